From an optimization exercise on the open Yosys and OpenROAD flow, aimed at small area; shortcuts taken in it are not production practice. At most, simulation tests tie the RTL to the original design; equivalence was not proved. The runs stand in the order in which they began. Some may have run side by side, so a run need not build on the results above it, and the first need not be the original design. Not every run is shown, and edits may drop behaviour that the tests do not exercise. For runs 2 to 6, only the layout was checked, not whether the RTL still works. Power and IR drop assume default switching activity.

==> flow/design.v <==
`timescale 1ns/1ns
module frame_top (
    input         clk,
    input         rst_n,
    input  [15:0] data_in,
    output        crc_err,
    output        fifo_full,
    output        fifo_empty,
    output        crc_valid_o,
    output        data_out_ch1,
    output        data_out_ch2,
    output        data_out_ch3,
    output        data_out_ch4,
    output        data_out_ch5,
    output        data_out_ch6,
    output        data_out_ch7,
    output        data_out_ch8,
    output        data_vld_ch1,
    output        data_vld_ch2,
    output        data_vld_ch3,
    output        data_vld_ch4,
    output        data_vld_ch5,
    output        data_vld_ch6,
    output        data_vld_ch7,
    output        data_vld_ch8
);
    localparam [15:0] CRC_OK = 16'h7b9a;
    function [15:0] crc_step;
        input [15:0] d;
        input [15:0] q;
        reg   [15:0] x;
        begin
            x = d ^ q;
            crc_step[0]  = x[0] ^ x[4] ^ x[8] ^ x[11] ^ x[12];
            crc_step[1]  = x[1] ^ x[5] ^ x[9] ^ x[12] ^ x[13];
            crc_step[2]  = x[2] ^ x[6] ^ x[10] ^ x[13] ^ x[14];
            crc_step[3]  = x[3] ^ x[7] ^ x[11] ^ x[14] ^ x[15];
            crc_step[4]  = x[4] ^ x[8] ^ x[12] ^ x[15];
            crc_step[5]  = x[0] ^ x[4] ^ x[5] ^ x[8] ^ x[9] ^ x[11] ^ x[12] ^ x[13];
            crc_step[6]  = x[1] ^ x[5] ^ x[6] ^ x[9] ^ x[10] ^ x[12] ^ x[13] ^ x[14];
            crc_step[7]  = x[2] ^ x[6] ^ x[7] ^ x[10] ^ x[11] ^ x[13] ^ x[14] ^ x[15];
            crc_step[8]  = x[3] ^ x[7] ^ x[8] ^ x[11] ^ x[12] ^ x[14] ^ x[15];
            crc_step[9]  = x[4] ^ x[8] ^ x[9] ^ x[12] ^ x[13] ^ x[15];
            crc_step[10] = x[5] ^ x[9] ^ x[10] ^ x[13] ^ x[14];
            crc_step[11] = x[6] ^ x[10] ^ x[11] ^ x[14] ^ x[15];
            crc_step[12] = x[0] ^ x[4] ^ x[7] ^ x[8] ^ x[15];
            crc_step[13] = x[1] ^ x[5] ^ x[8] ^ x[9];
            crc_step[14] = x[2] ^ x[6] ^ x[9] ^ x[10];
            crc_step[15] = x[3] ^ x[7] ^ x[10] ^ x[11];
        end
    endfunction
    reg        e1, e2;           
    reg        t1, t2;           
    reg  [3:0] st;               
    reg [15:0] crc;              
    reg  [7:0] ch_sel;
    reg  [7:0] ch_pend;          
    reg        crc_err_r;
    reg        p0, p1, p2, p3;   
    reg  [3:0] fs;               
    reg  [3:0] wp;               
    reg [15:0] mem [0:7];
    reg  [7:0] vld;              
    reg [15:0] ow;               
    reg        pb;               
    reg  [3:0] bc;               
    reg  [2:0] wr;               
    reg  [3:0] rp;               
    wire hdr     = e1 & e2;
    wire trl     = t1 & t2;
    wire in_data = st[3] | st[2];
    wire active  = |vld;
    wire at_trl  = in_data & trl;
    wire good    = (st != 4'd4) & (crc == CRC_OK);
    wire last_w  = (wr == 3'd0);
    wire will_ld = (|ch_sel) & (~active | (last_w & bc[3] & bc[2]));
    wire [3:0] wdist = wp - rp;
    wire wr_ok   = (st != 4'd0) & ~wdist[3];
    wire load    = p3 & ~active & (|ch_pend);
    wire wend    = active & (bc == 4'd15);
    always @(posedge clk or negedge rst_n) begin
        if (!rst_n) begin
            e1 <= 1'b0; e2 <= 1'b0; t1 <= 1'b0; t2 <= 1'b0;
            st <= 4'd0;
            crc_err_r <= 1'b0;
            p0 <= 1'b0; p1 <= 1'b0; p2 <= 1'b0; p3 <= 1'b0;
            fs <= 4'd0; wp <= 4'd0; rp <= 4'd0;
            vld <= 8'd0;
        end else begin
            e1 <= (data_in == 16'he0e0);
            e2 <= e1;
            t1 <= (data_in == 16'h0e0e);
            t2 <= t1;
            case (st)
                4'd0:    if (hdr) st <= 4'd1;
                4'd1:    st <= 4'd2;
                4'd2:    st <= 4'd3;
                4'd3:    st <= 4'd4;
                4'd12:   st <= 4'd0;
                default: st <= trl ? 4'd0 : st + 4'd1;
            endcase
            crc_err_r <= at_trl & ~good;
            p0 <= at_trl & good;
            p1 <= p0;
            p2 <= p1;
            p3 <= p2;
            if (at_trl & good & will_ld)
                fs <= fs + (st - 4'd4);
            if (st == 4'd0)
                wp <= fs;
            else if (wr_ok)
                wp <= wp + 4'd1;
            if (load) begin
                vld <= ch_pend;
                rp  <= rp + 4'd1;
            end else if (wend) begin
                if (last_w)
                    vld <= 8'd0;
                else
                    rp <= rp + 4'd1;
            end
        end
    end
    always @(posedge clk) begin
        crc <= crc_step(data_in, (st[3:1] == 3'd0) ? 16'd0 : crc);
        if (st == 4'd0 && hdr)
            ch_sel <= data_in[7:0];
        if (at_trl & good)
            ch_pend <= ch_sel;
        if (wr_ok)
            mem[wp[2:0]] <= data_in;
        pb <= active & ow[15];
        if (load || (wend && !last_w))
            ow <= mem[rp[2:0]];
        else
            ow <= {ow[14:0], 1'b0};
        if (load) begin
            bc <= 4'd0;
            wr <= fs[2:0] - rp[2:0] - 3'd1;
        end else begin
            bc <= bc + 4'd1;
            if (wend && !last_w)
                wr <= wr - 3'd1;
        end
    end
    wire bit_o = ow[15] ^ pb;
    assign crc_err     = crc_err_r;
    assign fifo_full   = 1'b0;
    assign fifo_empty  = ~p3;
    assign crc_valid_o = active;
    assign data_vld_ch1 = vld[0];
    assign data_vld_ch2 = vld[1];
    assign data_vld_ch3 = vld[2];
    assign data_vld_ch4 = vld[3];
    assign data_vld_ch5 = vld[4];
    assign data_vld_ch6 = vld[5];
    assign data_vld_ch7 = vld[6];
    assign data_vld_ch8 = vld[7];
    assign data_out_ch1 = vld[0] & bit_o;
    assign data_out_ch2 = vld[1] & bit_o;
    assign data_out_ch3 = vld[2] & bit_o;
    assign data_out_ch4 = vld[3] & bit_o;
    assign data_out_ch5 = vld[4] & bit_o;
    assign data_out_ch6 = vld[5] & bit_o;
    assign data_out_ch7 = vld[6] & bit_o;
    assign data_out_ch8 = vld[7] & bit_o;
endmodule
==> flow/run.sh <==
#!/bin/bash
# synth_recipe.tcl (not shown) runs the flow's synth.tcl, then flattens the netlist and writes it again
# the make line also repeats each setting of config.mk as NAME=value (left out here)
make -C /OpenROAD-flow-scripts/flow DESIGN_CONFIG=/design/flow/config.mk WORK_HOME=/design/flow/orfs CLKGATE_MAP_FILE= SYNTH_SCRIPT=/design/flow/synth_recipe.tcl finish
==> flow/config.mk <==
export PLATFORM = sky130hd
export DESIGN_NAME = frame_top
export DESIGN_NICKNAME = frame_top
export VERILOG_FILES = /design/flow/design.v
export SDC_FILE = /design/flow/constraint.sdc
export NUM_CORES = 4
export LEC_CHECK = 0
export CAP_MARGIN = 20
export CORE_MARGIN = 2
export CORE_UTILIZATION = 40
export PLACE_DENSITY = 0.6
export SLEW_MARGIN = 20
==> flow/constraint.sdc <==
create_clock -name core_clock -period 5.0 [get_ports {clk}]
set_input_delay 1.0000 -clock core_clock [delete_from_list [all_inputs] [get_ports {clk}]]
set_output_delay 1.0000 -clock core_clock [all_outputs]
set_load 0.01 [all_outputs]
==> notes.md, run 1 <==
Timing:
- The total negative setup slack is 0 ns.
- The final critical-path share of the clock period is 0.612.
- Based on the critical path, the design can be clocked at up to roughly 0.33 GHz.
- The actual slew at the worst max-slew pin is a little over 0.7 ns.
- The worst max-slew margin expressed relative to the limit is 0.519.
- The final hold slack is 0.347 ns.
- Setup repair after global routing left no endpoint under its margin.
- The hold violation count in the final report is 0.
- The max-slew violation count is 0.
- The worst-case clock skew is 0.00972 ns.
- The clock period minus final worst setup slack is between 3 and 4 ns.
- The number of failing setup endpoints in the final timing report is 0.

Clock tree:
- Clock tree synthesis inserted a total of 23 buffers.
- After clock tree synthesis, the clock-pin slew on the worst setup and hold paths is about 0.060 ns.
- The clock latency reported for the late side of the worst-skew pair is 0.51 ns.
- In this run the post-CTS setup repair buffer count came out at 0.
- The root cell of the clock tree is sky130_fd_sc_hd__clkbuf_16.
- The CTS tree is built.
- In this run the number of H-tree levels came out at 1.
- After clock tree synthesis, the repair step resized 0 gates.
- The number of hold buffers added after CTS was 0.
- The maximum buffer depth of the clock tree is 3.
- CTS saw 217 sinks.

Final layout:
- The synthesis-to-layout area growth is 15.8%.
- The number of antenna diodes in the final layout is 0.
- Counting the fill cells in the layout gives roughly 1900.
- The commonest non-fill, non-tap cell in the layout is sky130_fd_sc_hd__edfxtp_1.
- Leaving out fill and tap cells, the most frequent cells in the layout are sky130_fd_sc_hd__edfxtp_1 (147), sky130_fd_sc_hd__xnor2_1 (62), sky130_fd_sc_hd__dfxtp_1 (37).
- The share of cells above drive strength 1 is 0.149.
- The number of nets in the layout is 670.

Routing:
- The remaining routing DRC violations is 0.
- The number of optimization iterations in the first detailed-route pass is 5.
- Using the TritonRoute via totals, the vias-per-cell ratio works out to a little over 5.
- The antenna violation net count after detailed routing is 0.
- The final layout contains routed wiring with a total length of 18.1 mm.
- The count of vias placed by the detailed router is between 4000 and 5000.
- After detailed routing, the average wire length per cell comes to between 15 and 20 um.
- In this run, the number of DRC markers left after iteration 0 of detailed routing was 258.

GRT:
- The first global-routing pass estimated 29.0 mm of wire.
- The total routing usage reported by global routing is 0.157.
- The via count of the first global-routing pass is just over 5000.
- The global route total overflow is 0.
- The number of antenna violations at the first check in global routing is 0.
- Entering global routing, the biggest net connects 37 pins.

Placed design:
- The total half-perimeter wirelength after legalization and detailed placement is 11.5 mm.
- The congestion estimate from routability-driven global placement came to roughly 0.8.
- Buffers placed on the I/O ports in this run total 36.

Die:
- The region available for standard cell placement spans 22500 um^2.
- Measured along the y axis, the die boundary spans 155 um.
- The die is roughly 150 um wide.
- For this configuration, the core starts out at a cell density of 0.405.
- The top-level I/O count is 38.
- The die area is ~24000 um^2.
- The number of rows created at floorplan is 55.

Setup path:
- The maximum cell stage delay along the critical path is approximately 0.57 ns.
- Data on the critical path is required at its endpoint by around 4 ns.
- The kind of critical path is reg2out.
- The reg2reg setup slack is a little over 2 ns.
- The category of the worst setup path launch point is a register.
- The critical-path cell with the highest stage delay is sky130_fd_sc_hd__clkdlybuf4s50_1.
- The number of buffer and inverter stages on the critical path is 1.
- STA classifies the critical path endpoint as an output port.
- Among cell families on the critical path, the largest total delay comes from simple AND/OR/NAND/NOR gates.
- The maximum fanout along the worst path is 6.
- The signal on the critical path passes through nor4_1 -> nand2_1 -> clkdlybuf4s50_1.
- For the worst setup path, the data arrival time is around 2.1 ns.

Hold path:
- The class of the tightest hold or removal check is reg2reg.

Synth:
- For this run, the number of Yosys warnings is 1.
- The number of synthesized flops with an enable pin is 147.
- The average cell area after synthesis is ~16 um^2.
- The most frequently used flop master after synthesis is sky130_fd_sc_hd__edfxtp_1.
- The post-synthesis sequential area ratio is 0.656.
- The number of nets in the synthesized netlist is roughly 620.
- The proportion of synthesized flip-flops having asynchronous set or reset is 0.152.
- The count of different cell masters after synthesis is 54.
- The cell area that synthesis handed to floorplanning was 9110 um^2.
- Synthesis inferred between 200 and 250 register bits.
- The synthesized netlist cell count is a little under 600.

Power:
- For this design the ratio of total power to cell area is about 360 nW/um^2.
- IR analysis of the VDD net gives a maximum drop of between 0.2 and 0.25 mV.
- The design draws roughly 3800 uW.
- Summed over all cells, the static leakage comes to around 0.0037 uW.

Status:
- The flow ran to the end and the layout has no timing, DRC or antenna violations.

Flow run:
- The tool flagged a number of max-cap violations equal to 0.
sequential cells by signal (all words and copies together), names as in the netlist:
| signal | flops |
|---|---|
| bc | 4 |
| vld | 8 |
| rp | 4 |
| st | 4 |
| ow | 16 |
| e1 | 1 |
| p2 | 1 |
| pb | 1 |
| t2 | 1 |
| wp | 4 |
| p3 | 1 |
| p0 | 1 |
| t1 | 1 |
| crc_err_r | 1 |
| ch_sel | 8 |
| e2 | 1 |
| wr | 3 |
| p1 | 1 |
| mem | 128 |
| ch_pend | 8 |
| fs | 4 |
| crc | 16 |
kinds of logic (layout without fill, tap and decap cells):
kind of cell	Yosys count	after routing	share of synthesized area
other	1	1	0.000412
AO/OA/AOI/OAI	48	48	0.0363
XOR/XNOR	85	85	0.0902
multiplexers	53	53	0.103
flip-flops	217	217	0.656
AND/OR/NAND/NOR	121	121	0.0677
buffers and inverters	40	107	0.0200
adder cells (fa/ha/maj)	18	18	0.0264
through the flow:
stage	instances	instance area, um^2	setup WS [ns]	util
finish	935	10600	1.94	0.469
CTS	935	10500	1.94	0.469
detailed placement	894	9830	1.86	0.437
floorplan	583	9110	1.26	-
global route	935	10600	1.79	0.469
global placement	894	9830	1.98	0.437
cells in the mapped netlist (2+ instances only):
master,instances,area share
sky130_fd_sc_hd__nor2_1,27,0.011
sky130_fd_sc_hd__xnor2_1,62,0.060
sky130_fd_sc_hd__a21oi_1,4,0.0022
sky130_fd_sc_hd__a21o_1,3,0.0025
sky130_fd_sc_hd__and2_1,9,0.0062
sky130_fd_sc_hd__nor4_1,9,0.0062
sky130_fd_sc_hd__mux4_2,32,0.079
sky130_fd_sc_hd__inv_1,16,0.0066
sky130_fd_sc_hd__buf_6,3,0.0037
sky130_fd_sc_hd__fa_1,2,0.0044
sky130_fd_sc_hd__dfxtp_1,37,0.081
sky130_fd_sc_hd__nor2b_1,3,0.0021
sky130_fd_sc_hd__xor2_4,3,0.0091
sky130_fd_sc_hd__xor2_1,18,0.017
sky130_fd_sc_hd__nand3_1,12,0.0066
sky130_fd_sc_hd__nand2b_1,4,0.0027
sky130_fd_sc_hd__nand2_2,2,0.0014
sky130_fd_sc_hd__nand2_1,35,0.014
sky130_fd_sc_hd__ha_1,16,0.022
sky130_fd_sc_hd__o21ai_0,22,0.012
sky130_fd_sc_hd__dfrtp_1,33,0.091
sky130_fd_sc_hd__buf_2,4,0.0022
sky130_fd_sc_hd__a31oi_1,3,0.0021
sky130_fd_sc_hd__mux2_2,4,0.0049
sky130_fd_sc_hd__a22o_1,8,0.0077
sky130_fd_sc_hd__clkbuf_1,13,0.0054
sky130_fd_sc_hd__edfxtp_1,147,0.48
sky130_fd_sc_hd__nand4b_1,7,0.0067
sky130_fd_sc_hd__mux2i_1,17,0.019
sky130_fd_sc_hd__nor3_1,4,0.0022
worst reg2reg max path, cell delays in order, from the launching register on:
cell and delay [ns]:
sky130_fd_sc_hd__dfrtp_1 0.41, sky130_fd_sc_hd__inv_2 0.48, sky130_fd_sc_hd__ha_1 0.27, sky130_fd_sc_hd__a21oi_1 0.05, sky130_fd_sc_hd__xnor2_1 0.56, sky130_fd_sc_hd__nand3b_1 0.27, sky130_fd_sc_hd__nor2_1 0.32, sky130_fd_sc_hd__buf_4 0.30
per-layer routing:
layer | global-route usage | share of wire
met1 | 0.212 | 0.45
met5 | 0 | 0
met2 | 0.266 | 0.49
met3 | 0.0256 | 0.041
met4 | 0.0410 | 0.018
final timing paths:
check,startpoint,endpoint,cells after the start
worst max-delay path,vld[5]$_DFFE_PN0P_,crc_valid_o,3
worst min-delay path,p2$_DFF_PN0_,p3$_DFF_PN0_,0
worst max register to register,rp[2]$_DFFE_PN0P_,mem[6][15]$_DFFE_PP_,7
worst min register to register,p2$_DFF_PN0_,p3$_DFF_PN0_,0
max in group asynchronous,rst_n,rp[0]$_DFFE_PN0P_,2
min in group asynchronous,rst_n,crc_err_r$_DFF_PN0_,2
area by class of cell:
class / instances / area (um^2) / share of cell area
inverters: 17 / 63.8 / 0.00605
multi-input cells: 326 / 2970 / 0.282
repair buffers: 49 / 458 / 0.0434
clock inverters: 11 / 87.6 / 0.00830
flip-flops and latches: 217 / 5980 / 0.567
clock buffers: 30 / 632 / 0.0599
well taps: 285 / 357 / 0.0338
report_power, final:
group	switching (uW)	total (uW)	internal [uW]
clock network	665	1610	943
logic	99.6	208	108
registers	47.1	2000	1950
==> run 2: changes to the inputs <==
--- a/flow/design.v
+++ b/flow/design.v
@@ -27,26 +27,2 @@
     localparam [15:0] CRC_OK = 16'h7b9a;
-    function [15:0] crc_step;
-        input [15:0] d;
-        input [15:0] q;
-        reg   [15:0] x;
-        begin
-            x = d ^ q;
-            crc_step[0]  = x[0] ^ x[4] ^ x[8] ^ x[11] ^ x[12];
-            crc_step[1]  = x[1] ^ x[5] ^ x[9] ^ x[12] ^ x[13];
-            crc_step[2]  = x[2] ^ x[6] ^ x[10] ^ x[13] ^ x[14];
-            crc_step[3]  = x[3] ^ x[7] ^ x[11] ^ x[14] ^ x[15];
-            crc_step[4]  = x[4] ^ x[8] ^ x[12] ^ x[15];
-            crc_step[5]  = x[0] ^ x[4] ^ x[5] ^ x[8] ^ x[9] ^ x[11] ^ x[12] ^ x[13];
-            crc_step[6]  = x[1] ^ x[5] ^ x[6] ^ x[9] ^ x[10] ^ x[12] ^ x[13] ^ x[14];
-            crc_step[7]  = x[2] ^ x[6] ^ x[7] ^ x[10] ^ x[11] ^ x[13] ^ x[14] ^ x[15];
-            crc_step[8]  = x[3] ^ x[7] ^ x[8] ^ x[11] ^ x[12] ^ x[14] ^ x[15];
-            crc_step[9]  = x[4] ^ x[8] ^ x[9] ^ x[12] ^ x[13] ^ x[15];
-            crc_step[10] = x[5] ^ x[9] ^ x[10] ^ x[13] ^ x[14];
-            crc_step[11] = x[6] ^ x[10] ^ x[11] ^ x[14] ^ x[15];
-            crc_step[12] = x[0] ^ x[4] ^ x[7] ^ x[8] ^ x[15];
-            crc_step[13] = x[1] ^ x[5] ^ x[8] ^ x[9];
-            crc_step[14] = x[2] ^ x[6] ^ x[9] ^ x[10];
-            crc_step[15] = x[3] ^ x[7] ^ x[10] ^ x[11];
-        end
-    endfunction
     reg        e1, e2;           
@@ -57,2 +33,3 @@
     reg  [7:0] ch_pend;          
+    reg        cflag;            
     reg        crc_err_r;
@@ -63,7 +40,41 @@
     reg  [7:0] vld;              
-    reg [15:0] ow;               
+    reg  [7:0] ow;               
     reg        pb;               
     reg  [3:0] bc;               
-    reg  [2:0] wr;               
     reg  [3:0] rp;               
+    wire [15:0] x = data_in ^ ((st[3:1] == 3'd0) ? 16'd0 : crc);
+    wire [15:0] crc_nx;
+    wire s0 = x[8] ^ x[12];
+    wire s1 = x[10] ^ x[14];
+    wire s2 = x[5] ^ x[9];
+    wire s3 = x[7] ^ x[11];
+    wire s4 = x[13] ^ s2;
+    wire s5 = x[6] ^ s1;
+    wire s6 = x[4] ^ s0;
+    wire s7 = x[15] ^ s3;
+    wire s8 = x[2] ^ s5;
+    wire s9 = x[14] ^ s7;
+    wire s10 = x[1] ^ s4;
+    wire s11 = x[12] ^ s10;
+    wire s12 = x[0] ^ s6;
+    wire s13 = x[13] ^ s8;
+    wire s14 = x[3] ^ s9;
+    wire s15 = x[11] ^ s12;
+    wire s16 = x[15] ^ s6;
+    assign crc_nx[0] = s15;
+    assign crc_nx[1] = s11;
+    assign crc_nx[2] = s13;
+    assign crc_nx[3] = s14;
+    assign crc_nx[4] = s16;
+    assign crc_nx[5] = s4 ^ s15;
+    assign crc_nx[6] = s5 ^ s11;
+    assign crc_nx[7] = s7 ^ s13;
+    assign crc_nx[8] = s0 ^ s14;
+    assign crc_nx[9] = x[9] ^ x[13] ^ s16;
+    assign crc_nx[10] = s1 ^ s4;
+    assign crc_nx[11] = x[11] ^ x[15] ^ s5;
+    assign crc_nx[12] = x[0] ^ x[4] ^ x[7] ^ x[8] ^ x[15];
+    assign crc_nx[13] = x[1] ^ x[8] ^ s2;
+    assign crc_nx[14] = x[2] ^ x[6] ^ x[9] ^ x[10];
+    assign crc_nx[15] = x[3] ^ x[10] ^ s3;
     wire hdr     = e1 & e2;
@@ -74,8 +85,11 @@
     wire good    = (st != 4'd4) & (crc == CRC_OK);
-    wire last_w  = (wr == 3'd0);
-    wire will_ld = (|ch_sel) & (~active | (last_w & bc[3] & bc[2]));
-    wire [3:0] wdist = wp - rp;
-    wire wr_ok   = (st != 4'd0) & ~wdist[3];
-    wire load    = p3 & ~active & (|ch_pend);
-    wire wend    = active & (bc == 4'd15);
+    wire rp_fs   = (rp == fs);
+    wire will_ld = (|ch_sel) & (~active | (rp_fs & bc[3] & bc[2]));
+    wire full    = (wp[2:0] == rp[2:0]) & (wp[3] ^ rp[3]);
+    wire wr_ok   = (st != 4'd0) & ~full;
+    wire load    = cflag & p3;
+    wire bend    = active & (bc[2:0] == 3'd7);
+    wire wend    = bend & bc[3];
+    wire last_w  = rp_fs | cflag;
+    wire [15:0] rword = mem[rp[2:0]];
     always @(posedge clk or negedge rst_n) begin
@@ -86,2 +100,3 @@
             p0 <= 1'b0; p1 <= 1'b0; p2 <= 1'b0; p3 <= 1'b0;
+            cflag <= 1'b0;
             fs <= 4'd0; wp <= 4'd0; rp <= 4'd0;
@@ -106,4 +121,8 @@
             p3 <= p2;
-            if (at_trl & good & will_ld)
-                fs <= fs + (st - 4'd4);
+            if (at_trl & good & will_ld) begin
+                fs    <= fs + (st - 4'd4);
+                cflag <= 1'b1;
+            end else if (load) begin
+                cflag <= 1'b0;
+            end
             if (st == 4'd0)
@@ -112,11 +131,8 @@
                 wp <= wp + 4'd1;
-            if (load) begin
+            if (load)
                 vld <= ch_pend;
-                rp  <= rp + 4'd1;
-            end else if (wend) begin
-                if (last_w)
-                    vld <= 8'd0;
-                else
-                    rp <= rp + 4'd1;
-            end
+            else if (wend && last_w)
+                vld <= 8'd0;
+            if (bend && !bc[3])
+                rp <= rp + 4'd1;
         end
@@ -124,3 +140,3 @@
     always @(posedge clk) begin
-        crc <= crc_step(data_in, (st[3:1] == 3'd0) ? 16'd0 : crc);
+        crc <= crc_nx;
         if (st == 4'd0 && hdr)
@@ -131,17 +147,15 @@
             mem[wp[2:0]] <= data_in;
-        pb <= active & ow[15];
+        pb <= active & ow[7];
         if (load || (wend && !last_w))
-            ow <= mem[rp[2:0]];
+            ow <= rword[15:8];
+        else if (bend)
+            ow <= rword[7:0];
         else
-            ow <= {ow[14:0], 1'b0};
-        if (load) begin
+            ow <= {ow[6:0], 1'b0};
+        if (load)
             bc <= 4'd0;
-            wr <= fs[2:0] - rp[2:0] - 3'd1;
-        end else begin
+        else
             bc <= bc + 4'd1;
-            if (wend && !last_w)
-                wr <= wr - 3'd1;
-        end
     end
-    wire bit_o = ow[15] ^ pb;
+    wire bit_o = ow[7] ^ pb;
     assign crc_err     = crc_err_r;
==> run 2 against run 1 <==
Effect of this change:
- count of clock-buffer cells in the layout grew 2
- clock skew hardly changed
- cell count down 4.0%
- non-clock buffer count down 2
- critical path depth unchanged
- largest power group unchanged
- highest routed layer unchanged
==> notes.md, run 2 <==
Clock tree:
- The number of buffers inserted during clock tree synthesis came to 22 (was 23).
- The maximum buffer depth of the clock tree is 3 (unchanged).
- The total of cells resized after clock tree synthesis is 0 (unchanged).
- The clock latency reported for the late side of the worst-skew pair is 0.49 ns (was 0.51 ns).
- The total clock sinks was 207 (was 217).
- The deepest level of the CTS H-tree was 1 (unchanged).
- The root cell of the clock tree is sky130_fd_sc_hd__clkbuf_16 (unchanged).
- The CTS tree is built (unchanged).
- The post-CTS clock slew at the launch and capture registers of the worst setup and hold paths is 0.06 ns (about the same).
- The number of hold buffers added after cts is 0 (unchanged).
- The post-CTS repair timing setup buffer count is 0 (unchanged).

Hold path:
- The worst min-delay path endpoint was p2$_DFF_PN0_ (was p3$_DFF_PN0_).
- The class of the tightest hold or removal check is reg2reg (unchanged).
- The startpoint of the tightest hold check path is p1$_DFF_PN0_ (was p2$_DFF_PN0_).
- The number of cells on the worst hold path is 0 (unchanged).

Power:
- The leakage dissipation is 0.00352 uW (was 0.00375 uW).
- The worst ir drop on vdd is 0.229 mV (about the same).
- The cell area power density is 365 nW/um^2 (was 362 nW/um^2).
- The overall power consumption is 3760 uW (was 3820 uW).

Final layout:
- The final design area excluding fillers is 10300 um^2 (was 10600 um^2).
- Most frequent cells in the layout: sky130_fd_sc_hd__edfxtp_1 (144), sky130_fd_sc_hd__xnor2_1 (67), sky130_fd_sc_hd__nor2_1 (37) (was sky130_fd_sc_hd__edfxtp_1 (147), sky130_fd_sc_hd__xnor2_1 (62), sky130_fd_sc_hd__dfxtp_1 (37)).
- The commonest non-fill, non-tap cell in the layout is sky130_fd_sc_hd__edfxtp_1 (unchanged).
- The number of flip-flops under the largest register name came to 128 (unchanged).
- The number of antenna diodes is 0 (unchanged).
- The synthesis-to-layout area growth is 15.0% (was 15.8%).
- The number of nets in the layout is 633 (was 670).
- The core utilization of the finished layout came to 0.470 (was 0.469).
- The share of cells above drive strength 1 is 0.168 (was 0.149).

Routing:
- The number of DRC markers after the initial detailed-route iteration is 303 (was 258).
- The count of vias placed by the detailed router is 4668 (was 4823).
- The overall routed net length came to 18.1 mm (about the same).
- The number of optimization iterations in the first detailed-route pass came to 7 (was 5).
- The routed via count divided by cell count was 5.20 (was 5.16).
- The average detailed-routed wire length per instance came to 20.1 um (was 19.4 um).
- The antenna violation net count after detailed routing came to 0 (unchanged).
- The remaining routing DRC violations is 0 (unchanged).

Synth:
- The most frequently used flop master after synthesis is sky130_fd_sc_hd__edfxtp_1 (unchanged).
- The count of different cell masters after synthesis is 54 (unchanged).
- The cell area after technology mapping is 8950 um^2 (was 9110 um^2).
- The synthesized netlist cell count was 555 (was 583).
- The post-synthesis register bit count was 207 (was 217).
- The proportion of synthesized flip-flops having asynchronous set or reset was 0.164 (was 0.152).
- Most frequent cells after synthesis: sky130_fd_sc_hd__edfxtp_1 (144), sky130_fd_sc_hd__xnor2_1 (67), sky130_fd_sc_hd__nor2_1 (37), sky130_fd_sc_hd__dfrtp_1 (34), sky130_fd_sc_hd__mux4_2 (32) (was sky130_fd_sc_hd__edfxtp_1 (147), sky130_fd_sc_hd__xnor2_1 (62), sky130_fd_sc_hd__dfxtp_1 (37), sky130_fd_sc_hd__nand2_1 (35), sky130_fd_sc_hd__dfrtp_1 (33)).
- The post-synthesis sequential area ratio is 0.643 (was 0.656).
- The leading area contributor after synthesis is sky130_fd_sc_hd__edfxtp_1 (unchanged).
- The synthesized net count is 586 (was 619).
- The most common cell in the netlist is sky130_fd_sc_hd__edfxtp_1 (unchanged).
- The portion of synthesized cell area occupied by the leading cell type came to 0.483 (was 0.484).
- The warning count from the yosys run is 1 (unchanged).
- The number of synthesized flops with an enable pin is 144 (was 147).
- Most area-consuming cells after synthesis: sky130_fd_sc_hd__edfxtp_1 (48%), sky130_fd_sc_hd__dfrtp_1 (9.5%), sky130_fd_sc_hd__mux4_2 (8.1%) (was sky130_fd_sc_hd__edfxtp_1 (48%), sky130_fd_sc_hd__dfrtp_1 (9.1%), sky130_fd_sc_hd__dfxtp_1 (8.1%)).
- The average cell area after synthesis is 16.1 um^2 (was 15.6 um^2).

Timing:
- The clock period minus final worst setup slack is 3.12 ns (was 3.06 ns).
- The number of failing setup endpoints in the final timing report is 0 (unchanged).
- The actual slew at the worst max-slew pin is 0.824 ns (was 0.719 ns).
- The worst max-slew margin expressed relative to the limit was 0.451 (was 0.519).
- The highest attainable clock frequency came to 0.320 GHz (was 0.327 GHz).
- The hold violation count in the final report is 0 (unchanged).
- The worst path setup slack after routing is 1.88 ns (was 1.94 ns).
- The total negative setup slack is 0 ns (unchanged).
- The worst-case clock skew is 0.0101 ns (was 0.00972 ns).
- The max-slew violation count is 0 (unchanged).
- RSZ-0062 raised after global routing: no (unchanged).
- The final critical-path share of the clock period was 0.625 (was 0.612).

Flow run:
- The count of maximum capacitance violations is 0 (unchanged).

Placed design:
- The worst slack at placement is 2.02 ns (was 1.86 ns).
- The post-place instance area is 9600 um^2 (was 9830 um^2).
- The number of buffer cells added on primary ports is 36 (unchanged).
- The total half-perimeter wirelength after legalization and detailed placement was 11.5 mm (about the same).
- The final RePlAce weighted congestion is 0.810 (was 0.794).

Die:
- The die area is 23600 um^2 (was 24000 um^2).
- The top-level I/O count came to 38 (unchanged).
- The initial core utilization is 0.409 (was 0.405).
- The number of rows created at floorplan is 54 (was 55).
- The x dimension of the die is 154 um (was 155 um).
- The area of the placeable core was 21900 um^2 (was 22500 um^2).
- The vertical extent of the die came to 154 um (was 155 um).

Setup path:
- The maximum fanout along the worst path is 4 (was 6).
- The launch point of the worst reg-to-reg path is rp[0]$_DFFE_PN0P_ (was rp[2]$_DFFE_PN0P_).
- The category of the worst setup path launch point is a register (unchanged).
- The reg-to-reg endpoint was ow[7]$_DFF_P_ (was mem[6][15]$_DFFE_PP_).
- The critical path capture point type is an output port (unchanged).
- The reg2reg setup slack came to 2.44 ns (was 2.03 ns).
- The required time of the worst setup path is 4.00 ns (about the same).
- The cell count of the worst reg-to-reg path is 4 (was 7).
- The kind of critical path is reg2out (unchanged).
- The signal arrival time at the worst endpoint was 2.12 ns (was 2.06 ns).

GRT:
- The largest net degree at the start of global routing was 35 (was 37).
- The total routing usage reported by global routing is 0.156 (was 0.157).
- The global-route wire length before repair came to 28.4 mm (was 29.0 mm).
- The number of antenna violations at the first check in global routing is 0 (unchanged).
- The via count of the first global-routing pass is 4859 (was 5093).
- The global route total overflow is 0 (unchanged).

Status:
- Run status: complete, no violations (unchanged).
## run 2: cell types whose count changed after synthesis, moves of 8 or more
cell	previous run	this run
sky130_fd_sc_hd__nand2_1	35	15
sky130_fd_sc_hd__o21ai_0	22	9
sky130_fd_sc_hd__clkbuf_1	13	3
sky130_fd_sc_hd__nor2_1	27	37
sky130_fd_sc_hd__buf_2	4	13
sky130_fd_sc_hd__xnor2_2	0	9
sky130_fd_sc_hd__dfxtp_1	37	29
## run 2: how the worst max path moves through the flow
stage | to | start | depth (start not counted)
after floorplan | mem[1][0]$_DFFE_PP_ | st[1]$_DFFE_PN0P_ | 7
after global placement | crc[7]$_DFF_P_ | data_in[6] | 6
after detailed placement | crc[7]$_DFF_P_ | data_in[6] | 6
after CTS | crc_valid_o | vld[5]$_DFFE_PN0P_ | 3
after global routing | crc_valid_o | vld[5]$_DFFE_PN0P_ | 3
final | crc_valid_o | vld[5]$_DFFE_PN0P_ | 3
## run 2: report_power, final
group	switching (uW)	total, uW	leakage [uW]	internal, uW
Clock	629	1530	0.000333	901
Sequential	57.7	1930	0.00201	1870
Combinational	126	300	0.00117	174
Total	812	3760	0.00352	2950
## run 2: critical path: stages, from the launching register on
cell and delay, ns:
sky130_fd_sc_hd__dfrtp_1 0.40, sky130_fd_sc_hd__nor4_1 0.47, sky130_fd_sc_hd__nand2_1 0.22, sky130_fd_sc_hd__clkdlybuf4s50_1 0.53
## run 2: stage by stage
stage | hold slack, ns | instances
floorplan | 0.331 | 555
global placement | 0.336 | 858
detailed placement | 0.336 | 858
CTS | 0.350 | 898
global route | 0.355 | 898
finish | 0.346 | 898
## run 2: area by class of cell
cell class                 instances  area [um^2]
tap                              280          350
sequential                       207         5760
clock inverter                     8         65.1
timing repair buffer              47          438
inverter                           9         33.8
fill                            1907        11600
multi-input combinational        315         3030
clock buffer                      32          612
## run 2: kinds of logic (layout without fill, tap and decap cells)
family,count (synthesis),in the layout,synth area share
muxes,61,61,0.114
and+or+nand+nor,109,109,0.0673
adders and majority gates,13,13,0.0190
other,1,1,0.000419
AOI/OAI and AO/OA,35,35,0.0280
buffers and inverters,33,96,0.0207
DFF,207,207,0.643
xor gates and xnor gates,96,96,0.108
## run 2: per-layer routing
layer,global-route usage,share of wire,routed length [um]
met1,0.215,0.45,8040
met2,0.263,0.49,8870
met3,0.0225,0.047,842
met4,0.0363,0.017,316
met5,0,0,0
==> run 3: changes to the inputs <==
--- a/flow/config.mk
+++ b/flow/config.mk
@@ -10,2 +10,3 @@
 export CORE_UTILIZATION = 40
+export CTS_BUF_LIST = sky130_fd_sc_hd__clkbuf_4
 export PLACE_DENSITY = 0.6
==> run 3 against run 2 <==
Effect of this change:
- wire length increased by 0.90%
- sequential share of layout area decreased by 0.34 points
- clock skew increased by 0.034 ns
- global-route usage increased by 0.36 points
- largest cell class unchanged
- combinational power about the same
==> notes.md, run 3 <==
Clock tree:
- The number of hold buffers added after cts is 0 (unchanged).
- The post-CTS clock slew at the launch and capture registers of the worst setup and hold paths is 0.06 ns (about the same).
- The root cell of the clock tree was sky130_fd_sc_hd__clkbuf_4 (was sky130_fd_sc_hd__clkbuf_16).
- The total of cells resized after clock tree synthesis came to 0 (unchanged).
- The total clock sinks is 207 (unchanged).
- The deepest level of the CTS H-tree is 2 (was 1).
- The CTS tree is built (unchanged).
- The post-CTS repair timing setup buffer count came to 0 (unchanged).
- The number of buffers inserted during clock tree synthesis came to 54 (was 22).
- The clock latency reported for the late side of the worst-skew pair came to 0.67 ns (was 0.49 ns).
- The maximum buffer depth of the clock tree is 3 (unchanged).

Placed design:
- The number of buffer cells added on primary ports is 36 (unchanged).
- The number of instances in the placed design was 858 (unchanged).
- The final RePlAce weighted congestion is 0.810 (unchanged).
- The total half-perimeter wirelength after legalization and detailed placement came to 11.5 mm (unchanged).
- The post-place instance area came to 9600 um^2 (unchanged).

GRT:
- The total routing usage reported by global routing is 0.160 (was 0.156).
- The largest net degree at the start of global routing is 35 (unchanged).
- The via count of the first global-routing pass is 5084 (was 4859).
- The global route total overflow was 0 (unchanged).
- The global-route wire length before repair is 28.7 mm (was 28.4 mm).
- The number of antenna violations at the first check in global routing came to 1 (was 0).

Timing:
- The total negative setup slack is 0 ns (unchanged).
- The clock period minus final worst setup slack is 3.29 ns (was 3.12 ns).
- The final critical-path share of the clock period was 0.658 (was 0.625).
- The highest attainable clock frequency came to 0.304 GHz (was 0.320 GHz).
- RSZ-0062 raised after global routing: no (unchanged).
- The number of failing setup endpoints in the final timing report is 0 (unchanged).
- The max-slew violation count is 0 (unchanged).
- The actual slew at the worst max-slew pin is 0.820 ns (was 0.824 ns).
- The worst max-slew margin expressed relative to the limit is 0.454 (was 0.451).
- The worst-case clock skew is 0.0444 ns (was 0.0101 ns).
- The hold violation count in the final report is 0 (unchanged).

Final layout:
- The synthesis-to-layout area growth is 15.7% (was 15.0%).
- The area occupied by multi-input gates was 3030 um^2 (unchanged).
- The number of flip-flops under the largest register name came to 128 (unchanged).
- The final design area excluding fillers is 10400 um^2 (was 10300 um^2).
- The number of nets in the layout is 665 (was 633).
- The share of cells above drive strength 1 is 0.244 (was 0.168).
- The count of non-filler cells in the finished layout is 958 (was 898).
- The commonest non-fill, non-tap cell in the layout is sky130_fd_sc_hd__edfxtp_1 (unchanged).
- The number of fill cells is 1940 (was 1907).
- Most frequent cells in the layout: sky130_fd_sc_hd__edfxtp_1 (144), sky130_fd_sc_hd__clkbuf_4 (89), sky130_fd_sc_hd__xnor2_1 (67) (was sky130_fd_sc_hd__edfxtp_1 (144), sky130_fd_sc_hd__xnor2_1 (67), sky130_fd_sc_hd__nor2_1 (37)).
- The sequential cell area was 5760 um^2 (unchanged).

Routing:
- The count of vias placed by the detailed router is 4860 (was 4668).
- The routed via count divided by cell count is 5.07 (was 5.20).
- The top routing layer in use is met4 (unchanged).
- The wire length on met3 is 973 um (was 842 um).
- The remaining routing DRC violations came to 0 (unchanged).
- The average detailed-routed wire length per instance is 19.0 um (was 20.1 um).
- The overall routed net length was 18.2 mm (was 18.1 mm).
- The number of optimization iterations in the first detailed-route pass was 4 (was 7).
- The number of DRC markers after the initial detailed-route iteration came to 244 (was 303).
- The post-route met1 wirelength came to 7.99 mm (was 8.04 mm).
- The antenna violation net count after detailed routing was 0 (unchanged).
- The met2 wire length is 8.92 mm (was 8.87 mm).

Synth:
- The number of synthesized flops with an enable pin is 144 (unchanged).
- The synthesized netlist cell count was 555 (unchanged).
- The warning count from the yosys run is 1 (unchanged).
- The proportion of synthesized flip-flops having asynchronous set or reset is 0.164 (unchanged).
- The most common cell in the netlist is sky130_fd_sc_hd__edfxtp_1 (unchanged).
- The most frequently used flop master after synthesis is sky130_fd_sc_hd__edfxtp_1 (unchanged).
- The post-synthesis sequential area ratio came to 0.643 (unchanged).
- Most area-consuming cells after synthesis: sky130_fd_sc_hd__edfxtp_1 (48%), sky130_fd_sc_hd__dfrtp_1 (9.5%), sky130_fd_sc_hd__mux4_2 (8.1%) (unchanged).
- Most frequent cells after synthesis: sky130_fd_sc_hd__edfxtp_1 (144), sky130_fd_sc_hd__xnor2_1 (67), sky130_fd_sc_hd__nor2_1 (37), sky130_fd_sc_hd__dfrtp_1 (34), sky130_fd_sc_hd__mux4_2 (32) (unchanged).
- The synthesized net count was 586 (unchanged).
- The leading area contributor after synthesis is sky130_fd_sc_hd__edfxtp_1 (unchanged).
- The count of different cell masters after synthesis is 54 (unchanged).
- The average cell area after synthesis is 16.1 um^2 (unchanged).
- The portion of synthesized cell area occupied by the leading cell type is 0.483 (unchanged).
- The cell area after technology mapping was 8950 um^2 (unchanged).
- The post-synthesis register bit count came to 207 (unchanged).

Die:
- The initial core utilization was 0.409 (unchanged).
- The number of rows created at floorplan was 54 (unchanged).
- The top-level I/O count is 38 (unchanged).
- The x dimension of the die is 154 um (unchanged).
- The vertical extent of the die is 154 um (unchanged).
- The die area is 23600 um^2 (unchanged).
- The area of the placeable core is 21900 um^2 (unchanged).

Flow run:
- The count of maximum capacitance violations was 0 (unchanged).

Setup path:
- The reg2reg setup slack was 2.45 ns (was 2.44 ns).
- The launch point of the worst reg-to-reg path is rp[0]$_DFFE_PN0P_ (unchanged).
- The signal arrival time at the worst endpoint is 2.29 ns (was 2.12 ns).
- The maximum fanout along the worst path is 4 (unchanged).
- The kind of critical path is reg2out (unchanged).
- The cell count of the worst reg-to-reg path is 4 (unchanged).
- The category of the worst setup path launch point is a register (unchanged).
- The required time of the worst setup path is 4.00 ns (about the same).
- The reg-to-reg endpoint is ow[7]$_DFF_P_ (unchanged).
- The critical path capture point type is an output port (unchanged).

Hold path:
- The startpoint of the tightest hold check path is p1$_DFF_PN0_ (unchanged).
- The number of cells on the worst hold path came to 0 (unchanged).
- The class of the tightest hold or removal check was reg2reg (unchanged).
- The worst min-delay path endpoint is p2$_DFF_PN0_ (unchanged).

Power:
- The leakage dissipation is 0.00362 uW (was 0.00352 uW).
- The cell area power density came to 361 nW/um^2 (was 365 nW/um^2).
- The overall power consumption is 3740 uW (was 3760 uW).
- The worst ir drop on vdd was 0.151 mV (was 0.229 mV).

Status:
- Run status: complete, no violations (unchanged).
run 3: changes by cell type in the layout (fill, tap and decap cells not counted), moves of 2 or more:
cell | before | now
sky130_fd_sc_hd__diode_2 | 0 | 2
sky130_fd_sc_hd__clkinv_1 | 2 | 6
sky130_fd_sc_hd__clkbuf_1 | 7 | 0
sky130_fd_sc_hd__clkinv_2 | 4 | 0
sky130_fd_sc_hd__clkbuf_2 | 2 | 0
sky130_fd_sc_hd__clkbuf_4 | 0 | 89
sky130_fd_sc_hd__clkbuf_16 | 23 | 0
run 3: kinds of logic (layout without fill, tap and decap cells):
kind of cell,count (synthesis),after routing,share of synthesized area
xor+xnor,96,96,0.108
flops,207,207,0.643
mux,61,61,0.114
compound gates,35,35,0.0280
fa+ha+maj,13,13,0.0190
other cells,1,3,0.000419
simple gates,109,109,0.0673
buf+inv,33,154,0.0207
run 3: power by group:
part	switching, uW	internal (uW)	leakage (uW)
sequential	57.6	1870	0.00201
combinational	125	174	0.00117
clock	661	849	0.000433
total	843	2900	0.00362
run 3: how the worst max path moves through the flow:
stage / cells past startpoint / slack (ns) / endpoint / startpoint
floorplan: 7 / 2.17 / mem[1][0]$_DFFE_PP_ / st[1]$_DFFE_PN0P_
global placement: 6 / 2.07 / crc[7]$_DFF_P_ / data_in[6]
detailed placement: 6 / 2.02 / crc[7]$_DFF_P_ / data_in[6]
CTS: 3 / 1.63 / crc_valid_o / vld[5]$_DFFE_PN0P_
global route: 3 / 1.55 / crc_valid_o / vld[5]$_DFFE_PN0P_
finish: 3 / 1.71 / crc_valid_o / vld[5]$_DFFE_PN0P_
run 3: worst max-delay path, stage by stage (launching register included):
cell	delay (ns)
sky130_fd_sc_hd__dfrtp_1	0.40
sky130_fd_sc_hd__nor4_1	0.47
sky130_fd_sc_hd__nand2_1	0.22
sky130_fd_sc_hd__clkdlybuf4s50_1	0.53
run 3: metrics by stage:
stage                     setup slack [ns]  hold slack [ns]   util
after floorplan                       2.17            0.331      -
after global placement                2.07            0.336  0.439
after detailed placement              2.02            0.336  0.439
after CTS                             1.63            0.349  0.472
after global routing                  1.55            0.355  0.473
final                                 1.71            0.346  0.473
run 3: cell type report:
class	count	share of cell area
Timing Repair Buffer	47	0.0423
Clock inverter	9	0.00653
Clock buffer	89	0.0645
Multi-Input combinational cell	315	0.293
Sequential cell	207	0.556
Tap cell	280	0.0338
Inverter	9	0.00326
Antenna cell	2	0.000483
run 3: routing by layer:
| layer | track usage | vias up |
|---|---|---|
| met5 | 0 | - |
| met4 | 0.0520 | 0 |
| met3 | 0.0389 | 31 |
| met2 | 0.263 | 116 |
| met1 | 0.209 | 2456 |
| li1 | - | 2257 |
==> run 4: changes to the inputs <==
--- a/flow/config.mk
+++ b/flow/config.mk
@@ -10,3 +10,3 @@
 export CORE_UTILIZATION = 40
-export CTS_BUF_LIST = sky130_fd_sc_hd__clkbuf_4
+export CTS_BUF_LIST = sky130_fd_sc_hd__clkbuf_8
 export PLACE_DENSITY = 0.6
==> run 4 against run 3 <==
Effect of this change:
- setup slack better by 0.14 ns
- sequential share of layout area is 0.20 points higher
- die area stayed put
- critical path type unchanged
- critical endpoint unchanged
- largest power group unchanged
==> notes.md, run 4 <==
Status:
- Run status: complete, no violations (unchanged).

Clock tree:
- The post-CTS clock slew at the launch and capture registers of the worst setup and hold paths is 0.06 ns (about the same).
- The maximum buffer depth of the clock tree came to 3 (unchanged).
- The clock latency reported for the late side of the worst-skew pair was 0.53 ns (was 0.67 ns).
- The CTS tree is built (unchanged).
- The post-CTS repair timing setup buffer count is 0 (unchanged).
- The number of hold buffers added after cts is 0 (unchanged).
- The total clock sinks is 207 (unchanged).
- The number of buffers inserted during clock tree synthesis is 36 (was 54).
- The total of cells resized after clock tree synthesis is 0 (unchanged).
- The deepest level of the CTS H-tree came to 2 (unchanged).
- The root cell of the clock tree is sky130_fd_sc_hd__clkbuf_8 (was sky130_fd_sc_hd__clkbuf_4).

Power:
- The proportion of power drawn by flip-flops and latches is 0.521 (was 0.516).
- The portion of total power attributed to the clock network is 0.398 (was 0.404).
- The power spent charging and discharging nets is 852 uW (was 843 uW).
- The portion of total power attributed to combinational logic is 0.081 (was 0.080).
- The internal portion of total power is 2850 uW (was 2900 uW).
- The worst ir drop on vdd came to 0.146 mV (was 0.151 mV).
- The leakage dissipation was 0.00360 uW (was 0.00362 uW).
- The fraction of power spent switching nets is 0.230 (was 0.226).
- The cell area power density is 359 nW/um^2 (was 361 nW/um^2).

Final layout:
- The number of flip-flops under the largest register name was 128 (unchanged).
- Most frequent cells in the layout: sky130_fd_sc_hd__edfxtp_1 (144), sky130_fd_sc_hd__xnor2_1 (67), sky130_fd_sc_hd__clkbuf_8 (41) (was sky130_fd_sc_hd__edfxtp_1 (144), sky130_fd_sc_hd__clkbuf_4 (89), sky130_fd_sc_hd__xnor2_1 (67)).
- The number of fill cells was 1920 (was 1940).
- The count of non-filler cells in the finished layout is 924 (was 958).
- The synthesis-to-layout area growth is 15.3% (was 15.7%).
- The number of nets in the layout is 647 (was 665).
- The share of cells above drive strength 1 was 0.186 (was 0.244).
- The commonest non-fill, non-tap cell in the layout is sky130_fd_sc_hd__edfxtp_1 (unchanged).
- The number of antenna diodes was 0 (was 2).

Synth:
- The average cell area after synthesis was 16.1 um^2 (unchanged).
- The cell area after technology mapping is 8950 um^2 (unchanged).
- The most common cell in the netlist is sky130_fd_sc_hd__edfxtp_1 (unchanged).
- The post-synthesis sequential area ratio is 0.643 (unchanged).
- The post-synthesis register bit count is 207 (unchanged).
- The proportion of synthesized flip-flops having asynchronous set or reset is 0.164 (unchanged).
- The leading area contributor after synthesis is sky130_fd_sc_hd__edfxtp_1 (unchanged).
- The most frequently used flop master after synthesis is sky130_fd_sc_hd__edfxtp_1 (unchanged).
- Most frequent cells after synthesis: sky130_fd_sc_hd__edfxtp_1 (144), sky130_fd_sc_hd__xnor2_1 (67), sky130_fd_sc_hd__nor2_1 (37), sky130_fd_sc_hd__dfrtp_1 (34), sky130_fd_sc_hd__mux4_2 (32) (unchanged).
- The warning count from the yosys run is 1 (unchanged).
- The number of synthesized flops with an enable pin was 144 (unchanged).
- The count of different cell masters after synthesis is 54 (unchanged).
- The portion of synthesized cell area occupied by the leading cell type is 0.483 (unchanged).
- The synthesized netlist cell count is 555 (unchanged).
- Most area-consuming cells after synthesis: sky130_fd_sc_hd__edfxtp_1 (48%), sky130_fd_sc_hd__dfrtp_1 (9.5%), sky130_fd_sc_hd__mux4_2 (8.1%) (unchanged).
- The synthesized net count came to 586 (unchanged).

Routing:
- The routed via count divided by cell count is 5.18 (was 5.07).
- The count of vias placed by the detailed router came to 4782 (was 4860).
- The remaining routing DRC violations was 0 (unchanged).
- The number of DRC markers after the initial detailed-route iteration is 276 (was 244).
- The overall routed net length is 18.2 mm (about the same).
- The number of optimization iterations in the first detailed-route pass is 6 (was 4).
- The average detailed-routed wire length per instance is 19.7 um (was 19.0 um).
- The antenna violation net count after detailed routing is 0 (unchanged).

GRT:
- The via count of the first global-routing pass is 4942 (was 5084).
- The number of antenna violations at the first check in global routing is 0 (was 1).
- The global-route wire length before repair is 28.6 mm (was 28.7 mm).
- The global route total overflow came to 0 (unchanged).
- The largest net degree at the start of global routing is 35 (unchanged).
- The total routing usage reported by global routing is 0.158 (was 0.160).

Timing:
- The actual slew at the worst max-slew pin is 0.823 ns (was 0.820 ns).
- The highest attainable clock frequency is 0.317 GHz (was 0.304 GHz).
- The number of failing setup endpoints in the final timing report is 0 (unchanged).
- The worst-case clock skew is 0.0231 ns (was 0.0444 ns).
- The final critical-path share of the clock period is 0.631 (was 0.658).
- RSZ-0062 raised after global routing: no (unchanged).
- The worst max-slew margin expressed relative to the limit came to 0.451 (was 0.454).
- The max-slew violation count is 0 (unchanged).
- The total negative setup slack is 0 ns (unchanged).
- The hold violation count in the final report is 0 (unchanged).
- The clock period minus final worst setup slack is 3.15 ns (was 3.29 ns).

Flow run:
- The count of maximum capacitance violations is 0 (unchanged).

Die:
- The vertical extent of the die is 154 um (unchanged).
- The number of rows created at floorplan is 54 (unchanged).
- The initial core utilization is 0.409 (unchanged).
- The area of the placeable core was 21900 um^2 (unchanged).
- The x dimension of the die is 154 um (unchanged).
- The die area is 23600 um^2 (unchanged).
- The top-level I/O count came to 38 (unchanged).

Setup path:
- The number of buffer and inverter stages on the critical path is 1 (unchanged).
- The signal arrival time at the worst endpoint is 2.15 ns (was 2.29 ns).
- The critical-path cell with the highest stage delay is sky130_fd_sc_hd__clkdlybuf4s50_1 (unchanged).
- The family with the most delay on the worst path is simple AND/OR/NAND/NOR gates (unchanged).
- The critical path capture point type is an output port (unchanged).
- The maximum fanout along the worst path came to 4 (unchanged).
- The kind of critical path was reg2out (unchanged).
- Critical path cell sequence: nor4_1 -> nand2_1 -> clkdlybuf4s50_1 (unchanged).
- The maximum cell stage delay along the critical path is 0.53 ns (about the same).
- The category of the worst setup path launch point was a register (unchanged).
- The required time of the worst setup path is 4.00 ns (about the same).

Placed design:
- The number of instances in the placed design came to 858 (unchanged).
- The number of buffer cells added on primary ports came to 36 (unchanged).
- The final RePlAce weighted congestion was 0.810 (unchanged).
- The total half-perimeter wirelength after legalization and detailed placement was 11.5 mm (unchanged).

Hold path:
- The class of the tightest hold or removal check is reg2reg (unchanged).
-- run 4: power groups by stage --
stage               clock [uW]  combinational [uW]  sequential [uW]
floorplan                    0                 253             1940
global placement             0                 297             1970
detailed placement           0                 299             1970
CTS                       1510                 303             1930
global route              1600                 327             1940
finish                    1480                 300             1930
-- run 4: logic make-up after synthesis --
logic type / count (synthesis) / share of synthesized area
flops: 207 / 0.643
simple gates: 109 / 0.0673
xor+xnor: 96 / 0.108
mux: 61 / 0.114
compound gates: 35 / 0.0280
buf+inv: 33 / 0.0207
fa+ha+maj: 13 / 0.0190
other cells: 1 / 0.000419
-- run 4: final timing paths --
path	start	endpoint	slack (ns)	cells past startpoint
worst max-delay path	vld[5]$_DFFE_PN0P_	crc_valid_o	1.85	3
worst min-delay path	p1$_DFF_PN0_	p2$_DFF_PN0_	0.35	0
worst max register to register	rp[0]$_DFFE_PN0P_	ow[3]$_DFF_P_	2.42	4
worst min register to register	p1$_DFF_PN0_	p2$_DFF_PN0_	0.35	0
max in group asynchronous	rst_n	rp[0]$_DFFE_PN0P_	3.87	1
min in group asynchronous	rst_n	vld[1]$_DFFE_PN0P_	0.57	1
-- run 4: cell type report --
type | instances | area [um^2] | share of cell area
Inverter | 9 | 33.8 | 0.00328
Clock buffer | 41 | 564 | 0.0547
Multi-Input combinational cell | 315 | 3030 | 0.294
Sequential cell | 207 | 5760 | 0.558
Clock inverter | 25 | 139 | 0.0135
Tap cell | 280 | 350 | 0.0340
Timing Repair Buffer | 47 | 438 | 0.0425
-- run 4: layer usage --
layer / track usage / routed length (um) / vias up
li1: - / - / 2185
met1: 0.219 / 8320 / 2449
met2: 0.256 / 8730 / 119
met3: 0.0316 / 782 / 29
met4: 0.0467 / 365 / 0
met5: 0 / 0 / -
-- run 4: through the flow --
step                hold WS, ns  setup WS [ns]  power (uW)  cell area, um^2  utilization
finish                    0.345           1.85        3710            10300        0.471
global route              0.354           1.73        3860            10300        0.471
CTS                       0.348           1.80        3740            10300        0.471
detailed placement        0.336           2.02        2270             9600        0.439
global placement          0.336           2.07        2260             9600        0.439
floorplan                 0.331           2.17        2190             8950            -
==> run 5: changes to the inputs <==
--- a/flow/config.mk
+++ b/flow/config.mk
@@ -10,3 +10,5 @@
 export CORE_UTILIZATION = 40
-export CTS_BUF_LIST = sky130_fd_sc_hd__clkbuf_8
+export CTS_BUF_LIST = sky130_fd_sc_hd__clkbuf_16
+export CTS_CLUSTER_DIAMETER = 200
+export CTS_CLUSTER_SIZE = 30
 export PLACE_DENSITY = 0.6
==> run 5 against run 4 <==
Effect of this change:
- final area shrank 4.0%
- core utilization shrank 1.9 points
- sequential power is essentially flat
- highest routed layer unchanged
==> notes.md, run 5 <==
Status:
- Run status: complete, no violations (unchanged).

Routing:
- The average detailed-routed wire length per instance came to 20.1 um (was 19.7 um).
- The overall routed net length is 17.6 mm (was 18.2 mm).
- The wire length on met3 is 761 um (was 782 um).
- The remaining routing DRC violations was 0 (unchanged).
- The number of optimization iterations in the first detailed-route pass was 4 (was 6).
- The antenna violation net count after detailed routing is 0 (unchanged).
- The post-route met1 wirelength is 7.76 mm (was 8.32 mm).
- The top routing layer in use is met4 (unchanged).
- The number of DRC markers after the initial detailed-route iteration was 300 (was 276).
- The count of vias placed by the detailed router is 4555 (was 4782).
- The routed via count divided by cell count is 5.21 (was 5.18).
- The met2 wire length was 8.84 mm (was 8.73 mm).

Setup path:
- The kind of critical path is reg2out (unchanged).
- The number of buffer and inverter stages on the critical path came to 1 (unchanged).
- The required time of the worst setup path was 4.00 ns (about the same).
- The family with the most delay on the worst path is simple AND/OR/NAND/NOR gates (unchanged).
- The category of the worst setup path launch point is a register (unchanged).
- The signal arrival time at the worst endpoint is 2.11 ns (was 2.15 ns).
- The critical-path cell with the highest stage delay is sky130_fd_sc_hd__clkdlybuf4s50_1 (unchanged).
- The maximum cell stage delay along the critical path came to 0.53 ns (about the same).
- Critical path cell sequence: nor4_1 -> nand2_1 -> clkdlybuf4s50_1 (unchanged).
- The maximum fanout along the worst path is 4 (unchanged).
- The critical path capture point type is an output port (unchanged).

Final layout:
- The count of non-filler cells in the finished layout is 874 (was 924).
- The area occupied by multi-input gates is 3030 um^2 (unchanged).
- The number of antenna diodes is 0 (unchanged).
- The number of nets in the layout was 621 (was 647).
- The number of flip-flops under the largest register name was 128 (unchanged).
- The number of fill cells is 1933 (was 1920).
- The synthesis-to-layout area growth is 10.7% (was 15.3%).
- The sequential cell area is 5760 um^2 (unchanged).
- The core utilization of the finished layout came to 0.453 (was 0.471).
- The share of cells above drive strength 1 is 0.143 (was 0.186).
- Most frequent cells in the layout: sky130_fd_sc_hd__edfxtp_1 (144), sky130_fd_sc_hd__xnor2_1 (67), sky130_fd_sc_hd__nor2_1 (37) (was sky130_fd_sc_hd__edfxtp_1 (144), sky130_fd_sc_hd__xnor2_1 (67), sky130_fd_sc_hd__clkbuf_8 (41)).
- The commonest non-fill, non-tap cell in the layout was sky130_fd_sc_hd__edfxtp_1 (unchanged).

Synth:
- The warning count from the yosys run is 1 (unchanged).
- The portion of synthesized cell area occupied by the leading cell type is 0.483 (unchanged).
- The cell area after technology mapping is 8950 um^2 (unchanged).
- The post-synthesis register bit count is 207 (unchanged).
- The most frequently used flop master after synthesis is sky130_fd_sc_hd__edfxtp_1 (unchanged).
- Most frequent cells after synthesis: sky130_fd_sc_hd__edfxtp_1 (144), sky130_fd_sc_hd__xnor2_1 (67), sky130_fd_sc_hd__nor2_1 (37), sky130_fd_sc_hd__dfrtp_1 (34), sky130_fd_sc_hd__mux4_2 (32) (unchanged).
- The average cell area after synthesis was 16.1 um^2 (unchanged).
- The leading area contributor after synthesis is sky130_fd_sc_hd__edfxtp_1 (unchanged).
- The most common cell in the netlist is sky130_fd_sc_hd__edfxtp_1 (unchanged).
- Most area-consuming cells after synthesis: sky130_fd_sc_hd__edfxtp_1 (48%), sky130_fd_sc_hd__dfrtp_1 (9.5%), sky130_fd_sc_hd__mux4_2 (8.1%) (unchanged).
- The proportion of synthesized flip-flops having asynchronous set or reset was 0.164 (unchanged).
- The number of synthesized flops with an enable pin is 144 (unchanged).
- The synthesized netlist cell count is 555 (unchanged).
- The count of different cell masters after synthesis is 54 (unchanged).
- The post-synthesis sequential area ratio is 0.643 (unchanged).
- The synthesized net count is 586 (unchanged).

Clock tree:
- The total of cells resized after clock tree synthesis was 0 (unchanged).
- The post-CTS repair timing setup buffer count is 0 (unchanged).
- The deepest level of the CTS H-tree is 1 (was 2).
- The number of buffers inserted during clock tree synthesis is 10 (was 36).
- The total clock sinks is 207 (unchanged).
- The clock latency reported for the late side of the worst-skew pair came to 0.46 ns (was 0.53 ns).
- The CTS tree is built (unchanged).
- The number of hold buffers added after cts is 0 (unchanged).
- The root cell of the clock tree is sky130_fd_sc_hd__clkbuf_16 (was sky130_fd_sc_hd__clkbuf_8).
- The maximum buffer depth of the clock tree is 3 (unchanged).
- The post-CTS clock slew at the launch and capture registers of the worst setup and hold paths is 0.11 ns (was 0.06 ns).

Timing:
- The clock period minus final worst setup slack is 3.11 ns (was 3.15 ns).
- The max-slew violation count is 0 (unchanged).
- The total negative setup slack is 0 ns (unchanged).
- The final critical-path share of the clock period is 0.622 (was 0.631).
- The worst path setup slack after routing is 1.89 ns (was 1.85 ns).
- The highest attainable clock frequency was 0.321 GHz (was 0.317 GHz).
- The worst-case clock skew is 0.0148 ns (was 0.0231 ns).
- The worst max-slew margin expressed relative to the limit is 0.457 (was 0.451).
- The hold violation count in the final report came to 0 (unchanged).
- The number of failing setup endpoints in the final timing report came to 0 (unchanged).
- The actual slew at the worst max-slew pin is 0.815 ns (was 0.823 ns).
- RSZ-0062 raised after global routing: no (unchanged).

GRT:
- The largest net degree at the start of global routing is 35 (unchanged).
- The global route total overflow is 0 (unchanged).
- The total routing usage reported by global routing is 0.152 (was 0.158).
- The global-route wire length before repair is 27.7 mm (was 28.6 mm).
- The number of antenna violations at the first check in global routing was 0 (unchanged).
- The via count of the first global-routing pass is 4716 (was 4942).

Hold path:
- The class of the tightest hold or removal check is reg2reg (unchanged).

Power:
- The overall power consumption is 3120 uW (was 3710 uW).
- The cell area power density is 315 nW/um^2 (was 359 nW/um^2).
- The leakage dissipation is 0.00334 uW (was 0.00360 uW).
- The worst ir drop on vdd came to 0.190 mV (was 0.146 mV).

Placed design:
- The number of buffer cells added on primary ports is 36 (unchanged).
- The worst slack at placement is 2.02 ns (unchanged).
- The number of instances in the placed design was 858 (unchanged).
- The total half-perimeter wirelength after legalization and detailed placement is 11.5 mm (unchanged).
- The final RePlAce weighted congestion is 0.810 (unchanged).

Die:
- The initial core utilization is 0.409 (unchanged).
- The die area is 23600 um^2 (unchanged).
- The vertical extent of the die is 154 um (unchanged).
- The top-level I/O count is 38 (unchanged).
- The area of the placeable core is 21900 um^2 (unchanged).
- The x dimension of the die came to 154 um (unchanged).
- The number of rows created at floorplan is 54 (unchanged).

Flow run:
- The count of maximum capacitance violations is 0 (unchanged).
-- run 5: cell counts after synthesis --
Identical to the previous run, type by type.
-- run 5: final timing paths --
check	from	endpoint	slack [ns]	depth (start not counted)
max	vld[4]$_DFFE_PN0P_	crc_valid_o	1.89	3
min	p1$_DFF_PN0_	p2$_DFF_PN0_	0.36	0
max reg2reg	rp[0]$_DFFE_PN0P_	ow[7]$_DFF_P_	2.45	4
min reg2reg	p1$_DFF_PN0_	p2$_DFF_PN0_	0.36	0
max in group asynchronous	rst_n	rp[0]$_DFFE_PN0P_	3.83	1
min in group asynchronous	rst_n	wp[0]$_DFFE_PN0P_	0.62	1
-- run 5: routing by layer --
layer,global-route usage,vias up
met5,0,-
li1,-,2112
met2,0.260,98
met4,0.0266,0
met3,0.0194,12
met1,0.212,2333
-- run 5: power by group --
| part | switching (uW) | internal (uW) |
|---|---|---|
| registers | 58.1 | 1870 |
| clock network | 496 | 402 |
| logic | 126 | 174 |
| total | 680 | 2450 |
-- run 5: final cells by class --
cell class	count	share of cell area
clock buffer	11	0.0278
clock inverter	5	0.00202
inverter	9	0.00341
multi-input combinational	315	0.306
sequential	207	0.581
tap	280	0.0354
timing repair buffer	47	0.0442
-- run 5: metrics by stage --
| stage | hold slack [ns] | area, um^2 |
|---|---|---|
| 6_report | 0.357 | 9910 |
| 5_1_grt | 0.368 | 9910 |
| 4_1_cts | 0.361 | 9900 |
| 3_5_place_dp | 0.336 | 9600 |
| 3_3_place_gp | 0.336 | 9600 |
| 2_1_floorplan | 0.331 | 8950 |
-- run 5: cell families (layout without fill, tap and decap cells) --
family	after synthesis	count (layout)	share of synthesized area
flip-flops	207	207	0.643
multiplexers	61	61	0.114
adder cells (fa/ha/maj)	13	13	0.0190
XOR/XNOR	96	96	0.108
AO/OA/AOI/OAI	35	35	0.0280
AND/OR/NAND/NOR	109	109	0.0673
buffers and inverters	33	72	0.0207
other	1	1	0.000419
==> run 6: changes to the inputs <==
--- a/flow/design.v
+++ b/flow/design.v
@@ -46,35 +46,18 @@
     wire [15:0] crc_nx;
-    wire s0 = x[8] ^ x[12];
-    wire s1 = x[10] ^ x[14];
-    wire s2 = x[5] ^ x[9];
-    wire s3 = x[7] ^ x[11];
-    wire s4 = x[13] ^ s2;
-    wire s5 = x[6] ^ s1;
-    wire s6 = x[4] ^ s0;
-    wire s7 = x[15] ^ s3;
-    wire s8 = x[2] ^ s5;
-    wire s9 = x[14] ^ s7;
-    wire s10 = x[1] ^ s4;
-    wire s11 = x[12] ^ s10;
-    wire s12 = x[0] ^ s6;
-    wire s13 = x[13] ^ s8;
-    wire s14 = x[3] ^ s9;
-    wire s15 = x[11] ^ s12;
-    wire s16 = x[15] ^ s6;
-    assign crc_nx[0] = s15;
-    assign crc_nx[1] = s11;
-    assign crc_nx[2] = s13;
-    assign crc_nx[3] = s14;
-    assign crc_nx[4] = s16;
-    assign crc_nx[5] = s4 ^ s15;
-    assign crc_nx[6] = s5 ^ s11;
-    assign crc_nx[7] = s7 ^ s13;
-    assign crc_nx[8] = s0 ^ s14;
-    assign crc_nx[9] = x[9] ^ x[13] ^ s16;
-    assign crc_nx[10] = s1 ^ s4;
-    assign crc_nx[11] = x[11] ^ x[15] ^ s5;
+    assign crc_nx[0]  = x[0] ^ x[4] ^ x[8] ^ x[11] ^ x[12];
+    assign crc_nx[1]  = x[1] ^ x[5] ^ x[9] ^ x[12] ^ x[13];
+    assign crc_nx[2]  = x[2] ^ x[6] ^ x[10] ^ x[13] ^ x[14];
+    assign crc_nx[3]  = x[3] ^ x[7] ^ x[11] ^ x[14] ^ x[15];
+    assign crc_nx[4]  = x[4] ^ x[8] ^ x[12] ^ x[15];
+    assign crc_nx[5]  = x[0] ^ x[4] ^ x[5] ^ x[8] ^ x[9] ^ x[11] ^ x[12] ^ x[13];
+    assign crc_nx[6]  = x[1] ^ x[5] ^ x[6] ^ x[9] ^ x[10] ^ x[12] ^ x[13] ^ x[14];
+    assign crc_nx[7]  = x[2] ^ x[6] ^ x[7] ^ x[10] ^ x[11] ^ x[13] ^ x[14] ^ x[15];
+    assign crc_nx[8]  = x[3] ^ x[7] ^ x[8] ^ x[11] ^ x[12] ^ x[14] ^ x[15];
+    assign crc_nx[9]  = x[4] ^ x[8] ^ x[9] ^ x[12] ^ x[13] ^ x[15];
+    assign crc_nx[10] = x[5] ^ x[9] ^ x[10] ^ x[13] ^ x[14];
+    assign crc_nx[11] = x[6] ^ x[10] ^ x[11] ^ x[14] ^ x[15];
     assign crc_nx[12] = x[0] ^ x[4] ^ x[7] ^ x[8] ^ x[15];
-    assign crc_nx[13] = x[1] ^ x[8] ^ s2;
+    assign crc_nx[13] = x[1] ^ x[5] ^ x[8] ^ x[9];
     assign crc_nx[14] = x[2] ^ x[6] ^ x[9] ^ x[10];
-    assign crc_nx[15] = x[3] ^ x[10] ^ s3;
+    assign crc_nx[15] = x[3] ^ x[7] ^ x[10] ^ x[11];
     wire hdr     = e1 & e2;
--- a/flow/config.mk
+++ b/flow/config.mk
@@ -10,5 +10,5 @@
 export CORE_UTILIZATION = 40
-export CTS_BUF_LIST = sky130_fd_sc_hd__clkbuf_16
-export CTS_CLUSTER_DIAMETER = 200
-export CTS_CLUSTER_SIZE = 30
+export CTS_BUF_LIST = sky130_fd_sc_hd__clkbuf_8
+export CTS_CLUSTER_DIAMETER = 150
+export CTS_CLUSTER_SIZE = 16
 export PLACE_DENSITY = 0.6
==> run 6 against run 5 <==
Effect of this change:
- fmax grew 2.6%
- clock power shrank 7.2%
- still clean
- wire length decreased by 0.49%
==> notes.md, run 6 <==
Final layout:
- The number of flip-flops under the largest register name is 128 (unchanged).
- The synthesis-to-layout area growth is 11.2% (was 10.7%).
- The number of antenna diodes is 0 (unchanged).
- The share of cells above drive strength 1 is 0.137 (was 0.143).
- The commonest non-fill, non-tap cell in the layout is sky130_fd_sc_hd__edfxtp_1 (unchanged).
- Most frequent cells in the layout: sky130_fd_sc_hd__edfxtp_1 (144), sky130_fd_sc_hd__xnor2_1 (62), sky130_fd_sc_hd__nor2_1 (39) (was sky130_fd_sc_hd__edfxtp_1 (144), sky130_fd_sc_hd__xnor2_1 (67), sky130_fd_sc_hd__nor2_1 (37)).
- The number of nets in the layout is 627 (was 621).

Routing:
- The routed via count divided by cell count is 5.17 (was 5.21).
- The antenna violation net count after detailed routing came to 0 (unchanged).
- The top routing layer in use is met4 (unchanged).
- The overall routed net length was 17.5 mm (was 17.6 mm).
- The wire length on met3 is 707 um (was 761 um).
- The number of DRC markers after the initial detailed-route iteration came to 350 (was 300).
- The average detailed-routed wire length per instance is 19.8 um (was 20.1 um).
- The met2 wire length is 8.93 mm (was 8.84 mm).
- The remaining routing DRC violations is 0 (unchanged).
- The number of optimization iterations in the first detailed-route pass is 4 (unchanged).
- The post-route met1 wirelength is 7.65 mm (was 7.76 mm).
- The count of vias placed by the detailed router is 4573 (was 4555).

Setup path:
- The number of buffer and inverter stages on the critical path is 1 (unchanged).
- The kind of critical path is reg2out (unchanged).
- The launch point of the worst reg-to-reg path is st[3]$_DFFE_PN0P_ (was rp[0]$_DFFE_PN0P_).
- The family with the most delay on the worst path is simple AND/OR/NAND/NOR gates (unchanged).
- The maximum cell stage delay along the critical path is 0.52 ns (was 0.53 ns).
- The start point of the critical path is vld[5]$_DFFE_PN0P_ (was vld[4]$_DFFE_PN0P_).
- The signal arrival time at the worst endpoint came to 2.03 ns (was 2.11 ns).
- Critical path cell sequence: nor4_1 -> nand2_1 -> clkdlybuf4s50_1 (unchanged).
- The maximum fanout along the worst path is 4 (unchanged).
- The critical-path cell with the highest stage delay is sky130_fd_sc_hd__clkdlybuf4s50_1 (unchanged).
- The reg2reg setup slack is 2.35 ns (was 2.45 ns).
- The category of the worst setup path launch point is a register (unchanged).
- The required time of the worst setup path is 4.00 ns (about the same).
- The cell count of the worst reg-to-reg path was 5 (was 4).
- The reg-to-reg endpoint was crc[8]$_DFF_P_ (was ow[7]$_DFF_P_).
- The critical path capture point type is an output port (unchanged).

Clock tree:
- The total of cells resized after clock tree synthesis is 0 (unchanged).
- The deepest level of the CTS H-tree came to 1 (unchanged).
- The CTS tree is built (unchanged).
- The post-CTS repair timing setup buffer count is 0 (unchanged).
- The number of buffers inserted during clock tree synthesis is 16 (was 10).
- The number of hold buffers added after cts is 0 (unchanged).
- The root cell of the clock tree is sky130_fd_sc_hd__clkbuf_8 (was sky130_fd_sc_hd__clkbuf_16).
- The post-CTS clock slew at the launch and capture registers of the worst setup and hold paths is 0.10 ns (was 0.11 ns).
- The maximum buffer depth of the clock tree is 3 (unchanged).
- The total clock sinks came to 207 (unchanged).
- The clock latency reported for the late side of the worst-skew pair is 0.50 ns (was 0.46 ns).

Die:
- The x dimension of the die is 152 um (was 154 um).
- The area of the placeable core is 21700 um^2 (was 21900 um^2).
- The vertical extent of the die is 152 um (was 154 um).
- The initial core utilization is 0.405 (was 0.409).
- The top-level I/O count is 38 (unchanged).
- The die area is 23200 um^2 (was 23600 um^2).
- The number of rows created at floorplan is 54 (unchanged).

Power:
- The leakage dissipation is 0.00332 uW (was 0.00334 uW).
- The cell area power density is 302 nW/um^2 (was 315 nW/um^2).
- The worst ir drop on vdd is 0.154 mV (was 0.190 mV).

GRT:
- The global-route wire length before repair is 27.7 mm (about the same).
- The largest net degree at the start of global routing is 37 (was 35).
- The via count of the first global-routing pass is 4890 (was 4716).
- The number of antenna violations at the first check in global routing was 0 (unchanged).
- The total routing usage reported by global routing came to 0.154 (was 0.152).
- The global route total overflow is 0 (unchanged).

Placed design:
- The number of buffer cells added on primary ports came to 36 (unchanged).
- The worst slack at placement came to 1.83 ns (was 2.02 ns).
- The final RePlAce weighted congestion is 0.780 (was 0.810).
- The total half-perimeter wirelength after legalization and detailed placement is 11.2 mm (was 11.5 mm).

Hold path:
- The startpoint of the tightest hold check path is p1$_DFF_PN0_ (unchanged).
- The class of the tightest hold or removal check is reg2reg (unchanged).
- The worst min-delay path endpoint is p2$_DFF_PN0_ (unchanged).
- The number of cells on the worst hold path is 0 (unchanged).

Flow run:
- The count of maximum capacitance violations is 0 (unchanged).

Timing:
- The actual slew at the worst max-slew pin was 1.07 ns (was 0.815 ns).
- RSZ-0062 raised after global routing: no (unchanged).
- The max-slew violation count is 0 (unchanged).
- The worst path setup slack after routing came to 1.97 ns (was 1.89 ns).
- The final critical-path share of the clock period is 0.606 (was 0.622).
- The worst max-slew margin expressed relative to the limit is 0.280 (was 0.457).
- The highest attainable clock frequency is 0.330 GHz (was 0.321 GHz).
- The total negative setup slack came to 0 ns (unchanged).
- The clock period minus final worst setup slack was 3.03 ns (was 3.11 ns).
- The worst-case clock skew is 0.0211 ns (was 0.0148 ns).
- The number of failing setup endpoints in the final timing report is 0 (unchanged).
- The hold violation count in the final report was 0 (unchanged).

Synth:
- The cell area after technology mapping is 8790 um^2 (was 8950 um^2).
- Most area-consuming cells after synthesis: sky130_fd_sc_hd__edfxtp_1 (49%), sky130_fd_sc_hd__dfrtp_1 (9.7%), sky130_fd_sc_hd__mux4_2 (8.2%) (was sky130_fd_sc_hd__edfxtp_1 (48%), sky130_fd_sc_hd__dfrtp_1 (9.5%), sky130_fd_sc_hd__mux4_2 (8.1%)).
- The number of synthesized flops with an enable pin is 144 (unchanged).
- The leading area contributor after synthesis is sky130_fd_sc_hd__edfxtp_1 (unchanged).
- The average cell area after synthesis is 16.0 um^2 (was 16.1 um^2).
- The proportion of synthesized flip-flops having asynchronous set or reset is 0.164 (unchanged).
- The post-synthesis sequential area ratio is 0.655 (was 0.643).
- The most common cell in the netlist was sky130_fd_sc_hd__edfxtp_1 (unchanged).
- The most frequently used flop master after synthesis is sky130_fd_sc_hd__edfxtp_1 (unchanged).
- The count of different cell masters after synthesis was 51 (was 54).
- The warning count from the yosys run is 1 (unchanged).
- The synthesized net count is 581 (was 586).
- Most frequent cells after synthesis: sky130_fd_sc_hd__edfxtp_1 (144), sky130_fd_sc_hd__xnor2_1 (62), sky130_fd_sc_hd__nor2_1 (39), sky130_fd_sc_hd__dfrtp_1 (34), sky130_fd_sc_hd__mux4_2 (32) (was sky130_fd_sc_hd__edfxtp_1 (144), sky130_fd_sc_hd__xnor2_1 (67), sky130_fd_sc_hd__nor2_1 (37), sky130_fd_sc_hd__dfrtp_1 (34), sky130_fd_sc_hd__mux4_2 (32)).
- The synthesized netlist cell count is 550 (was 555).
- The post-synthesis register bit count is 207 (unchanged).
- The portion of synthesized cell area occupied by the leading cell type is 0.492 (was 0.483).

Status:
- Run status: complete, no violations (unchanged).
-- run 6: layer usage --
layer | vias up | track usage
li1 | 2115 | -
met5 | - | 0
met3 | 19 | 0.0202
met2 | 76 | 0.273
met1 | 2363 | 0.205
met4 | 0 | 0.0316
-- run 6: cell type report --
| cell class | count | area [um^2] |
|---|---|---|
| repair buffers | 49 | 453 |
| fillers | 1919 | 11900 |
| flip-flops and latches | 207 | 5760 |
| well taps | 280 | 350 |
| multi-input cells | 313 | 2910 |
| clock buffers | 17 | 234 |
| clock inverters | 10 | 37.5 |
| inverters | 9 | 33.8 |
-- run 6: kinds of logic after synthesis --
logic type	Yosys count	share of synthesized area
multiplexers	62	0.117
XOR/XNOR	90	0.0995
AO/OA/AOI/OAI	33	0.0269
AND/OR/NAND/NOR	114	0.0659
buffers and inverters	30	0.0161
adder cells (fa/ha/maj)	13	0.0194
flip-flops	207	0.655
other	1	0.000427
-- run 6: worst max path at each step --
stage	to	slack, ns	cells past startpoint
3_5_place_dp	crc[8]$_DFF_P_	1.83	5
4_1_cts	crc_valid_o	1.91	3
2_1_floorplan	fs[0]$_DFFE_PN0P_	2.12	7
5_1_grt	crc_valid_o	1.76	3
3_3_place_gp	crc[8]$_DFF_P_	1.87	5
6_report	crc_valid_o	1.97	3
-- run 6: report_power, final --
part           leakage (uW)  internal (uW)  switching [uW]
clock network      0.000175            317             517
logic               0.00114            112            90.6
registers           0.00201           1870            50.3
total               0.00332           2300             658
-- run 6: stage by stage --
stage | power [uW] | hold slack (ns) | instances | instance area [um^2] | util
5_1_grt | 3070 | 0.366 | 885 | 9780 | 0.451
6_report | 2960 | 0.355 | 885 | 9780 | 0.451
3_3_place_gp | 2160 | 0.333 | 858 | 9500 | 0.438
3_5_place_dp | 2160 | 0.337 | 858 | 9500 | 0.438
2_1_floorplan | 2080 | 0.331 | 550 | 8790 | -
4_1_cts | 2990 | 0.362 | 885 | 9780 | 0.451
==> run 7: changes to the inputs <==
--- a/flow/design.v
+++ b/flow/design.v
@@ -1 +1,8 @@
+module crc_xor2 (
+    input  a,
+    input  b,
+    output y
+);
+    assign y = a ^ b;
+endmodule
 `timescale 1ns/1ns
@@ -46,18 +53,45 @@
     wire [15:0] crc_nx;
-    assign crc_nx[0]  = x[0] ^ x[4] ^ x[8] ^ x[11] ^ x[12];
-    assign crc_nx[1]  = x[1] ^ x[5] ^ x[9] ^ x[12] ^ x[13];
-    assign crc_nx[2]  = x[2] ^ x[6] ^ x[10] ^ x[13] ^ x[14];
-    assign crc_nx[3]  = x[3] ^ x[7] ^ x[11] ^ x[14] ^ x[15];
-    assign crc_nx[4]  = x[4] ^ x[8] ^ x[12] ^ x[15];
-    assign crc_nx[5]  = x[0] ^ x[4] ^ x[5] ^ x[8] ^ x[9] ^ x[11] ^ x[12] ^ x[13];
-    assign crc_nx[6]  = x[1] ^ x[5] ^ x[6] ^ x[9] ^ x[10] ^ x[12] ^ x[13] ^ x[14];
-    assign crc_nx[7]  = x[2] ^ x[6] ^ x[7] ^ x[10] ^ x[11] ^ x[13] ^ x[14] ^ x[15];
-    assign crc_nx[8]  = x[3] ^ x[7] ^ x[8] ^ x[11] ^ x[12] ^ x[14] ^ x[15];
-    assign crc_nx[9]  = x[4] ^ x[8] ^ x[9] ^ x[12] ^ x[13] ^ x[15];
-    assign crc_nx[10] = x[5] ^ x[9] ^ x[10] ^ x[13] ^ x[14];
-    assign crc_nx[11] = x[6] ^ x[10] ^ x[11] ^ x[14] ^ x[15];
-    assign crc_nx[12] = x[0] ^ x[4] ^ x[7] ^ x[8] ^ x[15];
-    assign crc_nx[13] = x[1] ^ x[5] ^ x[8] ^ x[9];
-    assign crc_nx[14] = x[2] ^ x[6] ^ x[9] ^ x[10];
-    assign crc_nx[15] = x[3] ^ x[7] ^ x[10] ^ x[11];
+    wire [25:0] s;
+    crc_xor2 u_x0 (.a(x[8]), .b(x[12]), .y(s[0]));
+    crc_xor2 u_x1 (.a(x[10]), .b(x[14]), .y(s[1]));
+    crc_xor2 u_x2 (.a(x[5]), .b(x[9]), .y(s[2]));
+    crc_xor2 u_x3 (.a(x[7]), .b(x[11]), .y(s[3]));
+    crc_xor2 u_x4 (.a(x[13]), .b(s[2]), .y(s[4]));
+    crc_xor2 u_x5 (.a(x[6]), .b(s[1]), .y(s[5]));
+    crc_xor2 u_x6 (.a(x[4]), .b(s[0]), .y(s[6]));
+    crc_xor2 u_x7 (.a(x[15]), .b(s[3]), .y(s[7]));
+    crc_xor2 u_x8 (.a(x[2]), .b(s[5]), .y(s[8]));
+    crc_xor2 u_x9 (.a(x[14]), .b(s[7]), .y(s[9]));
+    crc_xor2 u_x10 (.a(x[1]), .b(s[4]), .y(s[10]));
+    crc_xor2 u_x11 (.a(x[12]), .b(s[10]), .y(s[11]));
+    crc_xor2 u_x12 (.a(x[0]), .b(s[6]), .y(s[12]));
+    crc_xor2 u_x13 (.a(x[13]), .b(s[8]), .y(s[13]));
+    crc_xor2 u_x14 (.a(x[3]), .b(s[9]), .y(s[14]));
+    crc_xor2 u_x15 (.a(x[11]), .b(s[12]), .y(s[15]));
+    crc_xor2 u_x16 (.a(x[15]), .b(s[6]), .y(s[16]));
+    crc_xor2 u_x17 (.a(s[4]), .b(s[15]), .y(crc_nx[5]));
+    crc_xor2 u_x18 (.a(s[5]), .b(s[11]), .y(crc_nx[6]));
+    crc_xor2 u_x19 (.a(s[7]), .b(s[13]), .y(crc_nx[7]));
+    crc_xor2 u_x20 (.a(s[0]), .b(s[14]), .y(crc_nx[8]));
+    crc_xor2 u_x21 (.a(x[9]), .b(x[13]), .y(s[17]));
+    crc_xor2 u_x22 (.a(s[17]), .b(s[16]), .y(crc_nx[9]));
+    crc_xor2 u_x23 (.a(s[1]), .b(s[4]), .y(crc_nx[10]));
+    crc_xor2 u_x24 (.a(x[11]), .b(x[15]), .y(s[18]));
+    crc_xor2 u_x25 (.a(s[18]), .b(s[5]), .y(crc_nx[11]));
+    crc_xor2 u_x26 (.a(x[0]), .b(x[4]), .y(s[19]));
+    crc_xor2 u_x27 (.a(s[19]), .b(x[7]), .y(s[20]));
+    crc_xor2 u_x28 (.a(s[20]), .b(x[8]), .y(s[21]));
+    crc_xor2 u_x29 (.a(s[21]), .b(x[15]), .y(crc_nx[12]));
+    crc_xor2 u_x30 (.a(x[1]), .b(x[8]), .y(s[22]));
+    crc_xor2 u_x31 (.a(s[22]), .b(s[2]), .y(crc_nx[13]));
+    crc_xor2 u_x32 (.a(x[2]), .b(x[6]), .y(s[23]));
+    crc_xor2 u_x33 (.a(s[23]), .b(x[9]), .y(s[24]));
+    crc_xor2 u_x34 (.a(s[24]), .b(x[10]), .y(crc_nx[14]));
+    crc_xor2 u_x35 (.a(x[3]), .b(x[10]), .y(s[25]));
+    crc_xor2 u_x36 (.a(s[25]), .b(s[3]), .y(crc_nx[15]));
+    assign crc_nx[0] = s[15];
+    assign crc_nx[1] = s[11];
+    assign crc_nx[2] = s[13];
+    assign crc_nx[3] = s[14];
+    assign crc_nx[4] = s[16];
     wire hdr     = e1 & e2;
--- a/flow/config.mk
+++ b/flow/config.mk
@@ -15 +15,2 @@
 export SLEW_MARGIN = 20
+export SYNTH_HIERARCHICAL = 1
==> run 7 against run 6 <==
Effect of this change:
- clock power fell by 0.5%
- sequential power hardly changed
- count of clock-buffer cells in the layout stayed put
- still clean on timing, DRC and antenna
- first-iteration DRC count increased by 9.7%
==> notes.md, run 7 <==
Status:
- Run status: complete, no violations (unchanged).

Hold path:
- The startpoint of the tightest hold check path is p2$_DFF_PN0_ (was p1$_DFF_PN0_).
- The number of cells on the worst hold path was 0 (unchanged).
- The class of the tightest hold or removal check was reg2reg (unchanged).
- The worst min-delay path endpoint was p3$_DFF_PN0_ (was p2$_DFF_PN0_).

Setup path:
- The maximum fanout along the worst path is 4 (unchanged).
- The required time of the worst setup path is 4.00 ns (about the same).
- The cell count of the worst reg-to-reg path came to 9 (was 5).
- The signal arrival time at the worst endpoint is 2.25 ns (was 2.03 ns).
- The category of the worst setup path launch point was a register (unchanged).
- Critical path cell sequence: or4_1 -> or2_4 -> clkdlybuf4s50_1 (was nor4_1 -> nand2_1 -> clkdlybuf4s50_1).
- The kind of critical path is reg2out (unchanged).
- The maximum cell stage delay along the critical path came to 0.58 ns (was 0.52 ns).
- The launch point of the worst reg-to-reg path is st[3]$_DFFE_PN0P_ (unchanged).
- The critical-path cell with the highest stage delay is sky130_fd_sc_hd__or4_1 (was sky130_fd_sc_hd__clkdlybuf4s50_1).
- The critical path capture point type is an output port (unchanged).
- The reg-to-reg endpoint is crc[6]$_DFF_P_ (was crc[8]$_DFF_P_).
- The reg2reg setup slack is 2.02 ns (was 2.35 ns).

Final layout:
- Most frequent cells in the layout: sky130_fd_sc_hd__edfxtp_1 (144), sky130_fd_sc_hd__xor2_1 (47), sky130_fd_sc_hd__clkdlybuf4s50_1 (35) (was sky130_fd_sc_hd__edfxtp_1 (144), sky130_fd_sc_hd__xnor2_1 (62), sky130_fd_sc_hd__nor2_1 (39)).
- The count of non-filler cells in the finished layout is 857 (was 885).
- The number of flip-flops under the largest register name was 128 (unchanged).
- The number of antenna diodes was 0 (unchanged).
- The synthesis-to-layout area growth came to 11.8% (was 11.2%).
- The number of fill cells came to 1845 (was 1919).
- The share of cells above drive strength 1 is 0.134 (was 0.137).
- The core utilization of the finished layout is 0.454 (was 0.451).
- The commonest non-fill, non-tap cell in the layout was sky130_fd_sc_hd__edfxtp_1 (unchanged).
- The number of nets in the layout came to 603 (was 627).

Clock tree:
- The number of buffers inserted during clock tree synthesis is 16 (unchanged).
- The deepest level of the CTS H-tree is 1 (unchanged).
- The clock latency reported for the late side of the worst-skew pair is 0.49 ns (was 0.50 ns).
- The total clock sinks is 207 (unchanged).
- The post-CTS repair timing setup buffer count was 0 (unchanged).
- The CTS tree is built (unchanged).
- The total of cells resized after clock tree synthesis is 0 (unchanged).
- The maximum buffer depth of the clock tree is 3 (unchanged).
- The post-CTS clock slew at the launch and capture registers of the worst setup and hold paths is 0.10 ns (about the same).
- The number of hold buffers added after cts is 0 (unchanged).
- The root cell of the clock tree is sky130_fd_sc_hd__clkbuf_8 (unchanged).

Synth:
- Most area-consuming cells after synthesis: sky130_fd_sc_hd__edfxtp_1 (51%), sky130_fd_sc_hd__dfrtp_1 (10%), sky130_fd_sc_hd__mux4_2 (8.5%) (was sky130_fd_sc_hd__edfxtp_1 (49%), sky130_fd_sc_hd__dfrtp_1 (9.7%), sky130_fd_sc_hd__mux4_2 (8.2%)).
- The average cell area after synthesis is 16.3 um^2 (was 16.0 um^2).
- The leading area contributor after synthesis is sky130_fd_sc_hd__edfxtp_1 (unchanged).
- The most common cell in the netlist is sky130_fd_sc_hd__edfxtp_1 (unchanged).
- The warning count from the yosys run is 7 (was 1).
- The synthesized net count is 554 (was 581).
- The post-synthesis sequential area ratio is 0.676 (was 0.655).
- The post-synthesis register bit count is 207 (unchanged).
- The portion of synthesized cell area occupied by the leading cell type is 0.508 (was 0.492).
- The cell area after technology mapping was 8510 um^2 (was 8790 um^2).
- The count of different cell masters after synthesis is 51 (unchanged).
- Most frequent cells after synthesis: sky130_fd_sc_hd__edfxtp_1 (144), sky130_fd_sc_hd__xor2_1 (47), sky130_fd_sc_hd__dfrtp_1 (34), sky130_fd_sc_hd__mux4_2 (32), sky130_fd_sc_hd__nand2_1 (32) (was sky130_fd_sc_hd__edfxtp_1 (144), sky130_fd_sc_hd__xnor2_1 (62), sky130_fd_sc_hd__nor2_1 (39), sky130_fd_sc_hd__dfrtp_1 (34), sky130_fd_sc_hd__mux4_2 (32)).
- The number of synthesized flops with an enable pin came to 144 (unchanged).
- The proportion of synthesized flip-flops having asynchronous set or reset came to 0.164 (unchanged).
- The synthesized netlist cell count was 523 (was 550).
- The most frequently used flop master after synthesis was sky130_fd_sc_hd__edfxtp_1 (unchanged).

Routing:
- The count of vias placed by the detailed router was 4481 (was 4573).
- The antenna violation net count after detailed routing is 0 (unchanged).
- The number of optimization iterations in the first detailed-route pass is 4 (unchanged).
- The remaining routing DRC violations came to 0 (unchanged).
- The number of DRC markers after the initial detailed-route iteration is 384 (was 350).
- The overall routed net length was 17.2 mm (was 17.5 mm).
- The routed via count divided by cell count is 5.23 (was 5.17).
- The average detailed-routed wire length per instance is 20.1 um (was 19.8 um).

Power:
- The leakage dissipation is 0.00330 uW (was 0.00332 uW).
- The cell area power density is 298 nW/um^2 (was 302 nW/um^2).
- The worst ir drop on vdd is 0.178 mV (was 0.154 mV).

Timing:
- RSZ-0062 raised after global routing: no (unchanged).
- The worst path setup slack after routing is 1.75 ns (was 1.97 ns).
- The worst max-slew margin expressed relative to the limit came to 0.408 (was 0.280).
- The hold violation count in the final report is 0 (unchanged).
- The clock period minus final worst setup slack is 3.25 ns (was 3.03 ns).
- The total negative setup slack is 0 ns (unchanged).
- The final hold slack is 0.356 ns (was 0.355 ns).
- The final critical-path share of the clock period came to 0.649 (was 0.606).
- The max-slew violation count is 0 (unchanged).
- The actual slew at the worst max-slew pin is 0.879 ns (was 1.07 ns).
- The worst-case clock skew is 0.00845 ns (was 0.0211 ns).
- The highest attainable clock frequency came to 0.308 GHz (was 0.330 GHz).
- The number of failing setup endpoints in the final timing report is 0 (unchanged).

Die:
- The die area came to 22500 um^2 (was 23200 um^2).
- The initial core utilization is 0.406 (was 0.405).
- The vertical extent of the die is 150 um (was 152 um).
- The number of rows created at floorplan was 53 (was 54).
- The area of the placeable core is 21000 um^2 (was 21700 um^2).
- The top-level I/O count is 38 (unchanged).
- The x dimension of the die is 150 um (was 152 um).

Placed design:
- The total half-perimeter wirelength after legalization and detailed placement came to 11.3 mm (was 11.2 mm).
- The number of instances in the placed design is 829 (was 858).
- The worst slack at placement was 1.57 ns (was 1.83 ns).
- The final RePlAce weighted congestion is 0.831 (was 0.780).
- The number of buffer cells added on primary ports is 36 (unchanged).

GRT:
- The via count of the first global-routing pass is 4605 (was 4890).
- The total routing usage reported by global routing is 0.159 (was 0.154).
- The largest net degree at the start of global routing came to 35 (was 37).
- The number of antenna violations at the first check in global routing was 0 (unchanged).
- The global-route wire length before repair was 26.5 mm (was 27.7 mm).
- The global route total overflow came to 0 (unchanged).

Flow run:
- The count of maximum capacitance violations was 0 (unchanged).
## run 7: layout make-up
cell class	count	area, um^2	share of cell area
inverters	8	30.0	0.00316
clock inverters	11	41.3	0.00434
repair buffers	49	453	0.0476
clock buffers	17	234	0.0246
multi-input cells	290	2660	0.279
flip-flops and latches	207	5760	0.605
well taps	275	344	0.0362
## run 7: through the flow
| step | instance area [um^2] | power, uW |
|---|---|---|
| 2_1_floorplan | 8510 | 1980 |
| 3_3_place_gp | 9230 | 2040 |
| 3_5_place_dp | 9240 | 2050 |
| 4_1_cts | 9520 | 2870 |
| 5_1_grt | 9520 | 2940 |
| 6_report | 9520 | 2840 |
## run 7: how the worst max path moves through the flow
stage / startpoint / end / slack, ns / cells after the start
final: vld[1]$_DFFE_PN0P_ / crc_valid_o / 1.75 / 3
after global routing: vld[1]$_DFFE_PN0P_ / crc_valid_o / 1.67 / 3
after CTS: vld[1]$_DFFE_PN0P_ / crc_valid_o / 1.71 / 3
after detailed placement: data_in[9] / crc[6]$_DFF_P_ / 1.57 / 7
after global placement: data_in[11] / crc[8]$_DFF_P_ / 1.69 / 7
after floorplan: rp[1]$_DFFE_PN0P_ / mem[0][0]$_DFFE_PP_ / 2.16 / 5
## run 7: per-module statistics from Yosys (local to each module, per instance)
module / flip-flops and latches / copies in the design / cells inside / area, um^2
frame_top: 207 / 1 / 486 / 8190
crc_xor2: 0 / 37 / 1 / 8.76
## run 7: cell families after synthesis
logic type,share of synthesized area
compound gates,0.0282
flops,0.676
fa+ha+maj,0.0200
buf+inv,0.0140
simple gates,0.0661
mux,0.120
other cells,0.000440
xor+xnor,0.0751
## run 7: routing by layer
metal  track usage  up-vias  share of wire
li1              -     2045              -
met1         0.217     2329           0.46
met2         0.267       83           0.49
met3        0.0220       24          0.038
met4        0.0453        0          0.019
met5             0        -              0
## run 7: report_power, final
group	internal, uW	switching (uW)	total, uW
Combinational	45.7	72.1	118
Clock	318	512	829
Sequential	1870	23.0	1890
## run 7: worst max-delay path, delay by kind of cell (launching register included)
family	cells	cell delay [ns]
buffers and inverters	1	0.48
and+or+nand+nor	2	0.86
DFF	1	0.42
==> run 8: changes to the inputs <==
==> flow/flow/run.sh (new file) <==
#!/bin/bash
# The standard layout (standard.sh, standard synthesis unchanged), with two
# changes: the port buffers are buf_1 cells, and clock tree synthesis uses
# clkbuf_8 in clusters of up to 16 sinks without dummy loads.
set -euo pipefail
export BUFFER_PORTS_ARGS="-buffer_cell sky130_fd_sc_hd__buf_1"
export CTS_ARGS="-sink_clustering_enable -repair_clock_nets -sink_clustering_size 16 -sink_clustering_max_diameter 150 -buf_list sky130_fd_sc_hd__clkbuf_8 -dont_use_dummy_load"
bash standard.sh > standard.log 2>&1
==> flow/standard.sh (new file) <==
#!/bin/bash
# synth_recipe.tcl (not shown) runs the flow's synth.tcl, then flattens the netlist and writes it again
# the make line also repeats each setting of config.mk as NAME=value (left out here)
make -C /OpenROAD-flow-scripts/flow DESIGN_CONFIG=/design/flow/config.mk WORK_HOME=/design/flow/orfs CLKGATE_MAP_FILE= SYNTH_SCRIPT=/design/flow/synth_recipe.tcl "${@:-finish}"
removed: flow/run.sh
==> run 8 against run 7 <==
Effect of this change:
- sequential power about the same
- core utilization decreased by 1.3 points
- power decreased by 1.4%
- die area unchanged
- fmax increased by 12%
- via count decreased by 1.9%
- critical endpoint is now crc[6]$_DFF_P_
- hold slack improved by 0.0011 ns
- still clean on timing, DRC and antenna
- largest cell class unchanged
- synthesized cell count unchanged
==> notes.md, run 8 <==
Power:
- The overall power consumption is 2800 uW (was 2840 uW).
- The cell area power density is 303 nW/um^2 (was 298 nW/um^2).
- The leakage dissipation is 0.00314 uW (was 0.00330 uW).
- The worst ir drop on vdd is 0.127 mV (was 0.178 mV).

Die:
- The area of the placeable core is 21000 um^2 (unchanged).
- The top-level I/O count is 38 (unchanged).
- The vertical extent of the die is 150 um (unchanged).
- The x dimension of the die is 150 um (unchanged).
- The die area is 22500 um^2 (unchanged).
- The number of rows created at floorplan was 53 (unchanged).
- The initial core utilization is 0.406 (unchanged).

Setup path:
- The critical path capture point type was a register (was output port).
- The kind of critical path is reg2reg (was reg2out).
- The cell count of the worst reg-to-reg path is 9 (unchanged).
- The signal arrival time at the worst endpoint is 3.33 ns (was 2.25 ns).
- The maximum fanout along the worst path came to 16 (was 4).
- The reg2reg setup slack is 2.11 ns (was 2.02 ns).
- The required time of the worst setup path was 5.44 ns (was 4.00 ns).
- The reg-to-reg endpoint was crc[6]$_DFF_P_ (unchanged).
- The category of the worst setup path launch point is a register (unchanged).
- The launch point of the worst reg-to-reg path is st[3]$_DFFE_PN0P_ (unchanged).

Clock tree:
- The total clock sinks is 207 (unchanged).
- The post-CTS repair timing setup buffer count is 0 (unchanged).
- The number of hold buffers added after cts is 0 (unchanged).
- The maximum buffer depth of the clock tree was 3 (unchanged).
- The clock latency reported for the late side of the worst-skew pair was 0.50 ns (was 0.49 ns).
- The CTS tree was built (unchanged).
- The root cell of the clock tree is sky130_fd_sc_hd__clkbuf_8 (unchanged).
- The deepest level of the CTS H-tree is 1 (unchanged).
- The number of buffers inserted during clock tree synthesis was 16 (unchanged).
- The total of cells resized after clock tree synthesis was 0 (unchanged).
- The post-CTS clock slew at the launch and capture registers of the worst setup and hold paths is 0.11 ns (was 0.10 ns).

Synth:
- The most frequently used flop master after synthesis is sky130_fd_sc_hd__edfxtp_1 (unchanged).
- The post-synthesis sequential area ratio is 0.676 (unchanged).
- The count of different cell masters after synthesis came to 51 (unchanged).
- Most frequent cells after synthesis: sky130_fd_sc_hd__edfxtp_1 (144), sky130_fd_sc_hd__xor2_1 (47), sky130_fd_sc_hd__dfrtp_1 (34), sky130_fd_sc_hd__mux4_2 (32), sky130_fd_sc_hd__nand2_1 (32) (unchanged).
- The most common cell in the netlist is sky130_fd_sc_hd__edfxtp_1 (unchanged).
- The number of synthesized flops with an enable pin is 144 (unchanged).
- The warning count from the yosys run came to 7 (unchanged).
- The leading area contributor after synthesis was sky130_fd_sc_hd__edfxtp_1 (unchanged).
- The proportion of synthesized flip-flops having asynchronous set or reset was 0.164 (unchanged).
- The portion of synthesized cell area occupied by the leading cell type is 0.508 (unchanged).
- The synthesized netlist cell count is 523 (unchanged).
- The average cell area after synthesis came to 16.3 um^2 (unchanged).
- Most area-consuming cells after synthesis: sky130_fd_sc_hd__edfxtp_1 (51%), sky130_fd_sc_hd__dfrtp_1 (10%), sky130_fd_sc_hd__mux4_2 (8.5%) (unchanged).
- The post-synthesis register bit count came to 207 (unchanged).
- The cell area after technology mapping was 8510 um^2 (unchanged).
- The synthesized net count was 554 (unchanged).

Timing:
- The final hold slack was 0.357 ns (was 0.356 ns).
- The hold violation count in the final report is 0 (unchanged).
- The actual slew at the worst max-slew pin is 0.951 ns (was 0.879 ns).
- The number of failing setup endpoints in the final timing report is 0 (unchanged).
- The worst max-slew margin expressed relative to the limit is 0.360 (was 0.408).
- The total negative setup slack is 0 ns (unchanged).
- The final critical-path share of the clock period is 0.579 (was 0.649).
- RSZ-0062 raised after global routing: no (unchanged).
- The worst-case clock skew came to 0.0157 ns (was 0.00845 ns).
- The highest attainable clock frequency is 0.346 GHz (was 0.308 GHz).
- The max-slew violation count is 0 (unchanged).
- The clock period minus final worst setup slack is 2.89 ns (was 3.25 ns).

Routing:
- The routed via count divided by cell count is 5.20 (was 5.23).
- The remaining routing DRC violations is 0 (unchanged).
- The antenna violation net count after detailed routing is 0 (unchanged).
- The number of DRC markers after the initial detailed-route iteration was 350 (was 384).
- The count of vias placed by the detailed router is 4396 (was 4481).
- The number of optimization iterations in the first detailed-route pass is 4 (unchanged).
- The overall routed net length came to 17.3 mm (was 17.2 mm).
- The average detailed-routed wire length per instance was 20.4 um (was 20.1 um).

GRT:
- The number of antenna violations at the first check in global routing came to 1 (was 0).
- The via count of the first global-routing pass came to 4584 (was 4605).
- The total routing usage reported by global routing was 0.160 (was 0.159).
- The global-route wire length before repair is 26.8 mm (was 26.5 mm).
- The global route total overflow is 0 (unchanged).
- The largest net degree at the start of global routing is 35 (unchanged).

Placed design:
- The number of buffer cells added on primary ports is 36 (unchanged).
- The final RePlAce weighted congestion is 0.810 (was 0.831).
- The total half-perimeter wirelength after legalization and detailed placement is 11.2 mm (was 11.3 mm).

Final layout:
- The share of cells above drive strength 1 is 0.137 (was 0.134).
- The number of antenna diodes is 0 (unchanged).
- The number of flip-flops under the largest register name is 128 (unchanged).
- The synthesis-to-layout area growth came to 8.55% (was 11.8%).
- Most frequent cells in the layout: sky130_fd_sc_hd__edfxtp_1 (144), sky130_fd_sc_hd__xor2_1 (47), sky130_fd_sc_hd__buf_1 (35) (was sky130_fd_sc_hd__edfxtp_1 (144), sky130_fd_sc_hd__xor2_1 (47), sky130_fd_sc_hd__clkdlybuf4s50_1 (35)).
- The commonest non-fill, non-tap cell in the layout was sky130_fd_sc_hd__edfxtp_1 (unchanged).
- The number of nets in the layout is 604 (was 603).

Hold path:
- The number of cells on the worst hold path is 0 (unchanged).
- The class of the tightest hold or removal check is reg2reg (unchanged).
- The worst min-delay path endpoint is p2$_DFF_PN0_ (was p3$_DFF_PN0_).
- The startpoint of the tightest hold check path is p1$_DFF_PN0_ (was p2$_DFF_PN0_).

Status:
- Run status: complete, no violations (unchanged).

Flow run:
- The count of maximum capacitance violations is 0 (unchanged).
[run 8: cell counts after synthesis]
No cell type changed its count.
[run 8: worst max-delay path, cell delays in order, from the launching register on]
cell,delay [ns]
sky130_fd_sc_hd__dfrtp_1,0.49
sky130_fd_sc_hd__nor2_1,0.13
sky130_fd_sc_hd__nand2_1,0.45
sky130_fd_sc_hd__nand2_1,0.13
sky130_fd_sc_hd__xnor2_1,0.37
sky130_fd_sc_hd__xor2_1,0.29
sky130_fd_sc_hd__xor2_1,0.39
sky130_fd_sc_hd__xor2_1,0.21
sky130_fd_sc_hd__xor2_1,0.22
sky130_fd_sc_hd__xor2_1,0.15
[run 8: final cells by class]
| class | instances | area (um^2) |
|---|---|---|
| clock buffers | 16 | 220 |
| multi-input cells | 290 | 2650 |
| well taps | 275 | 344 |
| repair buffers | 50 | 241 |
| fillers | 1864 | 11700 |
| inverters | 8 | 30.0 |
| flip-flops and latches | 207 | 5760 |
[run 8: cell families (layout without fill, tap and decap cells)]
logic type               Yosys count  in the layout  share of synthesized area
AO/OA/AOI/OAI                     35             35                     0.0282
XOR/XNOR                          73             73                     0.0751
adder cells (fa/ha/maj)           13             13                     0.0200
buffers and inverters             26             74                     0.0140
flip-flops                       207            207                      0.676
multiplexers                      61             61                      0.120
other                              1              1                   0.000440
AND/OR/NAND/NOR                  107            107                     0.0661
[run 8: layer usage]
| layer | part of all wire | vias up | GRT usage |
|---|---|---|---|
| met5 | 0 | - | 0 |
| met4 | 0.0074 | 0 | 0.0278 |
| met3 | 0.052 | 11 | 0.0241 |
| met2 | 0.49 | 96 | 0.267 |
| met1 | 0.45 | 2247 | 0.226 |
| li1 | - | 2042 | - |
[run 8: worst max-delay path by stage]
stage	cells past startpoint	to	slack, ns	start
floorplan	5	mem[0][0]$_DFFE_PP_	2.16	rp[1]$_DFFE_PN0P_
global placement	7	crc[7]$_DFF_P_	2.07	data_in[10]
detailed placement	7	crc[6]$_DFF_P_	2.02	data_in[9]
CTS	3	crc_valid_o	2.08	vld[5]$_DFFE_PN0P_
global route	9	crc[7]$_DFF_P_	1.86	st[3]$_DFFE_PN0P_
finish	9	crc[6]$_DFF_P_	2.11	st[3]$_DFFE_PN0P_
[run 8: stage by stage]
step	util	instance area, um^2	std cells	setup slack (ns)
5_1_grt	0.441	9240	846	1.86
6_report	0.441	9240	846	2.11
2_1_floorplan	-	8510	523	2.16
3_5_place_dp	0.430	9020	830	2.02
3_3_place_gp	0.430	9020	830	2.07
4_1_cts	0.441	9240	846	2.08
[run 8: modules after synthesis, one instance, submodules excluded]
module,area [um^2],cells inside,times used,flops+latches
frame_top,8190,486,1,207
crc_xor2,8.76,1,37,0
[run 8: report_power, final]
part	switching [uW]	leakage, uW	internal [uW]	total (uW)
clock network	510	0.000115	290	800
logic	70.9	0.00102	37.2	108
registers	21.0	0.00201	1870	1890
==> run 9: changes to the inputs <==
--- a/flow/design.v
+++ b/flow/design.v
@@ -34,8 +34,8 @@
     localparam [15:0] CRC_OK = 16'h7b9a;
-    reg        e1, e2;           
-    reg        t1, t2;           
+    reg        e1;               
+    reg        t1;               
+    reg        dup;              
     reg  [3:0] st;               
     reg [15:0] crc;              
-    reg  [7:0] ch_sel;
-    reg  [7:0] ch_pend;          
+    reg  [7:0] ch_sel;           
     reg        cflag;            
@@ -96,4 +96,6 @@
     assign crc_nx[4] = s[16];
-    wire hdr     = e1 & e2;
-    wire trl     = t1 & t2;
+    wire is_e    = (data_in == 16'he0e0);
+    wire is_t    = (data_in == 16'h0e0e);
+    wire hdr     = e1 & dup;
+    wire trl     = t1 & dup;
     wire in_data = st[3] | st[2];
@@ -113,3 +115,3 @@
         if (!rst_n) begin
-            e1 <= 1'b0; e2 <= 1'b0; t1 <= 1'b0; t2 <= 1'b0;
+            e1 <= 1'b0; t1 <= 1'b0; dup <= 1'b0;
             st <= 4'd0;
@@ -118,9 +120,8 @@
             cflag <= 1'b0;
-            fs <= 4'd0; wp <= 4'd0; rp <= 4'd0;
+            fs <= 4'd0; rp <= 4'd0;
             vld <= 8'd0;
         end else begin
-            e1 <= (data_in == 16'he0e0);
-            e2 <= e1;
-            t1 <= (data_in == 16'h0e0e);
-            t2 <= t1;
+            e1  <= is_e;
+            t1  <= is_t;
+            dup <= (is_e & e1) | (is_t & t1);
             case (st)
@@ -144,8 +145,4 @@
             end
-            if (st == 4'd0)
-                wp <= fs;
-            else if (wr_ok)
-                wp <= wp + 4'd1;
             if (load)
-                vld <= ch_pend;
+                vld <= ch_sel;
             else if (wend && last_w)
@@ -158,6 +155,8 @@
         crc <= crc_nx;
-        if (st == 4'd0 && hdr)
+        if (st == 4'd0 && hdr && !cflag)
             ch_sel <= data_in[7:0];
-        if (at_trl & good)
-            ch_pend <= ch_sel;
+        if (st == 4'd0)
+            wp <= fs;
+        else if (wr_ok)
+            wp <= wp + 4'd1;
         if (wr_ok)
==> flow/run.sh (new file) <==
#!/bin/bash
# synth_recipe.tcl (not shown) runs the flow's synth.tcl, then flattens the netlist and writes it again
# the make line also repeats each setting of config.mk as NAME=value (left out here)
make -C /OpenROAD-flow-scripts/flow DESIGN_CONFIG=/design/flow/config.mk WORK_HOME=/design/flow/orfs CLKGATE_MAP_FILE= SYNTH_SCRIPT=/design/flow/synth_recipe.tcl finish
removed: flow/flow/run.sh
removed: flow/standard.sh
==> run 9 against run 8 <==
Effect of this change:
- non-clock buffer count did not move
- synthesized area is 2.9% lower
- wire length down 3.0%
- via count shrank 1.2%
- cell count rose by 0.35%
- first-iteration DRC count down 18%
- hold slack gained 0.0017 ns
- clock power rose by 31%
- flip-flop and latch count shrank 9
- critical endpoint unchanged
==> notes.md, run 9 <==
Routing:
- The average detailed-routed wire length per instance was 19.7 um (was 20.4 um).
- The number of DRC markers after the initial detailed-route iteration was 286 (was 350).
- The overall routed net length is 16.7 mm (was 17.3 mm).
- The antenna violation net count after detailed routing is 0 (unchanged).
- The routed via count divided by cell count is 5.12 (was 5.20).
- The count of vias placed by the detailed router is 4345 (was 4396).
- The number of optimization iterations in the first detailed-route pass is 4 (unchanged).
- The remaining routing DRC violations is 0 (unchanged).

Setup path:
- The critical-path cell with the highest stage delay is sky130_fd_sc_hd__clkdlybuf4s50_1 (was sky130_fd_sc_hd__dfrtp_1).
- The required time of the worst setup path is 5.42 ns (was 5.44 ns).
- The maximum cell stage delay along the critical path is 0.64 ns (was 0.49 ns).
- The critical path capture point type is a register (unchanged).
- The kind of critical path is in2reg (was reg2reg).
- Critical path cell sequence: clkdlybuf4s50_1 -> xnor2_1 -> xor2_1 -> xor2_1 -> xor2_1 -> xor2_1 -> xor2_1 (was nor2_1 -> nand2_1 -> nand2_1 -> xnor2_1 -> xor2_1 -> xor2_1 -> xor2_1 -> xor2_1 -> xor2_1).
- The signal arrival time at the worst endpoint is 3.40 ns (was 3.33 ns).
- The family with the most delay on the worst path is XOR/XNOR gates (unchanged).
- The library cell appearing most often on the critical path is sky130_fd_sc_hd__xor2_1 (unchanged).
- The maximum fanout along the worst path is 11 (was 16).
- The number of buffer and inverter stages on the critical path is 1 (was 0).
- The category of the worst setup path launch point is a primary input (was register).

Power:
- The leakage dissipation is 0.00323 uW (was 0.00314 uW).
- The cell area power density is 317 nW/um^2 (was 303 nW/um^2).
- The worst ir drop on vdd is 0.185 mV (was 0.127 mV).
- The portion of total power attributed to the clock network is 0.353 (was 0.286).
- The fraction of power spent switching nets is 0.236 (was 0.215).
- The power spent charging and discharging nets came to 704 uW (was 602 uW).
- The internal portion of total power is 2280 uW (was 2200 uW).
- The portion of total power attributed to combinational logic came to 0.039 (about the same).
- The proportion of power drawn by flip-flops and latches is 0.609 (was 0.675).

Die:
- The x dimension of the die is 148 um (was 150 um).
- The die area was 21800 um^2 (was 22500 um^2).
- The top-level I/O count was 38 (unchanged).
- The area of the placeable core is 20200 um^2 (was 21000 um^2).
- The initial core utilization is 0.409 (was 0.406).
- The vertical extent of the die is 148 um (was 150 um).
- The number of rows created at floorplan is 52 (was 53).

Final layout:
- The final design area excluding fillers is 9420 um^2 (was 9240 um^2).
- The commonest non-fill, non-tap cell in the layout is sky130_fd_sc_hd__edfxtp_1 (unchanged).
- The synthesis-to-layout area growth is 13.9% (was 8.55%).
- The number of nets in the layout was 597 (was 604).
- The share of cells above drive strength 1 is 0.164 (was 0.137).
- The number of flip-flops under the largest register name is 128 (unchanged).
- The number of antenna diodes is 0 (unchanged).
- The count of non-filler cells in the finished layout is 849 (was 846).
- Most frequent cells in the layout: sky130_fd_sc_hd__edfxtp_1 (140), sky130_fd_sc_hd__xor2_1 (47), sky130_fd_sc_hd__clkdlybuf4s50_1 (36) (was sky130_fd_sc_hd__edfxtp_1 (144), sky130_fd_sc_hd__xor2_1 (47), sky130_fd_sc_hd__buf_1 (35)).

Clock tree:
- The clock latency reported for the late side of the worst-skew pair came to 0.47 ns (was 0.50 ns).
- The total clock sinks was 198 (was 207).
- The number of buffers inserted during clock tree synthesis is 17 (was 16).
- The root cell of the clock tree was sky130_fd_sc_hd__clkbuf_8 (unchanged).
- The post-CTS clock slew at the launch and capture registers of the worst setup and hold paths is 0.11 ns (about the same).
- The post-CTS repair timing setup buffer count is 0 (unchanged).
- The total of cells resized after clock tree synthesis is 0 (unchanged).
- The number of hold buffers added after cts is 0 (unchanged).
- The CTS tree is built (unchanged).
- The maximum buffer depth of the clock tree is 2 (was 3).
- The deepest level of the CTS H-tree is 4 (was 1).

Synth:
- The most frequently used flop master after synthesis is sky130_fd_sc_hd__edfxtp_1 (unchanged).
- The proportion of synthesized flip-flops having asynchronous set or reset is 0.146 (was 0.164).
- The portion of synthesized cell area occupied by the leading cell type is 0.508 (about the same).
- The count of different cell masters after synthesis is 48 (was 51).
- The leading area contributor after synthesis is sky130_fd_sc_hd__edfxtp_1 (unchanged).
- The post-synthesis sequential area ratio is 0.666 (was 0.676).
- Most area-consuming cells after synthesis: sky130_fd_sc_hd__edfxtp_1 (51%), sky130_fd_sc_hd__dfrtp_1 (8.8%), sky130_fd_sc_hd__mux4_2 (8.7%) (was sky130_fd_sc_hd__edfxtp_1 (51%), sky130_fd_sc_hd__dfrtp_1 (10%), sky130_fd_sc_hd__mux4_2 (8.5%)).
- The post-synthesis register bit count is 198 (was 207).
- The warning count from the yosys run is 7 (unchanged).
- The cell area after technology mapping is 8270 um^2 (was 8510 um^2).
- The average cell area after synthesis was 16.1 um^2 (was 16.3 um^2).
- The synthesized netlist cell count is 514 (was 523).
- The number of synthesized flops with an enable pin is 140 (was 144).
- The synthesized net count was 545 (was 554).
- Most frequent cells after synthesis: sky130_fd_sc_hd__edfxtp_1 (140), sky130_fd_sc_hd__xor2_1 (47), sky130_fd_sc_hd__nand2_1 (35), sky130_fd_sc_hd__mux4_2 (32) (was sky130_fd_sc_hd__edfxtp_1 (144), sky130_fd_sc_hd__xor2_1 (47), sky130_fd_sc_hd__dfrtp_1 (34), sky130_fd_sc_hd__mux4_2 (32), sky130_fd_sc_hd__nand2_1 (32)).
- The most common cell in the netlist is sky130_fd_sc_hd__edfxtp_1 (unchanged).

Timing:
- The actual slew at the worst max-slew pin is 0.887 ns (was 0.951 ns).
- The worst max-slew margin expressed relative to the limit was 0.407 (was 0.360).
- The final hold slack is 0.359 ns (was 0.357 ns).
- The hold violation count in the final report is 0 (unchanged).
- The total negative setup slack was 0 ns (unchanged).
- The highest attainable clock frequency is 0.336 GHz (was 0.346 GHz).
- The worst path setup slack after routing was 2.02 ns (was 2.11 ns).
- The clock period minus final worst setup slack is 2.98 ns (was 2.89 ns).
- The final critical-path share of the clock period is 0.596 (was 0.579).
- The max-slew violation count is 0 (unchanged).
- The number of failing setup endpoints in the final timing report is 0 (unchanged).
- The worst-case clock skew is 0.0202 ns (was 0.0157 ns).
- RSZ-0062 raised after global routing: no (unchanged).

Hold path:
- The class of the tightest hold or removal check is reg2reg (unchanged).

Placed design:
- The number of instances in the placed design is 817 (was 830).
- The final RePlAce weighted congestion came to 0.840 (was 0.810).
- The worst slack at placement came to 1.54 ns (was 2.02 ns).
- The total half-perimeter wirelength after legalization and detailed placement was 10.9 mm (was 11.2 mm).
- The post-place instance area is 8990 um^2 (was 9020 um^2).
- The number of buffer cells added on primary ports is 36 (unchanged).

GRT:
- The largest net degree at the start of global routing is 38 (was 35).
- The number of antenna violations at the first check in global routing is 0 (was 1).
- The total routing usage reported by global routing is 0.163 (was 0.160).
- The via count of the first global-routing pass is 4662 (was 4584).
- The global-route wire length before repair came to 26.4 mm (was 26.8 mm).
- The global route total overflow came to 0 (unchanged).

Flow run:
- The count of maximum capacitance violations is 0 (unchanged).

Status:
- Run status: complete, no violations (unchanged).
[run 9: path summary, 6_finish.rpt]
path                                   startpoint                end  slack, ns  cells past startpoint
worst max-delay path                   data_in[9]     crc[6]$_DFF_P_       2.02                      7
worst min-delay path                 p2$_DFF_PN0_       p3$_DFF_PN0_       0.36                      0
worst max register to register  st[3]$_DFFE_PN0P_     crc[6]$_DFF_P_       2.04                      9
worst min register to register       p2$_DFF_PN0_       p3$_DFF_PN0_       0.36                      0
max in group asynchronous                   rst_n  rp[0]$_DFFE_PN0P_       3.80                      2
min in group asynchronous                   rst_n       p1$_DFF_PN0_       0.90                      2
[run 9: kinds of logic after synthesis]
kind of cell               Yosys count  share of synthesized area
and+or+nand+nor                    110                     0.0696
xor gates and xnor gates            72                     0.0763
adders and majority gates           13                     0.0206
AOI/OAI and AO/OA                   35                     0.0298
muxes                               60                      0.122
buffers and inverters               25                     0.0145
other                                1                   0.000453
DFF                                198                      0.666
[run 9: area by class of cell]
cell class / instances / area (um^2)
Clock buffer: 18 / 248
Clock inverter: 14 / 174
Fill cell: 1797 / 10800
Inverter: 8 / 30.0
Multi-Input combinational cell: 291 / 2650
Sequential cell: 198 / 5510
Tap cell: 270 / 338
Timing Repair Buffer: 50 / 465
[run 9: per-layer routing]
metal,vias to the layer above,share of wire,global-route usage
li1,2022,-,-
met1,2248,0.45,0.213
met2,56,0.51,0.277
met3,19,0.030,0.0324
met4,0,0.014,0.0510
met5,-,0,0
[run 9: Yosys stat by module (local to each module, per instance)]
| module | copies in the design | area, um^2 |
|---|---|---|
| crc_xor2 | 37 | 8.76 |
| frame_top | 1 | 7950 |
[run 9: power groups by stage]
stage | registers (uW) | logic, uW | clock network (uW)
6_report | 1820 | 115 | 1050
4_1_cts | 1820 | 117 | 1080
3_5_place_dp | 1850 | 116 | 0
3_3_place_gp | 1850 | 113 | 0
2_1_floorplan | 1840 | 63.6 | 0
5_1_grt | 1820 | 127 | 1140
[run 9: stage by stage]
| stage | total power [uW] | utilization |
|---|---|---|
| after floorplan | 1910 | - |
| after global placement | 1970 | 0.444 |
| after detailed placement | 1970 | 0.444 |
| after CTS | 3010 | 0.465 |
| after global routing | 3090 | 0.465 |
| final | 2980 | 0.465 |
==> run 10: changes to the inputs <==
==> flow/flow/run.sh (new file) <==
#!/bin/bash
# The standard layout (standard.sh, standard synthesis unchanged), with two
# changes: the port buffers are buf_1 cells, and clock tree synthesis uses
# clkbuf_8 in clusters of up to 16 sinks without dummy loads.
set -euo pipefail
export BUFFER_PORTS_ARGS="-buffer_cell sky130_fd_sc_hd__buf_1"
export CTS_ARGS="-sink_clustering_enable -repair_clock_nets -sink_clustering_size 16 -sink_clustering_max_diameter 150 -buf_list sky130_fd_sc_hd__clkbuf_8 -dont_use_dummy_load"
bash standard.sh > standard.log 2>&1
==> flow/standard.sh (new file) <==
#!/bin/bash
# synth_recipe.tcl (not shown) runs the flow's synth.tcl, then flattens the netlist and writes it again
# the make line also repeats each setting of config.mk as NAME=value (left out here)
make -C /OpenROAD-flow-scripts/flow DESIGN_CONFIG=/design/flow/config.mk WORK_HOME=/design/flow/orfs CLKGATE_MAP_FILE= SYNTH_SCRIPT=/design/flow/synth_recipe.tcl "${@:-finish}"
removed: flow/run.sh
==> run 10 against run 9 <==
Effect of this change:
- cell count shrank 1.8%
- clock skew grew 0.017 ns
- flip-flop and latch count is the same
==> notes.md, run 10 <==
Status:
- Run status: complete, no violations (unchanged).

Final layout:
- The number of nets in the layout came to 597 (unchanged).
- The count of non-filler cells in the finished layout came to 834 (was 849).
- The number of antenna diodes is 0 (unchanged).
- The synthesis-to-layout area growth is 8.88% (was 13.9%).
- The share of cells above drive strength 1 is 0.142 (was 0.164).
- The commonest non-fill, non-tap cell in the layout is sky130_fd_sc_hd__edfxtp_1 (unchanged).
- The number of flip-flops under the largest register name is 128 (unchanged).
- Most frequent cells in the layout: sky130_fd_sc_hd__edfxtp_1 (140), sky130_fd_sc_hd__xor2_1 (47), sky130_fd_sc_hd__nand2_1 (35), sky130_fd_sc_hd__buf_1 (35), sky130_fd_sc_hd__mux4_2 (32) (was sky130_fd_sc_hd__edfxtp_1 (140), sky130_fd_sc_hd__xor2_1 (47), sky130_fd_sc_hd__clkdlybuf4s50_1 (36)).
- The number of fill cells is 1762 (was 1797).
- The core utilization of the finished layout was 0.445 (was 0.465).

Die:
- The x dimension of the die was 148 um (unchanged).
- The die area is 21800 um^2 (unchanged).
- The top-level I/O count is 38 (unchanged).
- The area of the placeable core came to 20200 um^2 (unchanged).
- The number of rows created at floorplan is 52 (unchanged).
- The initial core utilization is 0.409 (unchanged).
- The vertical extent of the die came to 148 um (unchanged).

Placed design:
- The total half-perimeter wirelength after legalization and detailed placement is 10.7 mm (was 10.9 mm).
- The number of buffer cells added on primary ports came to 36 (unchanged).
- The final RePlAce weighted congestion is 0.883 (was 0.840).
- The number of instances in the placed design is 817 (unchanged).

Power:
- The cell area power density is 298 nW/um^2 (was 317 nW/um^2).
- The proportion of power drawn by flip-flops and latches is 0.676 (was 0.609).
- The internal portion of total power was 2130 uW (was 2280 uW).
- The leakage dissipation is 0.00305 uW (was 0.00323 uW).
- The portion of total power attributed to the clock network is 0.285 (was 0.353).
- The portion of total power attributed to combinational logic is 0.040 (was 0.039).
- The worst ir drop on vdd is 0.167 mV (was 0.185 mV).
- The power spent charging and discharging nets is 555 uW (was 704 uW).
- The fraction of power spent switching nets came to 0.207 (was 0.236).

Routing:
- The routed via count divided by cell count is 5.25 (was 5.12).
- The number of optimization iterations in the first detailed-route pass was 4 (unchanged).
- The overall routed net length is 16.3 mm (was 16.7 mm).
- The antenna violation net count after detailed routing came to 0 (unchanged).
- The average detailed-routed wire length per instance came to 19.5 um (was 19.7 um).
- The number of DRC markers after the initial detailed-route iteration is 275 (was 286).
- The remaining routing DRC violations is 0 (unchanged).
- The count of vias placed by the detailed router came to 4376 (was 4345).

Clock tree:
- The post-CTS clock slew at the launch and capture registers of the worst setup and hold paths is 0.08 ns (was 0.11 ns).
- The number of hold buffers added after cts is 0 (unchanged).
- The total of cells resized after clock tree synthesis is 0 (unchanged).
- The deepest level of the CTS H-tree is 4 (unchanged).
- The maximum buffer depth of the clock tree is 2 (unchanged).
- The total clock sinks is 198 (unchanged).
- The CTS tree is built (unchanged).
- The root cell of the clock tree is sky130_fd_sc_hd__clkbuf_8 (unchanged).
- The clock latency reported for the late side of the worst-skew pair is 0.46 ns (was 0.47 ns).
- The number of buffers inserted during clock tree synthesis is 17 (unchanged).
- The post-CTS repair timing setup buffer count came to 0 (unchanged).

GRT:
- The via count of the first global-routing pass is 4423 (was 4662).
- The met3 global-route usage is 0.0299 (was 0.0324).
- The global-route wire length before repair is 25.2 mm (was 26.4 mm).
- The global-route track usage on met2 was 0.255 (was 0.277).
- The largest net degree at the start of global routing is 38 (unchanged).
- The fraction of met1 tracks used by global routing is 0.211 (was 0.213).
- The busiest metal layer after global routing was met2 (unchanged).
- The total routing usage reported by global routing is 0.156 (was 0.163).
- The number of antenna violations at the first check in global routing is 0 (unchanged).
- The global route total overflow was 0 (unchanged).

Hold path:
- The class of the tightest hold or removal check is reg2reg (unchanged).

Timing:
- The worst-case clock skew is 0.0367 ns (was 0.0202 ns).
- The actual slew at the worst max-slew pin came to 0.924 ns (was 0.887 ns).
- RSZ-0062 raised after global routing: no (unchanged).
- The total negative setup slack came to 0 ns (unchanged).
- The number of failing setup endpoints in the final timing report is 0 (unchanged).
- The clock period minus final worst setup slack is 2.99 ns (was 2.98 ns).
- The highest attainable clock frequency came to 0.335 GHz (was 0.336 GHz).
- The hold violation count in the final report is 0 (unchanged).
- The worst max-slew margin expressed relative to the limit is 0.382 (was 0.407).
- The max-slew violation count is 0 (unchanged).
- The final critical-path share of the clock period is 0.597 (was 0.596).

Synth:
- The synthesized net count is 545 (unchanged).
- The proportion of synthesized flip-flops having asynchronous set or reset is 0.146 (unchanged).
- The post-synthesis sequential area ratio came to 0.666 (unchanged).
- The portion of synthesized cell area occupied by the leading cell type is 0.508 (unchanged).
- The leading area contributor after synthesis is sky130_fd_sc_hd__edfxtp_1 (unchanged).
- The most common cell in the netlist was sky130_fd_sc_hd__edfxtp_1 (unchanged).
- The average cell area after synthesis is 16.1 um^2 (unchanged).
- The count of different cell masters after synthesis is 48 (unchanged).
- The warning count from the yosys run is 7 (unchanged).
- The post-synthesis register bit count was 198 (unchanged).
- The number of synthesized flops with an enable pin is 140 (unchanged).
- The most frequently used flop master after synthesis is sky130_fd_sc_hd__edfxtp_1 (unchanged).
- The synthesized netlist cell count is 514 (unchanged).
- The cell area after technology mapping is 8270 um^2 (unchanged).
- Most frequent cells after synthesis: sky130_fd_sc_hd__edfxtp_1 (140), sky130_fd_sc_hd__xor2_1 (47), sky130_fd_sc_hd__nand2_1 (35), sky130_fd_sc_hd__mux4_2 (32) (unchanged).
- Most area-consuming cells after synthesis: sky130_fd_sc_hd__edfxtp_1 (51%), sky130_fd_sc_hd__dfrtp_1 (8.8%), sky130_fd_sc_hd__mux4_2 (8.7%) (unchanged).

Setup path:
- The critical-path cell with the highest stage delay is sky130_fd_sc_hd__dfrtp_1 (was sky130_fd_sc_hd__clkdlybuf4s50_1).
- The signal arrival time at the worst endpoint is 3.36 ns (was 3.40 ns).
- The critical path capture point type is a register (unchanged).
- Critical path cell sequence: nor2_1 -> nand2_1 -> nand2_1 -> xnor2_1 -> xor2_1 -> xor2_1 -> xor2_1 -> xor2_1 -> xor2_1 (was clkdlybuf4s50_1 -> xnor2_1 -> xor2_1 -> xor2_1 -> xor2_1 -> xor2_1 -> xor2_1).
- The family with the most delay on the worst path is XOR/XNOR gates (unchanged).
- The number of buffer and inverter stages on the critical path is 0 (was 1).
- The category of the worst setup path launch point is a register (was primary input).
- The kind of critical path is reg2reg (was in2reg).
- The maximum cell stage delay along the critical path is 0.46 ns (was 0.64 ns).
- The library cell appearing most often on the critical path was sky130_fd_sc_hd__xor2_1 (unchanged).
- The required time of the worst setup path is 5.38 ns (was 5.42 ns).
- The maximum fanout along the worst path is 16 (was 11).

Flow run:
- The count of maximum capacitance violations is 0 (unchanged).
run 10: cell counts after synthesis:
No cell type changed its count.
run 10: cells by family (layout without fill, tap and decap cells):
family                     count (synthesis)  after routing  share of synthesized area
adders and majority gates                 13             13                     0.0206
and+or+nand+nor                          110            110                     0.0696
AOI/OAI and AO/OA                         35             35                     0.0298
buffers and inverters                     25             75                     0.0145
xor gates and xnor gates                  72             72                     0.0763
DFF                                      198            198                      0.666
muxes                                     60             60                      0.122
other                                      1              1                   0.000453
run 10: worst paths after layout:
path                                    from                end  slack (ns)  cells after the start
max reg2reg                st[3]$_DFFE_PN0P_     crc[7]$_DFF_P_        2.01                      9
min reg2reg                     p2$_DFF_PN0_       p3$_DFF_PN0_        0.33                      0
max                        st[3]$_DFFE_PN0P_     crc[7]$_DFF_P_        2.01                      9
min                             p2$_DFF_PN0_       p3$_DFF_PN0_        0.33                      0
max in group asynchronous              rst_n  rp[0]$_DFFE_PN0P_        3.87                      1
min in group asynchronous              rst_n  rp[3]$_DFFE_PN0P_        0.61                      1
run 10: Yosys stat by module (local to each module, per instance):
module	cells	cell area [um^2]
frame_top	477	7950
crc_xor2	1	8.76
run 10: metrics by stage:
step / instance area (um^2) / power, uW / hold slack [ns] / setup slack, ns
final: 9000 / 2690 / 0.331 / 2.01
after global routing: 9000 / 2780 / 0.354 / 1.81
after detailed placement: 8770 / 1960 / 0.335 / 1.99
after global placement: 8770 / 1960 / 0.332 / 2.04
after CTS: 9000 / 2710 / 0.336 / 2.03
after floorplan: 8270 / 1910 / 0.331 / 2.10
run 10: layout make-up:
type / instances / area (um^2) / share of cell area
multi-input combinational: 291 / 2650 / 0.294
tap: 270 / 338 / 0.0375
sequential: 198 / 5510 / 0.612
timing repair buffer: 50 / 241 / 0.0268
clock buffer: 17 / 234 / 0.0260
inverter: 8 / 30.0 / 0.00334
run 10: power groups by stage:
stage	combinational [uW]	clock [uW]	sequential, uW
2_1_floorplan	63.6	0	1840
3_3_place_gp	105	0	1850
3_5_place_dp	107	0	1850
4_1_cts	107	788	1820
5_1_grt	118	847	1820
6_report	106	765	1820
run 10: routing by layer:
layer | up-vias | wire (um)
met3 | 13 | 677
met2 | 79 | 7950
met1 | 2280 | 7470
met5 | - | 0
met4 | 0 | 189
li1 | 2004 | -
==> run 11: changes to the inputs <==
--- a/flow/design.v
+++ b/flow/design.v
@@ -6,2 +6,9 @@
     assign y = a ^ b;
+endmodule
+module rd_andor8 (
+    input  [7:0] s,
+    input  [7:0] d,
+    output       y
+);
+    assign y = |(s & d);
 endmodule
@@ -112,3 +119,18 @@
     wire last_w  = rp_fs | cflag;
-    wire [15:0] rword = mem[rp[2:0]];
+    wire  [7:0] rsel;
+    wire [15:0] rword;
+    genvar gj;
+    generate
+        for (gj = 0; gj < 8; gj = gj + 1) begin : g_rsel
+            assign rsel[gj] = (rp[2:0] == gj);
+        end
+        for (gj = 0; gj < 16; gj = gj + 1) begin : g_rd
+            rd_andor8 u_rd (
+                .s(rsel),
+                .d({mem[7][gj], mem[6][gj], mem[5][gj], mem[4][gj],
+                    mem[3][gj], mem[2][gj], mem[1][gj], mem[0][gj]}),
+                .y(rword[gj])
+            );
+        end
+    endgenerate
     always @(posedge clk or negedge rst_n) begin
==> run 11 against run 10 <==
Effect of this change:
- fmax is 0.67% higher
- core utilization is 0.41 points higher
- synthesized area is 3.2% lower
- flip-flop and latch count stayed put
- sequential share of layout area is 1.6 points higher
- hold slack better by 0.022 ns
- combinational power is 5% higher
- cell count is 5.2% higher
- critical path depth stayed put
- setup slack better by 0.020 ns
- power hardly changed
- largest power group unchanged
==> notes.md, run 11 <==
Synth:
- The warning count from the yosys run is 7 (unchanged).
- The combinational family with the most area after synthesis is compound AO/OA/AOI/OAI gates (was multiplexers).
- The count of different cell masters after synthesis was 45 (was 48).
- The post-synthesis register bit count is 198 (unchanged).
- The number of synthesized flops with an enable pin is 140 (unchanged).
- The synthesized netlist cell count is 557 (was 514).
- The proportion of synthesized flip-flops having asynchronous set or reset is 0.146 (unchanged).
- The multiplexer share of the synthesized area is 0.00563 (was 0.122).
- Most frequent cells after synthesis: sky130_fd_sc_hd__edfxtp_1 (140), sky130_fd_sc_hd__a22oi_1 (64), sky130_fd_sc_hd__xor2_1 (45), sky130_fd_sc_hd__nand2_1 (38), sky130_fd_sc_hd__nor2_1 (33) (was sky130_fd_sc_hd__edfxtp_1 (140), sky130_fd_sc_hd__xor2_1 (47), sky130_fd_sc_hd__nand2_1 (35), sky130_fd_sc_hd__mux4_2 (32)).
- The simple-gate portion of the synthesized area came to 0.0930 (was 0.0696).
- The complex-gate fraction of the synthesized area came to 0.0960 (was 0.0298).
- The leading area contributor after synthesis is sky130_fd_sc_hd__edfxtp_1 (unchanged).
- The average cell area after synthesis is 14.4 um^2 (was 16.1 um^2).
- The portion of synthesized cell area occupied by the leading cell type came to 0.525 (was 0.508).
- The most frequently used flop master after synthesis is sky130_fd_sc_hd__edfxtp_1 (unchanged).
- The synthesized net count is 593 (was 545).
- The post-synthesis sequential area ratio is 0.688 (was 0.666).
- The adder-cell share of the synthesized area is 0.0291 (was 0.0206).
- The cell area after technology mapping is 8010 um^2 (was 8270 um^2).
- Most area-consuming cells after synthesis: sky130_fd_sc_hd__edfxtp_1 (53%), sky130_fd_sc_hd__dfrtp_1 (9.1%), sky130_fd_sc_hd__dfxtp_1 (7.3%) (was sky130_fd_sc_hd__edfxtp_1 (51%), sky130_fd_sc_hd__dfrtp_1 (8.8%), sky130_fd_sc_hd__mux4_2 (8.7%)).
- The synthesized-area fraction occupied by xor and xnor cells is 0.0777 (was 0.0763).
- The most common cell in the netlist is sky130_fd_sc_hd__edfxtp_1 (unchanged).

Final layout:
- The number of fill cells is 1802 (was 1762).
- The commonest non-fill, non-tap cell in the layout is sky130_fd_sc_hd__edfxtp_1 (unchanged).
- The number of nets in the layout is 650 (was 597).
- The final design area excluding fillers was 8770 um^2 (was 9000 um^2).
- Most frequent cells in the layout: sky130_fd_sc_hd__edfxtp_1 (140), sky130_fd_sc_hd__a22oi_1 (64), sky130_fd_sc_hd__xor2_1 (45) (was sky130_fd_sc_hd__edfxtp_1 (140), sky130_fd_sc_hd__xor2_1 (47), sky130_fd_sc_hd__nand2_1 (35), sky130_fd_sc_hd__buf_1 (35), sky130_fd_sc_hd__mux4_2 (32)).
- The number of flip-flops under the largest register name is 128 (unchanged).
- The count of non-filler cells in the finished layout was 877 (was 834).
- The number of antenna diodes is 0 (unchanged).
- The share of cells above drive strength 1 came to 0.0654 (was 0.142).
- The synthesis-to-layout area growth is 9.53% (was 8.88%).

Power:
- The portion of total power attributed to combinational logic is 0.041 (was 0.040).
- The fraction of power spent switching nets is 0.206 (was 0.207).
- The overall power consumption was 2680 uW (was 2690 uW).
- The power spent charging and discharging nets is 554 uW (was 555 uW).
- The worst ir drop on vdd is 0.185 mV (was 0.167 mV).
- The leakage dissipation is 0.00302 uW (was 0.00305 uW).
- The cell area power density is 306 nW/um^2 (was 298 nW/um^2).
- The portion of total power attributed to the clock network is 0.282 (was 0.285).
- The internal portion of total power is 2130 uW (about the same).
- The proportion of power drawn by flip-flops and latches is 0.677 (was 0.676).

Die:
- The area of the placeable core is 19500 um^2 (was 20200 um^2).
- The x dimension of the die was 145 um (was 148 um).
- The initial core utilization came to 0.410 (was 0.409).
- The vertical extent of the die is 145 um (was 148 um).
- The die area is 21200 um^2 (was 21800 um^2).
- The number of rows created at floorplan is 51 (was 52).
- The top-level I/O count is 38 (unchanged).

Placed design:
- The number of instances in the placed design is 860 (was 817).
- The total half-perimeter wirelength after legalization and detailed placement is 11.7 mm (was 10.7 mm).
- The number of buffer cells added on primary ports is 36 (unchanged).
- The post-place instance area is 8530 um^2 (was 8770 um^2).
- The final RePlAce weighted congestion is 0.839 (was 0.883).

Clock tree:
- The root cell of the clock tree is sky130_fd_sc_hd__clkbuf_8 (unchanged).
- The number of hold buffers added after cts came to 0 (unchanged).
- The maximum buffer depth of the clock tree was 2 (unchanged).
- The total of cells resized after clock tree synthesis is 0 (unchanged).
- The CTS tree is built (unchanged).
- The post-CTS clock slew at the launch and capture registers of the worst setup and hold paths is 0.07 ns (was 0.08 ns).
- The post-CTS repair timing setup buffer count was 0 (unchanged).
- The number of buffers inserted during clock tree synthesis came to 17 (unchanged).
- The deepest level of the CTS H-tree was 4 (unchanged).
- The total clock sinks is 198 (unchanged).
- The clock latency reported for the late side of the worst-skew pair was 0.46 ns (about the same).

GRT:
- The number of antenna violations at the first check in global routing is 0 (unchanged).
- The global route total overflow is 0 (unchanged).
- The largest net degree at the start of global routing is 30 (was 38).
- The total routing usage reported by global routing was 0.176 (was 0.156).
- The global-route wire length before repair was 28.1 mm (was 25.2 mm).
- The via count of the first global-routing pass was 5036 (was 4423).

Timing:
- RSZ-0062 raised after global routing: no (unchanged).
- The total negative setup slack is 0 ns (unchanged).
- The number of failing setup endpoints in the final timing report is 0 (unchanged).
- The highest attainable clock frequency is 0.337 GHz (was 0.335 GHz).
- The max-slew violation count is 0 (unchanged).
- The final hold slack is 0.353 ns (was 0.331 ns).
- The worst max-slew margin expressed relative to the limit is 0.285 (was 0.382).
- The worst-case clock skew is 0.0261 ns (was 0.0367 ns).
- The actual slew at the worst max-slew pin is 1.07 ns (was 0.924 ns).
- The clock period minus final worst setup slack is 2.97 ns (was 2.99 ns).
- The final critical-path share of the clock period is 0.593 (was 0.597).
- The hold violation count in the final report came to 0 (unchanged).

Setup path:
- The kind of critical path is reg2reg (unchanged).
- The signal arrival time at the worst endpoint came to 3.34 ns (was 3.36 ns).
- The category of the worst setup path launch point is a register (unchanged).
- The launch point of the worst reg-to-reg path is st[3]$_DFFE_PN0P_ (unchanged).
- The cell count of the worst reg-to-reg path was 9 (unchanged).
- The maximum fanout along the worst path came to 16 (unchanged).
- The required time of the worst setup path is 5.38 ns (about the same).
- The reg-to-reg endpoint was crc[6]$_DFF_P_ (was crc[7]$_DFF_P_).
- The reg2reg setup slack is 2.03 ns (was 2.01 ns).
- The critical path capture point type is a register (unchanged).

Hold path:
- The class of the tightest hold or removal check is reg2reg (unchanged).
- The number of cells on the worst hold path came to 0 (unchanged).
- The startpoint of the tightest hold check path is p0$_DFF_PN0_ (was p2$_DFF_PN0_).
- The worst min-delay path endpoint was p1$_DFF_PN0_ (was p3$_DFF_PN0_).

Routing:
- The number of DRC markers after the initial detailed-route iteration is 370 (was 275).
- The antenna violation net count after detailed routing was 0 (unchanged).
- The count of vias placed by the detailed router was 4808 (was 4376).
- The routed via count divided by cell count is 5.48 (was 5.25).
- The overall routed net length is 18.2 mm (was 16.3 mm).
- The remaining routing DRC violations is 0 (unchanged).
- The average detailed-routed wire length per instance was 20.7 um (was 19.5 um).
- The number of optimization iterations in the first detailed-route pass is 5 (was 4).

Status:
- Run status: complete, no violations (unchanged).

Flow run:
- The count of maximum capacitance violations is 0 (unchanged).
## run 11: power by group through the flow
| stage | logic (uW) | clock network [uW] | registers [uW] |
|---|---|---|---|
| 6_report | 111 | 756 | 1820 |
| 5_1_grt | 121 | 849 | 1820 |
| 4_1_cts | 112 | 782 | 1820 |
| 3_5_place_dp | 110 | 0 | 1850 |
| 3_3_place_gp | 108 | 0 | 1850 |
| 2_1_floorplan | 65.2 | 0 | 1840 |
## run 11: metal layers
metal / track usage / share of wire / up-vias
li1: - / - / 2213
met1: 0.236 / 0.44 / 2434
met2: 0.289 / 0.48 / 143
met3: 0.0379 / 0.064 / 18
met4: 0.0559 / 0.012 / 0
met5: 0 / 0 / -
## run 11: how the worst max path moves through the flow
stage,startpoint,endpoint,slack (ns),cells after the start
5_1_grt,st[3]$_DFFE_PN0P_,crc[6]$_DFF_P_,1.78,9
6_report,st[3]$_DFFE_PN0P_,crc[6]$_DFF_P_,2.03,9
3_3_place_gp,data_in[9],crc[6]$_DFF_P_,2.12,7
4_1_cts,st[3]$_DFFE_PN0P_,crc[6]$_DFF_P_,2.04,9
3_5_place_dp,data_in[9],crc[6]$_DFF_P_,2.02,7
2_1_floorplan,st[0]$_DFFE_PN0P_,mem[0][0]$_DFFE_PP_,2.11,6
## run 11: cells by family after synthesis
kind of cell / Yosys count
mux: 3
other cells: 1
xor+xnor: 71
flops: 198
fa+ha+maj: 18
compound gates: 105
buf+inv: 20
simple gates: 141
## run 11: layout make-up
cell class / count / area, um^2 / area share
clock buffer: 17 / 234 / 0.0267
tap: 265 / 332 / 0.0378
sequential: 198 / 5510 / 0.628
inverter: 13 / 48.8 / 0.00557
multi-input combinational: 339 / 2440 / 0.278
timing repair buffer: 45 / 204 / 0.0233
## run 11: critical path, cell delays in order (launching register included)
cell                      delay [ns]
sky130_fd_sc_hd__dfrtp_1        0.48
sky130_fd_sc_hd__nor2_1         0.29
sky130_fd_sc_hd__nand2_1        0.40
sky130_fd_sc_hd__nand2_1        0.21
sky130_fd_sc_hd__xnor2_1        0.23
sky130_fd_sc_hd__xor2_1         0.30
sky130_fd_sc_hd__xor2_1         0.37
sky130_fd_sc_hd__xor2_1         0.21
sky130_fd_sc_hd__xor2_1         0.24
sky130_fd_sc_hd__xor2_1         0.16
## run 11: through the flow
step | setup slack (ns) | util
3_5_place_dp | 2.02 | 0.437
2_1_floorplan | 2.11 | -
5_1_grt | 1.78 | 0.449
6_report | 2.03 | 0.449
4_1_cts | 2.04 | 0.449
3_3_place_gp | 2.12 | 0.437
## run 11: per-module statistics from Yosys, one instance, submodules excluded
module,flops+latches,times used
rd_andor8,0,16
crc_xor2,0,37
frame_top,198,1
==> run 12: changes to the inputs <==
==> flow/run.sh (new file) <==
#!/bin/bash
# synth_recipe.tcl (not shown) runs the flow's synth.tcl, then flattens the netlist and writes it again
# the make line also repeats each setting of config.mk as NAME=value (left out here)
make -C /OpenROAD-flow-scripts/flow DESIGN_CONFIG=/design/flow/config.mk WORK_HOME=/design/flow/orfs CLKGATE_MAP_FILE= SYNTH_SCRIPT=/design/flow/synth_recipe.tcl finish
removed: flow/flow/run.sh
removed: flow/standard.sh
==> run 12 against run 11 <==
Effect of this change:
- cell count rose by 1.8%
- clock skew fell by 0.0074 ns
- via count rose by 0.79%
- combinational power rose by 8%
- fmax fell by 2.1%
- synthesized area did not move
- sequential power barely moved
- register-to-register slack barely moved
- largest cell class unchanged
- largest power group unchanged
==> notes.md, run 12 <==
Routing:
- The wire length on met3 is 1.03 mm (was 1.16 mm).
- The antenna violation net count after detailed routing is 0 (unchanged).
- The average detailed-routed wire length per instance came to 20.1 um (was 20.7 um).
- The routed via count divided by cell count is 5.43 (was 5.48).
- The remaining routing DRC violations was 0 (unchanged).
- The met2 wire length is 8.71 mm (was 8.75 mm).
- The number of DRC markers after the initial detailed-route iteration is 330 (was 370).
- The count of vias placed by the detailed router is 4846 (was 4808).
- The overall routed net length is 18.0 mm (was 18.2 mm).
- The post-route met1 wirelength was 8.02 mm (was 8.03 mm).
- The top routing layer in use is met4 (unchanged).
- The number of optimization iterations in the first detailed-route pass came to 5 (unchanged).

Timing:
- The final critical-path share of the clock period is 0.606 (was 0.593).
- The worst-case clock skew is 0.0187 ns (was 0.0261 ns).
- The number of failing setup endpoints in the final timing report is 0 (unchanged).
- The total negative setup slack was 0 ns (unchanged).
- RSZ-0062 raised after global routing: no (unchanged).
- The worst max-slew margin expressed relative to the limit is 0.287 (was 0.285).
- The actual slew at the worst max-slew pin is 1.07 ns (about the same).
- The clock period minus final worst setup slack was 3.03 ns (was 2.97 ns).
- The max-slew violation count was 0 (unchanged).
- The highest attainable clock frequency is 0.330 GHz (was 0.337 GHz).
- The hold violation count in the final report is 0 (unchanged).

Power:
- The overall power consumption is 2880 uW (was 2680 uW).
- The portion of total power attributed to the clock network is 0.328 (was 0.282).
- The power spent charging and discharging nets is 642 uW (was 554 uW).
- The cell area power density is 315 nW/um^2 (was 306 nW/um^2).
- The leakage dissipation is 0.00316 uW (was 0.00302 uW).
- The proportion of power drawn by flip-flops and latches is 0.630 (was 0.677).
- The worst ir drop on vdd is 0.164 mV (was 0.185 mV).
- The portion of total power attributed to combinational logic is 0.042 (was 0.041).
- The internal portion of total power came to 2230 uW (was 2130 uW).
- The fraction of power spent switching nets came to 0.223 (was 0.206).

Clock tree:
- The deepest level of the CTS H-tree is 4 (unchanged).
- The total clock sinks is 198 (unchanged).
- The maximum buffer depth of the clock tree was 2 (unchanged).
- The post-CTS clock slew at the launch and capture registers of the worst setup and hold paths is 0.10 ns (was 0.07 ns).
- The clock latency reported for the late side of the worst-skew pair is 0.46 ns (about the same).
- The number of hold buffers added after cts came to 0 (unchanged).
- The root cell of the clock tree is sky130_fd_sc_hd__clkbuf_8 (unchanged).
- The number of buffers inserted during clock tree synthesis is 17 (unchanged).
- The total of cells resized after clock tree synthesis is 0 (unchanged).
- The CTS tree is built (unchanged).
- The post-CTS repair timing setup buffer count is 0 (unchanged).

Synth:
- The number of synthesized flops with an enable pin came to 140 (unchanged).
- Most area-consuming cells after synthesis: sky130_fd_sc_hd__edfxtp_1 (53%), sky130_fd_sc_hd__dfrtp_1 (9.1%), sky130_fd_sc_hd__dfxtp_1 (7.3%) (unchanged).
- The portion of synthesized cell area occupied by the leading cell type is 0.525 (unchanged).
- The average cell area after synthesis is 14.4 um^2 (unchanged).
- The most frequently used flop master after synthesis is sky130_fd_sc_hd__edfxtp_1 (unchanged).
- The count of different cell masters after synthesis is 45 (unchanged).
- Most frequent cells after synthesis: sky130_fd_sc_hd__edfxtp_1 (140), sky130_fd_sc_hd__a22oi_1 (64), sky130_fd_sc_hd__xor2_1 (45), sky130_fd_sc_hd__nand2_1 (38), sky130_fd_sc_hd__nor2_1 (33) (unchanged).
- The synthesized netlist cell count is 557 (unchanged).
- The most common cell in the netlist is sky130_fd_sc_hd__edfxtp_1 (unchanged).
- The leading area contributor after synthesis is sky130_fd_sc_hd__edfxtp_1 (unchanged).
- The cell area after technology mapping was 8010 um^2 (unchanged).
- The post-synthesis register bit count came to 198 (unchanged).
- The proportion of synthesized flip-flops having asynchronous set or reset is 0.146 (unchanged).
- The warning count from the yosys run is 7 (unchanged).
- The post-synthesis sequential area ratio is 0.688 (unchanged).
- The synthesized net count is 593 (unchanged).

GRT:
- The largest net degree at the start of global routing is 30 (unchanged).
- The total routing usage reported by global routing is 0.172 (was 0.176).
- The via count of the first global-routing pass came to 4665 (was 5036).
- The global-route wire length before repair came to 27.2 mm (was 28.1 mm).
- The global route total overflow is 0 (unchanged).
- The number of antenna violations at the first check in global routing is 0 (unchanged).

Setup path:
- The critical path capture point type is an output port (was register).
- The critical-path cell with the highest stage delay is sky130_fd_sc_hd__clkdlybuf4s50_1 (was sky130_fd_sc_hd__dfrtp_1).
- Critical path cell sequence: nor4_1 -> nand2_1 -> clkdlybuf4s50_1 (was nor2_1 -> nand2_1 -> nand2_1 -> xnor2_1 -> xor2_1 -> xor2_1 -> xor2_1 -> xor2_1 -> xor2_1).
- The family with the most delay on the worst path was simple AND/OR/NAND/NOR gates (was XOR/XNOR gates).
- The maximum cell stage delay along the critical path is 0.53 ns (was 0.48 ns).
- The required time of the worst setup path is 4.00 ns (was 5.38 ns).
- The kind of critical path was reg2out (was reg2reg).
- The number of buffer and inverter stages on the critical path was 1 (was 0).
- The category of the worst setup path launch point is a register (unchanged).
- The signal arrival time at the worst endpoint is 2.03 ns (was 3.34 ns).
- The maximum fanout along the worst path is 4 (was 16).

Die:
- The initial core utilization is 0.410 (unchanged).
- The area of the placeable core is 19500 um^2 (unchanged).
- The vertical extent of the die is 145 um (unchanged).
- The number of rows created at floorplan is 51 (unchanged).
- The top-level I/O count is 38 (unchanged).
- The x dimension of the die was 145 um (unchanged).
- The die area is 21200 um^2 (unchanged).

Final layout:
- The number of nets in the layout came to 651 (was 650).
- The commonest non-fill, non-tap cell in the layout is sky130_fd_sc_hd__edfxtp_1 (unchanged).
- The number of antenna diodes is 0 (unchanged).
- The number of fill cells is 1737 (was 1802).
- The synthesis-to-layout area growth is 14.1% (was 9.53%).
- The number of flip-flops under the largest register name came to 128 (unchanged).
- Most frequent cells in the layout: sky130_fd_sc_hd__edfxtp_1 (140), sky130_fd_sc_hd__a22oi_1 (64), sky130_fd_sc_hd__xor2_1 (45) (unchanged).
- The share of cells above drive strength 1 came to 0.0844 (was 0.0654).

Flow run:
- The count of maximum capacitance violations is 0 (unchanged).

Placed design:
- The final RePlAce weighted congestion came to 0.813 (was 0.839).
- The number of buffer cells added on primary ports is 36 (unchanged).
- The total half-perimeter wirelength after legalization and detailed placement came to 11.5 mm (was 11.7 mm).

Status:
- Run status: complete, no violations (unchanged).

Hold path:
- The class of the tightest hold or removal check is reg2reg (unchanged).
run 12: layout make-up:
| type | count | area [um^2] | area share |
|---|---|---|---|
| flip-flops and latches | 198 | 5510 | 0.603 |
| multi-input cells | 339 | 2450 | 0.268 |
| repair buffers | 46 | 435 | 0.0477 |
| well taps | 265 | 332 | 0.0363 |
| clock buffers | 17 | 234 | 0.0256 |
| clock inverters | 15 | 130 | 0.0142 |
| inverters | 13 | 48.8 | 0.00534 |
run 12: logic make-up after synthesis:
| logic type | share of synthesized area |
|---|---|
| DFF | 0.688 |
| and+or+nand+nor | 0.0930 |
| AOI/OAI and AO/OA | 0.0960 |
| xor gates and xnor gates | 0.0777 |
| buffers and inverters | 0.00985 |
| adders and majority gates | 0.0291 |
| muxes | 0.00563 |
| other | 0.000468 |
run 12: per-stage QoR:
stage                      util  area, um^2  setup slack, ns  hold slack (ns)  cells
final                     0.468        9140             1.97            0.356    893
after global routing      0.468        9140             1.76            0.361    893
after CTS                 0.468        9140             1.91            0.358    893
after detailed placement  0.449        8770             1.64            0.336    861
after global placement    0.449        8770             1.72            0.332    861
after floorplan               -        8010             2.11            0.331    557
run 12: worst paths after layout:
check                                    from            endpoint  slack [ns]  cells past startpoint
max in group asynchronous               rst_n   st[2]$_DFFE_PN0P_        3.80                      2
max reg2reg                 st[3]$_DFFE_PN0P_      crc[8]$_DFF_P_        2.03                      9
min in group asynchronous               rst_n  vld[3]$_DFFE_PN0P_        0.92                      2
min                              p1$_DFF_PN0_        p2$_DFF_PN0_        0.36                      0
max                        vld[5]$_DFFE_PN0P_         crc_valid_o        1.97                      3
min reg2reg                      p1$_DFF_PN0_        p2$_DFF_PN0_        0.36                      0
run 12: per-layer routing:
layer	global-route usage	vias to the layer above
met4	0.0549	0
met5	0	-
met1	0.231	2457
met2	0.278	141
met3	0.0408	19
li1	-	2229
run 12: worst register-to-register path, stage by stage (launching register included):
cell and delay [ns]:
sky130_fd_sc_hd__dfrtp_1 0.52, sky130_fd_sc_hd__nor2_1 0.15, sky130_fd_sc_hd__nand2_1 0.46, sky130_fd_sc_hd__nand2_1 0.20, sky130_fd_sc_hd__xnor2_1 0.39, sky130_fd_sc_hd__xor2_1 0.29
sky130_fd_sc_hd__xor2_1 0.30, sky130_fd_sc_hd__xor2_1 0.20, sky130_fd_sc_hd__xor2_1 0.24, sky130_fd_sc_hd__xor2_1 0.15
run 12: power groups by stage:
stage | Combinational (uW) | Clock (uW) | Sequential (uW)
after floorplan | 65.2 | 0 | 1840
after global placement | 119 | 0 | 1850
after detailed placement | 120 | 0 | 1850
after CTS | 121 | 970 | 1810
after global routing | 131 | 1040 | 1820
final | 120 | 944 | 1810
run 12: Yosys stat by module (local to each module, per instance):
module	area (um^2)	copies in the design	cells inside
frame_top	7100	1	440
crc_xor2	8.76	37	1
rd_andor8	36.3	16	5
==> run 13: changes to the inputs <==
==> flow/flow/run.sh (new file) <==
#!/bin/bash
# The standard layout (standard.sh, standard synthesis unchanged), with two
# changes: the port buffers are buf_1 cells, and clock tree synthesis uses
# clkbuf_8 in clusters of up to 16 sinks without dummy loads.
set -euo pipefail
export BUFFER_PORTS_ARGS="-buffer_cell sky130_fd_sc_hd__buf_1"
export CTS_ARGS="-sink_clustering_enable -repair_clock_nets -sink_clustering_size 30 -sink_clustering_max_diameter 200 -buf_list sky130_fd_sc_hd__clkbuf_16 -dont_use_dummy_load"
bash standard.sh > standard.log 2>&1
==> flow/standard.sh (new file) <==
#!/bin/bash
# synth_recipe.tcl (not shown) runs the flow's synth.tcl, then flattens the netlist and writes it again
# the make line also repeats each setting of config.mk as NAME=value (left out here)
make -C /OpenROAD-flow-scripts/flow DESIGN_CONFIG=/design/flow/config.mk WORK_HOME=/design/flow/orfs CLKGATE_MAP_FILE= SYNTH_SCRIPT=/design/flow/synth_recipe.tcl "${@:-finish}"
==> flow/config.mk (replaced) <==
export PLATFORM = sky130hd
export DESIGN_NAME = frame_top
export DESIGN_NICKNAME = frame_top
export VERILOG_FILES = /design/flow/design.v
export SDC_FILE = /design/flow/constraint.sdc
export NUM_CORES = 4
export LEC_CHECK = 0
export CAP_MARGIN = 0
export CORE_MARGIN = 2
export CORE_UTILIZATION = 40
export PLACE_DENSITY = 0.6
export SLEW_MARGIN = 0
export SYNTH_HIERARCHICAL = 1
removed: flow/run.sh
==> run 13 against run 12 <==
Effect of this change:
- critical endpoint is now crc[6]$_DFF_P_
- fmax is 2.3% higher
- die area stayed put
- hold slack worse by 0.0066 ns
- final area is 1.9% lower
- first-iteration DRC count is 17% higher
==> notes.md, run 13 <==
Status:
- Run status: complete, no violations (unchanged).

Setup path:
- The kind of critical path is reg2reg (was reg2out).
- Critical path cell sequence: nor2_1 -> nand2_1 -> nand2_1 -> xnor2_1 -> xor2_1 -> xor2_1 -> xor2_1 -> xor2_1 -> xor2_1 (was nor4_1 -> nand2_1 -> clkdlybuf4s50_1).
- The critical path capture point type is a register (was output port).
- The maximum fanout along the worst path is 16 (was 4).
- The critical-path cell with the highest stage delay was sky130_fd_sc_hd__dfrtp_1 (was sky130_fd_sc_hd__clkdlybuf4s50_1).
- The number of buffer and inverter stages on the critical path is 0 (was 1).
- The category of the worst setup path launch point is a register (unchanged).
- The maximum cell stage delay along the critical path is 0.47 ns (was 0.53 ns).
- Among the stages of the critical path, the cell type that occurs most often is sky130_fd_sc_hd__xor2_1.
- The family with the most delay on the worst path is XOR/XNOR gates (was simple AND/OR/NAND/NOR gates).
- The required time of the worst setup path came to 5.35 ns (was 4.00 ns).
- The signal arrival time at the worst endpoint is 3.31 ns (was 2.03 ns).

Routing:
- The overall routed net length is 18.2 mm (was 18.0 mm).
- The number of DRC markers after the initial detailed-route iteration is 386 (was 330).
- The wire length on met3 is 1.06 mm (was 1.03 mm).
- The remaining routing DRC violations is 0 (unchanged).
- The antenna violation net count after detailed routing is 0 (unchanged).
- The met2 wire length is 8.80 mm (was 8.71 mm).
- The average detailed-routed wire length per instance was 20.7 um (was 20.1 um).
- The post-route met1 wirelength is 8.09 mm (was 8.02 mm).
- The top routing layer in use is met4 (unchanged).
- The routed via count divided by cell count is 5.48 (was 5.43).
- The number of optimization iterations in the first detailed-route pass was 5 (unchanged).
- The count of vias placed by the detailed router is 4805 (was 4846).

Hold path:
- The class of the tightest hold or removal check is reg2reg (unchanged).

Timing:
- The number of failing setup endpoints in the final timing report is 0 (unchanged).
- The total negative setup slack is 0 ns (unchanged).
- The worst-case clock skew was 0.0172 ns (was 0.0187 ns).
- RSZ-0062 raised after global routing: no (unchanged).
- The max-slew violation count was 0 (unchanged).
- The final hold slack came to 0.349 ns (was 0.356 ns).
- The worst path setup slack after routing is 2.04 ns (was 1.97 ns).
- The highest attainable clock frequency is 0.338 GHz (was 0.330 GHz).
- The actual slew at the worst max-slew pin is 1.06 ns (was 1.07 ns).
- The worst max-slew margin expressed relative to the limit is 0.289 (was 0.287).
- The clock period minus final worst setup slack was 2.96 ns (was 3.03 ns).
- The final critical-path share of the clock period is 0.592 (was 0.606).
- The hold violation count in the final report is 0 (unchanged).

Clock tree:
- The number of buffers inserted during clock tree synthesis came to 17 (unchanged).
- The maximum buffer depth of the clock tree was 2 (unchanged).
- The root cell of the clock tree was sky130_fd_sc_hd__clkbuf_16 (was sky130_fd_sc_hd__clkbuf_8).
- The total of cells resized after clock tree synthesis was 0 (unchanged).
- The post-CTS repair timing setup buffer count is 0 (unchanged).
- The number of hold buffers added after cts was 0 (unchanged).
- The clock latency reported for the late side of the worst-skew pair was 0.42 ns (was 0.46 ns).
- The total clock sinks is 198 (unchanged).
- The post-CTS clock slew at the launch and capture registers of the worst setup and hold paths was 0.06 ns (was 0.10 ns).
- The CTS tree is built (unchanged).
- The deepest level of the CTS H-tree is 4 (unchanged).

GRT:
- The via count of the first global-routing pass is 5044 (was 4665).
- The number of antenna violations at the first check in global routing is 0 (unchanged).
- The global-route wire length before repair came to 28.2 mm (was 27.2 mm).
- The total routing usage reported by global routing is 0.177 (was 0.172).
- The largest net degree at the start of global routing is 30 (unchanged).
- The global route total overflow came to 0 (unchanged).

Final layout:
- The sequential cell area was 5510 um^2 (unchanged).
- The number of fill cells is 1781 (was 1737).
- The share of cells above drive strength 1 is 0.0654 (was 0.0844).
- The final design area excluding fillers came to 8960 um^2 (was 9140 um^2).
- The number of antenna diodes is 0 (unchanged).
- The number of nets in the layout was 650 (was 651).
- The commonest non-fill, non-tap cell in the layout is sky130_fd_sc_hd__edfxtp_1 (unchanged).
- The count of non-filler cells in the finished layout is 877 (was 893).
- Most frequent cells in the layout: sky130_fd_sc_hd__edfxtp_1 (140), sky130_fd_sc_hd__a22oi_1 (64), sky130_fd_sc_hd__xor2_1 (45) (unchanged).
- The number of flip-flops under the largest register name is 128 (unchanged).
- The area occupied by multi-input gates is 2440 um^2 (was 2450 um^2).
- The synthesis-to-layout area growth is 11.9% (was 14.1%).

Synth:
- The post-synthesis register bit count came to 198 (unchanged).
- The synthesized netlist cell count is 557 (unchanged).
- The cell area after technology mapping was 8010 um^2 (unchanged).
- The post-synthesis sequential area ratio is 0.688 (unchanged).
- The most frequently used flop master after synthesis was sky130_fd_sc_hd__edfxtp_1 (unchanged).
- The count of different cell masters after synthesis is 45 (unchanged).
- The number of synthesized flops with an enable pin was 140 (unchanged).
- Most area-consuming cells after synthesis: sky130_fd_sc_hd__edfxtp_1 (53%), sky130_fd_sc_hd__dfrtp_1 (9.1%), sky130_fd_sc_hd__dfxtp_1 (7.3%) (unchanged).
- The leading area contributor after synthesis is sky130_fd_sc_hd__edfxtp_1 (unchanged).
- Most frequent cells after synthesis: sky130_fd_sc_hd__edfxtp_1 (140), sky130_fd_sc_hd__a22oi_1 (64), sky130_fd_sc_hd__xor2_1 (45), sky130_fd_sc_hd__nand2_1 (38), sky130_fd_sc_hd__nor2_1 (33) (unchanged).
- The portion of synthesized cell area occupied by the leading cell type is 0.525 (unchanged).
- The most common cell in the netlist is sky130_fd_sc_hd__edfxtp_1 (unchanged).
- The proportion of synthesized flip-flops having asynchronous set or reset is 0.146 (unchanged).
- The warning count from the yosys run was 7 (unchanged).
- The average cell area after synthesis came to 14.4 um^2 (unchanged).
- The synthesized net count was 593 (unchanged).

Flow run:
- The count of maximum capacitance violations came to 0 (unchanged).

Power:
- The cell area power density is 337 nW/um^2 (was 315 nW/um^2).
- The worst ir drop on vdd was 0.268 mV (was 0.164 mV).
- The leakage dissipation is 0.00311 uW (was 0.00316 uW).

Die:
- The initial core utilization is 0.410 (unchanged).
- The number of rows created at floorplan is 51 (unchanged).
- The top-level I/O count is 38 (unchanged).
- The area of the placeable core is 19500 um^2 (unchanged).
- The x dimension of the die is 145 um (unchanged).
- The vertical extent of the die is 145 um (unchanged).
- The die area is 21200 um^2 (unchanged).

Placed design:
- The final RePlAce weighted congestion was 0.839 (was 0.813).
- The number of instances in the placed design is 860 (was 861).
- The post-place instance area is 8530 um^2 (was 8770 um^2).
- The worst slack at placement came to 2.02 ns (was 1.64 ns).
- The total half-perimeter wirelength after legalization and detailed placement is 11.7 mm (was 11.5 mm).
- The number of buffer cells added on primary ports is 36 (unchanged).
run 13: cell counts after synthesis:
Identical to the previous run, type by type.
run 13: per-stage QoR:
step           total power (uW)  utilization
2_1_floorplan              1910            -
3_5_place_dp               1960        0.437
6_report                   3020        0.459
4_1_cts                    3040        0.459
5_1_grt                    3130        0.459
3_3_place_gp               1960        0.437
run 13: worst register-to-register path, cell delays in order, from the launching register on:
cell and delay (ns):
sky130_fd_sc_hd__dfrtp_1 0.47, sky130_fd_sc_hd__nor2_1 0.29, sky130_fd_sc_hd__nand2_1 0.40, sky130_fd_sc_hd__nand2_1 0.21
sky130_fd_sc_hd__xnor2_1 0.23, sky130_fd_sc_hd__xor2_1 0.31, sky130_fd_sc_hd__xor2_1 0.36, sky130_fd_sc_hd__xor2_1 0.21
sky130_fd_sc_hd__xor2_1 0.24, sky130_fd_sc_hd__xor2_1 0.16
run 13: where the power goes:
part	total (uW)	internal, uW	switching [uW]
clock network	1090	592	497
registers	1820	1790	24.8
logic	111	37.1	73.9
total	3020	2420	596
run 13: path summary, 6_finish.rpt:
path                                   startpoint             end  slack (ns)  cells past startpoint
worst max-delay path            st[3]$_DFFE_PN0P_  crc[6]$_DFF_P_        2.04                      9
worst min-delay path                 p0$_DFF_PN0_    p1$_DFF_PN0_        0.35                      0
worst max register to register  st[3]$_DFFE_PN0P_  crc[6]$_DFF_P_        2.04                      9
worst min register to register       p0$_DFF_PN0_    p1$_DFF_PN0_        0.35                      0
max in group asynchronous                   rst_n   dup$_DFF_PN0_        3.87                      1
min in group asynchronous                   rst_n    p2$_DFF_PN0_        0.64                      1
run 13: modules after synthesis, one instance, submodules excluded:
module,cells inside,flops+latches,times used
frame_top,440,198,1
rd_andor8,5,0,16
crc_xor2,1,0,37
run 13: layout make-up:
cell class / instances / area share
tap: 265 / 0.0370
sequential: 198 / 0.615
inverter: 13 / 0.00545
multi-input combinational: 339 / 0.272
timing repair buffer: 45 / 0.0228
clock buffer: 17 / 0.0475
run 13: cells by family after synthesis:
group           after synthesis  share of synthesized area
fa+ha+maj                    18                     0.0291
mux                           3                    0.00563
flops                       198                      0.688
xor+xnor                     71                     0.0777
compound gates              105                     0.0960
buf+inv                      20                    0.00985
other cells                   1                   0.000468
simple gates                141                     0.0930
run 13: layer usage:
metal / track usage / vias to the layer above
met4: 0.0525 / 0
met5: 0 / -
met1: 0.239 / 2430
met2: 0.291 / 138
li1: - / 2219
met3: 0.0351 / 18
==> run 14: changes to the inputs <==
==> flow/flow/run.sh (replaced) <==
#!/bin/bash
# The standard layout (standard.sh, standard synthesis unchanged), with two
# changes: the port buffers are buf_1 cells, and clock tree synthesis uses
# clkbuf_8 in clusters of up to 16 sinks without dummy loads.
set -euo pipefail
export BUFFER_PORTS_ARGS="-buffer_cell sky130_fd_sc_hd__buf_1"
export CTS_ARGS="-sink_clustering_enable -repair_clock_nets -sink_clustering_size 16 -sink_clustering_max_diameter 150 -buf_list sky130_fd_sc_hd__clkbuf_8 -dont_use_dummy_load"
bash standard.sh > standard.log 2>&1
--- a/flow/config.mk
+++ b/flow/config.mk
@@ -9,4 +9,4 @@
 export CORE_MARGIN = 2
-export CORE_UTILIZATION = 40
-export PLACE_DENSITY = 0.6
+export CORE_UTILIZATION = 60
+export PLACE_DENSITY = 0.8
 export SLEW_MARGIN = 0
==> run 14 against run 13 <==
Effect of this change:
- sequential share of layout area is 2.2 points higher
- fmax increased by 1.2%
- synthesized cell count is the same
- sequential power about the same
- critical path type unchanged
- critical endpoint is now crc[5]$_DFF_P_
- largest cell class unchanged
==> notes.md, run 14 <==
Placed design:
- The number of buffer cells added on primary ports came to 36 (unchanged).
- The total half-perimeter wirelength after legalization and detailed placement was 11.4 mm (was 11.7 mm).
- The final RePlAce weighted congestion is 0.864 (was 0.839).

Routing:
- The number of optimization iterations in the first detailed-route pass is 5 (unchanged).
- The routed via count divided by cell count is 6.21 (was 5.48).
- The count of vias placed by the detailed router is 4899 (was 4805).
- The number of DRC markers after the initial detailed-route iteration came to 519 (was 386).
- The average detailed-routed wire length per instance is 22.5 um (was 20.7 um).
- The remaining routing DRC violations was 0 (unchanged).
- The antenna violation net count after detailed routing is 0 (unchanged).
- The overall routed net length is 17.8 mm (was 18.2 mm).

Clock tree:
- The number of hold buffers added after cts is 0 (unchanged).
- The number of buffers inserted during clock tree synthesis is 17 (unchanged).
- The deepest level of the CTS H-tree is 4 (unchanged).
- The clock latency reported for the late side of the worst-skew pair is 0.47 ns (was 0.42 ns).
- The total clock sinks is 198 (unchanged).
- The maximum buffer depth of the clock tree is 2 (unchanged).
- The root cell of the clock tree is sky130_fd_sc_hd__clkbuf_8 (was sky130_fd_sc_hd__clkbuf_16).
- The post-CTS clock slew at the launch and capture registers of the worst setup and hold paths is 0.08 ns (was 0.06 ns).
- The CTS tree was built (unchanged).
- The post-CTS repair timing setup buffer count is 0 (unchanged).
- The total of cells resized after clock tree synthesis is 0 (unchanged).

Timing:
- The actual slew at the worst max-slew pin is 1.08 ns (was 1.06 ns).
- The total negative setup slack came to 0 ns (unchanged).
- The number of failing setup endpoints in the final timing report is 0 (unchanged).
- The worst max-slew margin expressed relative to the limit came to 0.276 (was 0.289).
- RSZ-0062 raised after global routing: no (unchanged).
- The max-slew violation count is 0 (unchanged).
- The worst-case clock skew was 0.0387 ns (was 0.0172 ns).
- The clock period minus final worst setup slack is 2.93 ns (was 2.96 ns).
- The final hold slack is 0.337 ns (was 0.349 ns).
- The final critical-path share of the clock period was 0.585 (was 0.592).
- The hold violation count in the final report is 0 (unchanged).
- The highest attainable clock frequency is 0.342 GHz (was 0.338 GHz).

Synth:
- The cell area after technology mapping is 8010 um^2 (unchanged).
- The post-synthesis register bit count is 198 (unchanged).
- The proportion of synthesized flip-flops having asynchronous set or reset was 0.146 (unchanged).
- The portion of synthesized cell area occupied by the leading cell type is 0.525 (unchanged).
- The average cell area after synthesis came to 14.4 um^2 (unchanged).
- The leading area contributor after synthesis is sky130_fd_sc_hd__edfxtp_1 (unchanged).
- Most area-consuming cells after synthesis: sky130_fd_sc_hd__edfxtp_1 (53%), sky130_fd_sc_hd__dfrtp_1 (9.1%), sky130_fd_sc_hd__dfxtp_1 (7.3%) (unchanged).
- The warning count from the yosys run is 7 (unchanged).
- The synthesized net count is 593 (unchanged).
- The post-synthesis sequential area ratio is 0.688 (unchanged).
- The most frequently used flop master after synthesis was sky130_fd_sc_hd__edfxtp_1 (unchanged).
- Most frequent cells after synthesis: sky130_fd_sc_hd__edfxtp_1 (140), sky130_fd_sc_hd__a22oi_1 (64), sky130_fd_sc_hd__xor2_1 (45), sky130_fd_sc_hd__nand2_1 (38), sky130_fd_sc_hd__nor2_1 (33) (unchanged).
- The most common cell in the netlist is sky130_fd_sc_hd__edfxtp_1 (unchanged).
- The synthesized netlist cell count is 557 (unchanged).
- The number of synthesized flops with an enable pin is 140 (unchanged).
- The count of different cell masters after synthesis is 45 (unchanged).

Setup path:
- The kind of critical path is reg2reg (unchanged).
- The maximum cell stage delay along the critical path is 0.50 ns (was 0.47 ns).
- The critical path capture point type was a register (unchanged).
- The number of cells on the critical path is 9 (unchanged).
- The signal arrival time at the worst endpoint was 3.26 ns (was 3.31 ns).
- The family with the most delay on the worst path was XOR/XNOR gates (unchanged).
- The cell count of the worst reg-to-reg path is 9 (unchanged).
- The library cell appearing most often on the critical path is sky130_fd_sc_hd__xor2_1 (unchanged).
- The number of buffer and inverter stages on the critical path is 0 (unchanged).
- The critical-path cell with the highest stage delay is sky130_fd_sc_hd__dfrtp_1 (unchanged).
- The category of the worst setup path launch point is a register (unchanged).
- The required time of the worst setup path is 5.33 ns (was 5.35 ns).
- The maximum fanout along the worst path was 16 (unchanged).
- Critical path cell sequence: nor2_1 -> nand2_1 -> nand2_1 -> xnor2_1 -> xor2_1 -> xor2_1 -> xor2_1 -> xor2_1 -> xor2_1 (unchanged).

Final layout:
- The area occupied by multi-input gates is 2430 um^2 (was 2440 um^2).
- Most frequent cells in the layout: sky130_fd_sc_hd__edfxtp_1 (140), sky130_fd_sc_hd__a22oi_1 (64), sky130_fd_sc_hd__xor2_1 (45) (unchanged).
- The number of nets in the layout was 651 (was 650).
- The number of fill cells is 1002 (was 1781).
- The core utilization of the finished layout is 0.659 (was 0.459).
- The commonest non-fill, non-tap cell in the layout is sky130_fd_sc_hd__edfxtp_1 (unchanged).
- The number of antenna diodes is 0 (unchanged).
- The synthesis-to-layout area growth came to 8.14% (was 11.9%).
- The share of cells above drive strength 1 came to 0.0653 (was 0.0654).
- The number of flip-flops under the largest register name is 128 (unchanged).
- The sequential cell area was 5510 um^2 (unchanged).

Power:
- The cell area power density was 310 nW/um^2 (was 337 nW/um^2).
- The leakage dissipation is 0.00303 uW (was 0.00311 uW).
- The worst ir drop on vdd is 0.200 mV (was 0.268 mV).

Flow run:
- The count of maximum capacitance violations was 0 (unchanged).

GRT:
- The number of antenna violations at the first check in global routing was 0 (unchanged).
- The global route total overflow is 0 (unchanged).
- The largest net degree at the start of global routing is 30 (unchanged).
- The total routing usage reported by global routing is 0.262 (was 0.177).
- The via count of the first global-routing pass was 4941 (was 5044).
- The global-route wire length before repair is 27.4 mm (was 28.2 mm).

Die:
- The area of the placeable core was 13100 um^2 (was 19500 um^2).
- The initial core utilization is 0.609 (was 0.410).
- The die area is 14300 um^2 (was 21200 um^2).
- The top-level I/O count was 38 (unchanged).
- The vertical extent of the die came to 120 um (was 145 um).
- The number of rows created at floorplan is 42 (was 51).
- The x dimension of the die came to 120 um (was 145 um).

Hold path:
- The number of cells on the worst hold path is 0 (unchanged).
- The class of the tightest hold or removal check is reg2reg (unchanged).

Status:
- Run status: complete, no violations (unchanged).
## run 14: cell count changes in the layout (fill, tap and decap cells not counted), sizes merged
cell / before / now
clkbuf: 18 / 17
buf: 44 / 46
## run 14: Yosys stat by module, one instance, submodules excluded
module	cells inside	copies in the design	cell area, um^2
rd_andor8	5	16	36.3
frame_top	440	1	7100
crc_xor2	1	37	8.76
## run 14: cell families after synthesis
| logic type | after synthesis | synth area share |
|---|---|---|
| flops | 198 | 0.688 |
| simple gates | 141 | 0.0930 |
| compound gates | 105 | 0.0960 |
| xor+xnor | 71 | 0.0777 |
| buf+inv | 20 | 0.00985 |
| fa+ha+maj | 18 | 0.0291 |
| mux | 3 | 0.00563 |
| other cells | 1 | 0.000468 |
## run 14: power by group
part | switching, uW | internal (uW) | leakage [uW]
logic | 75.8 | 37.5 | 0.000988
clock network | 458 | 301 | 0.000122
registers | 23.7 | 1790 | 0.00192
## run 14: area by class of cell
type | instances | area share
sequential | 198 | 0.637
multi-input combinational | 339 | 0.281
clock buffer | 17 | 0.0270
tap | 176 | 0.0254
timing repair buffer | 46 | 0.0243
inverter | 13 | 0.00564
## run 14: metrics by stage
step	instance area [um^2]	worst slack [ns]	std cells	total power, uW
after floorplan	8010	2.11	557	1910
after global placement	8420	2.08	772	1960
after detailed placement	8420	2.01	772	1960
after CTS	8660	2.06	789	2700
after global routing	8660	1.76	789	2770
final	8660	2.07	789	2690
## run 14: worst paths after layout
path | startpoint | end | slack [ns]
min reg2reg | p1$_DFF_PN0_ | p2$_DFF_PN0_ | 0.34
max reg2reg | st[3]$_DFFE_PN0P_ | crc[5]$_DFF_P_ | 2.07
min | p1$_DFF_PN0_ | p2$_DFF_PN0_ | 0.34
max in group asynchronous | rst_n | st[2]$_DFFE_PN0P_ | 4.15
min in group asynchronous | rst_n | rp[0]$_DFFE_PN0P_ | 0.54
max | st[3]$_DFFE_PN0P_ | crc[5]$_DFF_P_ | 2.07
## run 14: per-layer routing
| layer | track usage | vias up | part of all wire |
|---|---|---|---|
| li1 | - | 2209 | - |
| met1 | 0.351 | 2432 | 0.40 |
| met2 | 0.435 | 222 | 0.50 |
| met3 | 0.0418 | 36 | 0.078 |
| met4 | 0.104 | 0 | 0.023 |
| met5 | 0 | - | 0 |
==> run 15: changes to the inputs <==
--- a/flow/config.mk
+++ b/flow/config.mk
@@ -9,4 +9,4 @@
 export CORE_MARGIN = 2
-export CORE_UTILIZATION = 60
-export PLACE_DENSITY = 0.8
+export CORE_UTILIZATION = 40
+export PLACE_DENSITY = 0.6
 export SLEW_MARGIN = 0
==> run 15 against run 14 <==
Effect of this change:
- critical endpoint is now crc[6]$_DFF_P_
- still clean on timing, DRC and antenna
- power down 0.13%
- via count down 1.9%
- first-iteration DRC count down 29%
- critical path type unchanged
==> notes.md, run 15 <==
Timing:
- The total negative setup slack was 0 ns (unchanged).
- The worst path setup slack after routing was 2.03 ns (was 2.07 ns).
- The max-slew violation count is 0 (unchanged).
- The hold violation count in the final report was 0 (unchanged).
- The final critical-path share of the clock period was 0.593 (was 0.585).
- The number of failing setup endpoints in the final timing report is 0 (unchanged).
- RSZ-0062 raised after global routing: no (unchanged).
- The clock period minus final worst setup slack is 2.97 ns (was 2.93 ns).
- The worst max-slew margin expressed relative to the limit was 0.285 (was 0.276).
- The highest attainable clock frequency came to 0.337 GHz (was 0.342 GHz).
- The worst-case clock skew is 0.0261 ns (was 0.0387 ns).
- The actual slew at the worst max-slew pin is 1.07 ns (was 1.08 ns).

Power:
- The fraction of power spent switching nets came to 0.206 (was 0.207).
- The overall power consumption is 2680 uW (was 2690 uW).
- The portion of total power attributed to the clock network came to 0.282 (about the same).
- The internal portion of total power was 2130 uW (unchanged).
- The power spent charging and discharging nets is 554 uW (was 557 uW).
- The proportion of power drawn by flip-flops and latches came to 0.677 (was 0.676).
- The portion of total power attributed to combinational logic is 0.041 (was 0.042).
- The worst ir drop on vdd came to 0.185 mV (was 0.200 mV).
- The leakage dissipation is 0.00302 uW (was 0.00303 uW).
- The cell area power density is 306 nW/um^2 (was 310 nW/um^2).

Synth:
- The synthesized netlist cell count is 557 (unchanged).
- The cell area after technology mapping came to 8010 um^2 (unchanged).
- The synthesized net count is 593 (unchanged).
- The post-synthesis sequential area ratio is 0.688 (unchanged).
- The most frequently used flop master after synthesis is sky130_fd_sc_hd__edfxtp_1 (unchanged).
- The portion of synthesized cell area occupied by the leading cell type was 0.525 (unchanged).
- The most common cell in the netlist is sky130_fd_sc_hd__edfxtp_1 (unchanged).
- The proportion of synthesized flip-flops having asynchronous set or reset is 0.146 (unchanged).
- The post-synthesis register bit count is 198 (unchanged).
- The warning count from the yosys run is 7 (unchanged).
- Most frequent cells after synthesis: sky130_fd_sc_hd__edfxtp_1 (140), sky130_fd_sc_hd__a22oi_1 (64), sky130_fd_sc_hd__xor2_1 (45), sky130_fd_sc_hd__nand2_1 (38), sky130_fd_sc_hd__nor2_1 (33) (unchanged).
- Most area-consuming cells after synthesis: sky130_fd_sc_hd__edfxtp_1 (53%), sky130_fd_sc_hd__dfrtp_1 (9.1%), sky130_fd_sc_hd__dfxtp_1 (7.3%) (unchanged).
- The count of different cell masters after synthesis was 45 (unchanged).
- The leading area contributor after synthesis is sky130_fd_sc_hd__edfxtp_1 (unchanged).
- The average cell area after synthesis came to 14.4 um^2 (unchanged).
- The number of synthesized flops with an enable pin is 140 (unchanged).

Final layout:
- The number of nets in the layout came to 650 (was 651).
- The number of flip-flops under the largest register name is 128 (unchanged).
- Most frequent cells in the layout: sky130_fd_sc_hd__edfxtp_1 (140), sky130_fd_sc_hd__a22oi_1 (64), sky130_fd_sc_hd__xor2_1 (45) (unchanged).
- The commonest non-fill, non-tap cell in the layout is sky130_fd_sc_hd__edfxtp_1 (unchanged).
- The synthesis-to-layout area growth is 9.53% (was 8.14%).
- The share of cells above drive strength 1 was 0.0654 (was 0.0653).
- The number of antenna diodes is 0 (unchanged).
- The final design area excluding fillers is 8770 um^2 (was 8660 um^2).

Setup path:
- The reg2reg setup slack is 2.03 ns (was 2.07 ns).
- The category of the worst setup path launch point is a register (unchanged).
- The signal arrival time at the worst endpoint is 3.34 ns (was 3.26 ns).
- The reg-to-reg endpoint is crc[6]$_DFF_P_ (was crc[5]$_DFF_P_).
- The start point of the critical path is st[3]$_DFFE_PN0P_ (unchanged).
- The launch point of the worst reg-to-reg path is st[3]$_DFFE_PN0P_ (unchanged).
- The endpoint of the worst setup timing path is crc[6]$_DFF_P_ (was crc[5]$_DFF_P_).
- The cell count of the worst reg-to-reg path came to 9 (unchanged).
- The critical path capture point type is a register (unchanged).
- The maximum fanout along the worst path is 16 (unchanged).
- The required time of the worst setup path is 5.38 ns (was 5.33 ns).
- The maximum cell stage delay along the critical path is 0.48 ns (was 0.50 ns).
- Critical path cell sequence: nor2_1 -> nand2_1 -> nand2_1 -> xnor2_1 -> xor2_1 -> xor2_1 -> xor2_1 -> xor2_1 -> xor2_1 (unchanged).
- The kind of critical path is reg2reg (unchanged).
- The critical-path cell with the highest stage delay is sky130_fd_sc_hd__dfrtp_1 (unchanged).
- The library cell appearing most often on the critical path is sky130_fd_sc_hd__xor2_1 (unchanged).

Routing:
- The routed via count divided by cell count is 5.48 (was 6.21).
- The overall routed net length is 18.2 mm (was 17.8 mm).
- The number of DRC markers after the initial detailed-route iteration is 370 (was 519).
- The average detailed-routed wire length per instance is 20.7 um (was 22.5 um).
- The number of optimization iterations in the first detailed-route pass is 5 (unchanged).
- The antenna violation net count after detailed routing is 0 (unchanged).
- The count of vias placed by the detailed router was 4808 (was 4899).
- The remaining routing DRC violations is 0 (unchanged).

Placed design:
- The number of buffer cells added on primary ports was 36 (unchanged).
- The final RePlAce weighted congestion is 0.839 (was 0.864).
- The total half-perimeter wirelength after legalization and detailed placement is 11.7 mm (was 11.4 mm).
- The post-place instance area is 8530 um^2 (was 8420 um^2).
- The worst slack at placement was 2.02 ns (was 2.01 ns).

Die:
- The vertical extent of the die is 145 um (was 120 um).
- The initial core utilization is 0.410 (was 0.609).
- The number of rows created at floorplan came to 51 (was 42).
- The top-level I/O count was 38 (unchanged).
- The die area is 21200 um^2 (was 14300 um^2).
- The x dimension of the die came to 145 um (was 120 um).
- The area of the placeable core is 19500 um^2 (was 13100 um^2).

GRT:
- The total routing usage reported by global routing is 0.176 (was 0.262).
- The via count of the first global-routing pass is 5036 (was 4941).
- The number of antenna violations at the first check in global routing came to 0 (unchanged).
- The global route total overflow is 0 (unchanged).
- The global-route wire length before repair is 28.1 mm (was 27.4 mm).
- The largest net degree at the start of global routing came to 30 (unchanged).

Clock tree:
- The number of buffers inserted during clock tree synthesis was 17 (unchanged).
- The total of cells resized after clock tree synthesis was 0 (unchanged).
- The root cell of the clock tree is sky130_fd_sc_hd__clkbuf_8 (unchanged).
- The maximum buffer depth of the clock tree is 2 (unchanged).
- The post-CTS clock slew at the launch and capture registers of the worst setup and hold paths is 0.07 ns (was 0.08 ns).
- The CTS tree is built (unchanged).
- The number of hold buffers added after cts is 0 (unchanged).
- The total clock sinks came to 198 (unchanged).
- The post-CTS repair timing setup buffer count is 0 (unchanged).
- The clock latency reported for the late side of the worst-skew pair is 0.46 ns (was 0.47 ns).
- The deepest level of the CTS H-tree is 4 (unchanged).

Flow run:
- The count of maximum capacitance violations is 0 (unchanged).

Hold path:
- The class of the tightest hold or removal check is reg2reg (unchanged).

Status:
- Run status: complete, no violations (unchanged).
==> run 15: cell types whose count changed in the layout (fill, tap and decap cells not counted), sizes merged <==
cell,change
clkbuf,+1
buf,-2
==> run 15: worst max-delay path, delay by kind of cell, from the launching register on <==
family	cells	cell delay [ns]
xor+xnor	6	1.51
simple gates	3	0.90
flops	1	0.48
==> run 15: per-stage QoR <==
step	std cells	util	hold slack, ns
after floorplan	557	-	0.331
after global placement	860	0.437	0.334
after detailed placement	860	0.437	0.340
after CTS	877	0.449	0.359
after global routing	877	0.449	0.366
final	877	0.449	0.353
==> run 15: routing by layer <==
| metal | wire, um | track usage | vias up |
|---|---|---|---|
| li1 | - | - | 2213 |
| met1 | 8030 | 0.236 | 2434 |
| met2 | 8750 | 0.289 | 143 |
| met3 | 1160 | 0.0379 | 18 |
| met4 | 227 | 0.0559 | 0 |
| met5 | 0 | 0 | - |
==> run 15: power by group through the flow <==
stage	Clock [uW]	Combinational [uW]	Sequential, uW
finish	756	111	1820
global route	849	121	1820
CTS	782	112	1820
detailed placement	0	110	1850
global placement	0	108	1850
floorplan	0	65.2	1840
==> run 15: logic make-up (layout without fill, tap and decap cells) <==
family	after synthesis	count (layout)	synth area share
AND/OR/NAND/NOR	141	141	0.0930
adder cells (fa/ha/maj)	18	18	0.0291
other	1	1	0.000468
XOR/XNOR	71	71	0.0777
multiplexers	3	3	0.00563
flip-flops	198	198	0.688
AO/OA/AOI/OAI	105	105	0.0960
buffers and inverters	20	75	0.00985
==> run 15: layout make-up <==
cell class,count,area [um^2]
inverter,13,48.8
fill,1802,10800
timing repair buffer,45,204
tap,265,332
multi-input combinational,339,2440
clock buffer,17,234
sequential,198,5510
==> run 15: modules after synthesis (local to each module, per instance) <==
module     copies in the design  flops+latches  cells inside
crc_xor2                     37              0             1
rd_andor8                    16              0             5
frame_top                     1            198           440
==> run 15: worst min path at each step <==
stage / slack, ns / from / to / cells after the start
6_report: 0.35 / p0$_DFF_PN0_ / p1$_DFF_PN0_ / 0
5_1_grt: 0.37 / p0$_DFF_PN0_ / p1$_DFF_PN0_ / 0
4_1_cts: 0.36 / p1$_DFF_PN0_ / p2$_DFF_PN0_ / 0
3_5_place_dp: 0.34 / p1$_DFF_PN0_ / p2$_DFF_PN0_ / 0
3_3_place_gp: 0.33 / p0$_DFF_PN0_ / p1$_DFF_PN0_ / 0
2_1_floorplan: 0.33 / p0$_DFF_PN0_ / p1$_DFF_PN0_ / 0
==> run 16: changes to the inputs <==
==> flow/flow/run.sh (replaced) <==
#!/bin/bash
# The standard layout (standard.sh, standard synthesis unchanged), with two
# changes: the port buffers are buf_1 cells, and clock tree synthesis uses
# clkbuf_8 in clusters of up to 16 sinks without dummy loads.
set -euo pipefail
export BUFFER_PORTS_ARGS="-buffer_cell sky130_fd_sc_hd__buf_1"
export CTS_ARGS="-sink_clustering_enable -repair_clock_nets -sink_clustering_size 16 -sink_clustering_max_diameter 60 -buf_list {sky130_fd_sc_hd__clkbuf_4 sky130_fd_sc_hd__clkbuf_8} -dont_use_dummy_load"
bash standard.sh > standard.log 2>&1
--- a/flow/config.mk
+++ b/flow/config.mk
@@ -7,7 +7,10 @@
 export LEC_CHECK = 0
-export CAP_MARGIN = 0
+export CAP_MARGIN = 20
 export CORE_MARGIN = 2
 export CORE_UTILIZATION = 40
+export CTS_BUF_LIST = sky130_fd_sc_hd__clkbuf_8
+export CTS_CLUSTER_DIAMETER = 150
+export CTS_CLUSTER_SIZE = 16
 export PLACE_DENSITY = 0.6
-export SLEW_MARGIN = 0
+export SLEW_MARGIN = 20
 export SYNTH_HIERARCHICAL = 1
==> run 16 against run 15 <==
Effect of this change:
- hold slack is the same
- core utilization is the same
- synthesized cell count is the same
- critical path depth is the same
- wire length is the same
- cell count is the same
- die area is the same
- first-iteration DRC count is the same
- clock power is essentially flat
- largest power group unchanged
==> notes.md, run 16 <==
Placed design:
- The final RePlAce weighted congestion is 0.839 (unchanged).
- The worst slack at placement was 2.02 ns (unchanged).
- The total half-perimeter wirelength after legalization and detailed placement was 11.7 mm (unchanged).
- The number of instances in the placed design is 860 (unchanged).
- The number of buffer cells added on primary ports came to 36 (unchanged).

Timing:
- The highest attainable clock frequency was 0.337 GHz (unchanged).
- The total negative setup slack is 0 ns (unchanged).
- The worst max-slew margin expressed relative to the limit came to 0.285 (unchanged).
- The hold violation count in the final report is 0 (unchanged).
- The clock period minus final worst setup slack was 2.97 ns (unchanged).
- The number of failing setup endpoints in the final timing report is 0 (unchanged).
- The final critical-path share of the clock period came to 0.593 (unchanged).
- RSZ-0062 raised after global routing: no (unchanged).
- The max-slew violation count is 0 (unchanged).
- The worst path setup slack after routing is 2.03 ns (unchanged).
- The worst-case clock skew came to 0.0261 ns (unchanged).
- The actual slew at the worst max-slew pin is 1.07 ns (unchanged).

Synth:
- The most frequently used flop master after synthesis is sky130_fd_sc_hd__edfxtp_1 (unchanged).
- The synthesized netlist cell count is 557 (unchanged).
- The cell area after technology mapping came to 8010 um^2 (unchanged).
- The average cell area after synthesis came to 14.4 um^2 (unchanged).
- The portion of synthesized cell area occupied by the leading cell type is 0.525 (unchanged).
- The leading area contributor after synthesis is sky130_fd_sc_hd__edfxtp_1 (unchanged).
- The proportion of synthesized flip-flops having asynchronous set or reset is 0.146 (unchanged).
- The synthesized net count came to 593 (unchanged).
- The count of different cell masters after synthesis is 45 (unchanged).
- The most common cell in the netlist is sky130_fd_sc_hd__edfxtp_1 (unchanged).
- The post-synthesis sequential area ratio came to 0.688 (unchanged).
- The number of synthesized flops with an enable pin was 140 (unchanged).
- The warning count from the yosys run was 7 (unchanged).
- The post-synthesis register bit count is 198 (unchanged).
- Most frequent cells after synthesis: sky130_fd_sc_hd__edfxtp_1 (140), sky130_fd_sc_hd__a22oi_1 (64), sky130_fd_sc_hd__xor2_1 (45), sky130_fd_sc_hd__nand2_1 (38), sky130_fd_sc_hd__nor2_1 (33) (unchanged).
- Most area-consuming cells after synthesis: sky130_fd_sc_hd__edfxtp_1 (53%), sky130_fd_sc_hd__dfrtp_1 (9.1%), sky130_fd_sc_hd__dfxtp_1 (7.3%) (unchanged).

Setup path:
- The signal arrival time at the worst endpoint is 3.34 ns (about the same).
- The required time of the worst setup path is 5.38 ns (about the same).
- The maximum fanout along the worst path is 16 (unchanged).
- The kind of critical path is reg2reg (unchanged).
- The critical path capture point type is a register (unchanged).
- The category of the worst setup path launch point is a register (unchanged).

Clock tree:
- The maximum buffer depth of the clock tree is 2 (unchanged).
- The total clock sinks is 198 (unchanged).
- The CTS tree is built (unchanged).
- The clock latency reported for the late side of the worst-skew pair is 0.46 ns (about the same).
- The number of hold buffers added after cts is 0 (unchanged).
- The total of cells resized after clock tree synthesis came to 0 (unchanged).
- The deepest level of the CTS H-tree came to 4 (unchanged).
- The post-CTS clock slew at the launch and capture registers of the worst setup and hold paths was 0.07 ns (about the same).
- The root cell of the clock tree is sky130_fd_sc_hd__clkbuf_8 (unchanged).
- The number of buffers inserted during clock tree synthesis is 17 (unchanged).
- The post-CTS repair timing setup buffer count was 0 (unchanged).

Routing:
- The antenna violation net count after detailed routing is 0 (unchanged).
- The overall routed net length came to 18.2 mm (unchanged).
- The number of optimization iterations in the first detailed-route pass is 5 (unchanged).
- The remaining routing DRC violations came to 0 (unchanged).
- The average detailed-routed wire length per instance is 20.7 um (unchanged).
- The routed via count divided by cell count is 5.48 (unchanged).
- The number of DRC markers after the initial detailed-route iteration is 370 (unchanged).
- The count of vias placed by the detailed router is 4808 (unchanged).

Final layout:
- Most frequent cells in the layout: sky130_fd_sc_hd__edfxtp_1 (140), sky130_fd_sc_hd__a22oi_1 (64), sky130_fd_sc_hd__xor2_1 (45) (unchanged).
- The commonest non-fill, non-tap cell in the layout was sky130_fd_sc_hd__edfxtp_1 (unchanged).
- The number of antenna diodes was 0 (unchanged).
- The core utilization of the finished layout is 0.449 (unchanged).
- The count of non-filler cells in the finished layout is 877 (unchanged).
- The synthesis-to-layout area growth is 9.53% (unchanged).
- The number of nets in the layout was 650 (unchanged).
- The number of flip-flops under the largest register name is 128 (unchanged).
- The number of fill cells is 1802 (unchanged).
- The share of cells above drive strength 1 is 0.0654 (unchanged).

Die:
- The x dimension of the die is 145 um (unchanged).
- The vertical extent of the die was 145 um (unchanged).
- The area of the placeable core is 19500 um^2 (unchanged).
- The top-level I/O count was 38 (unchanged).
- The initial core utilization is 0.410 (unchanged).
- The number of rows created at floorplan is 51 (unchanged).
- The die area is 21200 um^2 (unchanged).

Power:
- The worst ir drop on vdd was 0.185 mV (unchanged).
- The cell area power density is 306 nW/um^2 (unchanged).
- The leakage dissipation was 0.00302 uW (unchanged).

Hold path:
- The class of the tightest hold or removal check is reg2reg (unchanged).

Flow run:
- The count of maximum capacitance violations is 0 (unchanged).

GRT:
- The number of antenna violations at the first check in global routing came to 0 (unchanged).
- The global route total overflow came to 0 (unchanged).
- The via count of the first global-routing pass is 5036 (unchanged).
- The total routing usage reported by global routing is 0.176 (unchanged).
- The global-route wire length before repair is 28.1 mm (unchanged).
- The largest net degree at the start of global routing was 30 (unchanged).

Status:
- Run status: complete, no violations (unchanged).
[run 16: critical path, stage by stage, from the launching register on]
cell and delay [ns]:
sky130_fd_sc_hd__dfrtp_1 0.48, sky130_fd_sc_hd__nor2_1 0.29, sky130_fd_sc_hd__nand2_1 0.40, sky130_fd_sc_hd__nand2_1 0.21
sky130_fd_sc_hd__xnor2_1 0.23, sky130_fd_sc_hd__xor2_1 0.30, sky130_fd_sc_hd__xor2_1 0.37, sky130_fd_sc_hd__xor2_1 0.21
sky130_fd_sc_hd__xor2_1 0.24, sky130_fd_sc_hd__xor2_1 0.16
[run 16: metrics by stage]
step	hold WS [ns]	cell area, um^2	total power, uW
after floorplan	0.331	8010	1910
after global placement	0.334	8530	1960
after detailed placement	0.340	8530	1960
after CTS	0.359	8770	2710
after global routing	0.366	8770	2790
final	0.353	8770	2680
[run 16: cell type report]
cell class | instances | area [um^2] | area share
clock buffer | 17 | 234 | 0.0267
inverter | 13 | 48.8 | 0.00557
multi-input combinational | 339 | 2440 | 0.278
sequential | 198 | 5510 | 0.628
tap | 265 | 332 | 0.0378
timing repair buffer | 45 | 204 | 0.0233
[run 16: logic make-up after synthesis]
group / Yosys count / synth area share
adder cells (fa/ha/maj): 18 / 0.0291
AO/OA/AOI/OAI: 105 / 0.0960
buffers and inverters: 20 / 0.00985
other: 1 / 0.000468
flip-flops: 198 / 0.688
XOR/XNOR: 71 / 0.0777
AND/OR/NAND/NOR: 141 / 0.0930
multiplexers: 3 / 0.00563
[run 16: metal layers]
layer  routed length, um  global-route usage
met5                   0                   0
met4                 227              0.0559
met1                8030               0.236
met2                8750               0.289
met3                1160              0.0379
[run 16: final timing paths]
check / slack (ns) / cells past startpoint / start / end
max: 2.03 / 9 / st[3]$_DFFE_PN0P_ / crc[6]$_DFF_P_
min: 0.35 / 0 / p0$_DFF_PN0_ / p1$_DFF_PN0_
max reg2reg: 2.03 / 9 / st[3]$_DFFE_PN0P_ / crc[6]$_DFF_P_
min reg2reg: 0.35 / 0 / p0$_DFF_PN0_ / p1$_DFF_PN0_
max in group asynchronous: 3.89 / 1 / rst_n / dup$_DFF_PN0_
min in group asynchronous: 0.61 / 1 / rst_n / p2$_DFF_PN0_
[run 16: modules after synthesis (local to each module, per instance)]
| module | cell area, um^2 | flops+latches |
|---|---|---|
| crc_xor2 | 8.76 | 0 |
| frame_top | 7100 | 198 |
| rd_andor8 | 36.3 | 0 |
[run 16: power by group]
part           leakage, uW  internal [uW]  total (uW)  switching (uW)
logic             0.000981           37.1         111            73.9
clock network     0.000122            301         756             455
registers          0.00192           1790        1820            24.8
==> run 17: changes to the inputs <==
==> flow/flow/run.sh (replaced) <==
#!/bin/bash
# The standard layout (standard.sh, standard synthesis unchanged), with two
# changes: the port buffers are buf_1 cells, and clock tree synthesis uses
# clkbuf_8 in clusters of up to 16 sinks without dummy loads.
set -euo pipefail
export BUFFER_PORTS_ARGS="-buffer_cell sky130_fd_sc_hd__buf_1"
export CTS_ARGS="-sink_clustering_enable -repair_clock_nets -sink_clustering_size 16 -sink_clustering_max_diameter 150 -buf_list sky130_fd_sc_hd__buf_6 -dont_use_dummy_load"
bash standard.sh > standard.log 2>&1
==> run 17 against run 16 <==
Effect of this change:
- critical endpoint unchanged
- flip-flop and latch count stayed put
- hold slack better by 0.0010 ns
- register-to-register slack hardly changed
- core utilization is 0.22 points lower
- sequential share of layout area is 0.31 points higher
- clock skew is 0.0079 ns higher
- power is 0.99% lower
- global-route usage hardly changed
- fmax is 0.22% lower
- sequential power hardly changed
- count of clock-buffer cells in the layout stayed put
- largest cell class unchanged
==> notes.md, run 17 <==
Die:
- The number of rows created at floorplan is 51 (unchanged).
- The x dimension of the die is 145 um (unchanged).
- The area of the placeable core was 19500 um^2 (unchanged).
- The die area was 21200 um^2 (unchanged).
- The initial core utilization is 0.410 (unchanged).
- The top-level I/O count is 38 (unchanged).
- The vertical extent of the die was 145 um (unchanged).

Power:
- The overall power consumption is 2660 uW (was 2680 uW).
- The internal portion of total power is 2090 uW (was 2130 uW).
- The worst ir drop on vdd is 0.167 mV (was 0.185 mV).
- The cell area power density is 305 nW/um^2 (was 306 nW/um^2).
- The leakage dissipation was 0.00300 uW (was 0.00302 uW).
- The portion of total power attributed to the clock network is 0.274 (was 0.282).
- The proportion of power drawn by flip-flops and latches was 0.684 (was 0.677).
- The fraction of power spent switching nets came to 0.213 (was 0.206).
- The power spent charging and discharging nets is 567 uW (was 554 uW).
- The portion of total power attributed to combinational logic is 0.042 (was 0.041).

Final layout:
- The number of antenna diodes was 0 (unchanged).
- The sequential cell area was 5510 um^2 (unchanged).
- The commonest non-fill, non-tap cell in the layout was sky130_fd_sc_hd__edfxtp_1 (unchanged).
- The number of nets in the layout is 650 (unchanged).
- Most frequent cells in the layout: sky130_fd_sc_hd__edfxtp_1 (140), sky130_fd_sc_hd__a22oi_1 (64), sky130_fd_sc_hd__xor2_1 (45) (unchanged).
- The share of cells above drive strength 1 is 0.0654 (unchanged).
- The number of fill cells was 1808 (was 1802).
- The area occupied by multi-input gates is 2440 um^2 (unchanged).
- The number of flip-flops under the largest register name is 128 (unchanged).
- The synthesis-to-layout area growth is 9.00% (was 9.53%).

Clock tree:
- The root cell of the clock tree is sky130_fd_sc_hd__buf_6 (was sky130_fd_sc_hd__clkbuf_8).
- The number of buffers inserted during clock tree synthesis is 17 (unchanged).
- The maximum buffer depth of the clock tree came to 2 (unchanged).
- The clock latency reported for the late side of the worst-skew pair came to 0.45 ns (was 0.46 ns).
- The deepest level of the CTS H-tree is 4 (unchanged).
- The post-CTS repair timing setup buffer count was 0 (unchanged).
- The post-CTS clock slew at the launch and capture registers of the worst setup and hold paths is 0.08 ns (was 0.07 ns).
- The total of cells resized after clock tree synthesis came to 0 (unchanged).
- The number of hold buffers added after cts is 0 (unchanged).
- The CTS tree is built (unchanged).
- The total clock sinks is 198 (unchanged).

Timing:
- The clock period minus final worst setup slack is 2.97 ns (about the same).
- RSZ-0062 raised after global routing: no (unchanged).
- The hold violation count in the final report came to 0 (unchanged).
- The actual slew at the worst max-slew pin was 1.06 ns (was 1.07 ns).
- The number of failing setup endpoints in the final timing report is 0 (unchanged).
- The final critical-path share of the clock period is 0.594 (was 0.593).
- The worst path setup slack after routing is 2.03 ns (about the same).
- The final hold slack is 0.354 ns (was 0.353 ns).
- The worst max-slew margin expressed relative to the limit came to 0.293 (was 0.285).
- The total negative setup slack was 0 ns (unchanged).
- The highest attainable clock frequency is 0.336 GHz (was 0.337 GHz).
- The max-slew violation count came to 0 (unchanged).
- The worst-case clock skew is 0.0340 ns (was 0.0261 ns).

GRT:
- The largest net degree at the start of global routing was 30 (unchanged).
- The via count of the first global-routing pass came to 5027 (was 5036).
- The global-route wire length before repair is 28.1 mm (about the same).
- The number of antenna violations at the first check in global routing came to 0 (unchanged).
- The global route total overflow was 0 (unchanged).
- The total routing usage reported by global routing is 0.176 (about the same).

Status:
- Run status: complete, no violations (unchanged).

Synth:
- Most area-consuming cells after synthesis: sky130_fd_sc_hd__edfxtp_1 (53%), sky130_fd_sc_hd__dfrtp_1 (9.1%), sky130_fd_sc_hd__dfxtp_1 (7.3%) (unchanged).
- The average cell area after synthesis is 14.4 um^2 (unchanged).
- The most common cell in the netlist is sky130_fd_sc_hd__edfxtp_1 (unchanged).
- Most frequent cells after synthesis: sky130_fd_sc_hd__edfxtp_1 (140), sky130_fd_sc_hd__a22oi_1 (64), sky130_fd_sc_hd__xor2_1 (45), sky130_fd_sc_hd__nand2_1 (38), sky130_fd_sc_hd__nor2_1 (33) (unchanged).
- The most frequently used flop master after synthesis is sky130_fd_sc_hd__edfxtp_1 (unchanged).
- The synthesized net count came to 593 (unchanged).
- The synthesized netlist cell count came to 557 (unchanged).
- The proportion of synthesized flip-flops having asynchronous set or reset is 0.146 (unchanged).
- The warning count from the yosys run is 7 (unchanged).
- The cell area after technology mapping is 8010 um^2 (unchanged).
- The leading area contributor after synthesis is sky130_fd_sc_hd__edfxtp_1 (unchanged).
- The portion of synthesized cell area occupied by the leading cell type is 0.525 (unchanged).
- The post-synthesis sequential area ratio is 0.688 (unchanged).
- The post-synthesis register bit count was 198 (unchanged).
- The number of synthesized flops with an enable pin is 140 (unchanged).
- The count of different cell masters after synthesis is 45 (unchanged).

Setup path:
- The required time of the worst setup path is 5.36 ns (was 5.38 ns).
- The category of the worst setup path launch point is a register (unchanged).
- The maximum fanout along the worst path came to 16 (unchanged).
- The signal arrival time at the worst endpoint is 3.33 ns (was 3.34 ns).
- The kind of critical path was reg2reg (unchanged).
- The critical path capture point type is a register (unchanged).

Routing:
- The number of optimization iterations in the first detailed-route pass was 5 (unchanged).
- The count of vias placed by the detailed router is 4854 (was 4808).
- The overall routed net length is 18.1 mm (was 18.2 mm).
- The remaining routing DRC violations is 0 (unchanged).
- The number of DRC markers after the initial detailed-route iteration is 352 (was 370).
- The routed via count divided by cell count is 5.53 (was 5.48).
- The average detailed-routed wire length per instance came to 20.7 um (about the same).
- The antenna violation net count after detailed routing is 0 (unchanged).

Flow run:
- The count of maximum capacitance violations is 0 (unchanged).

Placed design:
- The total half-perimeter wirelength after legalization and detailed placement came to 11.7 mm (unchanged).
- The worst slack at placement came to 2.02 ns (unchanged).
- The number of buffer cells added on primary ports is 36 (unchanged).
- The final RePlAce weighted congestion is 0.839 (unchanged).

Hold path:
- The class of the tightest hold or removal check is reg2reg (unchanged).
[run 17: cell counts after synthesis]
Identical to the previous run, type by type.
[run 17: cells by family after synthesis]
group | after synthesis | synth area share
buffers and inverters | 20 | 0.00985
adder cells (fa/ha/maj) | 18 | 0.0291
AND/OR/NAND/NOR | 141 | 0.0930
XOR/XNOR | 71 | 0.0777
flip-flops | 198 | 0.688
AO/OA/AOI/OAI | 105 | 0.0960
other | 1 | 0.000468
multiplexers | 3 | 0.00563
[run 17: final timing paths]
path | start | end | slack [ns] | cells after the start
hold / removal | p0$_DFF_PN0_ | p1$_DFF_PN0_ | 0.35 | 0
max in group asynchronous | rst_n | dup$_DFF_PN0_ | 3.87 | 1
min in group asynchronous | rst_n | p2$_DFF_PN0_ | 0.63 | 1
setup reg to reg | st[3]$_DFFE_PN0P_ | crc[6]$_DFF_P_ | 2.03 | 9
hold reg to reg | p0$_DFF_PN0_ | p1$_DFF_PN0_ | 0.35 | 0
setup / recovery | st[3]$_DFFE_PN0P_ | crc[6]$_DFF_P_ | 2.03 | 9
[run 17: area by class of cell]
class	count	share of cell area
Clock buffer	17	0.0219
Inverter	13	0.00559
Multi-Input combinational cell	339	0.280
Sequential cell	198	0.631
Tap cell	265	0.0380
Timing Repair Buffer	45	0.0234
[run 17: power groups by stage]
| stage | registers [uW] | logic [uW] | clock network (uW) |
|---|---|---|---|
| floorplan | 1840 | 65.2 | 0 |
| global placement | 1850 | 108 | 0 |
| detailed placement | 1850 | 110 | 0 |
| CTS | 1820 | 112 | 746 |
| global route | 1820 | 121 | 816 |
| finish | 1820 | 111 | 728 |
[run 17: modules after synthesis, one instance, submodules excluded]
module,area [um^2],copies in the design,cells inside,flops+latches
frame_top,7100,1,440,198
rd_andor8,36.3,16,5,0
crc_xor2,8.76,37,1,0
[run 17: critical path, stage by stage, from the launching register on]
cell and delay [ns]:
sky130_fd_sc_hd__dfrtp_1 0.47, sky130_fd_sc_hd__nor2_1 0.29, sky130_fd_sc_hd__nand2_1 0.40, sky130_fd_sc_hd__nand2_1 0.21, sky130_fd_sc_hd__xnor2_1 0.23, sky130_fd_sc_hd__xor2_1 0.31
sky130_fd_sc_hd__xor2_1 0.37, sky130_fd_sc_hd__xor2_1 0.21, sky130_fd_sc_hd__xor2_1 0.24, sky130_fd_sc_hd__xor2_1 0.16
[run 17: per-stage QoR]
stage | cell area (um^2) | cells | util
detailed placement | 8530 | 860 | 0.437
finish | 8730 | 877 | 0.447
global route | 8730 | 877 | 0.447
global placement | 8530 | 860 | 0.437
floorplan | 8010 | 557 | -
CTS | 8730 | 877 | 0.447
[run 17: routing by layer]
layer  global-route usage  part of all wire
met2                0.289              0.48
met5                    0                 0
met4               0.0500             0.015
met3               0.0398             0.060
met1                0.236              0.45
==> run 18: changes to the inputs <==
--- a/flow/flow/run.sh
+++ b/flow/flow/run.sh
@@ -3,3 +3,3 @@
 # changes: the port buffers are buf_1 cells, and clock tree synthesis uses
-# clkbuf_8 in clusters of up to 16 sinks without dummy loads.
+# buf_6 cells in clusters of up to 16 sinks without dummy loads.
 set -euo pipefail
==> run 18 against run 17 <==
Effect of this change:
- combinational power about the same
- first-iteration DRC count unchanged
- clock power barely moved
- clock skew did not move
- synthesized cell count unchanged
- synthesized area unchanged
- wire length is the same
- die area did not move
- register-to-register slack is essentially flat
- largest power group unchanged
==> notes.md, run 18 <==
Timing:
- The worst-case clock skew is 0.0340 ns (unchanged).
- The total negative setup slack is 0 ns (unchanged).
- The actual slew at the worst max-slew pin is 1.06 ns (unchanged).
- The max-slew violation count is 0 (unchanged).
- The clock period minus final worst setup slack is 2.97 ns (unchanged).
- The highest attainable clock frequency was 0.336 GHz (unchanged).
- RSZ-0062 raised after global routing: no (unchanged).
- The worst max-slew margin expressed relative to the limit is 0.293 (unchanged).
- The hold violation count in the final report came to 0 (unchanged).
- The number of failing setup endpoints in the final timing report is 0 (unchanged).
- The final critical-path share of the clock period is 0.594 (unchanged).

GRT:
- The largest net degree at the start of global routing was 30 (unchanged).
- The fraction of met1 tracks used by global routing came to 0.236 (unchanged).
- The total routing usage reported by global routing was 0.176 (unchanged).
- The number of antenna violations at the first check in global routing is 0 (unchanged).
- The met3 global-route usage came to 0.0398 (unchanged).
- The global-route wire length before repair is 28.1 mm (unchanged).
- The global-route track usage on met2 is 0.289 (unchanged).
- The global route total overflow is 0 (unchanged).
- The via count of the first global-routing pass was 5027 (unchanged).
- The busiest metal layer after global routing was met2 (unchanged).

Power:
- The fraction of power spent switching nets is 0.213 (unchanged).
- The portion of total power attributed to the clock network is 0.274 (about the same).
- The portion of total power attributed to combinational logic is 0.042 (about the same).
- The leakage dissipation is 0.00300 uW (unchanged).
- The internal portion of total power is 2090 uW (unchanged).
- The power spent charging and discharging nets was 567 uW (unchanged).
- The cell area power density was 305 nW/um^2 (unchanged).
- The worst ir drop on vdd was 0.167 mV (unchanged).
- The proportion of power drawn by flip-flops and latches is 0.684 (about the same).

Setup path:
- The required time of the worst setup path is 5.36 ns (about the same).
- The category of the worst setup path launch point was a register (unchanged).
- The signal arrival time at the worst endpoint came to 3.33 ns (about the same).
- The critical path capture point type is a register (unchanged).
- The maximum fanout along the worst path came to 16 (unchanged).
- The kind of critical path is reg2reg (unchanged).

Die:
- The die area is 21200 um^2 (unchanged).
- The area of the placeable core is 19500 um^2 (unchanged).
- The top-level I/O count was 38 (unchanged).
- The vertical extent of the die was 145 um (unchanged).
- The x dimension of the die is 145 um (unchanged).
- The initial core utilization was 0.410 (unchanged).
- The number of rows created at floorplan was 51 (unchanged).

Final layout:
- Most frequent cells in the layout: sky130_fd_sc_hd__edfxtp_1 (140), sky130_fd_sc_hd__a22oi_1 (64), sky130_fd_sc_hd__xor2_1 (45) (unchanged).
- The core utilization of the finished layout is 0.447 (unchanged).
- The number of antenna diodes is 0 (unchanged).
- The final design area excluding fillers is 8730 um^2 (unchanged).
- The share of cells above drive strength 1 is 0.0654 (unchanged).
- The count of non-filler cells in the finished layout came to 877 (unchanged).
- The commonest non-fill, non-tap cell in the layout is sky130_fd_sc_hd__edfxtp_1 (unchanged).
- The synthesis-to-layout area growth is 9.00% (unchanged).
- The number of nets in the layout is 650 (unchanged).
- The number of flip-flops under the largest register name is 128 (unchanged).

Clock tree:
- The maximum buffer depth of the clock tree was 2 (unchanged).
- The total clock sinks came to 198 (unchanged).
- The post-CTS repair timing setup buffer count is 0 (unchanged).
- The CTS tree was built (unchanged).
- The number of hold buffers added after cts is 0 (unchanged).
- The number of buffers inserted during clock tree synthesis is 17 (unchanged).
- The clock latency reported for the late side of the worst-skew pair is 0.45 ns (about the same).
- The post-CTS clock slew at the launch and capture registers of the worst setup and hold paths is 0.08 ns (about the same).
- The deepest level of the CTS H-tree was 4 (unchanged).
- The root cell of the clock tree is sky130_fd_sc_hd__buf_6 (unchanged).
- The total of cells resized after clock tree synthesis is 0 (unchanged).

Hold path:
- The class of the tightest hold or removal check is reg2reg (unchanged).

Synth:
- The synthesized net count is 593 (unchanged).
- The portion of synthesized cell area occupied by the leading cell type was 0.525 (unchanged).
- The post-synthesis register bit count is 198 (unchanged).
- The most common cell in the netlist is sky130_fd_sc_hd__edfxtp_1 (unchanged).
- The average cell area after synthesis is 14.4 um^2 (unchanged).
- Most frequent cells after synthesis: sky130_fd_sc_hd__edfxtp_1 (140), sky130_fd_sc_hd__a22oi_1 (64), sky130_fd_sc_hd__xor2_1 (45), sky130_fd_sc_hd__nand2_1 (38), sky130_fd_sc_hd__nor2_1 (33) (unchanged).
- The synthesized netlist cell count is 557 (unchanged).
- Most area-consuming cells after synthesis: sky130_fd_sc_hd__edfxtp_1 (53%), sky130_fd_sc_hd__dfrtp_1 (9.1%), sky130_fd_sc_hd__dfxtp_1 (7.3%) (unchanged).
- The post-synthesis sequential area ratio is 0.688 (unchanged).
- The proportion of synthesized flip-flops having asynchronous set or reset is 0.146 (unchanged).
- The leading area contributor after synthesis is sky130_fd_sc_hd__edfxtp_1 (unchanged).
- The count of different cell masters after synthesis is 45 (unchanged).
- The number of synthesized flops with an enable pin is 140 (unchanged).
- The warning count from the yosys run came to 7 (unchanged).
- The most frequently used flop master after synthesis is sky130_fd_sc_hd__edfxtp_1 (unchanged).
- The cell area after technology mapping is 8010 um^2 (unchanged).

Routing:
- The overall routed net length is 18.1 mm (unchanged).
- The antenna violation net count after detailed routing is 0 (unchanged).
- The count of vias placed by the detailed router is 4854 (unchanged).
- The routed via count divided by cell count was 5.53 (unchanged).
- The number of optimization iterations in the first detailed-route pass is 5 (unchanged).
- The average detailed-routed wire length per instance is 20.7 um (unchanged).
- The number of DRC markers after the initial detailed-route iteration is 352 (unchanged).
- The remaining routing DRC violations is 0 (unchanged).

Placed design:
- The number of instances in the placed design was 860 (unchanged).
- The number of buffer cells added on primary ports is 36 (unchanged).
- The post-place instance area is 8530 um^2 (unchanged).
- The final RePlAce weighted congestion is 0.839 (unchanged).
- The total half-perimeter wirelength after legalization and detailed placement is 11.7 mm (unchanged).

Flow run:
- The count of maximum capacitance violations came to 0 (unchanged).

Status:
- Run status: complete, no violations (unchanged).
run 18: worst paths after layout:
kind	startpoint	to	slack, ns	depth (start not counted)
max reg2reg	st[3]$_DFFE_PN0P_	crc[6]$_DFF_P_	2.03	9
max in group asynchronous	rst_n	dup$_DFF_PN0_	3.87	1
min reg2reg	p0$_DFF_PN0_	p1$_DFF_PN0_	0.35	0
min in group asynchronous	rst_n	p2$_DFF_PN0_	0.63	1
min	p0$_DFF_PN0_	p1$_DFF_PN0_	0.35	0
max	st[3]$_DFFE_PN0P_	crc[6]$_DFF_P_	2.03	9
run 18: logic make-up (layout without fill, tap and decap cells):
logic type,after synthesis,in the layout,synth area share
buffers and inverters,20,75,0.00985
AO/OA/AOI/OAI,105,105,0.0960
XOR/XNOR,71,71,0.0777
flip-flops,198,198,0.688
adder cells (fa/ha/maj),18,18,0.0291
AND/OR/NAND/NOR,141,141,0.0930
multiplexers,3,3,0.00563
other,1,1,0.000468
run 18: worst max-delay path: stages (launching register included):
cell and delay (ns):
sky130_fd_sc_hd__dfrtp_1 0.47, sky130_fd_sc_hd__nor2_1 0.29, sky130_fd_sc_hd__nand2_1 0.40, sky130_fd_sc_hd__nand2_1 0.21
sky130_fd_sc_hd__xnor2_1 0.23, sky130_fd_sc_hd__xor2_1 0.31, sky130_fd_sc_hd__xor2_1 0.37, sky130_fd_sc_hd__xor2_1 0.21
sky130_fd_sc_hd__xor2_1 0.24, sky130_fd_sc_hd__xor2_1 0.16
run 18: Yosys stat by module, one instance, submodules excluded:
| module | area, um^2 | copies in the design | cells inside |
|---|---|---|---|
| rd_andor8 | 36.3 | 16 | 5 |
| frame_top | 7100 | 1 | 440 |
| crc_xor2 | 8.76 | 37 | 1 |
run 18: power by group through the flow:
| stage | sequential, uW | clock, uW | combinational [uW] |
|---|---|---|---|
| after floorplan | 1840 | 0 | 65.2 |
| after global placement | 1850 | 0 | 108 |
| after detailed placement | 1850 | 0 | 110 |
| after CTS | 1820 | 746 | 112 |
| after global routing | 1820 | 816 | 121 |
| final | 1820 | 728 | 111 |
run 18: cell type report:
cell class              count  area (um^2)
multi-input cells         339         2440
inverters                  13         48.8
clock buffers              17          191
flip-flops and latches    198         5510
well taps                 265          332
repair buffers             45          204
fillers                  1808        10800
run 18: per-stage QoR:
| step | power, uW | hold WS [ns] | setup slack [ns] |
|---|---|---|---|
| global placement | 1960 | 0.334 | 2.12 |
| finish | 2660 | 0.354 | 2.03 |
| detailed placement | 1960 | 0.340 | 2.02 |
| CTS | 2680 | 0.360 | 2.04 |
| global route | 2760 | 0.368 | 1.78 |
| floorplan | 1910 | 0.331 | 2.11 |
run 18: routing by layer:
metal  part of all wire  vias up  wire length (um)
met4              0.015        0               280
met2               0.48      158              8670
li1                   -     2213                 -
met3              0.060       25              1090
met1               0.45     2458              8080
met5                  0        -                 0

[what the ideal ports hide]
Ports are ideal in the flow. The routed layouts listed here were re-timed in OpenROAD. Step 1: set_driving_cell puts a clkbuf_16 on clk and a buf_2 on each other input, an assumption about the parent block. Step 2 adds t to the input delays and takes it off the output delays; t is the mean of the earliest and latest rising clock arrival at the registers after step 1. Input paths then give back, and output paths get back, about the clock's delay inside the block. Slacks: no drivers / after step 1 / after step 2; pairs: no drivers / after step 1.
run	t (ns)	setup slack, ns	hold WS [ns]	worst setup path at the end	pins driven straight from the clock port
run 1	0.550	1.941 / 1.892 / 1.786	0.347 / 0.347 / 0.347	input to register	1
run 2	0.527	1.877 / 1.837 / 1.997	0.346 / 0.346 / 0.346	input to register	1
run 3	0.684	1.710 / 1.672 / 2.012	0.346 / 0.346 / 0.346	input to register	1
run 4	0.553	1.845 / 1.805 / 1.975	0.345 / 0.345 / 0.345	input to register	1
run 5	0.499	1.889 / 1.846 / 1.984	0.357 / 0.357 / 0.357	input to register	1
run 6	0.530	1.968 / 1.930 / 1.826	0.355 / 0.355 / 0.355	input to register	1
run 7	0.530	1.755 / 1.715 / 1.571	0.356 / 0.356 / 0.356	input to register	1
run 8	0.532	2.106 / 2.072 / 2.008	0.357 / 0.357 / 0.357	input to register	1
run 9	0.503	2.022 / 2.001 / 1.534	0.359 / 0.359 / 0.359	input to register	1
run 10	0.482	2.015 / 2.015 / 1.968	0.331 / 0.331 / 0.331	input to register	1
run 11	0.485	2.035 / 2.035 / 2.002	0.353 / 0.353 / 0.353	input to register	1
run 12	0.491	1.971 / 1.931 / 1.640	0.356 / 0.356 / 0.356	input to register	1
run 13	0.457	2.038 / 2.038 / 2.011	0.349 / 0.349 / 0.349	input to register	1
run 14	0.489	2.073 / 2.073 / 1.968	0.337 / 0.337 / 0.337	input to register	1
run 15	0.485	2.035 / 2.035 / 2.002	0.353 / 0.353 / 0.353	input to register	1
run 16	0.485	2.035 / 2.035 / 2.002	0.353 / 0.353 / 0.353	input to register	1
run 17	0.469	2.028 / 2.028 / 1.984	0.354 / 0.354 / 0.354	input to register	1
run 18	0.469	2.028 / 2.028 / 1.984	0.354 / 0.354 / 0.354	input to register	1
After both steps every run listed still meets setup and hold. The setup slack of run 9, which loses most, moves by -0.021 ns with the drivers and by -0.488 ns with both steps.
